Background: an optimization exercise with open tools, aiming at small area. Do not read the settings as production practice.
RTL that was checked went through simulation tests only; none was proved equivalent to the original.
The runs stand in the order in which they began. Some may have run side by side, so a run need not build on the results above it, and the first need not be the original design.
The series may have gaps, and a smaller design here may also do less where the tests do not look.
No functional check of the RTL was part of runs 2 and 3.
No activity file was given, so power comes from the tool's default toggle rates.

==> design.v <==
module ALU (	OpA,
		OpB,
		ALUOp,
		OpCode,
		ShiftA,
		ALUOut
	  );
input [31:0]	OpA;
input [31:0]	OpB;
input [5:0]	ALUOp;
input [5:0]	OpCode;
input [4:0]	ShiftA;
output [31:0]	ALUOut;
 reg [32:0]	Xout;
    always @(OpA or OpB or ALUOp or OpCode)
	    casex ({OpCode, ALUOp})
		    {6'h00,6'h20}  : Xout = OpA + OpB;
		    {6'h08,6'hxx} : Xout = OpA + OpB;
		    {6'h09,6'hxx}: Xout = {1'b0, OpA + OpB};
		    {6'h00,6'h21} : Xout = {1'b0, OpA + OpB};
		    {6'h00,6'h24}  : Xout = {1'b0, OpA & OpB};
		    {6'h0C,6'hxx} : Xout = {1'b0, OpA & OpB};
		    {6'h23,6'hxx}   : Xout = OpA + OpB;
		    {6'h00,6'h27}  : Xout = {1'b0, ~(OpA | OpB)};
		    {6'h00,6'h25}   : Xout = {1'b0,  (OpA | OpB)};
		    {6'h0D,6'hxx}  : Xout = {1'b0,  (OpA | OpB)};
		    {6'h00,6'h2A}  : Xout = (OpA < OpB) ? 32'h1 : 32'h0;
		    {6'h0A,6'hxx} : Xout = (OpA < OpB) ? 32'h1 : 32'h0;
		    {6'h0B,6'hxx}: Xout = (OpA < OpB) ? 32'h1 : 32'h0;
		    {6'h00,6'h2B} : Xout = (OpA < OpB) ? 32'h1 : 32'h0;
		    {6'h00,6'h00}  : Xout = OpA << ShiftA;
		    {6'h00,6'h02}  : Xout = OpA >> ShiftA;
		    {6'h2B,6'hxx}   : Xout = OpA + OpB;
		    {6'h00,6'h22}  : Xout = OpA - OpB;
		    {6'h00,6'h23} : Xout = {1'b0, (OpA - OpB)};
		    {6'h0F,6'hxx}  : Xout = {OpB[15:0],16'b0};
		   default: Xout = {1'b0,OpB}; 
	    endcase
 assign ALUOut = Xout[31:0];
endmodule
module branch_unit (
		RFOutA,
		RFOutB,
		id_ALUOut,
		ex_ALUOut,
		wr_Data,
		OpCode,
		ALUOp,
		ex_MemRd,
		ex_RegDest,
		id_RegDest,
		wr_RegDest,
		ex_RegWriteSel,
		id_RegWriteSel,
		wr_RegWriteSel,
		RS,
		RT,
		if_PCSrcSel,      
 		BranchInstr,
		JumpRegInstr,
		JumpLnkInstr,
		JBInstr,
		BranchTaken
		);
input [31:0]	RFOutA;
input [31:0]	RFOutB;
input [31:0]	id_ALUOut;
input [31:0]	ex_ALUOut;
input [31:0]	wr_Data;
input [5:0]	OpCode;
input [5:0]	ALUOp;
input		ex_MemRd;
input [4:0]	ex_RegDest;
input [4:0]	id_RegDest;
input [4:0]	wr_RegDest;
input		ex_RegWriteSel;
input		id_RegWriteSel;
input		wr_RegWriteSel;
input [4:0]	RS;
input [4:0]	RT;
output [2:0]	if_PCSrcSel;   
output		BranchInstr;
output		JumpRegInstr;  		
output          JumpLnkInstr;
output		JBInstr;
output          BranchTaken;
wire [1:0]	BForwardA;
wire [1:0]	BForwardB;
reg [31:0]	BRFOutA;
reg [31:0]	BRFOutB;
reg		CondTrue;
assign 	BranchInstr  = (OpCode == 6'h04) || (OpCode == 6'h05) || (OpCode == 6'h01 && RT==1) || (OpCode == 6'h07 && RT==0) || (OpCode == 6'h06 && RT==0) || (OpCode == 6'h01 && RT==0);
wire 	JumpInstr    = (OpCode == 6'h02);
assign 	JumpLnkInstr = (OpCode == 6'h03);
assign 	JumpRegInstr = (OpCode == 6'h00	 && ALUOp == 6'h8);
wire 	JInstr  = JumpInstr || JumpLnkInstr || JumpRegInstr;
assign	JBInstr = BranchInstr || JInstr;
wire  	RegDepInstr = BranchInstr || JumpRegInstr;
assign  BranchTaken = JBInstr && CondTrue;
 always @(RFOutA or id_ALUOut or ex_ALUOut or wr_Data or BForwardA)
	 case (BForwardA)
		 0: BRFOutA = RFOutA;
		 1: BRFOutA = id_ALUOut;
		 2: BRFOutA = ex_ALUOut;
		 3: BRFOutA = wr_Data;
	 endcase
  always @(RFOutB or id_ALUOut or ex_ALUOut or wr_Data or BForwardB)
	 case (BForwardB)
		 0: BRFOutB = RFOutB;
		 1: BRFOutB = id_ALUOut;
		 2: BRFOutB = ex_ALUOut;
		 3: BRFOutB = wr_Data;
	 endcase
 assign 
    BForwardA = (RegDepInstr && id_RegWriteSel && (id_RegDest == RS))              ? 1
              : (RegDepInstr && ex_RegWriteSel && (ex_RegDest == RS) && !ex_MemRd) ? 2
	      : (RegDepInstr && wr_RegWriteSel && (wr_RegDest == RS))              ? 3
		  							           : 0;
 assign 
    BForwardB = (RegDepInstr && id_RegWriteSel && (id_RegDest == RT))              ? 1
              : (RegDepInstr && ex_RegWriteSel && (ex_RegDest == RT) && !ex_MemRd) ? 2
	      : (RegDepInstr && wr_RegWriteSel && (wr_RegDest == RT))              ? 3
		  							           : 0;
 always @(OpCode or ALUOp or RT or BRFOutA or BRFOutB)
	case (OpCode)
	      6'h04  : CondTrue = (BRFOutA == BRFOutB); 
              6'h05  : CondTrue = (BRFOutA != BRFOutB);
	      6'h01 : begin
		       CondTrue = (BRFOutA >= 0) && RT == 1;  
		       CondTrue = (BRFOutA <  0) && RT == 0;  
	       	       end
              6'h07 : CondTrue = (BRFOutA >  0) && RT == 0;
              6'h06 : CondTrue = (BRFOutA <= 0) && RT == 0;
              6'h00   : CondTrue = ALUOp == 6'h08;
              6'h02  : CondTrue = 1;
              6'h03  : CondTrue = 1;
	      default: CondTrue = 0;
        endcase
 assign
	if_PCSrcSel = (BranchInstr  && CondTrue) ? 1
      		    : (JumpInstr    && CondTrue) ? 2
		    : (JumpLnkInstr && CondTrue) ? 2
	    	    : (JumpRegInstr && CondTrue) ? 3
					         : 0;	    
endmodule
module decode_stage (	clock, 
			reset,
		        if_instr,
			if_PC,
                        wr_RegWriteSel,
		        wr_Data,       
                        wr_RegDest,
			hz_clear,
			ex_MemRd,
			ex_RegDest,
			ex_RegWriteSel,
			id_ALUOut,
			ex_ALUOut,
	  		id_PC,
                        id_ALUOp,
			id_OpCode,
                        id_ALUSrcSel,
                        id_SHF,
                        id_RT,
                        id_RS,
                        id_RD,
                        id_RegDestSel,
			id_MemRegSel,
                        id_RegWriteSel,
			id_RFOutA,
			id_RFOutB,
			id_SignExtImm,
			id_ZeroExtImm,
			id_MemRd,
			id_MemWr,
			if_RFOutA,
			if_PCSrcSel,
			stall
		        );
input		clock;
input		reset;
input  [31:0]	if_instr;
input  [31:0]	if_PC;
input  		wr_RegWriteSel;
input  [31:0]	wr_Data;
input  [4:0]	wr_RegDest;   
input		hz_clear;
input  [4:0]	ex_RegDest;
input		ex_MemRd;
input  [31:0]	id_ALUOut;
input  [31:0]	ex_ALUOut;
input		ex_RegWriteSel;
output [31:0]	id_PC;
output [5:0]	id_ALUOp;
output [5:0]	id_OpCode;
output [1:0]	id_ALUSrcSel;
output [4:0]	id_SHF;
output [4:0]	id_RT;
output [4:0]	id_RS;
output [4:0]	id_RD;
output		id_RegDestSel;
output		id_MemRegSel;
output		id_RegWriteSel;
output [31:0]	id_RFOutA;
output [31:0]	id_RFOutB;
output [31:0]	id_SignExtImm;
output [31:0]	id_ZeroExtImm;
output 		id_MemWr;
output		id_MemRd;
output [31:0]	if_RFOutA;
output [2:0]	if_PCSrcSel;
output		stall;
integer		i,j;
reg 		RFormat;
reg		JFormat;
reg		FFormat;
reg		IFormat;
reg		MemRd;
reg		MemWr;
reg [ 5:0]	id_ALUOp     ;
reg [ 4:0]	id_SHF       ;
reg [ 4:0]	id_RD        ;
reg [ 4:0]	id_RT        ;
reg [ 4:0]	id_RS        ;
reg [ 5:0]	id_OpCode    ;
reg 		id_RegDestSel;
reg [ 4:0] 	id_RegDest   ;
reg [ 1:0] 	id_ALUSrcSel ;
reg 		id_MemRegSel ;
reg 		id_RegWriteSel;
reg [31:0]	id_RFOutA    ;
reg [31:0]	id_RFOutB    ;
reg [31:0]	id_PC	     ;
reg 		id_MemRd     ;
reg		id_MemWr     ;
reg [31:0]	id_SignExtImm;
reg [31:0]	id_ZeroExtImm;
reg [1:0]	ALUSrcSel    ;
reg [31:0]	SignExtImm   ;
reg             BranchTaken_q;
reg             clear_q      ;
reg [31:0]	rf_mem[0:31] ;
wire[31:0]      rf_zero = rf_mem[00];
wire[31:0]      rf_at   = rf_mem[01];
wire[31:0]      rf_v0   = rf_mem[02];
wire[31:0]      rf_v1   = rf_mem[03];
wire[31:0]      rf_a0   = rf_mem[04];
wire[31:0]      rf_a1   = rf_mem[05];
wire[31:0]      rf_a2   = rf_mem[06];
wire[31:0]      rf_a3   = rf_mem[07];
wire[31:0]      rf_t0   = rf_mem[08];
wire[31:0]      rf_t1   = rf_mem[09];
wire[31:0]      rf_t2   = rf_mem[10];
wire[31:0]      rf_t3   = rf_mem[11];
wire[31:0]      rf_t4   = rf_mem[12];
wire[31:0]      rf_t5   = rf_mem[13];
wire[31:0]      rf_t6   = rf_mem[14];
wire[31:0]      rf_t7   = rf_mem[15];
wire[31:0]      rf_s0   = rf_mem[16];
wire[31:0]      rf_s1   = rf_mem[17];
wire[31:0]      rf_s2   = rf_mem[18];
wire[31:0]      rf_s3   = rf_mem[19];
wire[31:0]      rf_s4   = rf_mem[20];
wire[31:0]      rf_s5   = rf_mem[21];
wire[31:0]      rf_s6   = rf_mem[22];
wire[31:0]      rf_s7   = rf_mem[23];
wire[31:0]      rf_t8   = rf_mem[24];
wire[31:0]      rf_t9   = rf_mem[25];
wire[31:0]      rf_k0   = rf_mem[26];
wire[31:0]      rf_k1   = rf_mem[27];
wire[31:0]      rf_gp   = rf_mem[28];
wire[31:0]      rf_sp   = rf_mem[29];
wire[31:0]      rf_fp   = rf_mem[30];
wire[31:0]      rf_ra   = rf_mem[31];
wire[31:0]	RFOutA;
wire[31:0]	RFOutB;
wire 		LwForwardRS;
wire		LwForwardRT;
wire		stall1;
wire		stall2;
wire            stall3;
wire 		BranchInstr;
wire 		JumpRegInstr;
wire            JumpLnkInstr;
wire		JInstr;
wire            BranchTaken;
wire [5:0]	ALUOp    = if_instr[5:0]  ;
wire [4:0]	SHF      = if_instr[10:6] ;
wire [4:0]	RD       = if_instr[15:11];
wire [4:0]	RT       = (JumpLnkInstr) ? 31 : if_instr[20:16];
wire [4:0] 	RS       = if_instr[25:21];
wire [5:0]	OpCode   = if_instr[31:26];
wire [15:0]	Imm      = if_instr[15:0] ;
wire 		RegDestSel = RFormat;
wire		MemRegSel  = MemRd;
assign		if_RFOutA = RFOutA;
wire [31:0]	ZeroExtImm = {16'b0,Imm[15:0]};
 always @(Imm)
 	begin
	SignExtImm[15:0] = Imm[15:0];
	for (j=16;j<=31;j=j+1)
	     SignExtImm[j] = Imm[15];
     	end
  always @(OpCode)
	  begin
	  RFormat = 0;
	  JFormat = 0;
	  FFormat = 0;
	  IFormat = 0;
	  casex (OpCode)
		  6'b00_0000: RFormat = 1;
		  6'b00_001x: JFormat = 1;
		  6'b01_00xx: FFormat = 1;
		  default   : IFormat = 1;
	  endcase
	  end
 always @(IFormat or RFormat or ALUOp or OpCode)
	 if (IFormat)
		 case (OpCode)
			 6'h0C,
			 6'h0D,
			 6'h0f : ALUSrcSel = 2'b10;
		      default : ALUSrcSel = 2'b01;
		 endcase
	else
		ALUSrcSel = 2'b00;
 always @(OpCode)
	case (OpCode)
		6'h24,
		6'h25,
		6'h23 : begin
		      MemRd = 1;
		      MemWr = 0;
	      	      end
		6'h28,
		6'h29,
		6'h2B : begin
		      MemWr = 1;
		      MemRd = 0;
	              end
	     default: begin
		      MemRd = 0;
		      MemWr = 0;
	      	      end
	endcase
 branch_unit branch (
		.RFOutA		(RFOutA),
		.RFOutB		(RFOutB),
		.id_ALUOut	(id_ALUOut),
		.ex_ALUOut	(ex_ALUOut),
		.wr_Data	(wr_Data),
		.OpCode		(OpCode),
		.ALUOp		(ALUOp),
		.ex_MemRd	(ex_MemRd),
		.ex_RegDest	(ex_RegDest),
		.id_RegDest	(id_RegDest),
		.wr_RegDest	(wr_RegDest),
		.ex_RegWriteSel (ex_RegWriteSel),
		.id_RegWriteSel (id_RegWriteSel),
		.wr_RegWriteSel (wr_RegWriteSel),
		.RS		(RS),
		.RT		(RT),
		.if_PCSrcSel	(if_PCSrcSel),
		.JBInstr	(JBInstr),
		.BranchInstr  	(BranchInstr),
		.JumpRegInstr	(JumpRegInstr),
		.JumpLnkInstr   (JumpLnkInstr),
		.BranchTaken    (BranchTaken)
		);
wire 	RegWriteEn = !(MemWr || JBInstr) || JumpLnkInstr; 
wire [4:0]  RegDest =  (RegDestSel)  ? RD : RT;
 always @(posedge clock)
	if (reset)
	    for (i=0;i<=31;i=i+1)
		    rf_mem[i] = 0;
	else
	   if (wr_RegWriteSel)
	       rf_mem[wr_RegDest] = wr_Data;
 assign       
	 RFOutA = (LwForwardRS) ? wr_Data : rf_mem[RS],
 	 RFOutB = (JumpLnkInstr) ? if_PC + 4
	        : (LwForwardRT)  ? wr_Data 
		                 : rf_mem[RT];
 assign
 	stall1 = id_MemRd && (id_RT == RS || id_RT == RT),
	stall2 =    ex_MemRd
       		&& (BranchInstr || JumpRegInstr)	
		&& (ex_RegDest == RS || ex_RegDest == RT),
	stall  = stall1 || stall2;
 assign
       	LwForwardRS = (wr_RegDest == RS) && wr_RegWriteSel,
       	LwForwardRT = (wr_RegDest == RT) && wr_RegWriteSel;
 wire	clear = BranchTaken && !BranchTaken_q;
 always @(posedge clock)
       if (reset)
          begin
          id_ALUOp     <= 0;
          id_SHF       <= 0;
          id_RD        <= 0;
          id_RT        <= 0;
          id_RS        <= 0;
          id_OpCode    <= 0;
          id_RegDestSel<= 0;
          id_ALUSrcSel <= 0;
          id_MemRegSel <= 0;
          id_RegWriteSel<= 0;
	  id_RFOutA    <= 0;
	  id_RFOutB    <= 0;
          id_PC        <= 0;
	  id_SignExtImm<= 0;
	  id_ZeroExtImm<= 0;
	  id_MemWr     <= 0;
	  id_MemRd     <= 0;
	  id_RegDest   <= 0;
          end
       else
	  begin
	  id_PC <= if_PC;
	  BranchTaken_q <= BranchTaken;
	  clear_q <= clear;
          if (hz_clear || stall)  
	     begin
             id_ALUOp     <= 0;
             id_SHF       <= 0;
             id_RD        <= 0;
             id_RT        <= 0;
             id_RS        <= 0;
             id_OpCode    <= 0;
             id_RegDestSel<= 0;
             id_ALUSrcSel <= 0;
             id_MemRegSel <= 0;
             id_RegWriteSel<= 0;
	     id_RFOutA    <= 0;
	     id_RFOutB    <= 0;
             id_SignExtImm<= 0;
	     id_ZeroExtImm<= 0;
	     id_MemWr     <= 0;
	     id_MemRd     <= 0;
	     id_RegDest   <= 0;
             end
	  else
	     begin
             id_ALUOp     <= ALUOp;
             id_SHF       <= SHF;
             id_RD        <= RD;
             id_RT        <= RT;
             id_RS        <= RS;
             id_OpCode    <= OpCode;
             id_RegDestSel<= RegDestSel;
             id_ALUSrcSel <= ALUSrcSel;
             id_MemRegSel <= MemRegSel;
             id_RegWriteSel<= RegWriteEn;
	     id_RFOutA    <= RFOutA;
	     id_RFOutB    <= RFOutB;
	     id_SignExtImm<= SignExtImm;
             id_ZeroExtImm<= ZeroExtImm;
	     id_MemWr     <= MemWr;
	     id_MemRd     <= MemRd;
	     id_RegDest   <= RegDest;
	     end
          end
endmodule       
module execute_stage (	clock, 
			reset, 
                        id_ALUOp,
			id_OpCode,
                        id_ALUSrcSel,
                        id_SHF,
                        id_RT,
                        id_RS,
                        id_RD,
                        id_RegDestSel,
			id_MemRegSel,
                        id_RegWriteSel,
			id_RFOutA,
			id_RFOutB,
			id_SignExtImm,
			id_ZeroExtImm,
			id_MemRd,
			id_MemWr,
			me_Data,
			wr_Data,
			me_RegDest,
			me_RegWriteSel,
			ex_MemWr,
                        ex_MemRd,
                        ex_ALUOut,
                        id_ALUOut,
                        ex_OpB_pre,
                        ex_RegDest,
                        ex_MemRegSel,
                        ex_RegWriteSel
		     );
input		clock;
input		reset;
input [5:0]	id_ALUOp;
input [5:0]	id_OpCode;
input [1:0] 	id_ALUSrcSel;
input [4:0]	id_SHF;
input [4:0]	id_RT;
input [4:0]	id_RS;
input [4:0]	id_RD;
input		id_RegDestSel;
input		id_MemRegSel;
input		id_RegWriteSel;
input [31:0]	id_RFOutA;
input [31:0]	id_RFOutB;
input [31:0]	id_SignExtImm;
input [31:0]	id_ZeroExtImm;
input [31:0]	me_Data;
input [31:0]	wr_Data;
input [4:0]	me_RegDest;
input		me_RegWriteSel;
input		id_MemWr;
input		id_MemRd;
output 		ex_MemWr;
output 		ex_MemRd;
output [31:0]	ex_ALUOut;
output [31:0]	id_ALUOut;
output [31:0]	ex_OpB_pre;
output [4:0]	ex_RegDest;
output 		ex_MemRegSel;
output 		ex_RegWriteSel;
reg  [31:0]	OpA;
reg  [31:0]	OpB;
reg  [31:0]	OpB_pre;
reg		ex_MemWr;
reg		ex_MemRd;
reg  [31:0]	ex_ALUOut;
reg  [31:0]	ex_OpB_pre;
reg  [4:0]	ex_RegDest;
reg		ex_MemRegSel;
reg		ex_RegWriteSel;
wire [31:0]	ALUOut;
wire [1:0]      ForwardA;
wire [1:0]      ForwardB;
assign		id_ALUOut = ALUOut;
 always @(ForwardA or ex_ALUOut or wr_Data or id_RFOutA)
	 case (ForwardA)
		2'b00: OpA = id_RFOutA;
	        2'b01: OpA = ex_ALUOut;
		2'b10: OpA = wr_Data;
	      default: OpA = id_RFOutA;
        endcase
 always @(ForwardB or ex_ALUOut or wr_Data or id_RFOutB)
 	case (ForwardB)
       		2'b00: OpB_pre = id_RFOutB;
		2'b01: OpB_pre = ex_ALUOut;
		2'b10: OpB_pre = wr_Data;
	     default : OpB_pre = id_RFOutB;
         endcase
 always @(id_ALUSrcSel or OpB_pre or id_SignExtImm or id_ZeroExtImm)
	 case(id_ALUSrcSel)
		 2'b00: OpB = OpB_pre;
		 2'b01: OpB = id_SignExtImm;
		 2'b10: OpB = id_ZeroExtImm;
	     default  : OpB = OpB_pre;
          endcase
 ALU ALU (
	 .OpA	(OpA),
	 .OpB	(OpB),
	 .ALUOp (id_ALUOp),
	 .OpCode(id_OpCode),
	 .ShiftA(id_SHF),
	 .ALUOut(ALUOut)
 	 );
wire [4:0]  RegDest = (id_RegDestSel) ? id_RD : id_RT;
 assign ForwardA = (ex_RegWriteSel && (ex_RegDest == id_RS))   ? 2'b01
                 : (ex_RegWriteSel && (ex_RegDest == RegDest)) ? 2'b01
 		 : (me_RegWriteSel && (me_RegDest == id_RS))   ? 2'b10
		                                               : 2'b00;
 assign ForwardB = (ex_RegWriteSel && (ex_RegDest == id_RT)) ? 2'b01
 		 : (me_RegWriteSel && (me_RegDest == id_RT)) ? 2'b10
		                                             : 2'b00;
 always @(posedge clock)
	 if (reset)
	     begin
	     ex_MemWr       <= 0;
	     ex_MemRd       <= 0;
	     ex_ALUOut      <= 0;
	     ex_OpB_pre     <= 0;
	     ex_RegDest     <= 0;
	     ex_MemRegSel   <= 0;
	     ex_RegWriteSel <= 0;
             end
	 else
 	     begin
 	     ex_MemWr       <= id_MemWr;
	     ex_MemRd       <= id_MemRd;
	     ex_ALUOut	    <= ALUOut;
	     ex_OpB_pre     <= OpB_pre;
	     ex_RegDest     <= RegDest;
	     ex_MemRegSel   <= id_MemRegSel;
	     ex_RegWriteSel <= id_RegWriteSel;
  	     end
endmodule       
module fetch_stage (	clock, 
			reset, 
			if_instr, 
			id_PC,
			if_PCSrcSel,
			if_RFOutA,
			stall,
			if_PC);
input		clock;
input		reset;
input  [31:0]	if_instr;
input  [31:0]	id_PC;
input  [2:0]	if_PCSrcSel;
input  [31:0]	if_RFOutA;
input		stall;
output [31:0]	if_PC;
integer i;
reg  [31:0]	PCMuxOut;
reg  [31:0]	PCReg;
reg  [31:0]	BranchAddr;
reg  [31:0]	AddrSignExtend;
wire [15:0] 	ImmAddr     = if_instr[15:0];
wire [25:0]	JAddr       = if_instr[25:0];
wire [31:0] 	JumpAddr    = {id_PC[31:28],JAddr,2'b00};
assign		if_PC       = PCReg;
 always @(id_PC or ImmAddr)
 	 begin
	 AddrSignExtend[17:0] = {ImmAddr,2'b00};
	 for (i=18;i<=31;i=i+1)
		 AddrSignExtend[i] = ImmAddr[15];
	 BranchAddr = id_PC + 4 + AddrSignExtend;
 	 end
 always @(if_PCSrcSel or  BranchAddr or JumpAddr or PCReg or if_RFOutA)
	  case (if_PCSrcSel)
 		  2'b00: PCMuxOut = PCReg + 4;
		  2'b01: PCMuxOut = BranchAddr;
		  2'b10: PCMuxOut = JumpAddr;
		  3'b11: PCMuxOut = if_RFOutA;
		default: PCMuxOut = PCReg;
	  endcase
 always @(posedge clock)
	if (reset)
	    PCReg <= 0;
	else
	   if (!stall)
	       PCReg <= PCMuxOut;
endmodule       
module memory_stage (	 
		clock,
		reset,
		ex_MemWr,
		ex_MemRd,
		ex_ALUOut,
		ex_OpB_pre,
		ex_RegDest,
		ex_MemRegSel,
		ex_RegWriteSel,
		me_ExtMemAddr,
		me_ExtMemWrData,
		me_ExtMemWrEn,
		me_ExtMemRdEn,
		me_MemRegSel,
		me_RegWriteSel,
		me_RegDest,
		me_ByData        
		);
input  		clock;
input  		reset;
input  		ex_MemWr;
input  		ex_MemRd;
input  [31:0]	ex_ALUOut;
input  [31:0]	ex_OpB_pre;
input  [4:0]	ex_RegDest;
input  		ex_MemRegSel;
input		ex_RegWriteSel;
output [31:0]	me_ExtMemAddr;
output [31:0]	me_ExtMemWrData;
output 		me_ExtMemWrEn;
output 		me_ExtMemRdEn;
output 		me_MemRegSel;
output 		me_RegWriteSel;
output [4:0]	me_RegDest;
output [31:0]	me_ByData;
reg 		me_MemRegSel;
reg 		me_RegWriteSel;
reg [4:0]	me_RegDest;
reg [31:0]	me_ByData;
assign		me_ExtMemAddr   = ex_ALUOut;
assign 		me_ExtMemWrData = ex_OpB_pre;
assign		me_ExtMemWrEn   = ex_MemWr;
assign		me_ExtMemRdEn   = ex_MemRd;
 always @(posedge clock)
	 if (reset)
	    begin
	    me_MemRegSel    <= 0;
            me_RegWriteSel  <= 0;
            me_RegDest      <= 0;
	    me_ByData       <= 0;            
  	    end
	 else
	    begin
	    me_MemRegSel    <= ex_MemRegSel;
            me_RegWriteSel  <= ex_RegWriteSel;
            me_RegDest      <= ex_RegDest;
            me_ByData       <= ex_ALUOut; 
	    end
endmodule       
module wback_stage (	 
		me_ExtMemRdData,
		me_MemRegSel,
		me_RegWriteSel,
		me_RegDest,
		me_ByData,
		wr_RegDest,
		wr_Data,
		wr_RegWriteSel	
		);
input  [31:0]	me_ExtMemRdData;
input 		me_MemRegSel;
input 		me_RegWriteSel;
input  [4:0]	me_RegDest;
input  [31:0]	me_ByData;
output [4:0]	wr_RegDest;
output [31:0]	wr_Data;
output 		wr_RegWriteSel;
 assign	  wr_Data = (me_MemRegSel) ? me_ExtMemRdData
 				   : me_ByData;
 assign   wr_RegDest     = me_RegDest;
 assign   wr_RegWriteSel = me_RegWriteSel;
endmodule       
module mips_top (	
		clock, 
		reset,
		instr_data,
		me_ExtMemRdData,
		instr_addr,
		instr_en,
		me_ExtMemWrData,
		me_ExtMemAddr,
		me_ExtMemWrEn,
		me_ExtMemRdEn
	    );
input 		clock;
input		reset;
input  [31:0]	instr_data;
input  [31:0]	me_ExtMemRdData;
output [31:0]	instr_addr;
output		instr_en;
output		me_ExtMemWrEn;
output		me_ExtMemRdEn;
output [31:0]	me_ExtMemWrData;
output [31:0]	me_ExtMemAddr;
wire		clock;
wire		reset;
wire  [31:0]	if_instr = instr_data;
wire  [31:0]	if_PC;
wire  [2:0]	if_PCSrcSel;
wire  [31:0]	if_RFOutA;
wire [31:0]	id_PC;
wire [5:0]	id_ALUOp;
wire [5:0]	id_OpCode;
wire [1:0]	id_ALUSrcSel;
wire [4:0]	id_SHF;
wire [4:0]	id_RT;
wire [4:0]	id_RS;
wire [4:0]	id_RD;
wire		id_RegDestSel;
wire		id_MemRegSel;
wire		id_RegWriteSel;
wire [31:0]	id_RFOutA;
wire [31:0]	id_RFOutB;
wire [31:0]	id_SignExtImm;
wire [31:0]	id_ZeroExtImm;
wire		ex_MemWr;      
wire 		ex_MemRd;      
wire  [31:0]	ex_ALUOut;     
wire  [31:0]	id_ALUOut;     
wire  [31:0]	ex_OpB_pre;    
wire  [4:0]	ex_RegDest;   
wire 		ex_MemRegSel;  
wire 		ex_RegWriteSel;
wire  [31:0]	me_Data = me_ExtMemAddr;
wire 		me_MemRegSel;
wire 		me_RegWriteSel;
wire  [4:0]	me_RegDest;
wire  [31:0]	me_ByData;
wire  		wr_RegWriteSel;
wire  [31:0]	wr_Data;
wire  [4:0]	wr_RegDest;
wire		hz_clear = 0;
wire 		stall;
assign          instr_addr = if_PC;
assign          instr_en   = !stall;
 fetch_stage fetch_stage (
	 	.clock 		(clock		),
		.reset 		(reset		),
		.if_instr 	(if_instr	),
		.id_PC 		(id_PC		),
		.if_PCSrcSel	(if_PCSrcSel	),
		.if_RFOutA      (if_RFOutA      ),
		.stall		(stall	        ),
		.if_PC		(if_PC		)
		);
 decode_stage decode_stage (
		.clock		(clock	       ), 
		.reset		(reset	       ),
		.if_instr	(if_instr      ),
		.if_PC		(if_PC	       ),
                .wr_RegWriteSel (wr_RegWriteSel),
		.wr_Data	(wr_Data       ),       
                .wr_RegDest	(wr_RegDest    ),
		.hz_clear	(hz_clear      ),
		.ex_MemRd 	(ex_MemRd      ),
		.ex_RegDest	(ex_RegDest    ),
		.ex_RegWriteSel (ex_RegWriteSel),
		.ex_ALUOut	(ex_ALUOut     ),
		.id_ALUOut	(id_ALUOut     ),
	  	.id_PC		(id_PC	       ),
                .id_ALUOp	(id_ALUOp      ),
		.id_OpCode	(id_OpCode     ),
                .id_ALUSrcSel	(id_ALUSrcSel  ),
                .id_SHF		(id_SHF	       ),
                .id_RT		(id_RT	       ),
                .id_RS		(id_RS	       ),
                .id_RD		(id_RD	       ),
                .id_RegDestSel	(id_RegDestSel ),
		.id_MemRegSel	(id_MemRegSel  ),
                .id_RegWriteSel (id_RegWriteSel),
		.id_RFOutA      (id_RFOutA     ),
		.id_RFOutB      (id_RFOutB     ),
		.id_SignExtImm  (id_SignExtImm ),
		.id_ZeroExtImm  (id_ZeroExtImm ),
		.id_MemWr	(id_MemWr      ),
		.id_MemRd	(id_MemRd      ),
		.if_PCSrcSel    (if_PCSrcSel   ),
		.if_RFOutA      (if_RFOutA     ),
		.stall		(stall	       )
		);	 	
execute_stage execute_stage (	
		.clock		(clock	       ), 
		.reset		(reset	       ), 
                .id_ALUOp	(id_ALUOp      ),
		.id_OpCode	(id_OpCode     ),
                .id_ALUSrcSel	(id_ALUSrcSel  ),
                .id_SHF		(id_SHF	       ),
                .id_RT		(id_RT	       ),
                .id_RS		(id_RS	       ),
                .id_RD		(id_RD	       ),
                .id_RegDestSel	(id_RegDestSel ),
		.id_MemRegSel	(id_MemRegSel  ),
                .id_RegWriteSel	(id_RegWriteSel),
		.id_RFOutA	(id_RFOutA     ),
		.id_RFOutB	(id_RFOutB     ),
		.id_SignExtImm	(id_SignExtImm ),
		.id_ZeroExtImm	(id_ZeroExtImm ),
		.id_MemRd	(id_MemRd      ),
		.id_MemWr	(id_MemWr      ),
		.me_Data	(me_Data       ),
		.wr_Data	(wr_Data       ),
		.me_RegDest	(me_RegDest    ),
		.me_RegWriteSel (me_RegWriteSel),
		.ex_MemWr	(ex_MemWr      ),
                .ex_MemRd	(ex_MemRd      ),
                .ex_ALUOut	(ex_ALUOut     ),
		.id_ALUOut	(id_ALUOut     ),
                .ex_OpB_pre	(ex_OpB_pre    ),
                .ex_RegDest	(ex_RegDest    ),
                .ex_MemRegSel	(ex_MemRegSel  ),
                .ex_RegWriteSel (ex_RegWriteSel)
		);
memory_stage memory_stage (
		.clock		(clock		),
		.reset		(reset		),
		.ex_MemWr	(ex_MemWr	),
		.ex_MemRd	(ex_MemRd	),
		.ex_ALUOut	(ex_ALUOut	),
		.ex_OpB_pre	(ex_OpB_pre	),
		.ex_RegDest	(ex_RegDest	),
		.ex_MemRegSel   (ex_MemRegSel	),
		.ex_RegWriteSel (ex_RegWriteSel ),
		.me_ExtMemAddr	(me_ExtMemAddr	),
		.me_ExtMemWrData(me_ExtMemWrData),
		.me_ExtMemWrEn	(me_ExtMemWrEn	),
		.me_ExtMemRdEn	(me_ExtMemRdEn	),
		.me_MemRegSel   (me_MemRegSel   ),
		.me_RegWriteSel (me_RegWriteSel ),
		.me_RegDest     (me_RegDest     ),
		.me_ByData      (me_ByData      )
		);
wback_stage wback_stage (
		.me_ExtMemRdData(me_ExtMemRdData),
		.me_MemRegSel   (me_MemRegSel   ),
		.me_RegWriteSel (me_RegWriteSel ),
		.me_RegDest     (me_RegDest     ),
		.me_ByData	(me_ByData	),
		.wr_RegDest	(wr_RegDest	),
		.wr_Data	(wr_Data	),
		.wr_RegWriteSel (wr_RegWriteSel )
		);
endmodule       
==> run.sh <==
#!/bin/bash
# synth_recipe.tcl (not shown) runs the flow's synth.tcl, then flattens the netlist and writes it again
# the make line also repeats each setting of config.mk as NAME=value (left out here)
make -C /OpenROAD-flow-scripts/flow DESIGN_CONFIG=/design/flow/config.mk WORK_HOME=/design/flow/orfs CLKGATE_MAP_FILE= SYNTH_SCRIPT=/design/flow/synth_recipe.tcl finish
==> config.mk <==
export PLATFORM = sky130hd
export DESIGN_NAME = mips_top
export DESIGN_NICKNAME = mips_top
export VERILOG_FILES = /design/flow/design.v
export SDC_FILE = /design/flow/constraint.sdc
export NUM_CORES = 4
export LEC_CHECK = 0
export CAP_MARGIN = 20
export CORE_MARGIN = 2
export CORE_UTILIZATION = 30
export PLACE_DENSITY = 0.5
export SLEW_MARGIN = 20
==> constraint.sdc <==
create_clock -name core_clock -period 12.0 [get_ports {clock}]
set_input_delay 2.4000 -clock core_clock [delete_from_list [all_inputs] [get_ports {clock}]]
set_output_delay 2.4000 -clock core_clock [all_outputs]
set_load 0.01 [all_outputs]
==> flow_summary.toml, run 1 <==
[global_route]
grt-ovfl-total = 0
grt_pass1_wl_mm = 699
grtUsageTotal = 0.357
grt_max_degree = 118
antenna_found_initial = 47
first_global_vias = 75400

[synth]
ys_ff_latch = 1306
ys_seq_area_frac = 0.432
synth-edff-count = 1024
synth_cell_types = 110
synthArstFlopShare = 0
ys_warn_count = 9
netlist_area_mm2 = 0.0842
avgSynthCellArea_um2 = 10.1
synthesis.instances = 8350
synth_flop_cell = "edfxtp_1"

[die]
fp.dieW_um = 534
initial_core_util = 0.301
rows = 194
fp.dieH_um = 534
pin_count = 165
dieArea_mm2 = 0.285
core_mm2 = 0.279

[cts]
cts_hold_buf = 0
cts_max_path_buffers = 4
h-tree-depth = 4
root_buffer = "clkbuf_16"
path_clk_slew_ns = 0.06
cts_buffers = 163
cts-resized-gates = 0
cts_tree = "yes"
post_cts_buffers = 0
clk_latency_ns = 0.92
cts.sinks = 1306

[timing]
maxSlewViolCount = 0
tns_ns = 0
period_share = 0.931
grt_setup_unrepaired = "no"
tightest_slew_ns = 1.29
period_needed_ns = 11.17
timing.fmax_mhz = 89.5
hold_viol = 0
skew_ns = 0.0974
max_slew_margin = 0.135
finalSetupViolations = 0

[power]
p_per_area_mw_per_mm2 = 138
p_seq_frac = 0.391
clkPwrFrac = 0.375
p_int_mw = 8.83
p_sw_mw = 4.58
irDropWorstVdd_mv = 0.104
leakage_nw = 33.6
p_comb_frac = 0.235
switching_share = 0.342

[setup_path]
startpoint = "memory_stage.me_RegDest[0]"
reg2reg_to = "fetch_stage.PCReg[19]"
slowest_delay_ns = 1.03
path_max_fanout = 20
arrival_ns = 11.86
crit_path_start_kind = "flip-flop"
path_class = "reg -> reg"
rrSetupSlack_ns = 0.83
endpoint = "fetch_stage.PCReg[19]"
crit_required_ns = 12.69
crit_path_end_kind = "flip-flop"
timing.rr.start = "memory_stage.me_RegDest[0]"
critPathSlowestCell = "xnor2_1"
rr_worst_depth = 33

[placement]
gp_congestion = 1.05
io_buffers = 164
placed_area_mm2 = 0.0918
dpl.hpwl_mm = 371

[drt]
drt_iter0_markers = 13900
avgViaCountPerCell = 6.57
wire_per_inst_um = 43.3
wl_mm = 527
drt_first_pass_iters = 10
ant_nets = 0
vias = 80000
drc = 0

[final_layout]
finish.instance_area_mm2 = 0.0970
final_nets = 8545
layout-drive-gt1-share = 0.174
syn_to_final_growth_pct = 15.2

[run]
drv_cap = 0

[outcome]
status = "timing/DRC/antenna clean"

[worst_hold_path]
holdCritPathClass = "reg -> reg"
[kinds of logic after synthesis]
family | Yosys count | share of synthesized area
xor+xnor | 124 | 0.0129
compound gates | 1979 | 0.166
mux | 876 | 0.161
simple gates | 2917 | 0.156
fa+ha+maj | 165 | 0.0248
flops | 1306 | 0.432
buf+inv | 983 | 0.0479
[how the worst min path moves through the flow]
stage / startpoint / to / slack [ns] / cells after the start
finish: decode_stage.id_MemRegSel / execute_stage.ex_MemRegSel / 0.55 / 1
global route: decode_stage.id_MemRegSel / execute_stage.ex_MemRegSel / 0.54 / 1
CTS: decode_stage.id_MemRegSel / execute_stage.ex_MemRegSel / 0.54 / 1
detailed placement: decode_stage.id_MemRegSel / execute_stage.ex_MemRegSel / 0.53 / 1
global placement: decode_stage.id_MemWr / execute_stage.ex_MemWr / 0.53 / 1
floorplan: decode_stage.id_MemWr / execute_stage.ex_MemWr / 0.41 / 1
[flip-flops by register name, summed over array words and instances, names as in the netlist, 2 cells and up]
| register | count |
|---|---|
| fetch_stage.PCReg | 32 |
| decode_stage.rf_mem | 1024 |
| decode_stage.id_RFOutA | 32 |
| memory_stage.me_RegDest | 5 |
| execute_stage.ex_OpB_pre | 32 |
| decode_stage.id_RS | 5 |
| decode_stage.id_RT | 5 |
| execute_stage.ex_RegDest | 5 |
| decode_stage.id_ALUSrcSel | 2 |
| decode_stage.id_SignExtImm | 16 |
| decode_stage.id_RegDest | 5 |
| memory_stage.me_ByData | 32 |
| decode_stage.id_OpCode | 6 |
| decode_stage.id_PC | 32 |
| decode_stage.id_RFOutB | 32 |
| execute_stage.ex_ALUOut | 32 |
[metal layers]
metal | track usage | vias up | share of wire
met2 | 0.526 | 6433 | 0.42
li1 | - | 31600 | -
met1 | 0.455 | 40500 | 0.38
met4 | 0.236 | 30 | 0.080
met5 | 0 | - | 0.00035
met3 | 0.103 | 1409 | 0.12
[worst max-delay path, delay by kind of cell, from the launching register on]
kind	cells	cell delay, ns
AO/OA/AOI/OAI	16	4.47
AND/OR/NAND/NOR	8	3.24
buffers and inverters	6	1.04
XOR/XNOR	1	1.03
adder cells (fa/ha/maj)	2	0.68
flip-flops	1	0.53
[final cells by class]
type / count / area (um^2)
clock buffers: 199 / 4320
repair buffers: 596 / 5150
clock inverters: 83 / 830
flip-flops and latches: 1306 / 36400
inverters: 186 / 703
multi-input cells: 6061 / 44900
fillers: 28000 / 182000
diodes: 19 / 47.5
well taps: 3724 / 4660
[power groups by stage]
stage	clock network, mW	registers (mW)	logic (mW)
after floorplan	0	5.22	1.52
after global placement	0	5.32	3.02
after detailed placement	0	5.32	3.00
after CTS	5.04	5.23	3.01
after global routing	5.20	5.25	3.17
final	5.03	5.24	3.15
[through the flow]
step	total power [mW]	hold WS, ns	worst slack (ns)	utilization	cells
after detailed placement	8.32	0.528	0.449	0.328	11900
after CTS	13.3	0.540	1.23	0.347	12200
after floorplan	6.74	0.414	3.39	-	8350
after global routing	13.6	0.543	0.862	0.347	12200
final	13.4	0.555	0.833	0.347	12200
after global placement	8.33	0.529	0.429	0.328	11900
[synthesized netlist by cell type, types with 133 or more instances]
cell / n / share of area
a21oi_1: 372 / 0.022
clkbuf_1: 523 / 0.023
dfxtp_1: 282 / 0.067
edfxtp_1: 1024 / 0.37
ha_1: 162 / 0.024
inv_1: 181 / 0.0081
mux2_2: 176 / 0.024
mux2i_1: 326 / 0.039
mux4_2: 362 / 0.097
nand2_1: 488 / 0.022
nand3_1: 140 / 0.0083
nor2_1: 1549 / 0.069
nor2b_1: 133 / 0.0099
o21ai_0: 301 / 0.018
[placed cells by master, fill, tap and decap left out, types with 60 or more instances in the layout]
cell / n
inv_1: 179
clkbuf_16: 163
nor2b_1: 132
dfxtp_1: 276
a221oi_1: 127
nor3_1: 118
nand2_1: 454
a21oi_1: 366
ha_1: 160
o221ai_1: 105
edfxtp_1: 1024
o22ai_1: 110
nor2_1: 1538
nand3_1: 140
clkdlybuf4s50_1: 153
mux2_2: 176
buf_4: 413
mux4_2: 362
and2_1: 60
o211ai_1: 84
o21ai_0: 292
a22oi_1: 110
mux2i_1: 300
a211oi_1: 101
xnor2_1: 82
==> run 2: changes to the inputs <==
==> design.v (replaced) <==
module mips_top (
		clock,
		reset,
		instr_data,
		me_ExtMemRdData,
		instr_addr,
		instr_en,
		me_ExtMemWrData,
		me_ExtMemAddr,
		me_ExtMemWrEn,
		me_ExtMemRdEn
	    );
input 		clock;
input		reset;
input  [31:0]	instr_data;
input  [31:0]	me_ExtMemRdData;
output [31:0]	instr_addr;
output		instr_en;
output		me_ExtMemWrEn;
output		me_ExtMemRdEn;
output [31:0]	me_ExtMemWrData;
output [31:0]	me_ExtMemAddr;
reg  [31:0]	PCReg;
reg		id_RegWriteSel;		 
reg		id_MemRd;		 
reg		id_MemWr;		 
reg  [31:0]	id_PCp4;		 
reg  [31:0]	id_OpA;			 
reg  [31:0]	id_OpB;			 
reg		id_LdA;			 
reg		id_LdB;			 
reg  [15:0]	id_Imm;
reg  [4:0]	id_RegDest;
reg  [1:0]	id_BSel;		 
reg		id_Sub;
reg		id_Right;
reg  [2:0]	id_RSel;		 
reg		ex_RegWriteSel;
reg		ex_MemRd;
reg		ex_MemWr;
reg  [31:0]	ex_ALUOut;
reg  [31:0]	ex_OpB;
reg  [4:0]	ex_RegDest;
reg		me_RegWriteSel;
reg		me_MemRegSel;
reg  [4:0]	me_RegDest;
reg  [31:0]	me_ByData;
reg  [31:0]	rf [0:31];
wire [1023:0]	rf_flat;
 genvar gf;
 generate
	for (gf = 0; gf < 32; gf = gf + 1) begin : rff
	    assign rf_flat[gf*32 +: 32] = rf[gf];
	end
 endgenerate
wire [31:0]	wr_Data = me_MemRegSel ? me_ExtMemRdData : me_ByData;
wire [31:0]	instr  = instr_data;
wire [5:0]	OpCode = instr[31:26];
wire [4:0]	RS     = instr[25:21];
wire [4:0]	RTraw  = instr[20:16];
wire [4:0]	RD     = instr[15:11];
wire [5:0]	Funct  = instr[5:0];
wire [15:0]	Imm    = instr[15:0];
wire		opR    = (OpCode == 6'h00);
wire		opJAL  = (OpCode == 6'h03);
wire		opJ    = (OpCode[5:1] == 5'b00001);
wire		opF    = (OpCode[5:2] == 4'b0100);
wire		opI    = !(opR || opJ || opF);
wire [4:0]	RT     = RTraw | {5{opJAL}};
wire		rt0    = (RTraw == 5'd0);
wire		opBEQ  = (OpCode == 6'h04);
wire		opBNE  = (OpCode == 6'h05);
wire		opBLEZ = (OpCode == 6'h06) && rt0;
wire		opBGTZ = (OpCode == 6'h07) && rt0;
wire		opB01  = (OpCode == 6'h01) && (RTraw[4:1] == 4'd0);
wire		JR     = opR && (Funct == 6'h08);
wire		BranchInstr = opBEQ || opBNE || opBLEZ || opBGTZ || opB01;
wire		RegDep = BranchInstr || JR;
wire		JBInstr = BranchInstr || opJ || JR;
wire		MemRd  = (OpCode == 6'h23) || (OpCode == 6'h24) || (OpCode == 6'h25);
wire		MemWr  = (OpCode == 6'h28) || (OpCode == 6'h29) || (OpCode == 6'h2B);
wire		RegWriteEn = !(MemWr || JBInstr) || opJAL;
wire [4:0]	RegDest = opR ? RD : RT;
wire		opZX   = (OpCode == 6'h0C) || (OpCode == 6'h0D);
wire		opLUI  = (OpCode == 6'h0F);
wire [1:0]	BSel   = !opI ? 2'd0 : opLUI ? 2'd3 : opZX ? 2'd2 : 2'd1;
wire		aADD = (opR && (Funct == 6'h20 || Funct == 6'h21))
		     || OpCode == 6'h08 || OpCode == 6'h09
		     || OpCode == 6'h23 || OpCode == 6'h2B;
wire		aSUB = opR && (Funct == 6'h22 || Funct == 6'h23);
wire		aAND = (opR && Funct == 6'h24) || OpCode == 6'h0C;
wire		aOR  = (opR && Funct == 6'h25) || OpCode == 6'h0D;
wire		aNOR = opR && Funct == 6'h27;
wire		aSLT = (opR && (Funct == 6'h2A || Funct == 6'h2B))
		     || OpCode == 6'h0A || OpCode == 6'h0B;
wire		aSLL = opR && Funct == 6'h00;
wire		aSRL = opR && Funct == 6'h02;
wire [2:0]	RSel = aADD || aSUB ? 3'd0
		     : aAND ? 3'd1
		     : aOR  ? 3'd2
		     : aNOR ? 3'd3
		     : aSLT ? 3'd4
		     : (aSLL || aSRL) ? 3'd5
		     : 3'd7;
wire		Sub  = aSUB || aSLT;
wire [31:0]	ALUOut;
wire [31:0]	PCp4 = PCReg + 32'd4;
wire		wbA = me_RegWriteSel && (me_RegDest == RS);
wire		wbB = me_RegWriteSel && (me_RegDest == RT);
wire		idA = id_RegWriteSel && ((id_RegDest == RS) || (!RegDep && id_RegDest == RegDest));
wire		exA = ex_RegWriteSel && (ex_RegDest == RS);
wire		idB = id_RegWriteSel && (id_RegDest == RT);
wire		exB = ex_RegWriteSel && (ex_RegDest == RT);
wire		sA_id = idA && !JR;
wire		sA_ex = !sA_id && exA && !ex_MemRd && !JR;
wire		sA_wb = !sA_id && !sA_ex && wbA;
wire		sA_rf = !sA_id && !sA_ex && !wbA;
wire		sB_id = idB;
wire		sB_ex = !idB && exB && !ex_MemRd;
wire		sB_pc = !sB_id && !sB_ex && opJAL;
wire		sB_wb = !sB_id && !sB_ex && !opJAL && wbB;
wire		sB_rf = !sB_id && !sB_ex && !opJAL && !wbB;
wire		LdA  = !idA && exA && ex_MemRd;
wire		LdB  = !idB && exB && ex_MemRd;
wire [35:0]	selA, selB;
 genvar g;
 generate
	for (g = 0; g < 32; g = g + 1) begin : dec
	    assign selA[g] = sA_rf && (RS == g);
	    assign selB[g] = sB_rf && (RT == g);
	end
 endgenerate
assign selA[35:32] = {1'b0, sA_ex, sA_id, sA_wb};
assign selB[35:32] = {sB_pc, sB_ex, sB_id, sB_wb};
wire [31:0]	FwdA, FwdB;
 rf_port portA (.rf(rf_flat), .wb(wr_Data), .idv(ALUOut), .exv(ex_ALUOut), .xv(32'd0),
		.sel(selA), .out(FwdA));
 rf_port portB (.rf(rf_flat), .wb(wr_Data), .idv(ALUOut), .exv(ex_ALUOut), .xv(PCp4),
		.sel(selB), .out(FwdB));
wire [31:0]	RFOutA = FwdA;
wire		eqAB = (FwdA == FwdB);
wire		zA   = (FwdA == 32'd0);
wire		Taken = (opBEQ && eqAB) || (opBNE && !eqAB)
		      || (opBGTZ && !zA) || (opBLEZ && zA);
wire		stall1 = id_MemRd && (id_RegDest == RS || id_RegDest == RT);
wire		stall2 = ex_MemRd && RegDep && (ex_RegDest == RS || ex_RegDest == RT);
wire		stall  = stall1 || stall2;
wire [3:0]	idPCHi = (id_PCp4[27:2] == 26'd0) ? id_PCp4[31:28] - 4'd1 : id_PCp4[31:28];
wire [31:0]	BranchAddr = id_PCp4 + {{14{Imm[15]}}, Imm, 2'b00};
wire [31:0]	JumpAddr = {idPCHi, instr[25:0], 2'b00};
wire [31:0]	PCNext = Taken ? BranchAddr
		       : opJ   ? JumpAddr
		       : JR    ? RFOutA
		               : PCp4;
 always @(posedge clock)
	if (reset)
	    PCReg <= 0;
	else if (!stall)
	    PCReg <= PCNext;
 always @(posedge clock)
	if (reset) begin
	    id_RegWriteSel <= 0;
	    id_MemRd       <= 0;
	    id_MemWr       <= 0;
	    id_PCp4        <= 32'd4;
	end else begin
	    id_RegWriteSel <= RegWriteEn && !stall;
	    id_MemRd       <= MemRd && !stall;
	    id_MemWr       <= MemWr && !stall;
	    id_PCp4        <= PCp4;
	end
 always @(posedge clock) begin
	id_OpA     <= FwdA;
	id_OpB     <= FwdB;
	id_LdA     <= LdA;
	id_LdB     <= LdB;
	id_Imm     <= Imm;
	id_RegDest <= RegDest;
	id_BSel    <= BSel;
	id_Sub     <= Sub;
	id_Right   <= aSRL;
	id_RSel    <= RSel;
 end
wire [31:0]	OpA  = id_LdA ? me_ExtMemRdData : id_OpA;
wire [31:0]	OpBp = id_LdB ? me_ExtMemRdData : id_OpB;
wire [31:0]	OpB  = (id_BSel == 2'd0) ? OpBp
		     : (id_BSel == 2'd1) ? {{16{id_Imm[15]}}, id_Imm}
		     : (id_BSel == 2'd2) ? {16'd0, id_Imm}
		                         : {id_Imm, 16'd0};
wire [32:0]	Sum  = {1'b0, OpA} + {1'b0, OpB ^ {32{id_Sub}}} + {32'd0, id_Sub};
wire		Less = !Sum[32];
wire [4:0]	ShA  = id_Imm[10:6];
wire [31:0]	Shift = id_Right ? (OpA >> ShA) : (OpA << ShA);
 assign ALUOut = (id_RSel == 3'd0) ? Sum[31:0]
		: (id_RSel == 3'd1) ? (OpA & OpB)
		: (id_RSel == 3'd2) ? (OpA | OpB)
		: (id_RSel == 3'd3) ? ~(OpA | OpB)
		: (id_RSel == 3'd4) ? {31'd0, Less}
		: (id_RSel == 3'd5) ? Shift
		:                     OpB;
 always @(posedge clock)
	if (reset) begin
	    ex_RegWriteSel <= 0;
	    ex_MemRd       <= 0;
	    ex_MemWr       <= 0;
	end else begin
	    ex_RegWriteSel <= id_RegWriteSel;
	    ex_MemRd       <= id_MemRd;
	    ex_MemWr       <= id_MemWr;
	end
 always @(posedge clock) begin
	ex_ALUOut  <= ALUOut;
	ex_OpB     <= OpBp;
	ex_RegDest <= id_RegDest;
 end
 always @(posedge clock)
	if (reset)
	    me_RegWriteSel <= 0;
	else
	    me_RegWriteSel <= ex_RegWriteSel;
 always @(posedge clock) begin
	me_MemRegSel <= ex_MemRd;
	me_RegDest   <= ex_RegDest;
	me_ByData    <= ex_ALUOut;
 end
wire [31:0]	wd = reset ? 32'd0 : wr_Data;
 generate
	for (g = 0; g < 32; g = g + 1) begin : rfw
	    always @(posedge clock)
		if (reset || (me_RegWriteSel && me_RegDest == g))
		    rf[g] <= wd;
	end
 endgenerate
assign instr_addr      = PCReg;
assign instr_en        = !stall;
assign me_ExtMemAddr   = ex_ALUOut;
assign me_ExtMemWrData = ex_OpB;
assign me_ExtMemWrEn   = ex_MemWr;
assign me_ExtMemRdEn   = ex_MemRd;
endmodule
module rf_port (rf, wb, idv, exv, xv, sel, out);
input  [1023:0]	rf;
input  [31:0]	wb, idv, exv, xv;
input  [35:0]	sel;
output [31:0]	out;
 genvar b, r;
 generate
	for (b = 0; b < 32; b = b + 1) begin : bt
	    wire [35:0] d;
	    for (r = 0; r < 32; r = r + 1) begin : row
		assign d[r] = rf[r*32 + b];
	    end
	    assign d[35:32] = {xv[b], exv[b], idv[b], wb[b]};
	    ao36 u (.d(d), .s(sel), .y(out[b]));
	end
 endgenerate
endmodule
module ao36 (d, s, y);
input  [35:0]	d;
input  [35:0]	s;
output		y;
wire   [11:0]	t;
 genvar k;
 generate
	for (k = 0; k < 12; k = k + 1) begin : g
	    aoi222 u (.a1(d[3*k]), .a2(s[3*k]), .b1(d[3*k+1]), .b2(s[3*k+1]),
		      .c1(d[3*k+2]), .c2(s[3*k+2]), .y(t[k]));
	end
 endgenerate
assign y = ~&t;
endmodule
module aoi222 (a1, a2, b1, b2, c1, c2, y);
input  a1, a2, b1, b2, c1, c2;
output y;
assign y = ~((a1 & a2) | (b1 & b2) | (c1 & c2));
endmodule
--- a/config.mk
+++ b/config.mk
@@ -10,3 +10,4 @@
 export CORE_UTILIZATION = 30
 export PLACE_DENSITY = 0.5
 export SLEW_MARGIN = 20
+export SYNTH_HIERARCHICAL = 1
==> run 2 against run 1 <==
Compared with the run above: largest cell class is now registers; first-iteration DRC count is 16% lower; cell count shrank 36%; final area fell by 25%.
==> flow_summary.toml, run 2 <==
[outcome]
status = "timing/DRC/antenna clean"

[setup_path]
crit_path_start_kind = "primary input"
reg2reg_to = "PCReg[0]"
crit_required_ns = 12.69
rrSetupSlack_ns = 2.84
rr_worst_depth = 30
arrival_ns = 11.86
timing.rr.start = "id_BSel[1]"
path_max_fanout = 25
crit_path_end_kind = "flip-flop"
path_class = "in -> reg"

[synth]
synth_top_area_cell = "edfxtp_1"
ys_ff_latch = 1296
synthTopCellsByCount = "edfxtp_1 (1024), a222oi_1 (768), dfxtp_1 (272), nor2_1 (261), nand2_1 (210)"
synth_top_cell_area_share = 0.505
avgSynthCellArea_um2 = 13.1
synthesis.instances = 4649
synth_cell_types = 85
synth-edff-count = 1024
synth_flop_cell = "edfxtp_1"
synthTopCellsByArea = "edfxtp_1 (50%), a222oi_1 (13%), dfxtp_1 (8.9%), mux2_2 (2.4%), nand4_1 (2.1%)"
yosysMostFrequentCell = "edfxtp_1"
synthArstFlopShare = 0
ys_warn_count = 8
ys_seq_area_frac = 0.594
netlist_area_mm2 = 0.0609

[drt]
drc = 0
wl_mm = 286
met1_length_mm = 106
topRoutingLayerUsed = "met5"
avgViaCountPerCell = 6.58
drt_iter0_markers = 11700
wl_met2_mm = 129
vias = 51600
wire_per_inst_um = 36.5
drt_first_pass_iters = 15
wl_met3_mm = 35.5
ant_nets = 0

[die]
initial_core_util = 0.302
pin_count = 165
fp.dieW_um = 455
rows = 165
core_mm2 = 0.202
dieArea_mm2 = 0.207
fp.dieH_um = 455

[worst_hold_path]
whs_path_depth = 0
holdCritPathClass = "reg -> reg"
min_from = "ex_RegDest[1]"
holdPathEnd = "me_RegDest[1]"

[placement]
io_buffers = 164
gp_congestion = 0.950
placed_area_mm2 = 0.0677
dpl.hpwl_mm = 200

[power]
p_sw_mw = 3.76
p_comb_frac = 0.172
p_seq_frac = 0.463
irDropWorstVdd_mv = 0.130
switching_share = 0.303
clkPwrFrac = 0.365
p_per_area_mw_per_mm2 = 171
p_int_mw = 8.65
leakage_nw = 25.4

[timing]
period_share = 0.931
grt_setup_unrepaired = "no"
hold_viol = 0
period_needed_ns = 11.17
finalSetupViolations = 0
timing.fmax_mhz = 89.5
max_slew_margin = 0.168
skew_ns = 0.0635
maxSlewViolCount = 0
tns_ns = 0
tightest_slew_ns = 1.25

[final_layout]
finish.instance_area_mm2 = 0.0726
syn_to_final_growth_pct = 19.2
layout_common_cells = "edfxtp_1 (1024), a222oi_1 (768), dfxtp_1 (262), nor2_1 (212), nand4_1 (208)"
fillers = 19600
layout_commonest_cell = "edfxtp_1"
multi_input_area_mm2 = 0.0246
layout-drive-gt1-share = 0.148
final_nets = 5170
largest_reg_flops = 1024
area.sequential_mm2 = 0.0362

[cts]
path_clk_slew_ns = 0.06
cts_max_path_buffers = 3
cts_buffers = 146
cts_tree = "yes"
cts.sinks = 1296
root_buffer = "clkbuf_16"
cts_hold_buf = 0
post_cts_buffers = 0
cts-resized-gates = 0
h-tree-depth = 4
clk_latency_ns = 0.82

[global_route]
grt-ovfl-total = 0
grt_max_degree = 66
antenna_found_initial = 29
grt_pass1_wl_mm = 388
grtUsageTotal = 0.265
first_global_vias = 48100

[run]
drv_cap = 0
-- run 2: worst max-delay path, cell delays in order --
cell and delay [ns]:
clkdlybuf4s50_1 0.71, or3_1 0.55, or4_1 0.65, mux2_2 0.37, xnor2_1 0.12, or4_1 0.54
o41ai_2 0.38, o2bb2ai_2 0.28, a211oi_2 0.22, nand2_1 0.54, nor2_4 0.17, buf_4 0.34
a222oi_1 0.42, nand4_1 0.29, or3_1 0.66, xor2_1 0.23, nor4_1 0.82, buf_4 0.23
nand4_1 0.12, o311a_1 0.43, a31oi_4 0.37, nor2_1 0.31, nor3_1 0.35, nor2_1 0.08
a211oi_1 0.23
-- run 2: area by class of cell --
| class | count | area share |
|---|---|---|
| Tap cell | 2672 | 0.0461 |
| Clock inverter | 86 | 0.0134 |
| Inverter | 87 | 0.00452 |
| Clock buffer | 180 | 0.0535 |
| Multi-Input combinational cell | 3144 | 0.339 |
| Timing Repair Buffer | 365 | 0.0439 |
| Sequential cell | 1296 | 0.499 |
| Antenna cell | 14 | 0.000483 |
-- run 2: power by group through the flow --
| stage | combinational [mW] | clock [mW] | sequential (mW) |
|---|---|---|---|
| floorplan | 1.08 | 0 | 5.69 |
| global placement | 2.06 | 0 | 5.82 |
| detailed placement | 2.06 | 0 | 5.82 |
| CTS | 2.07 | 4.57 | 5.73 |
| global route | 2.22 | 4.75 | 5.78 |
| finish | 2.14 | 4.53 | 5.74 |
-- run 2: per-stage QoR --
| step | hold WS [ns] | utilization | power (mW) | instances | worst slack, ns |
|---|---|---|---|---|---|
| floorplan | 0.374 | - | 6.77 | 4712 | 2.88 |
| global placement | 0.393 | 0.335 | 7.87 | 7562 | 0.507 |
| detailed placement | 0.389 | 0.335 | 7.88 | 7564 | 0.448 |
| CTS | 0.388 | 0.359 | 12.4 | 7830 | 1.24 |
| global route | 0.397 | 0.359 | 12.7 | 7831 | 0.797 |
| finish | 0.397 | 0.359 | 12.4 | 7844 | 0.832 |
-- run 2: worst max-delay path by stage --
stage | cells past startpoint | slack [ns] | from | to
final | 25 | 0.83 | instr_data[31] | PCReg[0]
after global routing | 25 | 0.80 | instr_data[31] | PCReg[0]
after CTS | 25 | 1.24 | instr_data[31] | PCReg[0]
after detailed placement | 25 | 0.45 | instr_data[31] | PCReg[0]
after global placement | 25 | 0.51 | instr_data[31] | PCReg[0]
after floorplan | 22 | 2.88 | instr_data[31] | PCReg[25]
-- run 2: metal layers --
layer  global-route usage  up-vias
li1                     -    21000
met1                0.341    26000
met2                0.419     3943
met3               0.0688      628
met4                0.120       12
met5             0.000233        -
-- run 2: Yosys stat by module (local to each module, per instance), a selection --
module | cells inside | times used | cell area (um^2)
mips_top | 3625 | 1 | 51600
ao36 | 4 | 64 | 25.0
aoi222 | 1 | 768 | 10.0
-- run 2: kinds of logic after synthesis --
logic type / after synthesis / synth area share
and+or+nand+nor: 1088 / 0.0910
buffers and inverters: 272 / 0.0173
AOI/OAI and AO/OA: 1464 / 0.200
DFF: 1296 / 0.594
xor gates and xnor gates: 163 / 0.0234
muxes: 301 / 0.0606
other: 1 / 0.0000616
adders and majority gates: 64 / 0.0134
==> run 3: changes to the inputs <==
--- a/design.v
+++ b/design.v
@@ -24,7 +24,7 @@
 reg		id_RegWriteSel;		 
 reg		id_MemRd;		 
 reg		id_MemWr;		 
-reg  [31:0]	id_PCp4;		 
+reg  [31:0]	id_PC;			 
 reg  [31:0]	id_OpA;			 
 reg  [31:0]	id_OpB;			 
 reg		id_LdA;			 
@@ -34,7 +34,8 @@
 reg  [1:0]	id_BSel;		 
 reg		id_Sub;
 reg		id_Right;
-reg  [2:0]	id_RSel;		 
+reg		id_SelSum, id_SelShL, id_SelShR, id_SelSlt;
+reg  [3:0]	id_Lutn;		 
 reg		ex_RegWriteSel;
 reg		ex_MemRd;
 reg		ex_MemWr;
@@ -53,7 +54,15 @@
 	    assign rf_flat[gf*32 +: 32] = rf[gf];
 	end
  endgenerate
-wire [31:0]	wr_Data = me_MemRegSel ? me_ExtMemRdData : me_ByData;
+wire [31:0]	wd;
+wire		wdRd = !reset && me_MemRegSel;
+wire		wdBy = !reset && !me_MemRegSel;
+ genvar gw;
+ generate
+	for (gw = 0; gw < 32; gw = gw + 1) begin : wdm
+	    c_ao2 W (.a1(wdRd), .a2(me_ExtMemRdData[gw]), .b1(wdBy), .b2(me_ByData[gw]), .y(wd[gw]));
+	end
+ endgenerate
 wire [31:0]	instr  = instr_data;
 wire [5:0]	OpCode = instr[31:26];
 wire [4:0]	RS     = instr[25:21];
@@ -95,16 +104,16 @@
 		     || OpCode == 6'h0A || OpCode == 6'h0B;
 wire		aSLL = opR && Funct == 6'h00;
 wire		aSRL = opR && Funct == 6'h02;
-wire [2:0]	RSel = aADD || aSUB ? 3'd0
-		     : aAND ? 3'd1
-		     : aOR  ? 3'd2
-		     : aNOR ? 3'd3
-		     : aSLT ? 3'd4
-		     : (aSLL || aSRL) ? 3'd5
-		     : 3'd7;
+wire		selSum = aADD || aSUB;
+wire		selShL = aSLL;
+wire		selShR = aSRL;
+wire		selSlt = aSLT;
+wire		aPASS = !(aADD || aSUB || aAND || aOR || aNOR || aSLT || aSLL || aSRL);
+wire [3:0]	lut  = aAND ? 4'b1000 : aOR ? 4'b1110 : aNOR ? 4'b0001
+		     : aPASS ? 4'b1010 : 4'b0000;
 wire		Sub  = aSUB || aSLT;
 wire [31:0]	ALUOut;
-wire [31:0]	PCp4 = PCReg + 32'd4;
+wire [31:0]	PCp4;
 wire		wbA = me_RegWriteSel && (me_RegDest == RS);
 wire		wbB = me_RegWriteSel && (me_RegDest == RT);
 wire		idA = id_RegWriteSel && ((id_RegDest == RS) || (!RegDep && id_RegDest == RegDest));
@@ -133,9 +142,9 @@
 assign selA[35:32] = {1'b0, sA_ex, sA_id, sA_wb};
 assign selB[35:32] = {sB_pc, sB_ex, sB_id, sB_wb};
 wire [31:0]	FwdA, FwdB;
- rf_port portA (.rf(rf_flat), .wb(wr_Data), .idv(ALUOut), .exv(ex_ALUOut), .xv(32'd0),
+ rf_port portA (.rf(rf_flat), .wb(wd), .idv(ALUOut), .exv(ex_ALUOut), .xv(32'd0),
 		.sel(selA), .out(FwdA));
- rf_port portB (.rf(rf_flat), .wb(wr_Data), .idv(ALUOut), .exv(ex_ALUOut), .xv(PCp4),
+ rf_port portB (.rf(rf_flat), .wb(wd), .idv(ALUOut), .exv(ex_ALUOut), .xv(PCp4),
 		.sel(selB), .out(FwdB));
 wire [31:0]	RFOutA = FwdA;
 wire		eqAB = (FwdA == FwdB);
@@ -145,29 +154,28 @@
 wire		stall1 = id_MemRd && (id_RegDest == RS || id_RegDest == RT);
 wire		stall2 = ex_MemRd && RegDep && (ex_RegDest == RS || ex_RegDest == RT);
 wire		stall  = stall1 || stall2;
-wire [3:0]	idPCHi = (id_PCp4[27:2] == 26'd0) ? id_PCp4[31:28] - 4'd1 : id_PCp4[31:28];
-wire [31:0]	BranchAddr = id_PCp4 + {{14{Imm[15]}}, Imm, 2'b00};
-wire [31:0]	JumpAddr = {idPCHi, instr[25:0], 2'b00};
-wire [31:0]	PCNext = Taken ? BranchAddr
-		       : opJ   ? JumpAddr
-		       : JR    ? RFOutA
-		               : PCp4;
+wire		sH = !reset && stall;
+wire		sG = !reset && !stall;
+wire		sB = sG && Taken;
+wire		sJ = sG && opJ;
+wire		sR = sG && JR;
+wire		sP = sG && !Taken && !opJ && !JR;
+wire [31:0]	PCNext;
+ pcu PCU (.PC(PCReg), .idPC(id_PC), .jt(instr[25:0]), .FwdA(FwdA),
+	  .sH(sH), .sB(sB), .sJ(sJ), .sR(sR), .sP(sP), .PCNext(PCNext), .PCp4(PCp4));
  always @(posedge clock)
-	if (reset)
-	    PCReg <= 0;
-	else if (!stall)
-	    PCReg <= PCNext;
+	PCReg <= PCNext;
  always @(posedge clock)
 	if (reset) begin
 	    id_RegWriteSel <= 0;
 	    id_MemRd       <= 0;
 	    id_MemWr       <= 0;
-	    id_PCp4        <= 32'd4;
+	    id_PC          <= 32'd0;
 	end else begin
 	    id_RegWriteSel <= RegWriteEn && !stall;
 	    id_MemRd       <= MemRd && !stall;
 	    id_MemWr       <= MemWr && !stall;
-	    id_PCp4        <= PCp4;
+	    id_PC          <= PCReg;
 	end
  always @(posedge clock) begin
 	id_OpA     <= FwdA;
@@ -179,25 +187,17 @@
 	id_BSel    <= BSel;
 	id_Sub     <= Sub;
 	id_Right   <= aSRL;
-	id_RSel    <= RSel;
+	id_SelSum  <= selSum;
+	id_SelShL  <= selShL;
+	id_SelShR  <= selShR;
+	id_SelSlt  <= selSlt;
+	id_Lutn    <= ~lut;
  end
-wire [31:0]	OpA  = id_LdA ? me_ExtMemRdData : id_OpA;
-wire [31:0]	OpBp = id_LdB ? me_ExtMemRdData : id_OpB;
-wire [31:0]	OpB  = (id_BSel == 2'd0) ? OpBp
-		     : (id_BSel == 2'd1) ? {{16{id_Imm[15]}}, id_Imm}
-		     : (id_BSel == 2'd2) ? {16'd0, id_Imm}
-		                         : {id_Imm, 16'd0};
-wire [32:0]	Sum  = {1'b0, OpA} + {1'b0, OpB ^ {32{id_Sub}}} + {32'd0, id_Sub};
-wire		Less = !Sum[32];
-wire [4:0]	ShA  = id_Imm[10:6];
-wire [31:0]	Shift = id_Right ? (OpA >> ShA) : (OpA << ShA);
- assign ALUOut = (id_RSel == 3'd0) ? Sum[31:0]
-		: (id_RSel == 3'd1) ? (OpA & OpB)
-		: (id_RSel == 3'd2) ? (OpA | OpB)
-		: (id_RSel == 3'd3) ? ~(OpA | OpB)
-		: (id_RSel == 3'd4) ? {31'd0, Less}
-		: (id_RSel == 3'd5) ? Shift
-		:                     OpB;
+wire [31:0]	OpBp;
+ alu ALU (.id_OpA(id_OpA), .id_OpB(id_OpB), .rd(me_ExtMemRdData), .LdA(id_LdA), .LdB(id_LdB),
+	  .BSel(id_BSel), .Imm(id_Imm), .Sub(id_Sub), .Right(id_Right),
+	  .selSum(id_SelSum), .selShL(id_SelShL), .selShR(id_SelShR), .selSlt(id_SelSlt),
+	  .lutn(id_Lutn), .ALUOut(ALUOut), .OpBp(OpBp));
  always @(posedge clock)
 	if (reset) begin
 	    ex_RegWriteSel <= 0;
@@ -223,7 +223,6 @@
 	me_RegDest   <= ex_RegDest;
 	me_ByData    <= ex_ALUOut;
  end
-wire [31:0]	wd = reset ? 32'd0 : wr_Data;
  generate
 	for (g = 0; g < 32; g = g + 1) begin : rfw
 	    always @(posedge clock)
@@ -274,3 +273,232 @@
 output y;
 assign y = ~((a1 & a2) | (b1 & b2) | (c1 & c2));
 endmodule
+module alu (id_OpA, id_OpB, rd, LdA, LdB, BSel, Imm, Sub, Right,
+	    selSum, selShL, selShR, selSlt, lutn, ALUOut, OpBp);
+input  [31:0]	id_OpA, id_OpB, rd;
+input		LdA, LdB;
+input  [1:0]	BSel;
+input  [15:0]	Imm;
+input		Sub, Right, selSum, selShL, selShR, selSlt;
+input  [3:0]	lutn;
+output [31:0]	ALUOut, OpBp;
+wire [31:0]	OpA, OpB, Sum, ShL;
+wire		Less;
+ opsel OPS (.id_OpA(id_OpA), .id_OpB(id_OpB), .rd(rd), .LdA(LdA), .LdB(LdB),
+	    .BSel(BSel), .Imm(Imm), .OpA(OpA), .OpBp(OpBp), .OpB(OpB));
+ adder ADD (.a(OpA), .b(OpB), .sub(Sub), .sum(Sum), .less(Less));
+ shifter SH (.a(OpA), .right(Right), .sh(Imm[10:6]), .y(ShL));
+ genvar i;
+ generate
+	for (i = 0; i < 32; i = i + 1) begin : rb
+	    wire lgn, ao;
+	    c_mx4 LG (.a0(lutn[0]), .a1(lutn[1]), .a2(lutn[2]), .a3(lutn[3]),
+		      .s0(OpB[i]), .s1(OpA[i]), .y(lgn));
+	    aoi222 AO (.a1(selSum), .a2(Sum[i]), .b1(selShL), .b2(ShL[i]),
+		       .c1(selShR), .c2(ShL[31-i]), .y(ao));
+	    if (i == 0) begin : b0
+		wire sl;
+		c_nd2 SL (.a(selSlt), .b(Less), .y(sl));
+		c_nd3 O (.a(ao), .b(lgn), .c(sl), .y(ALUOut[i]));
+	    end else begin : bn
+		c_nd2 O (.a(ao), .b(lgn), .y(ALUOut[i]));
+	    end
+	end
+ endgenerate
+endmodule
+module opsel (id_OpA, id_OpB, rd, LdA, LdB, BSel, Imm, OpA, OpBp, OpB);
+input  [31:0]	id_OpA, id_OpB, rd;
+input		LdA, LdB;
+input  [1:0]	BSel;		 
+input  [15:0]	Imm;
+output [31:0]	OpA, OpBp, OpB;
+wire		nLdA = !LdA;
+wire		nLdB = !LdB;
+wire		sR = (BSel == 2'd0);		 
+wire		sI = (BSel == 2'd1) || (BSel == 2'd2);	 
+wire		sS = (BSel == 2'd1) && Imm[15];	 
+wire		sU = (BSel == 2'd3);		 
+ genvar i;
+ generate
+	for (i = 0; i < 32; i = i + 1) begin : b
+	    c_ao2 A (.a1(LdA), .a2(rd[i]), .b1(nLdA), .b2(id_OpA[i]), .y(OpA[i]));
+	    c_ao2 B (.a1(LdB), .a2(rd[i]), .b1(nLdB), .b2(id_OpB[i]), .y(OpBp[i]));
+	    if (i < 16) begin : lo
+		c_ao2 S (.a1(sR), .a2(OpBp[i]), .b1(sI), .b2(Imm[i]), .y(OpB[i]));
+	    end else begin : hi
+		c_ao3 S (.a1(sR), .a2(OpBp[i]), .b1(sU), .b2(Imm[i-16]), .c1(sS), .c2(1'b1), .y(OpB[i]));
+	    end
+	end
+ endgenerate
+endmodule
+module c_ao2 (a1, a2, b1, b2, y);
+input a1, a2, b1, b2; output y;
+assign y = (a1 & a2) | (b1 & b2);
+endmodule
+module adder (a, b, sub, sum, less);
+input  [31:0]	a, b;
+input		sub;
+output [31:0]	sum;
+output		less;
+wire   [33:0]	t = {1'b0, a, 1'b1} + {1'b0, b ^ {32{sub}}, sub};
+assign sum  = t[32:1];
+assign less = !t[33];
+endmodule
+module shifter (a, right, sh, y);
+input  [31:0]	a;
+input		right;
+input  [4:0]	sh;
+output [31:0]	y;
+wire   [31:0]	l0, l1, l2, l3, l4, l5;
+wire		sh1n, sh3n;
+ c_inv I1 (.a(sh[1]), .y(sh1n));
+ c_inv I3 (.a(sh[3]), .y(sh3n));
+ genvar i;
+ generate
+	for (i = 0; i < 32; i = i + 1) begin : s
+	    c_mx2i R (.a0(a[i]), .a1(a[31-i]), .s(right), .y(l0[i]));
+	    if (i >= 1) begin : m1 c_mx2i M (.a0(l0[i]), .a1(l0[i-1]), .s(sh[0]), .y(l1[i])); end
+	    else        begin : z1 c_nr2  Z (.a(l0[i]), .b(sh[0]), .y(l1[i])); end
+	    if (i >= 2) begin : m2 c_mx2i M (.a0(l1[i]), .a1(l1[i-2]), .s(sh[1]), .y(l2[i])); end
+	    else        begin : z2 c_nd2  Z (.a(l1[i]), .b(sh1n), .y(l2[i])); end
+	    if (i >= 4) begin : m3 c_mx2i M (.a0(l2[i]), .a1(l2[i-4]), .s(sh[2]), .y(l3[i])); end
+	    else        begin : z3 c_nr2  Z (.a(l2[i]), .b(sh[2]), .y(l3[i])); end
+	    if (i >= 8) begin : m4 c_mx2i M (.a0(l3[i]), .a1(l3[i-8]), .s(sh[3]), .y(l4[i])); end
+	    else        begin : z4 c_nd2  Z (.a(l3[i]), .b(sh3n), .y(l4[i])); end
+	    if (i >= 16) begin : m5 c_mx2i M (.a0(l4[i]), .a1(l4[i-16]), .s(sh[4]), .y(l5[i])); end
+	    else         begin : z5 c_nr2  Z (.a(l4[i]), .b(sh[4]), .y(l5[i])); end
+	end
+ endgenerate
+assign y = l5;
+endmodule
+module c_inv (a, y);
+input a; output y;
+assign y = ~a;
+endmodule
+module c_nd2 (a, b, y);
+input a, b; output y;
+assign y = ~(a & b);
+endmodule
+module c_nr2 (a, b, y);
+input a, b; output y;
+assign y = ~(a | b);
+endmodule
+module c_nd3 (a, b, c, y);
+input a, b, c; output y;
+assign y = ~(a & b & c);
+endmodule
+module c_mx2i (a0, a1, s, y);
+input a0, a1, s; output y;
+assign y = ~(s ? a1 : a0);
+endmodule
+module c_mx4 (a0, a1, a2, a3, s0, s1, y);
+input a0, a1, a2, a3, s0, s1; output y;
+assign y = s1 ? (s0 ? a3 : a2) : (s0 ? a1 : a0);
+endmodule
+module pcu (PC, idPC, jt, FwdA, sH, sB, sJ, sR, sP, PCNext, PCp4);
+input  [31:0]	PC, idPC, FwdA;
+input  [25:0]	jt;		 
+input		sH, sB, sJ, sR, sP;
+output [31:0]	PCNext, PCp4;
+wire [31:0]	inc_c;
+assign PCp4[1:0] = PC[1:0];
+ c_inv PI (.a(PC[2]), .y(PCp4[2]));
+assign inc_c[3] = PC[2];
+ genvar i;
+ generate
+	for (i = 3; i < 32; i = i + 1) begin : pinc
+	    if (i < 31) begin : h
+		c_ha H (.a(PC[i]), .b(inc_c[i]), .s(PCp4[i]), .c(inc_c[i+1]));
+	    end else begin : x
+		c_xr2 X (.a(PC[i]), .b(inc_c[i]), .y(PCp4[i]));
+	    end
+	end
+ endgenerate
+wire [18:2]	bc;
+wire [17:2]	BA;
+ c_xn2 B2S (.a(idPC[2]), .b(jt[0]), .y(BA[2]));
+ c_or2 B2C (.a(idPC[2]), .b(jt[0]), .y(bc[3]));
+ generate
+	for (i = 3; i < 18; i = i + 1) begin : badd
+	    c_fa F (.a(idPC[i]), .b(jt[i-2]), .ci(bc[i]), .s(BA[i]), .co(bc[i+1]));
+	end
+ endgenerate
+wire [31:18]	U = idPC[31:18];
+wire [31:18]	Ui, Ud;
+wire [32:18]	ic, nb;		 
+ c_inv UI (.a(U[18]), .y(Ui[18]));
+ c_inv UD (.a(U[18]), .y(Ud[18]));
+assign ic[19] = U[18];
+assign nb[19] = U[18];
+ generate
+	for (i = 19; i < 32; i = i + 1) begin : ud
+	    c_ha H (.a(U[i]), .b(ic[i]), .s(Ui[i]), .c(ic[i+1]));
+	    c_xn2 D (.a(U[i]), .b(nb[i]), .y(Ud[i]));
+	    c_or2 DB (.a(U[i]), .b(nb[i]), .y(nb[i+1]));
+	end
+ endgenerate
+wire		s  = jt[15];
+wire		c18 = bc[18];
+wire		sBU = sB && (s == c18);
+wire		sBI = sB && !s && c18;
+wire		sBD = sB && s && !c18;
+wire		sHP = sH || sP;
+wire		sBUJ = sBU || sJ;
+ generate
+	for (i = 0; i < 32; i = i + 1) begin : nx
+	    if (i < 2) begin : lo
+		c_ao3 A (.a1(sHP), .a2(PC[i]), .b1(sB), .b2(idPC[i]), .c1(sR), .c2(FwdA[i]),
+			 .y(PCNext[i]));
+	    end else if (i < 18) begin : ba
+		c_ao5 A (.a1(sH), .a2(PC[i]), .b1(sB), .b2(BA[i]), .c1(sJ), .c2(jt[i-2]),
+			 .d1(sR), .d2(FwdA[i]), .e1(sP), .e2(PCp4[i]), .y(PCNext[i]));
+	    end else if (i < 28) begin : up
+		c_ao7 A (.a1(sH), .a2(PC[i]), .b1(sBU), .b2(U[i]), .c1(sBI), .c2(Ui[i]),
+			 .d1(sBD), .d2(Ud[i]), .e1(sJ), .e2(jt[i-2]),
+			 .f1(sR), .f2(FwdA[i]), .g1(sP), .g2(PCp4[i]), .y(PCNext[i]));
+	    end else begin : hi
+		c_ao6 A (.a1(sH), .a2(PC[i]), .b1(sBUJ), .b2(U[i]), .c1(sBI), .c2(Ui[i]),
+			 .d1(sBD), .d2(Ud[i]), .e1(sR), .e2(FwdA[i]), .f1(sP), .f2(PCp4[i]),
+			 .y(PCNext[i]));
+	    end
+	end
+ endgenerate
+endmodule
+module c_ha (a, b, s, c);
+input a, b; output s, c;
+assign s = a ^ b;
+assign c = a & b;
+endmodule
+module c_fa (a, b, ci, s, co);
+input a, b, ci; output s, co;
+assign s  = a ^ b ^ ci;
+assign co = (a & b) | (ci & (a ^ b));
+endmodule
+module c_xr2 (a, b, y);
+input a, b; output y;
+assign y = a ^ b;
+endmodule
+module c_xn2 (a, b, y);
+input a, b; output y;
+assign y = ~(a ^ b);
+endmodule
+module c_or2 (a, b, y);
+input a, b; output y;
+assign y = a | b;
+endmodule
+module c_ao3 (a1, a2, b1, b2, c1, c2, y);
+input a1, a2, b1, b2, c1, c2; output y;
+assign y = (a1 & a2) | (b1 & b2) | (c1 & c2);
+endmodule
+module c_ao5 (a1, a2, b1, b2, c1, c2, d1, d2, e1, e2, y);
+input a1, a2, b1, b2, c1, c2, d1, d2, e1, e2; output y;
+assign y = (a1 & a2) | (b1 & b2) | (c1 & c2) | (d1 & d2) | (e1 & e2);
+endmodule
+module c_ao6 (a1, a2, b1, b2, c1, c2, d1, d2, e1, e2, f1, f2, y);
+input a1, a2, b1, b2, c1, c2, d1, d2, e1, e2, f1, f2; output y;
+assign y = (a1 & a2) | (b1 & b2) | (c1 & c2) | (d1 & d2) | (e1 & e2) | (f1 & f2);
+endmodule
+module c_ao7 (a1, a2, b1, b2, c1, c2, d1, d2, e1, e2, f1, f2, g1, g2, y);
+input a1, a2, b1, b2, c1, c2, d1, d2, e1, e2, f1, f2, g1, g2; output y;
+assign y = (a1 & a2) | (b1 & b2) | (c1 & c2) | (d1 & d2) | (e1 & e2) | (f1 & f2) | (g1 & g2);
+endmodule
==> flow/run.sh (new file) <==
#!/bin/bash
# Standard layout, with two changes: ports are buffered with the
# smallest buffer, and the clock tree uses larger sink clusters and
# no dummy loads.  Make's output goes to flow_make.log.
set -euo pipefail
bash standard.sh \
  BUFFER_PORTS_ARGS="-buffer_cell sky130_fd_sc_hd__buf_2" \
  CTS_ARGS="-sink_clustering_enable -repair_clock_nets -sink_clustering_size 30 -sink_clustering_max_diameter 100 -buf_list {sky130_fd_sc_hd__clkbuf_8 sky130_fd_sc_hd__clkbuf_16} -dont_use_dummy_load" \
  finish > flow_make.log 2>&1
==> standard.sh (new file) <==
#!/bin/bash
# synth_recipe.tcl (not shown) runs the flow's synth.tcl, then flattens the netlist and writes it again
# the make line also repeats each setting of config.mk as NAME=value (left out here)
make -C /OpenROAD-flow-scripts/flow DESIGN_CONFIG=/design/flow/config.mk WORK_HOME=/design/flow/orfs CLKGATE_MAP_FILE= SYNTH_SCRIPT=/design/flow/synth_recipe.tcl "${@:-finish}"
removed: run.sh
==> run 3 against run 2 <==
Compared with the run above: still clean on timing, DRC and antenna; synthesized cell count down 19%; routed wire length down 11%; sequential share of layout area up 6.7 points; setup slack better by 0.35 ns; largest cell class unchanged; highest routed layer unchanged.
==> flow_summary.toml, run 3 <==
[timing]
timing.fmax_mhz = 92.4
maxSlewViolCount = 0
period_share = 0.902
grt_setup_unrepaired = "no"
hold_viol = 0
finalSetupViolations = 0
skew_ns = 0.107
period_needed_ns = 10.82
tightest_slew_ns = 1.17
tns_ns = 0
max_slew_margin = 0.217

[setup_path]
path_class = "reg -> reg"
arrival_ns = 11.44
crit_buf_inv = 1
critPathSlowestCell = "nor2_1"
crit_path_start_kind = "flip-flop"
crit_required_ns = 12.62
crit_path_end_kind = "flip-flop"
path_max_fanout = 14
slowest_delay_ns = 0.82
crit_path_frequent_cell = "ha_1"
path_delay_family = "adder cells"

[global_route]
grt_pass1_wl_mm = 347
grt-ovfl-total = 0
antenna_found_initial = 24
grtUsageTotal = 0.254
grt_max_degree = 65
first_global_vias = 42000

[cts]
cts_hold_buf = 0
root_buffer = "clkbuf_16"
cts_buffers = 53
cts_tree = "yes"
cts_max_path_buffers = 3
path_clk_slew_ns = 0.12
cts-resized-gates = 0
post_cts_buffers = 0
clk_latency_ns = 0.74
h-tree-depth = 2
cts.sinks = 1300

[placement]
gp_congestion = 0.943
dpl.hpwl_mm = 172
io_buffers = 164

[synth]
ys_ff_latch = 1300
synthArstFlopShare = 0
netlist_area_mm2 = 0.0568
synth-edff-count = 1024
synthTopCellsByArea = "edfxtp_1 (54%), a222oi_1 (15%), dfxtp_1 (9.7%), mux2i_1 (2.9%), nand4_1 (2.3%)"
synthesis.instances = 3773
ys_warn_count = 8
ys_seq_area_frac = 0.638
synth_top_cell_area_share = 0.541
synthTopCellsByCount = "edfxtp_1 (1024), a222oi_1 (844), dfxtp_1 (276), nand4_1 (213), mux2i_1 (162)"
synth_top_area_cell = "edfxtp_1"
yosysMostFrequentCell = "edfxtp_1"
synth_cell_types = 83
synth_flop_cell = "edfxtp_1"
avgSynthCellArea_um2 = 15.1

[drt]
drt_first_pass_iters = 17
ant_nets = 0
drc = 0
vias = 45100
wl_mm = 256
avgViaCountPerCell = 6.75
drt_iter0_markers = 11700
wire_per_inst_um = 38.3

[final_layout]
syn_to_final_growth_pct = 12.9
layout_common_cells = "edfxtp_1 (1024), a222oi_1 (844), dfxtp_1 (271), nand4_1 (213), buf_4 (171)"
fillers = 18300
layout-drive-gt1-share = 0.135
largest_reg_flops = 1024
final_nets = 4334
post-route-util = 0.341
layout_commonest_cell = "edfxtp_1"

[die]
pin_count = 165
rows = 159
fp.dieH_um = 439
core_mm2 = 0.188
dieArea_mm2 = 0.193
fp.dieW_um = 439
initial_core_util = 0.302

[worst_hold_path]
holdCritPathClass = "reg -> reg"

[run]
drv_cap = 0

[power]
p_per_area_mw_per_mm2 = 150
irDropWorstVdd_mv = 0.121
leakage_nw = 22.5

[outcome]
status = "timing/DRC/antenna clean"
[run 3: layout make-up]
| type | instances | area (um^2) | share of cell area |
|---|---|---|---|
| Tap cell | 2495 | 3120 | 0.0487 |
| Timing Repair Buffer | 334 | 2100 | 0.0327 |
| Multi-Input combinational cell | 2441 | 21100 | 0.329 |
| Clock buffer | 53 | 1330 | 0.0207 |
| Inverter | 47 | 176 | 0.00275 |
| Antenna cell | 14 | 35.0 | 0.000546 |
| Sequential cell | 1300 | 36300 | 0.566 |
[run 3: final timing paths]
kind / cells past startpoint / slack, ns / from / to
max: 43 / 1.18 / PCReg[3] / PCReg[24]
min: 0 / 0.38 / ex_ALUOut[25] / me_ByData[25]
max reg2reg: 43 / 1.18 / PCReg[3] / PCReg[24]
min reg2reg: 0 / 0.38 / ex_ALUOut[25] / me_ByData[25]
[run 3: logic make-up after synthesis]
logic type      synth area share
other cells             0.000132
compound gates             0.198
mux                       0.0412
buf+inv                  0.00850
xor+xnor                  0.0202
simple gates              0.0719
flops                      0.638
fa+ha+maj                 0.0220
[run 3: power by group]
part	internal, mW	switching [mW]
Sequential	5.37	0.278
Combinational	0.499	1.27
Clock	0.794	1.39
Total	6.66	2.94
[run 3: routing by layer]
layer | GRT usage | wire length (um) | vias up
li1 | - | - | 18100
met1 | 0.336 | 97000 | 23000
met2 | 0.397 | 114000 | 3482
met3 | 0.0541 | 30000 | 482
met4 | 0.119 | 14900 | 12
met5 | 0 | 74 | -
[run 3: per-stage QoR]
step	instance area [um^2]	hold slack [ns]	setup WS, ns	power, mW	instances
2_1_floorplan	57100	0.329	1.09	6.55	3851
3_3_place_gp	62800	0.373	0.977	7.44	6617
3_5_place_dp	62800	0.373	0.936	7.45	6617
4_1_cts	64100	0.384	1.40	9.56	6670
5_1_grt	64100	0.386	0.967	9.85	6672
6_report	64200	0.376	1.18	9.60	6684
[run 3: modules after synthesis, one instance, submodules excluded, a selection]
module,area [um^2],flops+latches,cells,times used
mips_top,39400,1300,1802,1
pcu,61.3,0,9,1
c_xr2,8.76,0,1,1
c_inv,3.75,0,1,5
c_mx2i,10.0,0,1,161
c_ha,12.5,0,1,41
c_mx4,22.5,0,1,32
c_or2,6.26,0,1,13
ao36,25.0,0,4,64
==> run 4: changes to the inputs <==
--- a/design.v
+++ b/design.v
@@ -139,11 +139,11 @@
 	    assign selB[g] = sB_rf && (RT == g);
 	end
  endgenerate
-assign selA[35:32] = {1'b0, sA_ex, sA_id, sA_wb};
+assign selA[35:32] = {1'b0, sA_ex, sA_id, sA_wb};	 
 assign selB[35:32] = {sB_pc, sB_ex, sB_id, sB_wb};
 wire [31:0]	FwdA, FwdB;
- rf_port portA (.rf(rf_flat), .wb(wd), .idv(ALUOut), .exv(ex_ALUOut), .xv(32'd0),
-		.sel(selA), .out(FwdA));
+ rf_port35 portA (.rf(rf_flat), .wb(wd), .idv(ALUOut), .exv(ex_ALUOut),
+		.sel(selA[34:0]), .out(FwdA));
  rf_port portB (.rf(rf_flat), .wb(wd), .idv(ALUOut), .exv(ex_ALUOut), .xv(PCp4),
 		.sel(selB), .out(FwdB));
 wire [31:0]	RFOutA = FwdA;
@@ -254,6 +254,38 @@
 	end
  endgenerate
 endmodule
+module rf_port35 (rf, wb, idv, exv, sel, out);
+input  [1023:0]	rf;
+input  [31:0]	wb, idv, exv;
+input  [34:0]	sel;
+output [31:0]	out;
+ genvar b, r;
+ generate
+	for (b = 0; b < 32; b = b + 1) begin : bt
+	    wire [34:0] d;
+	    for (r = 0; r < 32; r = r + 1) begin : row
+		assign d[r] = rf[r*32 + b];
+	    end
+	    assign d[34:32] = {exv[b], idv[b], wb[b]};
+	    ao35 u (.d(d), .s(sel), .y(out[b]));
+	end
+ endgenerate
+endmodule
+module ao35 (d, s, y);
+input  [34:0]	d;
+input  [34:0]	s;
+output		y;
+wire   [11:0]	t;
+ genvar k;
+ generate
+	for (k = 0; k < 11; k = k + 1) begin : g
+	    aoi222 u (.a1(d[3*k]), .a2(s[3*k]), .b1(d[3*k+1]), .b2(s[3*k+1]),
+		      .c1(d[3*k+2]), .c2(s[3*k+2]), .y(t[k]));
+	end
+ endgenerate
+assign t[11] = ~((d[33] & s[33]) | (d[34] & s[34]));
+assign y = ~&t;
+endmodule
 module ao36 (d, s, y);
 input  [35:0]	d;
 input  [35:0]	s;
@@ -316,7 +348,7 @@
 wire		nLdB = !LdB;
 wire		sR = (BSel == 2'd0);		 
 wire		sI = (BSel == 2'd1) || (BSel == 2'd2);	 
-wire		sS = (BSel == 2'd1) && Imm[15];	 
+wire		sS = (BSel == 2'd1);		 
 wire		sU = (BSel == 2'd3);		 
  genvar i;
  generate
@@ -326,7 +358,7 @@
 	    if (i < 16) begin : lo
 		c_ao2 S (.a1(sR), .a2(OpBp[i]), .b1(sI), .b2(Imm[i]), .y(OpB[i]));
 	    end else begin : hi
-		c_ao3 S (.a1(sR), .a2(OpBp[i]), .b1(sU), .b2(Imm[i-16]), .c1(sS), .c2(1'b1), .y(OpB[i]));
+		c_ao3 S (.a1(sR), .a2(OpBp[i]), .b1(sU), .b2(Imm[i-16]), .c1(sS), .c2(Imm[15]), .y(OpB[i]));
 	    end
 	end
  endgenerate
==> flow/run.sh (replaced) <==
#!/bin/bash
# Standard layout (standard.sh) with two changes: the ports are
# buffered with the smallest buffer, and the clock tree uses larger sink
# clusters and no dummy loads.  Make's full output goes to flow_make.log;
# each ORFS step also keeps its own log under orfs/logs.
set -euo pipefail
bash standard.sh \
  BUFFER_PORTS_ARGS="-buffer_cell sky130_fd_sc_hd__buf_1" \
  CTS_ARGS="-sink_clustering_enable -repair_clock_nets -sink_clustering_size 20 -sink_clustering_max_diameter 80 -buf_list {sky130_fd_sc_hd__clkbuf_8 sky130_fd_sc_hd__clkbuf_16} -dont_use_dummy_load" \
  finish > flow_make.log 2>&1
==> run 4 against run 3 <==
Compared with the run above: still clean on timing, DRC and antenna; utilization rose by 0.13 points; synthesized cell count about the same; register-to-register slack better by 0.19 ns; hold slack improved by 0.034 ns; combinational power rose by 4%; critical path type is now in -> reg; critical endpoint is now PCReg[1]; largest power group unchanged.
==> flow_summary.toml, run 4 <==
[outcome]
status = "timing/DRC/antenna clean"

[final_layout]
final_nets = 4291
largest_reg_flops = 1024
post-route-util = 0.343
syn_to_final_growth_pct = 13.4
layout_commonest_cell = "edfxtp_1"
fillers = 18200
layout_common_cells = "edfxtp_1 (1024), a222oi_1 (812), dfxtp_1 (271), nand4_1 (181), buf_4 (167)"
final_cells = 6636
layout-drive-gt1-share = 0.109

[die]
pin_count = 165
core_mm2 = 0.188
fp.dieW_um = 439
rows = 159
initial_core_util = 0.302
dieArea_mm2 = 0.193
fp.dieH_um = 439

[cts]
h-tree-depth = 3
cts_tree = "yes"
cts_buffers = 86
cts_max_path_buffers = 3
clk_latency_ns = 0.72
root_buffer = "clkbuf_16"
cts_hold_buf = 0
path_clk_slew_ns = 0.09
cts-resized-gates = 0
post_cts_buffers = 0
cts.sinks = 1300

[global_route]
grt-ovfl-total = 0
grt_pass1_wl_mm = 358
grt_max_degree = 46
grtUsageTotal = 0.264
antenna_found_initial = 14
first_global_vias = 42200

[timing]
tightest_slew_ns = 1.31
period_needed_ns = 10.66
tns_ns = 0
finalSetupViolations = 0
maxSlewViolCount = 0
skew_ns = 0.0766
fin_ws_ns = 1.34
hold_viol = 0
grt_setup_unrepaired = "no"
period_share = 0.888
timing.fmax_mhz = 93.8
max_slew_margin = 0.126

[placement]
io_buffers = 164
dpl.hpwl_mm = 180
gp_congestion = 0.999
pre_cts_ws_ns = 1.12
placed_cells = 6537

[synth]
synth-edff-count = 1024
avgSynthCellArea_um2 = 15.1
synthArstFlopShare = 0
ys_ff_latch = 1300
synth_top_area_cell = "edfxtp_1"
synth_top_cell_area_share = 0.541
yosysMostFrequentCell = "edfxtp_1"
netlist_area_mm2 = 0.0568
synth_flop_cell = "edfxtp_1"
synthesis.instances = 3770
synthTopCellsByArea = "edfxtp_1 (54%), a222oi_1 (14%), dfxtp_1 (9.7%), mux2i_1 (2.9%), a22o_1 (2.3%)"
ys_warn_count = 8
synth_cell_types = 82
synthTopCellsByCount = "edfxtp_1 (1024), a222oi_1 (812), dfxtp_1 (276), nand4_1 (181), mux2i_1 (162)"
ys_seq_area_frac = 0.639

[power]
leakage_nw = 22.2
p_per_area_mw_per_mm2 = 160
irDropWorstVdd_mv = 0.112

[drt]
drc = 0
avgViaCountPerCell = 6.90
wl_mm = 266
drt_first_pass_iters = 14
vias = 45800
drt_iter0_markers = 12100
wire_per_inst_um = 40.0
ant_nets = 0

[setup_path]
crit_path_end_kind = "flip-flop"
path_max_fanout = 31
arrival_ns = 11.22
path_class = "in -> reg"
crit_path_start_kind = "primary input"
crit_required_ns = 12.56

[run]
drv_cap = 0

[worst_hold_path]
holdCritPathClass = "reg -> reg"
==> run 4: cell types whose count changed in the layout (fill, tap and decap cells not counted), moves of 15 or more <==
cell / before / now
a222oi_1: 844 / 812
a22o_1: 110 / 127
nor2_4: 34 / 12
nand4_1: 213 / 181
nor2_2: 2 / 24
a22o_2: 4 / 19
conb_1: 80 / 0
clkbuf_16: 53 / 86
or4_1: 2 / 34
nand3_1: 38 / 70
buf_2: 163 / 0
buf_1: 0 / 162
or3_1: 67 / 35
==> run 4: area by class of cell <==
type / count / area, um^2 / area share
tap: 2495 / 3120 / 0.0485
clock buffer: 86 / 2150 / 0.0334
antenna: 9 / 22.5 / 0.000350
multi-input combinational: 2360 / 20700 / 0.321
sequential: 1300 / 36300 / 0.563
timing repair buffer: 339 / 1980 / 0.0308
inverter: 47 / 176 / 0.00274
==> run 4: cells by family (layout without fill, tap and decap cells) <==
group | after synthesis | in the layout | share of synthesized area
compound gates | 1214 | 1214 | 0.197
xor+xnor | 131 | 131 | 0.0202
fa+ha+maj | 91 | 91 | 0.0220
buf+inv | 110 | 472 | 0.00850
flops | 1300 | 1300 | 0.639
mux | 194 | 194 | 0.0412
other cells | 0 | 9 | 0
simple gates | 730 | 730 | 0.0718
==> run 4: critical path: stages <==
cell and delay, ns:
buf_1 0.40, a22o_1 0.28, a22o_1 0.20, xor2_1 0.20, ha_1 0.30, a21oi_1 0.29
o21ai_2 0.15, a2111oi_4 0.50, o31ai_2 0.26, o211ai_1 0.22, nand3b_1 0.15, xnor2_1 0.20
a222oi_1 0.45, nand2_1 0.28, a222oi_1 0.63, nand4_1 0.18, or3_1 0.51, xnor2_1 0.71
nand4_1 0.47, nor4_1 0.43, nand2_1 0.35, nor3_1 0.23, o21bai_1 0.13, nor4b_2 0.17
buf_4 0.29, or2_2 0.35, a222oi_1 0.38, inv_1 0.06
==> run 4: stage by stage <==
stage / cell area, um^2 / hold WS (ns) / power (mW)
final: 64400 / 0.411 / 10.3
after global routing: 64400 / 0.410 / 10.6
after CTS: 64300 / 0.407 / 10.2
after detailed placement: 62200 / 0.394 / 7.54
after global placement: 62200 / 0.393 / 7.53
after floorplan: 56800 / 0.329 / 6.62
==> run 4: where the power goes <==
group | switching [mW] | internal, mW | total [mW]
clock network | 1.51 | 1.27 | 2.78
registers | 0.286 | 5.40 | 5.69
logic | 1.34 | 0.506 | 1.84
total | 3.13 | 7.18 | 10.3
==> run 4: final timing paths <==
| check | start | end | slack (ns) | depth (start not counted) |
|---|---|---|---|---|
| min reg2reg | ex_ALUOut[4] | me_ByData[4] | 0.41 | 0 |
| max | me_ExtMemRdData[2] | PCReg[1] | 1.34 | 28 |
| max reg2reg | PCReg[2] | PCReg[1] | 1.37 | 43 |
| min | ex_ALUOut[4] | me_ByData[4] | 0.41 | 0 |
==> run 4: per-module statistics from Yosys (local to each module, per instance), excerpt <==
module / flip-flops and latches / times used
ao35: 0 / 32
ao36: 0 / 32
c_ao2: 0 / 112
c_ao3: 0 / 18
c_ao5: 0 / 16
c_ao7: 0 / 10
c_fa: 0 / 15
c_ha: 0 / 41
c_mx2i: 0 / 161
c_xn2: 0 / 14
c_xr2: 0 / 1
mips_top: 1300 / 1
opsel: 0 / 1
pcu: 0 / 1
==> run 4: per-layer routing <==
metal | vias to the layer above | global-route usage | wire [um]
met4 | 8 | 0.105 | 12300
met5 | - | 0.00546 | 56
met1 | 23700 | 0.338 | 98400
met2 | 3498 | 0.422 | 121000
li1 | 18100 | - | -
met3 | 474 | 0.0725 | 33500
==> run 5: changes to the inputs <==
--- a/config.mk
+++ b/config.mk
@@ -7,7 +7,7 @@
 export LEC_CHECK = 0
 export CAP_MARGIN = 20
 export CORE_MARGIN = 2
-export CORE_UTILIZATION = 30
-export PLACE_DENSITY = 0.5
+export CORE_UTILIZATION = 38
+export PLACE_DENSITY = 0.6
 export SLEW_MARGIN = 20
 export SYNTH_HIERARCHICAL = 1
==> run 5 against run 4 <==
Compared with the run above: sequential share of layout area increased by 0.70 points; register-to-register slack better by 0.40 ns; utilization increased by 8.7 points; clock-buffer cell count is 7 lower; final area is 1.2% lower; global-route usage grew 3.6 points; largest power group unchanged.
==> flow_summary.toml, run 5 <==
[outcome]
status = "timing/DRC/antenna clean"

[cts]
h-tree-depth = 3
clk_latency_ns = 0.74
post_cts_buffers = 0
cts_buffers = 79
cts_max_path_buffers = 3
root_buffer = "clkbuf_16"
cts-resized-gates = 0
cts.sinks = 1300
path_clk_slew_ns = 0.09
cts_tree = "yes"
cts_hold_buf = 0

[setup_path]
crit_path_end_kind = "flip-flop"
crit_path_start_kind = "flip-flop"
crit_path_frequent_cell = "ha_1"
reg2reg_to = "PCReg[23]"
rr_worst_depth = 44
startpoint = "PCReg[2]"
path_max_fanout = 22
path_class = "reg -> reg"
endpoint = "PCReg[23]"
rrSetupSlack_ns = 1.77
critPathSlowestCell = "nor2_1"
timing.rr.start = "PCReg[2]"
slowest_delay_ns = 0.76
crit_required_ns = 12.59
arrival_ns = 10.82

[run]
drv_cap = 0

[final_layout]
finish.instance_area_mm2 = 0.0636
post-route-util = 0.430
area.sequential_mm2 = 0.0363
largest_reg_flops = 1024
multi_input_area_mm2 = 0.0206
final_nets = 4310
fillers = 13200
layout-drive-gt1-share = 0.111
layout_common_cells = "edfxtp_1 (1024), a222oi_1 (812), dfxtp_1 (271), buf_4 (199), nand4_1 (181)"
layout_commonest_cell = "edfxtp_1"
final_cells = 6084
syn_to_final_growth_pct = 12.0

[synth]
synth_top_area_cell = "edfxtp_1"
synth_cell_types = 82
synthTopCellsByCount = "edfxtp_1 (1024), a222oi_1 (812), dfxtp_1 (276), nand4_1 (181), mux2i_1 (162)"
synth-edff-count = 1024
netlist_area_mm2 = 0.0568
avgSynthCellArea_um2 = 15.1
ys_ff_latch = 1300
synthArstFlopShare = 0
synthTopCellsByArea = "edfxtp_1 (54%), a222oi_1 (14%), dfxtp_1 (9.7%), mux2i_1 (2.9%), a22o_1 (2.3%)"
ys_seq_area_frac = 0.639
ys_warn_count = 8
synth_top_cell_area_share = 0.541
synth_flop_cell = "edfxtp_1"
yosysMostFrequentCell = "edfxtp_1"
synthesis.instances = 3770

[die]
core_mm2 = 0.148
dieArea_mm2 = 0.153
fp.dieH_um = 391
initial_core_util = 0.384
rows = 141
pin_count = 165
fp.dieW_um = 391

[placement]
dpl.hpwl_mm = 170
io_buffers = 164
gp_congestion = 1.05
placed_area_mm2 = 0.0616
placed_cells = 6002

[timing]
timing.fmax_mhz = 97.8
grt_setup_unrepaired = "no"
tightest_slew_ns = 1.04
hold_viol = 0
period_share = 0.852
tns_ns = 0
skew_ns = 0.0871
period_needed_ns = 10.23
finalSetupViolations = 0
hold_ws_ns = 0.394
max_slew_margin = 0.304
maxSlewViolCount = 0

[drt]
drt_iter0_markers = 11900
vias = 45300
ant_nets = 0
avgViaCountPerCell = 7.44
drt_first_pass_iters = 14
drc = 0
wl_mm = 238
wire_per_inst_um = 39.1

[global_route]
grt_pass1_wl_mm = 328
grtUsageTotal = 0.300
grt_max_degree = 51
antenna_found_initial = 14
grt-ovfl-total = 0
first_global_vias = 42000

[power]
p_per_area_mw_per_mm2 = 159
irDropWorstVdd_mv = 0.102
leakage_nw = 22.3

[worst_hold_path]
holdCritPathClass = "reg -> reg"
[run 5: cell counts after synthesis]
No cell type changed its count.
[run 5: cell type report]
class / instances / share of cell area
sequential: 1300 / 0.570
timing repair buffer: 365 / 0.0339
clock buffer: 79 / 0.0311
tap: 1930 / 0.0380
inverter: 47 / 0.00277
antenna: 3 / 0.000118
multi-input combinational: 2360 / 0.324
[run 5: how the worst min path moves through the flow]
stage,from,endpoint,cells after the start
after floorplan,id_RegDest[3],ex_RegDest[3],0
after global placement,ex_ALUOut[2],me_ByData[2],0
after global routing,ex_ALUOut[30],me_ByData[30],0
final,ex_ALUOut[30],me_ByData[30],0
after CTS,ex_ALUOut[30],me_ByData[30],0
after detailed placement,ex_ALUOut[2],me_ByData[2],0
[run 5: modules after synthesis (local to each module, per instance), excerpt]
module  area, um^2  copies in the design
ao35          33.8                    32
aoi222        10.0                   768
c_ao2         8.76                   112
c_ao5         21.3                    16
c_fa          20.0                    15
c_inv         3.75                     5
c_mx4         22.5                    32
c_nd2         3.75                    42
c_nr2         3.75                    21
c_or2         6.26                    13
[run 5: per-stage QoR]
stage	power [mW]	worst slack, ns
global placement	7.45	1.69
floorplan	6.62	1.08
CTS	10.0	1.96
detailed placement	7.47	1.70
finish	10.1	1.77
global route	10.3	1.49
[run 5: kinds of logic after synthesis]
| kind of cell | after synthesis | synth area share |
|---|---|---|
| flip-flops | 1300 | 0.639 |
| XOR/XNOR | 131 | 0.0202 |
| buffers and inverters | 110 | 0.00850 |
| adder cells (fa/ha/maj) | 91 | 0.0220 |
| multiplexers | 194 | 0.0412 |
| AND/OR/NAND/NOR | 730 | 0.0718 |
| AO/OA/AOI/OAI | 1214 | 0.197 |
[run 5: per-layer routing]
layer	part of all wire	up-vias	global-route usage
li1	-	18100	-
met1	0.35	22800	0.380
met2	0.45	3812	0.468
met3	0.14	599	0.0841
met4	0.062	12	0.160
met5	0.00031	-	0
[run 5: critical path: cells and delay by family, from the launching register on]
family	cells	cell delay (ns)
AO/OA/AOI/OAI	3	0.78
adder cells (fa/ha/maj)	28	5.50
flip-flops	1	0.41
buffers and inverters	1	0.30
XOR/XNOR	2	0.65
AND/OR/NAND/NOR	10	2.48
[run 5: report_power, final]
| part | switching [mW] | leakage, nW | total, mW | internal [mW] |
|---|---|---|---|---|
| combinational | 1.27 | 8.55 | 1.78 | 0.513 |
| clock | 1.46 | 0.974 | 2.63 | 1.17 |
| sequential | 0.286 | 12.8 | 5.69 | 5.40 |
| total | 3.01 | 22.3 | 10.1 | 7.08 |
==> run 6: changes to the inputs <==
--- a/design.v
+++ b/design.v
@@ -124,11 +124,12 @@
 wire		sA_ex = !sA_id && exA && !ex_MemRd && !JR;
 wire		sA_wb = !sA_id && !sA_ex && wbA;
 wire		sA_rf = !sA_id && !sA_ex && !wbA;
-wire		sB_id = idB;
-wire		sB_ex = !idB && exB && !ex_MemRd;
+wire		op67 = (OpCode[5:1] == 5'b00011);
+wire		sB_id = idB && !op67;
+wire		sB_ex = !idB && exB && !ex_MemRd && !op67;
 wire		sB_pc = !sB_id && !sB_ex && opJAL;
-wire		sB_wb = !sB_id && !sB_ex && !opJAL && wbB;
-wire		sB_rf = !sB_id && !sB_ex && !opJAL && !wbB;
+wire		sB_wb = !sB_id && !sB_ex && !opJAL && wbB && !op67;
+wire		sB_rf = !sB_id && !sB_ex && !opJAL && !wbB && !op67;
 wire		LdA  = !idA && exA && ex_MemRd;
 wire		LdB  = !idB && exB && ex_MemRd;
 wire [35:0]	selA, selB;
@@ -148,9 +149,7 @@
 		.sel(selB), .out(FwdB));
 wire [31:0]	RFOutA = FwdA;
 wire		eqAB = (FwdA == FwdB);
-wire		zA   = (FwdA == 32'd0);
-wire		Taken = (opBEQ && eqAB) || (opBNE && !eqAB)
-		      || (opBGTZ && !zA) || (opBLEZ && zA);
+wire		Taken = ((opBEQ || opBLEZ) && eqAB) || ((opBNE || opBGTZ) && !eqAB);
 wire		stall1 = id_MemRd && (id_RegDest == RS || id_RegDest == RT);
 wire		stall2 = ex_MemRd && RegDep && (ex_RegDest == RS || ex_RegDest == RT);
 wire		stall  = stall1 || stall2;
@@ -372,9 +371,28 @@
 input		sub;
 output [31:0]	sum;
 output		less;
-wire   [33:0]	t = {1'b0, a, 1'b1} + {1'b0, b ^ {32{sub}}, sub};
-assign sum  = t[32:1];
-assign less = !t[33];
+wire [31:0] bb = b ^ {32{sub}};
+wire [32:0] g0, p0;
+assign g0[0] = sub; assign p0[0] = 1'b0;
+assign g0[32:1] = a & bb; assign p0[32:1] = a ^ bb;
+reg [32:0] G, P; integer l, i;
+always @* begin
+  G = g0; P = p0;
+  for (l = 1; l < 33; l = l * 2) begin
+    for (i = 2*l - 1; i < 33; i = i + 2*l) begin
+      G[i] = G[i] | (P[i] & G[i-l]);
+      P[i] = P[i] & P[i-l];
+    end
+  end
+  for (l = 16; l >= 1; l = l / 2) begin
+    for (i = 3*l - 1; i < 33; i = i + 2*l) begin
+      G[i] = G[i] | (P[i] & G[i-l]);
+      P[i] = P[i] & P[i-l];
+    end
+  end
+end
+assign sum = p0[32:1] ^ G[31:0];
+assign less = !G[32];
 endmodule
 module shifter (a, right, sh, y);
 input  [31:0]	a;
@@ -433,18 +451,35 @@
 input		sH, sB, sJ, sR, sP;
 output [31:0]	PCNext, PCp4;
 wire [31:0]	inc_c;
+wire [31:17]	hi1;
 assign PCp4[1:0] = PC[1:0];
  c_inv PI (.a(PC[2]), .y(PCp4[2]));
 assign inc_c[3] = PC[2];
+ c_inv HI (.a(PC[17]), .y(hi1[17]));
+assign inc_c[18] = PC[17];
  genvar i;
  generate
-	for (i = 3; i < 32; i = i + 1) begin : pinc
-	    if (i < 31) begin : h
+	for (i = 3; i < 17; i = i + 1) begin : pinc
+	    if (i < 16) begin : h
 		c_ha H (.a(PC[i]), .b(inc_c[i]), .s(PCp4[i]), .c(inc_c[i+1]));
 	    end else begin : x
 		c_xr2 X (.a(PC[i]), .b(inc_c[i]), .y(PCp4[i]));
 	    end
 	end
+	for (i = 18; i < 32; i = i + 1) begin : hinc
+	    if (i < 31) begin : h
+		c_ha H (.a(PC[i]), .b(inc_c[i]), .s(hi1[i]), .c(inc_c[i+1]));
+	    end else begin : x
+		c_xr2 X (.a(PC[i]), .b(inc_c[i]), .y(hi1[i]));
+	    end
+	end
+ endgenerate
+wire		lo1 = &PC[16:2];
+wire		nlo1 = !lo1;
+ generate
+	for (i = 17; i < 32; i = i + 1) begin : hsel
+	    c_ao2 M (.a1(lo1), .a2(hi1[i]), .b1(nlo1), .b2(PC[i]), .y(PCp4[i]));
+	end
  endgenerate
 wire [18:2]	bc;
 wire [17:2]	BA;
--- a/flow/run.sh
+++ b/flow/run.sh
@@ -6,5 +6,5 @@
 set -euo pipefail
 bash standard.sh \
   BUFFER_PORTS_ARGS="-buffer_cell sky130_fd_sc_hd__buf_1" \
-  CTS_ARGS="-sink_clustering_enable -repair_clock_nets -sink_clustering_size 20 -sink_clustering_max_diameter 80 -buf_list {sky130_fd_sc_hd__clkbuf_8 sky130_fd_sc_hd__clkbuf_16} -dont_use_dummy_load" \
+  CTS_ARGS="-sink_clustering_enable -repair_clock_nets -sink_clustering_size 26 -sink_clustering_max_diameter 90 -buf_list {sky130_fd_sc_hd__clkbuf_8 sky130_fd_sc_hd__clkbuf_16} -dont_use_dummy_load" \
   finish > flow_make.log 2>&1
--- a/config.mk
+++ b/config.mk
@@ -7,7 +7,7 @@
 export LEC_CHECK = 0
 export CAP_MARGIN = 20
 export CORE_MARGIN = 2
-export CORE_UTILIZATION = 38
-export PLACE_DENSITY = 0.6
+export CORE_UTILIZATION = 34
+export PLACE_DENSITY = 0.55
 export SLEW_MARGIN = 20
 export SYNTH_HIERARCHICAL = 1
==> run 6 against run 5 <==
Compared with the run above: utilization decreased by 4.8 points; hold slack worse by 0.013 ns; critical endpoint is now PCReg[19]; combinational power is 13% lower; critical path depth shrank 21; sequential power down 0.7%; clock power is 13% lower; critical path type is now in -> reg; register-to-register slack better by 0.99 ns; final area fell by 0.97%.
==> flow_summary.toml, run 6 <==
[timing]
tns_ns = 0
hold_ws_ns = 0.381
skew_ns = 0.0738
hold_viol = 0
maxSlewViolCount = 0
tightest_slew_ns = 1.15
finalSetupViolations = 0
grt_setup_unrepaired = "no"
timing.fmax_mhz = 91.0
period_needed_ns = 10.99
fin_ws_ns = 1.01
max_slew_margin = 0.231
period_share = 0.916

[outcome]
status = "timing/DRC/antenna clean"

[global_route]
grt_max_degree = 55
grt-ovfl-total = 0
grt_pass1_wl_mm = 340
first_global_vias = 41300
antenna_found_initial = 20
grtUsageTotal = 0.283

[power]
leakage_nw = 22.0
irDropWorstVdd_mv = 0.122
finalPower_mw = 9.49
switching_share = 0.295
p_seq_frac = 0.595
p_int_mw = 6.69
p_per_area_mw_per_mm2 = 151
clkPwrFrac = 0.241
p_comb_frac = 0.163
p_sw_mw = 2.80

[cts]
clk_latency_ns = 0.73
cts_buffers = 59
cts-resized-gates = 0
cts_hold_buf = 0
h-tree-depth = 2
cts.sinks = 1300
path_clk_slew_ns = 0.10
root_buffer = "clkbuf_16"
cts_tree = "yes"
cts_max_path_buffers = 3
post_cts_buffers = 0

[synth]
synth_top_cell_area_share = 0.544
synthTopCellsByCount = "edfxtp_1 (1024), a222oi_1 (812), dfxtp_1 (276), nand4_1 (170), mux2i_1 (162)"
synthTopCellsByArea = "edfxtp_1 (54%), a222oi_1 (14%), dfxtp_1 (9.8%), mux2i_1 (2.9%), a22o_1 (2.5%)"
ys_warn_count = 9
synthArstFlopShare = 0
yosysMostFrequentCell = "edfxtp_1"
synth-edff-count = 1024
synth_flop_cell = "edfxtp_1"
synthesis.instances = 3700
avgSynthCellArea_um2 = 15.3
ys_ff_latch = 1300
ys_seq_area_frac = 0.642
synth_cell_types = 84
netlist_area_mm2 = 0.0565
synth_top_area_cell = "edfxtp_1"

[drt]
avgViaCountPerCell = 7.24
wl_met2_mm = 111
met1_length_mm = 91.3
vias = 45200
wl_met3_mm = 35.7
drt_first_pass_iters = 31
wire_per_inst_um = 40.1
wl_mm = 250
drt_iter0_markers = 12200
drc = 0
topRoutingLayerUsed = "met5"
ant_nets = 0

[placement]
io_buffers = 164
pre_cts_ws_ns = 0.821
dpl.hpwl_mm = 166
gp_congestion = 1.00
placed_area_mm2 = 0.0615
placed_cells = 6176

[setup_path]
path_class = "in -> reg"
crit_path_end_kind = "flip-flop"
path_max_fanout = 26
crit_required_ns = 12.64
arrival_ns = 11.63
slowest_delay_ns = 1.02
critPathSlowestCell = "nor4_2"
crit_chain = "buf_1 > nor4_4 > nand2_2 > nor4_2 > a21oi_1 > nor2_1 > o21ai_2 > nor4_2 > buf_4 > a222oi_1 > nand4_1 > or4_1 > xor2_1 > nor4_1 > nand4_1 > nor2_1 > buf_4 > xnor2_1 > nor4_2 > buf_4 > and2_1 > a222oi_1 > nand3_1"
crit_path_start_kind = "primary input"

[final_layout]
final_nets = 4221
layout-drive-gt1-share = 0.102
layout_common_cells = "edfxtp_1 (1024), a222oi_1 (812), dfxtp_1 (271), buf_4 (175), nand4_1 (170)"
final_cells = 6247
area.sequential_mm2 = 0.0363
largest_reg_flops = 1024
post-route-util = 0.382
syn_to_final_growth_pct = 11.5
fillers = 15500
finish.instance_area_mm2 = 0.0630
multi_input_area_mm2 = 0.0203
layout_commonest_cell = "edfxtp_1"

[die]
rows = 149
pin_count = 165
fp.dieH_um = 412
initial_core_util = 0.342
dieArea_mm2 = 0.169
fp.dieW_um = 412
core_mm2 = 0.165

[run]
drv_cap = 0

[worst_hold_path]
holdCritPathClass = "reg -> reg"
run 6: modules after synthesis (local to each module, per instance), a selection:
| module | cell area (um^2) | times used | flops+latches | cells |
|---|---|---|---|---|
| ao36 | 25.0 | 32 | 0 | 4 |
| c_ao2 | 8.76 | 127 | 0 | 1 |
| c_mx4 | 22.5 | 32 | 0 | 1 |
| c_ha | 12.5 | 39 | 0 | 1 |
| c_xr2 | 8.76 | 2 | 0 | 1 |
| aoi222 | 10.0 | 768 | 0 | 1 |
| c_nr2 | 3.75 | 21 | 0 | 1 |
| pcu | 97.6 | 1 | 0 | 15 |
| adder | 1670 | 1 | 0 | 197 |
| ao35 | 33.8 | 32 | 0 | 5 |
| c_ao5 | 21.3 | 16 | 0 | 3 |
| c_nd3 | 5.00 | 1 | 0 | 1 |
| c_ao6 | 27.5 | 4 | 0 | 4 |
| c_ao3 | 13.8 | 18 | 0 | 2 |
| c_or2 | 6.26 | 13 | 0 | 1 |
| opsel | 52.6 | 1 | 0 | 7 |
run 6: final timing paths:
check / start / endpoint / slack, ns / cells after the start
hold reg to reg: id_RegDest[2] / ex_RegDest[2] / 0.38 / 0
setup / recovery: instr_data[31] / PCReg[19] / 1.01 / 23
hold / removal: id_RegDest[2] / ex_RegDest[2] / 0.38 / 0
setup reg to reg: id_BSel[0] / PCReg[19] / 2.76 / 31
run 6: per-layer routing:
layer	global-route usage	up-vias
li1	-	17700
met1	0.374	23100
met2	0.440	3881
met3	0.0774	525
met4	0.107	8
met5	0	-
run 6: critical path: cells and delay by family:
family | cells | cell delay [ns]
buffers and inverters | 4 | 1.29
and+or+nand+nor | 13 | 6.51
xor gates and xnor gates | 2 | 0.36
AOI/OAI and AO/OA | 4 | 0.99
run 6: cells by family (layout without fill, tap and decap cells):
group	after synthesis	in the layout	synth area share
flops	1300	1300	0.642
compound gates	1148	1148	0.191
simple gates	713	713	0.0695
mux	196	196	0.0419
xor+xnor	120	120	0.0186
buf+inv	120	470	0.0101
fa+ha+maj	103	103	0.0269
other cells	0	8	0
run 6: power groups by stage:
stage / sequential (mW) / combinational (mW) / clock [mW]
after floorplan: 5.68 / 0.779 / 0
after global placement: 5.72 / 1.48 / 0
after detailed placement: 5.74 / 1.49 / 0
after CTS: 5.64 / 1.50 / 2.30
after global routing: 5.69 / 1.60 / 2.43
final: 5.65 / 1.55 / 2.29
run 6: cell type report:
class                      count  share of cell area
tap                         2189              0.0435
inverter                      67             0.00399
antenna                        8            0.000318
clock buffer                  59              0.0234
multi-input combinational   2280               0.321
sequential                  1300               0.576
timing repair buffer         344              0.0314
==> run 7: changes to the inputs <==
--- a/config.mk
+++ b/config.mk
@@ -5,9 +5,9 @@
 export SDC_FILE = /design/flow/constraint.sdc
 export NUM_CORES = 4
 export LEC_CHECK = 0
-export CAP_MARGIN = 20
+export CAP_MARGIN = 5
 export CORE_MARGIN = 2
 export CORE_UTILIZATION = 34
 export PLACE_DENSITY = 0.55
-export SLEW_MARGIN = 20
+export SLEW_MARGIN = 5
 export SYNTH_HIERARCHICAL = 1
==> run 7 against run 6 <==
Compared with the run above: now fails the layout checks on slew limit; die area stayed put; via count is 0.19% lower; largest power group unchanged; largest cell class unchanged; sequential cell count unchanged.
==> flow_summary.toml, run 7 <==
[outcome]
status = "failed layout checks"
violations = "slew limit"

[cts]
cts-resized-gates = 0
cts.sinks = 1300
h-tree-depth = 2
root_buffer = "clkbuf_16"
cts_tree = "yes"
cts_buffers = 60
path_clk_slew_ns = 0.11
clk_latency_ns = 0.74
post_cts_buffers = 0
cts_hold_buf = 0
cts_max_path_buffers = 3

[timing]
tns_ns = 0
finalSetupViolations = 0
hold_ws_ns = 0.392
hold_viol = 0
grt_setup_unrepaired = "no"
maxSlewViolCount = 1
tightest_slew_ns = 1.52
fin_ws_ns = 1.03
timing.fmax_mhz = 91.1
period_share = 0.914
period_needed_ns = 10.97
max_slew_margin = -0.0130
skew_ns = 0.0594

[global_route]
grt_pass1_wl_mm = 340
first_global_vias = 41500
grtUsageTotal = 0.282
grt-ovfl-total = 0
grt_max_degree = 55
antenna_found_initial = 15

[synth]
ys_ff_latch = 1300
netlist_area_mm2 = 0.0565
synth_top_cell_area_share = 0.544
synth_flop_cell = "edfxtp_1"
avgSynthCellArea_um2 = 15.3
synth-edff-count = 1024
synthTopCellsByArea = "edfxtp_1 (54%), a222oi_1 (14%), dfxtp_1 (9.8%), mux2i_1 (2.9%), a22o_1 (2.5%)"
synth_cell_types = 84
synthTopCellsByCount = "edfxtp_1 (1024), a222oi_1 (812), dfxtp_1 (276), nand4_1 (170), mux2i_1 (162)"
ys_warn_count = 9
yosysMostFrequentCell = "edfxtp_1"
ys_seq_area_frac = 0.642
synth_top_area_cell = "edfxtp_1"
synthesis.instances = 3700
synthArstFlopShare = 0

[power]
p_seq_frac = 0.594
p_int_mw = 6.70
switching_share = 0.296
clkPwrFrac = 0.243
p_comb_frac = 0.163
irDropWorstVdd_mv = 0.127
leakage_nw = 22.0
p_sw_mw = 2.81
p_per_area_mw_per_mm2 = 151

[placement]
io_buffers = 164
pre_cts_ws_ns = 0.725
gp_congestion = 1.00
placed_cells = 6174
dpl.hpwl_mm = 165

[setup_path]
crit_required_ns = 12.67
slowest_delay_ns = 1.23
arrival_ns = 11.64
crit_path_start_kind = "primary input"
rr_worst_depth = 31
path_class = "in -> reg"
crit_path_end_kind = "flip-flop"
critPathSlowestCell = "nor4_2"
crit_buf_inv = 4
crit_chain = "buf_1 > nor4_4 > nand2_2 > nor4_2 > a21oi_1 > nor2_1 > o21ai_2 > nor4_2 > buf_4 > a222oi_1 > nand4_1 > or4_1 > xor2_1 > nor4_1 > nand4_1 > nor2_1 > buf_4 > xnor2_1 > nor4_2 > buf_4 > and2_1 > a222oi_1 > nand3_1"
path_delay_family = "simple AND/OR/NAND/NOR gates"
rrSetupSlack_ns = 2.82
timing.rr.start = "id_BSel[1]"
path_max_fanout = 24
reg2reg_to = "PCReg[19]"

[drt]
vias = 45100
drt_iter0_markers = 12400
wl_mm = 249
wire_per_inst_um = 40.0
ant_nets = 0
avgViaCountPerCell = 7.23
drc = 0
drt_first_pass_iters = 30

[final_layout]
syn_to_final_growth_pct = 11.5
final_nets = 4217
final_cells = 6242
layout_common_cells = "edfxtp_1 (1024), a222oi_1 (812), dfxtp_1 (271), buf_4 (174), nand4_1 (170)"
fillers = 15500
layout-drive-gt1-share = 0.0994
largest_reg_flops = 1024
layout_commonest_cell = "edfxtp_1"

[worst_hold_path]
min_from = "id_RegDest[2]"
whs_path_depth = 0
holdPathEnd = "ex_RegDest[2]"
holdCritPathClass = "reg -> reg"

[run]
drv_cap = 0

[die]
fp.dieH_um = 412
core_mm2 = 0.165
dieArea_mm2 = 0.169
rows = 149
fp.dieW_um = 412
pin_count = 165
initial_core_util = 0.342
-- run 7: power groups by stage --
stage | combinational (mW) | sequential [mW] | clock, mW
3_3_place_gp | 1.48 | 5.72 | 0
3_5_place_dp | 1.49 | 5.74 | 0
2_1_floorplan | 0.779 | 5.68 | 0
5_1_grt | 1.59 | 5.69 | 2.45
4_1_cts | 1.49 | 5.64 | 2.32
6_report | 1.55 | 5.65 | 2.31
-- run 7: how the worst max path moves through the flow --
stage,cells after the start,slack [ns],endpoint,from
2_1_floorplan,23,1.58,PCReg[18],instr_data[31]
3_3_place_gp,23,0.83,PCReg[24],instr_data[31]
3_5_place_dp,23,0.73,PCReg[26],instr_data[31]
4_1_cts,23,1.47,PCReg[19],instr_data[31]
5_1_grt,24,1.08,PCReg[18],instr_data[31]
6_report,23,1.03,PCReg[19],instr_data[31]
-- run 7: final cells by class --
cell class | count | area (um^2) | area share
clock buffers | 60 | 1500 | 0.0239
inverters | 67 | 251 | 0.00399
diodes | 7 | 17.5 | 0.000278
well taps | 2189 | 2740 | 0.0435
repair buffers | 339 | 1940 | 0.0308
flip-flops and latches | 1300 | 36300 | 0.576
multi-input cells | 2280 | 20200 | 0.321
-- run 7: per-stage QoR --
step / utilization / instance area [um^2] / total power, mW
2_1_floorplan: - / 56500 / 6.46
3_3_place_gp: 0.372 / 61400 / 7.21
3_5_place_dp: 0.372 / 61400 / 7.23
4_1_cts: 0.381 / 62900 / 9.45
5_1_grt: 0.381 / 62900 / 9.73
6_report: 0.382 / 63000 / 9.52
-- run 7: kinds of logic after synthesis --
group,after synthesis,synth area share
buffers and inverters,120,0.0101
XOR/XNOR,120,0.0186
AO/OA/AOI/OAI,1148,0.191
adder cells (fa/ha/maj),103,0.0269
multiplexers,196,0.0419
AND/OR/NAND/NOR,713,0.0695
flip-flops,1300,0.642
-- run 7: routing by layer --
metal  global-route usage  part of all wire  vias to the layer above
li1                     -                 -                    17600
met1                0.371              0.36                    23000
met2                0.438              0.44                     3891
met3               0.0842              0.15                      544
met4                0.105             0.046                       12
met5                    0           0.00044                        -
-- run 7: Yosys stat by module, one instance, submodules excluded, a selection --
module | cells | flops+latches | cell area [um^2]
aoi222 | 1 | 0 | 10.0
c_or2 | 1 | 0 | 6.26
c_xn2 | 1 | 0 | 8.76
opsel | 7 | 0 | 52.6
ao36 | 4 | 0 | 25.0
c_mx2i | 1 | 0 | 10.0
==> run 8: changes to the inputs <==
==> config.mk (replaced) <==
export PLATFORM = sky130hd
export DESIGN_NAME = mips_top
export DESIGN_NICKNAME = mips_top
export VERILOG_FILES = /design/flow/design.v
export SDC_FILE = /design/flow/constraint.sdc
export NUM_CORES = 4
export LEC_CHECK = 0
export CAP_MARGIN = 20
export CORE_MARGIN = 2
export CORE_UTILIZATION = 30
export PLACE_DENSITY = 0.5
export SLEW_MARGIN = 20
export SYNTH_HIERARCHICAL = 1
==> run 8 against run 7 <==
Compared with the run above: the run now finishes clean; synthesized cell count unchanged; sequential cell count unchanged; register-to-register slack lost 0.65 ns; combinational power grew 3%; critical path depth did not move; first-iteration DRC count fell by 1.8%; critical path type unchanged; largest power group unchanged.
==> flow_summary.toml, run 8 <==
[placement]
gp_congestion = 0.976
dpl.hpwl_mm = 180
placed_area_mm2 = 0.0623
io_buffers = 164

[drt]
wl_mm = 266
vias = 45400
avgViaCountPerCell = 6.88
drc = 0
wire_per_inst_um = 40.3
drt_first_pass_iters = 14
drt_iter0_markers = 12100
ant_nets = 0

[cts]
cts.sinks = 1300
path_clk_slew_ns = 0.11
cts_max_path_buffers = 3
cts_tree = "yes"
root_buffer = "clkbuf_16"
post_cts_buffers = 0
cts_buffers = 67
cts-resized-gates = 0
clk_latency_ns = 0.74
h-tree-depth = 3
cts_hold_buf = 0

[global_route]
first_global_vias = 41400
grt_pass1_wl_mm = 357
antenna_found_initial = 17
grt-ovfl-total = 0
grt_max_degree = 39
grtUsageTotal = 0.265

[power]
irDropWorstVdd_mv = 0.111
p_seq_frac = 0.582
p_sw_mw = 2.89
clkPwrFrac = 0.253
switching_share = 0.297
p_int_mw = 6.82
p_per_area_mw_per_mm2 = 152
p_comb_frac = 0.165
leakage_nw = 22.4

[die]
initial_core_util = 0.301
fp.dieH_um = 438
core_mm2 = 0.187
dieArea_mm2 = 0.192
rows = 159
fp.dieW_um = 438
pin_count = 165

[synth]
synth_flop_cell = "edfxtp_1"
synth_cell_types = 84
ys_seq_area_frac = 0.642
synth-edff-count = 1024
synth_top_area_cell = "edfxtp_1"
netlist_area_mm2 = 0.0565
synthesis.instances = 3700
synth_top_cell_area_share = 0.544
synthTopCellsByArea = "edfxtp_1 (54%), a222oi_1 (14%), dfxtp_1 (9.8%), mux2i_1 (2.9%), a22o_1 (2.5%)"
synthTopCellsByCount = "edfxtp_1 (1024), a222oi_1 (812), dfxtp_1 (276), nand4_1 (170), mux2i_1 (162)"
yosysMostFrequentCell = "edfxtp_1"
ys_warn_count = 9
avgSynthCellArea_um2 = 15.3
ys_ff_latch = 1300
synthArstFlopShare = 0

[timing]
hold_ws_ns = 0.402
max_slew_margin = 0.119
finalSetupViolations = 0
period_share = 0.908
grt_setup_unrepaired = "no"
period_needed_ns = 10.90
tns_ns = 0
timing.fmax_mhz = 91.7
tightest_slew_ns = 1.32
skew_ns = 0.117
maxSlewViolCount = 0
hold_viol = 0

[final_layout]
post-route-util = 0.342
fillers = 18200
finish.instance_area_mm2 = 0.0640
layout_commonest_cell = "edfxtp_1"
syn_to_final_growth_pct = 13.4
layout_common_cells = "edfxtp_1 (1024), a222oi_1 (812), dfxtp_1 (271), buf_4 (202), nand4_1 (170)"
layout-drive-gt1-share = 0.114
final_nets = 4268
largest_reg_flops = 1024

[setup_path]
path_max_fanout = 31
path_class = "in -> reg"
slowest_delay_ns = 0.92
crit_required_ns = 12.56
crit_chain = "buf_1 > nor4_4 > a21oi_1 > o221ai_1 > nand4_1 > or4_1 > o2111ai_1 > nor2_2 > buf_4 > buf_4 > a222oi_1 > nand4_1 > or4_1 > xor2_1 > nor4_1 > nand4_1 > nor2_1 > xnor2_1 > o211ai_1 > nor3_2 > buf_4 > a22oi_1 > nand3_1"
crit_path_end_kind = "flip-flop"
crit_path_start_kind = "primary input"
rr_worst_depth = 29
critPathSlowestCell = "nor4_4"
arrival_ns = 11.46

[run]
drv_cap = 0

[worst_hold_path]
holdCritPathClass = "reg -> reg"
whs_path_depth = 0

[outcome]
status = "timing/DRC/antenna clean"
## run 8: cell counts after synthesis
Identical to the previous run, type by type.
## run 8: final timing paths
kind / from / to / slack (ns)
worst max register to register: id_LdB / PCReg[20] / 2.17
worst min-delay path: ex_ALUOut[21] / me_ByData[21] / 0.40
worst max-delay path: instr_data[31] / PCReg[20] / 1.10
worst min register to register: ex_ALUOut[21] / me_ByData[21] / 0.40
## run 8: stage by stage
| step | setup WS (ns) | total power [mW] | cells |
|---|---|---|---|
| floorplan | 1.58 | 6.46 | 3700 |
| global placement | 0.578 | 7.27 | 6519 |
| detailed placement | 0.726 | 7.28 | 6520 |
| CTS | 1.47 | 9.67 | 6587 |
| global route | 1.07 | 9.95 | 6595 |
| finish | 1.10 | 9.71 | 6596 |
## run 8: power by group through the flow
stage               clock network [mW]  logic, mW  registers (mW)
global placement                     0       1.53            5.73
global route                      2.62       1.64            5.69
finish                            2.46       1.60            5.65
CTS                               2.49       1.54            5.64
detailed placement                   0       1.54            5.74
floorplan                            0      0.779            5.68
## run 8: Yosys stat by module (local to each module, per instance), excerpt
module	cell area, um^2	flip-flops and latches	copies in the design
c_ao3	13.8	0	18
ao35	33.8	0	32
c_ao6	27.5	0	4
mips_top	39400	1300	1
c_xr2	8.76	0	2
c_ao5	21.3	0	16
c_or2	6.26	0	13
c_ha	12.5	0	39
c_nd3	5.00	0	1
pcu	97.6	0	1
adder	1670	0	1
aoi222	10.0	0	768
c_nr2	3.75	0	21
c_xn2	8.76	0	14
c_mx2i	10.0	0	161
## run 8: kinds of logic after synthesis
group,count (synthesis),share of synthesized area
compound gates,1148,0.191
xor+xnor,120,0.0186
fa+ha+maj,103,0.0269
buf+inv,120,0.0101
flops,1300,0.642
mux,196,0.0419
simple gates,713,0.0695
## run 8: cell type report
class,count,area [um^2],area share
sequential,1300,36300,0.567
multi-input combinational,2280,20300,0.317
tap,2495,3120,0.0488
timing repair buffer,383,2410,0.0376
clock buffer,67,1680,0.0262
inverter,67,251,0.00393
antenna,4,10.0,0.000156
## run 8: layer usage
layer | share of wire | GRT usage | up-vias
li1 | - | - | 17800
met4 | 0.045 | 0.102 | 4
met3 | 0.14 | 0.0741 | 472
met5 | 0.000079 | 0 | -
met2 | 0.44 | 0.409 | 3792
met1 | 0.38 | 0.353 | 23300
## run 8: critical path, delay by kind of cell
| family | cells | cell delay (ns) |
|---|---|---|
| xor gates and xnor gates | 2 | 0.43 |
| and+or+nand+nor | 11 | 4.80 |
| buffers and inverters | 4 | 1.02 |
| AOI/OAI and AO/OA | 6 | 2.65 |
==> run 9: changes to the inputs <==
--- a/flow/run.sh
+++ b/flow/run.sh
@@ -6,5 +6,5 @@
 set -euo pipefail
 bash standard.sh \
   BUFFER_PORTS_ARGS="-buffer_cell sky130_fd_sc_hd__buf_1" \
-  CTS_ARGS="-sink_clustering_enable -repair_clock_nets -sink_clustering_size 26 -sink_clustering_max_diameter 90 -buf_list {sky130_fd_sc_hd__clkbuf_8 sky130_fd_sc_hd__clkbuf_16} -dont_use_dummy_load" \
+  CTS_ARGS="-sink_clustering_enable -repair_clock_nets -sink_clustering_size 28 -sink_clustering_max_diameter 90 -buf_list {sky130_fd_sc_hd__clkbuf_8 sky130_fd_sc_hd__clkbuf_16} -dont_use_dummy_load" \
   finish > flow_make.log 2>&1
==> config.mk (replaced) <==
export PLATFORM = sky130hd
export DESIGN_NAME = mips_top
export DESIGN_NICKNAME = mips_top
export VERILOG_FILES = /design/flow/design.v
export SDC_FILE = /design/flow/constraint.sdc
export NUM_CORES = 4
export LEC_CHECK = 0
export CAP_MARGIN = 12
export CORE_MARGIN = 2
export CORE_UTILIZATION = 32
export PLACE_DENSITY = 0.5
export SLEW_MARGIN = 12
export SYNTH_HIERARCHICAL = 1
==> run 9 against run 8 <==
Compared with the run above: hold slack better by 0.013 ns; highest routed layer unchanged; still clean on timing, DRC and antenna; clock skew decreased by 0.020 ns; sequential power about the same; critical endpoint unchanged; largest cell class unchanged.
==> flow_summary.toml, run 9 <==
[timing]
maxSlewViolCount = 0
period_share = 0.932
tns_ns = 0
max_slew_margin = 0.117
tightest_slew_ns = 1.32
timing.fmax_mhz = 89.4
finalSetupViolations = 0
hold_ws_ns = 0.414
period_needed_ns = 11.18
grt_setup_unrepaired = "no"
skew_ns = 0.0978
hold_viol = 0

[cts]
cts_tree = "yes"
cts_buffers = 57
cts-resized-gates = 0
path_clk_slew_ns = 0.11
post_cts_buffers = 0
h-tree-depth = 2
clk_latency_ns = 0.74
cts.sinks = 1300
cts_max_path_buffers = 3
root_buffer = "clkbuf_16"
cts_hold_buf = 0

[synth]
synthesis.instances = 3700
synth_top_cell_area_share = 0.544
yosysMostFrequentCell = "edfxtp_1"
synth_flop_cell = "edfxtp_1"
synth_cell_types = 84
ys_warn_count = 9
ys_seq_area_frac = 0.642
synth-edff-count = 1024
synth-simple-area-share = 0.0695
synthTopCellsByCount = "edfxtp_1 (1024), a222oi_1 (812), dfxtp_1 (276), nand4_1 (170), mux2i_1 (162)"
ys_ff_latch = 1300
synth_top_area_cell = "edfxtp_1"
synthTopCellsByArea = "edfxtp_1 (54%), a222oi_1 (14%), dfxtp_1 (9.8%), mux2i_1 (2.9%), a22o_1 (2.5%)"
synthArstFlopShare = 0
netlist_area_mm2 = 0.0565
synth_xor_area_frac = 0.0186
avgSynthCellArea_um2 = 15.3
muxShareOfSynthArea = 0.0419
synthAdderAreaFrac = 0.0269
synth-compound-area-share = 0.191
synth_top_family_by_area = "compound AO/OA/AOI/OAI gates"

[setup_path]
path_delay_family = "simple AND/OR/NAND/NOR gates"
crit_cells = 22
timing.rr.start = "id_LdB"
crit_chain = "buf_1 > nor4_4 > a21oi_1 > o221ai_1 > nand4_1 > or4_1 > o2111ai_1 > nor2_2 > buf_4 > a222oi_1 > nand4_1 > or4_1 > xor2_1 > nor4_1 > nand4_1 > nor2_1 > xnor2_1 > o211ai_1 > nor3_2 > buf_12 > a22oi_1 > nand3_1"
path_max_fanout = 31
crit_buf_inv = 3
path_class = "in -> reg"
arrival_ns = 11.77
crit_path_frequent_cell = "nand4_1"
crit_required_ns = 12.59
slowest_delay_ns = 1.05
reg2reg_to = "PCReg[20]"
crit_path_end_kind = "flip-flop"
critPathSlowestCell = "o2111ai_1"
startpoint = "instr_data[31]"
rr_worst_depth = 27
rrSetupSlack_ns = 2.13
endpoint = "PCReg[20]"
crit_path_start_kind = "primary input"

[final_layout]
post-route-util = 0.360
multi_input_area_mm2 = 0.0203
final_nets = 4238
largest_reg_flops = 1024
syn_to_final_growth_pct = 12.1
fillers = 16800
layout_commonest_cell = "edfxtp_1"
area.sequential_mm2 = 0.0363
layout-drive-gt1-share = 0.107
layout_common_cells = "edfxtp_1 (1024), a222oi_1 (812), dfxtp_1 (271), buf_4 (194), nand4_1 (170)"

[die]
dieArea_mm2 = 0.180
pin_count = 165
rows = 154
fp.dieH_um = 424
fp.dieW_um = 424
initial_core_util = 0.321
core_mm2 = 0.176

[drt]
wire_per_inst_um = 40.7
wl_met2_mm = 116
avgViaCountPerCell = 7.04
vias = 45100
drt_first_pass_iters = 15
drt_iter0_markers = 12300
ant_nets = 0
topRoutingLayerUsed = "met5"
wl_met3_mm = 34.2
wl_mm = 261
met1_length_mm = 97.4
drc = 0

[power]
p_sw_mw = 2.83
p_per_area_mw_per_mm2 = 150
p_seq_frac = 0.596
clkPwrFrac = 0.240
switching_share = 0.298
irDropWorstVdd_mv = 0.143
finalPower_mw = 9.49
p_comb_frac = 0.165
p_int_mw = 6.66
leakage_nw = 22.1

[global_route]
grt_pass1_wl_mm = 352
grt-ovfl-total = 0
grt_max_degree = 65
antenna_found_initial = 20
grtUsageTotal = 0.277
first_global_vias = 41500

[run]
drv_cap = 0

[outcome]
status = "timing/DRC/antenna clean"

[worst_hold_path]
holdCritPathClass = "reg -> reg"

[placement]
dpl.hpwl_mm = 177
io_buffers = 164
gp_congestion = 0.989
-- run 9: metrics by stage --
stage | instances | setup WS, ns | cell area, um^2
detailed placement | 6348 | 0.301 | 61800
CTS | 6405 | 1.07 | 63300
global placement | 6348 | 0.377 | 61800
floorplan | 3700 | 1.58 | 56500
global route | 6408 | 0.803 | 63300
finish | 6412 | 0.815 | 63300
-- run 9: worst min path at each step --
stage                                to  depth (start not counted)          start  slack [ns]
after floorplan           ex_RegDest[3]                          0  id_RegDest[3]        0.33
after global placement    me_ByData[27]                          0  ex_ALUOut[27]        0.39
after detailed placement  me_ByData[27]                          0  ex_ALUOut[27]        0.39
after CTS                 me_ByData[25]                          0  ex_ALUOut[25]        0.41
after global routing      me_ByData[22]                          0  ex_ALUOut[22]        0.40
final                     ex_RegDest[2]                          0  id_RegDest[2]        0.41
-- run 9: worst register-to-register path, cell delays in order (launching register included) --
cell and delay [ns]:
dfxtp_1 0.34, inv_1 0.66, buf_4 0.36, a22o_1 0.28
a22o_1 0.24, xor2_1 0.45, ha_1 0.36, and4_1 0.25
a221oi_1 0.32, o21ai_1 0.23, a21oi_1 0.29, o21ai_1 0.14
fa_1 0.45, a222oi_1 0.83, nand2_1 0.37, a222oi_1 0.66
nand4_1 0.25, or3_1 0.50, xor2_1 0.23, nor4_1 0.19
nand4_1 0.12, nor2_1 0.51, xnor2_1 0.19, o211ai_1 0.26
nor3_2 0.09, buf_12 0.19, a22oi_1 0.85, nand3_1 0.13
-- run 9: cell type report --
type,instances,share of cell area
flip-flops and latches,1300,0.573
repair buffers,363,0.0339
multi-input cells,2280,0.320
diodes,5,0.000198
well taps,2340,0.0462
inverters,67,0.00397
clock buffers,57,0.0225
-- run 9: kinds of logic after synthesis --
logic type | Yosys count
muxes | 196
DFF | 1300
adders and majority gates | 103
buffers and inverters | 120
and+or+nand+nor | 713
AOI/OAI and AO/OA | 1148
xor gates and xnor gates | 120
-- run 9: routing by layer --
metal	global-route usage	vias to the layer above
met3	0.0788	489
li1	-	17700
met1	0.364	23300
met5	0	-
met2	0.431	3629
met4	0.113	10
-- run 9: power by group through the flow --
stage               registers (mW)  clock network, mW  logic [mW]
floorplan                     5.68                  0       0.779
global placement              5.73                  0        1.50
detailed placement            5.74                  0        1.50
CTS                           5.64               2.29        1.51
global route                  5.69               2.43        1.62
finish                        5.65               2.28        1.56
-- run 9: per-module statistics from Yosys (local to each module, per instance), excerpt --
module	times used	flops+latches	area [um^2]
adder	1	0	1670
c_ao3	18	0	13.8
pcu	1	0	97.6
c_inv	6	0	3.75
c_xn2	14	0	8.76
c_fa	15	0	20.0
c_ao7	10	0	30.0
c_or2	13	0	6.26
mips_top	1	1300	39400
ao36	32	0	25.0
c_mx4	32	0	22.5
ao35	32	0	33.8
aoi222	768	0	10.0
c_ao2	127	0	8.76
c_ao6	4	0	27.5
==> run 10: changes to the inputs <==
--- a/flow/run.sh
+++ b/flow/run.sh
@@ -6,5 +6,5 @@
 set -euo pipefail
 bash standard.sh \
   BUFFER_PORTS_ARGS="-buffer_cell sky130_fd_sc_hd__buf_1" \
-  CTS_ARGS="-sink_clustering_enable -repair_clock_nets -sink_clustering_size 28 -sink_clustering_max_diameter 90 -buf_list {sky130_fd_sc_hd__clkbuf_8 sky130_fd_sc_hd__clkbuf_16} -dont_use_dummy_load" \
+  CTS_ARGS="-sink_clustering_enable -repair_clock_nets -sink_clustering_size 26 -sink_clustering_max_diameter 90 -buf_list {sky130_fd_sc_hd__clkbuf_8 sky130_fd_sc_hd__clkbuf_16} -dont_use_dummy_load" \
   finish > flow_make.log 2>&1
==> config.mk (replaced) <==
export PLATFORM = sky130hd
export DESIGN_NAME = mips_top
export DESIGN_NICKNAME = mips_top
export VERILOG_FILES = /design/flow/design.v
export SDC_FILE = /design/flow/constraint.sdc
export NUM_CORES = 4
export LEC_CHECK = 0
export CAP_MARGIN = 20
export CORE_MARGIN = 2
export CORE_UTILIZATION = 40
export PLACE_DENSITY = 0.62
export SLEW_MARGIN = 20
export SYNTH_HIERARCHICAL = 1
==> run 10 against run 9 <==
Compared with the run above: still clean on timing, DRC and antenna; clock skew fell by 0.038 ns; setup slack gained 0.13 ns; fmax grew 1.2%; largest cell class unchanged; largest power group unchanged; highest routed layer unchanged.
==> flow_summary.toml, run 10 <==
[outcome]
status = "timing/DRC/antenna clean"

[drt]
ant_nets = 0
drt_first_pass_iters = 15
wl_mm = 235
vias = 45000
drt_iter0_markers = 12800
drc = 0
wire_per_inst_um = 39.7
avgViaCountPerCell = 7.60

[final_layout]
largest_reg_flops = 1024
layout_common_cells = "edfxtp_1 (1024), a222oi_1 (812), dfxtp_1 (271), nand4_1 (170), buf_4 (167)"
final_cells = 5918
syn_to_final_growth_pct = 10.6
layout_commonest_cell = "edfxtp_1"
layout-drive-gt1-share = 0.0988
final_nets = 4210

[cts]
cts_buffers = 59
h-tree-depth = 2
post_cts_buffers = 0
root_buffer = "clkbuf_16"
path_clk_slew_ns = 0.11
cts_tree = "yes"
cts-resized-gates = 0
cts_hold_buf = 0
cts.sinks = 1300
cts_max_path_buffers = 3
clk_latency_ns = 0.72

[run]
drv_cap = 0

[synth]
netlist_area_mm2 = 0.0565
synthTopCellsByCount = "edfxtp_1 (1024), a222oi_1 (812), dfxtp_1 (276), nand4_1 (170), mux2i_1 (162)"
synth-edff-count = 1024
avgSynthCellArea_um2 = 15.3
synth_top_area_cell = "edfxtp_1"
synth_cell_types = 84
ys_seq_area_frac = 0.642
synthesis.instances = 3700
ys_ff_latch = 1300
synth_flop_cell = "edfxtp_1"
synthTopCellsByArea = "edfxtp_1 (54%), a222oi_1 (14%), dfxtp_1 (9.8%), mux2i_1 (2.9%), a22o_1 (2.5%)"
synthArstFlopShare = 0
synth_top_cell_area_share = 0.544
ys_warn_count = 9
yosysMostFrequentCell = "edfxtp_1"

[setup_path]
rrSetupSlack_ns = 2.18
path_max_fanout = 18
path_class = "in -> reg"
endpoint = "PCReg[21]"
arrival_ns = 11.69
startpoint = "instr_data[31]"
crit_path_start_kind = "primary input"
crit_required_ns = 12.64
crit_path_end_kind = "flip-flop"
rr_worst_depth = 27
reg2reg_to = "PCReg[21]"
timing.rr.start = "id_LdB"

[placement]
placed_cells = 5856
io_buffers = 164
dpl.hpwl_mm = 158
gp_congestion = 1.00

[die]
fp.dieW_um = 380
pin_count = 165
dieArea_mm2 = 0.144
fp.dieH_um = 380
initial_core_util = 0.404
core_mm2 = 0.140
rows = 137

[power]
leakage_nw = 22.0
p_int_mw = 6.69
p_seq_frac = 0.597
clkPwrFrac = 0.240
p_comb_frac = 0.163
switching_share = 0.293
p_per_area_mw_per_mm2 = 151
p_sw_mw = 2.77
irDropWorstVdd_mv = 0.117

[timing]
period_needed_ns = 11.05
timing.fmax_mhz = 90.5
tightest_slew_ns = 1.26
max_slew_margin = 0.150
grt_setup_unrepaired = "no"
finalSetupViolations = 0
maxSlewViolCount = 0
skew_ns = 0.0595
hold_ws_ns = 0.408
tns_ns = 0
period_share = 0.921
hold_viol = 0

[global_route]
antenna_found_initial = 13
grt_pass1_wl_mm = 323
first_global_vias = 41100
grt-ovfl-total = 0
grt_max_degree = 65
grtUsageTotal = 0.310

[worst_hold_path]
holdCritPathClass = "reg -> reg"
==> run 10: critical path, stage by stage <==
cell       delay, ns
buf_1           0.22
nor4_4          0.95
nand2_2         0.37
nor4_2          0.75
a21oi_1         0.21
nor2_1          0.61
o2111ai_1       0.41
nor2_2          0.98
buf_4           0.45
a222oi_1        0.16
nand4_1         0.34
or4_1           0.55
xor2_1          0.13
nor4_1          1.08
nand4_1         0.16
nor2_1          0.27
xnor2_1         0.15
nor4_2          0.50
and3b_1         0.64
a22oi_1         0.18
nand3_1         0.13
==> run 10: power groups by stage <==
stage	combinational [mW]	clock [mW]	sequential, mW
floorplan	0.779	0	5.68
global placement	1.46	0	5.71
detailed placement	1.47	0	5.74
CTS	1.47	2.27	5.63
global route	1.58	2.41	5.68
finish	1.54	2.28	5.65
==> run 10: worst min path at each step <==
| stage | startpoint | endpoint | depth (start not counted) |
|---|---|---|---|
| 2_1_floorplan | id_RegDest[3] | ex_RegDest[3] | 0 |
| 5_1_grt | ex_ALUOut[27] | me_ByData[27] | 0 |
| 3_5_place_dp | id_RegDest[2] | ex_RegDest[2] | 0 |
| 3_3_place_gp | id_RegDest[2] | ex_RegDest[2] | 0 |
| 4_1_cts | ex_ALUOut[27] | me_ByData[27] | 0 |
| 6_report | ex_ALUOut[27] | me_ByData[27] | 0 |
==> run 10: layer usage <==
metal  GRT usage  share of wire  wire length [um]  up-vias
li1            -              -                 -    17600
met5           0        0.00024                57        -
met4       0.135          0.055             13000        8
met3      0.0890           0.15             35500      577
met2       0.481           0.44            104000     4162
met1       0.404           0.35             81800    22600
==> run 10: cell type report <==
cell class	instances	area [um^2]
fillers	12500	77400
flip-flops and latches	1300	36300
multi-input cells	2280	20200
well taps	1876	2350
repair buffers	333	1890
clock buffers	59	1480
inverters	67	251
diodes	3	7.51
==> run 10: cell families after synthesis <==
logic type      count (synthesis)  synth area share
xor+xnor                      120            0.0186
flops                        1300             0.642
simple gates                  713            0.0695
compound gates               1148             0.191
buf+inv                       120            0.0101
fa+ha+maj                     103            0.0269
mux                           196            0.0419
==> run 10: per-stage QoR <==
step,worst slack [ns],area (um^2),util,power (mW)
2_1_floorplan,1.58,56500,-,6.46
3_3_place_gp,0.635,61000,0.436,7.17
3_5_place_dp,0.613,61000,0.436,7.20
4_1_cts,1.32,62400,0.446,9.38
5_1_grt,0.787,62500,0.447,9.67
6_report,0.949,62500,0.447,9.46
==> run 10: per-module statistics from Yosys (local to each module, per instance), excerpt <==
module | flops+latches | times used | cells
opsel | 0 | 1 | 7
c_ao7 | 0 | 10 | 4
ao36 | 0 | 32 | 4
c_fa | 0 | 15 | 1
aoi222 | 0 | 768 | 1
c_mx2i | 0 | 161 | 1
c_xr2 | 0 | 2 | 1
c_ao2 | 0 | 127 | 1
c_nd3 | 0 | 1 | 1
c_nr2 | 0 | 21 | 1
==> run 11: changes to the inputs <==
--- a/config.mk
+++ b/config.mk
@@ -7,7 +7,8 @@
 export LEC_CHECK = 0
 export CAP_MARGIN = 20
 export CORE_MARGIN = 2
-export CORE_UTILIZATION = 40
-export PLACE_DENSITY = 0.62
+export CORE_UTILIZATION = 34
+export GPL_TIMING_DRIVEN = 0
+export PLACE_DENSITY = 0.55
 export SLEW_MARGIN = 20
 export SYNTH_HIERARCHICAL = 1
==> run 11 against run 10 <==
Compared with the run above: register-to-register slack got worse by 1.1 ns; still clean on timing, DRC and antenna; critical path type unchanged; power rose by 1.0%; fmax fell by 1.1%; largest cell class unchanged; non-clock buffer count rose by 183.
==> flow_summary.toml, run 11 <==
[die]
core_mm2 = 0.165
rows = 149
dieArea_mm2 = 0.169
pin_count = 165
fp.dieW_um = 412
initial_core_util = 0.342
fp.dieH_um = 412

[final_layout]
layout_commonest_cell = "edfxtp_1"
layout-drive-gt1-share = 0.142
multi_input_area_mm2 = 0.0205
syn_to_final_growth_pct = 16.2
layout_common_cells = "edfxtp_1 (1024), a222oi_1 (812), dfxtp_1 (262), nand4_1 (170), buf_1 (166)"
fillers = 15300
final_nets = 4394
post-route-util = 0.398
area.sequential_mm2 = 0.0363
largest_reg_flops = 1024

[cts]
cts_tree = "yes"
cts_hold_buf = 0
h-tree-depth = 2
path_clk_slew_ns = 0.12
post_cts_buffers = 0
root_buffer = "clkbuf_16"
cts_buffers = 60
cts_max_path_buffers = 3
clk_latency_ns = 0.74
cts-resized-gates = 0
cts.sinks = 1300

[run]
drv_cap = 0

[timing]
hold_ws_ns = 0.312
hold_viol = 0
maxSlewViolCount = 0
skew_ns = 0.0707
max_slew_margin = 0.138
period_share = 0.931
period_needed_ns = 11.17
timing.fmax_mhz = 89.5
grt_setup_unrepaired = "no"
tightest_slew_ns = 1.29
finalSetupViolations = 0

[outcome]
status = "timing/DRC/antenna clean"

[power]
switching_share = 0.295
p_sw_mw = 2.82
p_seq_frac = 0.590
p_comb_frac = 0.168
p_int_mw = 6.74
p_per_area_mw_per_mm2 = 146
leakage_nw = 23.3
irDropWorstVdd_mv = 0.117
clkPwrFrac = 0.242

[setup_path]
crit_buf_inv = 2
arrival_ns = 11.85
crit_required_ns = 12.68
crit_path_start_kind = "primary input"
path_class = "in -> reg"
crit_path_end_kind = "flip-flop"
crit_cells = 30
rr_worst_depth = 30
slowest_delay_ns = 0.81
path_max_fanout = 14
path_delay_family = "simple AND/OR/NAND/NOR gates"
critPathSlowestCell = "a222oi_1"

[drt]
drt_iter0_markers = 11400
vias = 45900
ant_nets = 0
wire_per_inst_um = 38.6
wl_mm = 248
avgViaCountPerCell = 7.15
drt_first_pass_iters = 31
drc = 0

[synth]
synth-edff-count = 1024
ys_warn_count = 9
synthArstFlopShare = 0
synthTopCellsByArea = "edfxtp_1 (54%), a222oi_1 (14%), dfxtp_1 (9.8%), mux2i_1 (2.9%), a22o_1 (2.5%)"
synth_top_area_cell = "edfxtp_1"
synth_cell_types = 84
synthesis.instances = 3700
yosysMostFrequentCell = "edfxtp_1"
netlist_area_mm2 = 0.0565
synth_flop_cell = "edfxtp_1"
synthTopCellsByCount = "edfxtp_1 (1024), a222oi_1 (812), dfxtp_1 (276), nand4_1 (170), mux2i_1 (162)"
ys_seq_area_frac = 0.642
synth_top_cell_area_share = 0.544
avgSynthCellArea_um2 = 15.3
ys_ff_latch = 1300

[placement]
gp_congestion = 1.02
dpl.hpwl_mm = 185
io_buffers = 160

[global_route]
antenna_found_initial = 10
first_global_vias = 42200
grt_pass1_wl_mm = 337
grtUsageTotal = 0.279
grt-ovfl-total = 0
grt_max_degree = 48

[worst_hold_path]
holdCritPathClass = "reg -> reg"
whs_path_depth = 0
run 11: cell count changes in the layout (fill, tap and decap cells not counted), sizes merged:
cell	previous run	this run
buf	332	492
clkbuf	60	84
run 11: final cells by class:
class                           instances  share of cell area
Sequential cell                      1300               0.553
Multi-Input combinational cell       2280               0.312
Timing Repair Buffer                  463              0.0616
Tap cell                             2189              0.0417
Clock buffer                           60              0.0229
Buffer                                 53             0.00490
Inverter                               67             0.00383
Antenna cell                            3            0.000114
run 11: worst paths after layout:
| path | startpoint | endpoint | slack, ns |
|---|---|---|---|
| setup / recovery | me_ExtMemRdData[5] | PCReg[18] | 0.83 |
| hold / removal | id_RegDest[4] | ex_RegDest[4] | 0.31 |
| setup reg to reg | id_LdB | PCReg[18] | 1.12 |
| hold reg to reg | id_RegDest[4] | ex_RegDest[4] | 0.31 |
run 11: metal layers:
layer / track usage / vias up / share of wire
met5: 0 / - / 0.000097
li1: - / 18000 / -
met1: 0.357 / 23400 / 0.36
met2: 0.447 / 3875 / 0.46
met3: 0.0773 / 583 / 0.14
met4: 0.112 / 6 / 0.049
run 11: power groups by stage:
stage               combinational [mW]  clock [mW]  sequential [mW]
global route                      1.66        2.46             5.67
detailed placement                1.55           0             5.73
finish                            1.61        2.32             5.64
floorplan                        0.779           0             5.68
global placement                  1.45           0             5.73
CTS                               1.55        2.32             5.62
run 11: Yosys stat by module, one instance, submodules excluded, excerpt:
module  flops+latches  times used  cells inside
ao35                0          32             5
ao36                0          32             4
c_ao3               0          18             2
c_ao6               0           4             4
c_ao7               0          10             4
c_ha                0          39             1
c_mx4               0          32             1
c_nd2               0          42             1
c_xn2               0          14             1
c_xr2               0           2             1
pcu                 0           1            15
run 11: logic make-up after synthesis:
kind of cell             count (synthesis)  synth area share
AND/OR/NAND/NOR                        713            0.0695
XOR/XNOR                               120            0.0186
flip-flops                            1300             0.642
AO/OA/AOI/OAI                         1148             0.191
buffers and inverters                  120            0.0101
multiplexers                           196            0.0419
adder cells (fa/ha/maj)                103            0.0269
run 11: through the flow:
stage               setup WS (ns)  power [mW]  std cells  setup TNS (ns)  cell area, um^2
finish                      0.828        9.56       6415               0            65600
global route                0.773        9.79       6412               0            65600
CTS                         0.742        9.49       6410               0            65600
detailed placement        -0.0313        7.27       6350          -0.213            64100
global placement            -8.52        7.18       6049         -323.61            59800
floorplan                    1.58        6.46       3700               0            56500
==> run 12: changes to the inputs <==
--- a/config.mk
+++ b/config.mk
@@ -7,8 +7,7 @@
 export LEC_CHECK = 0
 export CAP_MARGIN = 20
 export CORE_MARGIN = 2
-export CORE_UTILIZATION = 34
-export GPL_TIMING_DRIVEN = 0
-export PLACE_DENSITY = 0.55
+export CORE_UTILIZATION = 45
+export PLACE_DENSITY = 0.68
 export SLEW_MARGIN = 20
 export SYNTH_HIERARCHICAL = 1
==> run 12 against run 11 <==
Compared with the run above: non-clock buffer count shrank 187; sequential power is essentially flat; sequential cell count is the same; area after synthesis is the same; via count shrank 2.0%; cell count shrank 12%; critical path depth shrank 8; utilization grew 10 points; clock power shrank 3%; routed wire length shrank 6.8%; combinational power shrank 5%; global-route usage grew 6.7 points.
==> flow_summary.toml, run 12 <==
[outcome]
status = "timing/DRC/antenna clean"

[synth]
netlist_area_mm2 = 0.0565
ys_ff_latch = 1300
ys_warn_count = 9
synth_flop_cell = "edfxtp_1"
synth-edff-count = 1024
synthArstFlopShare = 0
synthTopCellsByArea = "edfxtp_1 (54%), a222oi_1 (14%), dfxtp_1 (9.8%), mux2i_1 (2.9%), a22o_1 (2.5%)"
yosysMostFrequentCell = "edfxtp_1"
synth_cell_types = 84
synthTopCellsByCount = "edfxtp_1 (1024), a222oi_1 (812), dfxtp_1 (276), nand4_1 (170), mux2i_1 (162)"
synth_top_area_cell = "edfxtp_1"
synth_top_cell_area_share = 0.544
avgSynthCellArea_um2 = 15.3
synthesis.instances = 3700
ys_seq_area_frac = 0.642

[placement]
placed_cells = 5611
gp_congestion = 1.03
dpl.hpwl_mm = 153
io_buffers = 164
pre_cts_ws_ns = 1.31
placed_area_mm2 = 0.0606

[drt]
wl_mm = 231
avgViaCountPerCell = 7.92
vias = 44900
drc = 0
ant_nets = 0
drt_iter0_markers = 13300
drt_first_pass_iters = 17
wire_per_inst_um = 40.7

[final_layout]
final_nets = 4205
layout_commonest_cell = "edfxtp_1"
fillers = 10400
largest_reg_flops = 1024
final_cells = 5673
finish.instance_area_mm2 = 0.0621
layout-drive-gt1-share = 0.0989
syn_to_final_growth_pct = 10.0
layout_common_cells = "edfxtp_1 (1024), a222oi_1 (812), dfxtp_1 (269), nand4_1 (170), buf_1 (163)"
post-route-util = 0.501

[setup_path]
startpoint = "instr_data[31]"
endpoint = "PCReg[28]"
crit_required_ns = 12.66
crit_buf_inv = 3
rrSetupSlack_ns = 2.38
crit_chain = "buf_1 > nor4_4 > nand2_2 > nor4_2 > a211o_1 > or4_1 > o2111ai_1 > buf_4 > nor2_2 > buf_4 > a222oi_1 > nand4_1 > or4_1 > xor2_1 > nor4_1 > nand4_1 > nor2_1 > xnor2_1 > nor4_2 > and3b_1 > a22oi_1 > nand3_1"
path_delay_family = "simple AND/OR/NAND/NOR gates"
crit_path_start_kind = "primary input"
critPathSlowestCell = "nor4_4"
crit_cells = 22
path_max_fanout = 18
slowest_delay_ns = 0.98
crit_path_end_kind = "flip-flop"
timing.rr.start = "id_BSel[0]"
rr_worst_depth = 28
path_class = "in -> reg"
reg2reg_to = "PCReg[28]"
arrival_ns = 11.39

[timing]
period_needed_ns = 10.74
finalSetupViolations = 0
period_share = 0.895
tightest_slew_ns = 1.30
tns_ns = 0
hold_viol = 0
hold_ws_ns = 0.401
maxSlewViolCount = 0
skew_ns = 0.0612
max_slew_margin = 0.135
grt_setup_unrepaired = "no"
fin_ws_ns = 1.26
timing.fmax_mhz = 93.1

[global_route]
first_global_vias = 41100
grt_pass1_wl_mm = 316
antenna_found_initial = 17
grt-ovfl-total = 0
grtUsageTotal = 0.346
grt_max_degree = 58

[cts]
root_buffer = "clkbuf_16"
cts_hold_buf = 0
path_clk_slew_ns = 0.11
post_cts_buffers = 0
cts.sinks = 1300
cts_buffers = 58
clk_latency_ns = 0.72
h-tree-depth = 2
cts-resized-gates = 0
cts_max_path_buffers = 3
cts_tree = "yes"

[die]
fp.dieW_um = 358
pin_count = 165
fp.dieH_um = 358
initial_core_util = 0.455
core_mm2 = 0.124
rows = 129
dieArea_mm2 = 0.128

[power]
leakage_nw = 21.9
p_per_area_mw_per_mm2 = 152
irDropWorstVdd_mv = 0.107
finalPower_mw = 9.43

[run]
drv_cap = 0

[worst_hold_path]
holdCritPathClass = "reg -> reg"
==> run 12: cell counts after synthesis <==
No cell type changed its count.
==> run 12: modules after synthesis, one instance, submodules excluded, a selection <==
module / cell area (um^2) / flip-flops and latches / copies in the design
c_mx4: 22.5 / 0 / 32
c_ao7: 30.0 / 0 / 10
c_xn2: 8.76 / 0 / 14
ao36: 25.0 / 0 / 32
c_fa: 20.0 / 0 / 15
c_ao5: 21.3 / 0 / 16
c_or2: 6.26 / 0 / 13
c_inv: 3.75 / 0 / 6
c_nr2: 3.75 / 0 / 21
c_ao3: 13.8 / 0 / 18
adder: 1670 / 0 / 1
c_nd2: 3.75 / 0 / 42
mips_top: 39400 / 1300 / 1
==> run 12: layer usage <==
layer  vias to the layer above  GRT usage  wire length [um]
li1                      17600          -                 -
met1                     22200      0.457             78400
met2                      4444      0.527            101000
met3                       637      0.110             38500
met4                        18      0.145             12600
met5                         -    0.00481               202
==> run 12: worst reg2reg max path, delay by kind of cell, from the launching register on <==
| family | cells | cell delay (ns) |
|---|---|---|
| buffers and inverters | 1 | 0.07 |
| DFF | 1 | 0.42 |
| xor gates and xnor gates | 4 | 1.15 |
| AOI/OAI and AO/OA | 8 | 2.79 |
| adders and majority gates | 3 | 1.51 |
| and+or+nand+nor | 12 | 3.64 |
==> run 12: power by group <==
group / switching [mW] / internal, mW / total [mW]
Combinational: 1.10 / 0.427 / 1.53
Clock: 1.38 / 0.862 / 2.25
Sequential: 0.269 / 5.39 / 5.66
Total: 2.75 / 6.67 / 9.43
==> run 12: final cells by class <==
class / instances / area [um^2] / share of cell area
sequential: 1300 / 36300 / 0.584
multi-input combinational: 2280 / 20200 / 0.326
tap: 1637 / 2050 / 0.0330
timing repair buffer: 329 / 1870 / 0.0301
clock buffer: 58 / 1450 / 0.0234
inverter: 67 / 251 / 0.00405
antenna: 2 / 5.00 / 0.0000805
==> run 12: cell families (layout without fill, tap and decap cells) <==
| logic type | Yosys count | in the layout | share of synthesized area |
|---|---|---|---|
| xor gates and xnor gates | 120 | 120 | 0.0186 |
| adders and majority gates | 103 | 103 | 0.0269 |
| other | 0 | 2 | 0 |
| buffers and inverters | 120 | 454 | 0.0101 |
| AOI/OAI and AO/OA | 1148 | 1148 | 0.191 |
| muxes | 196 | 196 | 0.0419 |
| DFF | 1300 | 1300 | 0.642 |
| and+or+nand+nor | 713 | 713 | 0.0695 |
==> run 12: how the worst min path moves through the flow <==
stage / start / to / slack (ns) / cells after the start
after floorplan: id_RegDest[3] / ex_RegDest[3] / 0.33 / 0
after global placement: ex_ALUOut[31] / me_ByData[31] / 0.41 / 0
after detailed placement: ex_ALUOut[31] / me_ByData[31] / 0.40 / 0
after CTS: ex_ALUOut[31] / me_ByData[31] / 0.41 / 0
after global routing: ex_ALUOut[31] / me_ByData[31] / 0.40 / 0
final: ex_ALUOut[31] / me_ByData[31] / 0.40 / 0
==> run 13: changes to the inputs <==
--- a/config.mk
+++ b/config.mk
@@ -7,7 +7,7 @@
 export LEC_CHECK = 0
 export CAP_MARGIN = 20
 export CORE_MARGIN = 2
-export CORE_UTILIZATION = 45
-export PLACE_DENSITY = 0.68
+export CORE_UTILIZATION = 52
+export PLACE_DENSITY = 0.72
 export SLEW_MARGIN = 20
 export SYNTH_HIERARCHICAL = 1
==> run 13 against run 12 <==
Compared with the run above: still clean; critical path depth stayed put; clock-buffer cell count stayed put; area after synthesis stayed put; critical path type unchanged.
==> flow_summary.toml, run 13 <==
[final_layout]
largest_reg_flops = 1024
area.sequential_mm2 = 0.0363
multi_input_area_mm2 = 0.0202
layout_commonest_cell = "edfxtp_1"
layout_common_cells = "edfxtp_1 (1024), a222oi_1 (812), dfxtp_1 (271), nand4_1 (170), buf_4 (165)"
fillers = 8435
final_nets = 4207
layout-drive-gt1-share = 0.0974
final_cells = 5442
syn_to_final_growth_pct = 9.48

[power]
irDropWorstVdd_mv = 0.122
p_per_area_mw_per_mm2 = 152
leakage_nw = 21.9

[placement]
gp_congestion = 1.03
io_buffers = 164
dpl.hpwl_mm = 149
placed_cells = 5379

[synth]
ys_seq_area_frac = 0.642
synth_flop_cell = "edfxtp_1"
synthArstFlopShare = 0
synth_top_cell_area_share = 0.544
synth_cell_types = 84
netlist_area_mm2 = 0.0565
synthTopCellsByArea = "edfxtp_1 (54%), a222oi_1 (14%), dfxtp_1 (9.8%), mux2i_1 (2.9%), a22o_1 (2.5%)"
synthTopCellsByCount = "edfxtp_1 (1024), a222oi_1 (812), dfxtp_1 (276), nand4_1 (170), mux2i_1 (162)"
yosysMostFrequentCell = "edfxtp_1"
avgSynthCellArea_um2 = 15.3
ys_warn_count = 9
synth_top_area_cell = "edfxtp_1"
synth-edff-count = 1024
ys_ff_latch = 1300
synthesis.instances = 3700

[drt]
drt_first_pass_iters = 22
drt_iter0_markers = 14300
avgViaCountPerCell = 8.36
vias = 45500
wire_per_inst_um = 42.0
drc = 0
ant_nets = 0
wl_mm = 228

[cts]
cts_max_path_buffers = 3
cts.sinks = 1300
clk_latency_ns = 0.74
cts_tree = "yes"
cts_buffers = 58
post_cts_buffers = 0
cts-resized-gates = 0
root_buffer = "clkbuf_16"
h-tree-depth = 2
cts_hold_buf = 0
path_clk_slew_ns = 0.11

[timing]
hold_viol = 0
tightest_slew_ns = 1.41
grt_setup_unrepaired = "no"
period_needed_ns = 10.87
tns_ns = 0
max_slew_margin = 0.0617
skew_ns = 0.0605
hold_ws_ns = 0.404
period_share = 0.906
timing.fmax_mhz = 92.0
maxSlewViolCount = 0
finalSetupViolations = 0

[setup_path]
arrival_ns = 11.49
rrSetupSlack_ns = 2.31
crit_path_start_kind = "primary input"
crit_required_ns = 12.63
path_max_fanout = 18
path_class = "in -> reg"
crit_path_end_kind = "flip-flop"

[die]
fp.dieW_um = 334
pin_count = 165
dieArea_mm2 = 0.111
rows = 120
fp.dieH_um = 334
initial_core_util = 0.526
core_mm2 = 0.107

[global_route]
grt_max_degree = 65
grtUsageTotal = 0.396
grt-ovfl-total = 0
antenna_found_initial = 12
first_global_vias = 41800
grt_pass1_wl_mm = 316

[worst_hold_path]
holdCritPathClass = "reg -> reg"

[run]
drv_cap = 0

[outcome]
status = "timing/DRC/antenna clean"
run 13: layout make-up:
type,count,share of cell area
clock buffers,58,0.0235
well taps,1403,0.0284
repair buffers,331,0.0303
multi-input cells,2280,0.327
inverters,67,0.00407
flip-flops and latches,1300,0.587
diodes,3,0.000121
run 13: worst paths after layout:
| check | endpoint | cells after the start | startpoint |
|---|---|---|---|
| worst max-delay path | PCReg[19] | 22 | instr_data[31] |
| worst min-delay path | me_ByData[15] | 0 | ex_ALUOut[15] |
| worst max register to register | PCReg[19] | 30 | id_LdB |
| worst min register to register | me_ByData[15] | 0 | ex_ALUOut[15] |
run 13: routing by layer:
layer,GRT usage,up-vias,part of all wire
met5,0,-,0.00045
li1,-,17600,-
met3,0.156,740,0.18
met2,0.594,4706,0.43
met1,0.508,22400,0.33
met4,0.174,14,0.060
run 13: metrics by stage:
step	total power [mW]	util	setup slack, ns	area (um^2)
detailed placement	7.17	0.562	0.953	60300
finish	9.41	0.576	1.13	61800
global route	9.59	0.576	1.17	61800
floorplan	6.46	-	1.58	56500
CTS	9.29	0.576	1.65	61800
global placement	7.13	0.562	1.07	60300
run 13: power breakdown:
part	switching [mW]	internal, mW
registers	0.265	5.39
logic	1.10	0.426
clock network	1.37	0.862
run 13: logic make-up (layout without fill, tap and decap cells):
group | Yosys count | in the layout | share of synthesized area
other cells | 0 | 3 | 0
fa+ha+maj | 103 | 103 | 0.0269
flops | 1300 | 1300 | 0.642
mux | 196 | 196 | 0.0419
simple gates | 713 | 713 | 0.0695
xor+xnor | 120 | 120 | 0.0186
compound gates | 1148 | 1148 | 0.191
buf+inv | 120 | 456 | 0.0101
run 13: per-module statistics from Yosys (local to each module, per instance), excerpt:
| module | copies in the design | cells inside | cell area, um^2 | flops+latches |
|---|---|---|---|---|
| adder | 1 | 197 | 1670 | 0 |
| ao35 | 32 | 5 | 33.8 | 0 |
| ao36 | 32 | 4 | 25.0 | 0 |
| c_ao2 | 127 | 1 | 8.76 | 0 |
| c_ao3 | 18 | 2 | 13.8 | 0 |
| c_ao7 | 10 | 4 | 30.0 | 0 |
| c_fa | 15 | 1 | 20.0 | 0 |
| c_ha | 39 | 1 | 12.5 | 0 |
| c_or2 | 13 | 1 | 6.26 | 0 |
| c_xr2 | 2 | 1 | 8.76 | 0 |
| opsel | 1 | 7 | 52.6 | 0 |
run 13: worst max-delay path, cell delays in order:
cell      delay, ns
buf_1          0.22
nor4_4         0.95
nand2_2        0.37
nor4_2         0.77
a21oi_1        0.21
nor2_1         0.62
o21ai_2        0.41
nor4_2         0.96
buf_4          0.45
a222oi_1       0.17
nand4_1        0.34
or4_1          0.63
xor2_1         0.14
nor4_1         0.62
nand4_1        0.18
nor2_1         0.21
xnor2_1        0.19
o211ai_1       0.13
nor3_2         0.85
buf_4          0.39
a22oi_1        0.12
nand3_1        0.11

==> static timing again, ports no longer ideal <==
In the flow no input, the clock included, has a driving cell. The finished layouts below were timed again as built, in two steps.
Step 1 assumes that a clkbuf_16 drives the clock port and a buf_2 every other input.
Step 2 times the ports against the registers' clock, not the clock port: input delays grow and output delays shrink by t, the midpoint of the rising clock arrivals with the driver on.
a / b / c = no drivers / after step 1 / after step 2; a / b = the first two.
run	t (ns)	slack for setup (ns)	cell pins on the clock port's net
run 1	0.943	0.833 / 0.833 / 0.028	1
run 2	0.864	0.832 / 0.884 / 0.020	1
run 3	0.773	1.182 / 1.182 / 0.482	1
run 4	0.761	1.342 / 1.373 / 0.635	1
run 5	0.774	1.771 / 1.771 / 1.202	1
run 6	0.772	1.012 / 1.064 / 0.292	1
run 7	0.800	1.029 / 1.093 / 0.292	1
run 8	0.762	1.100 / 1.161 / 0.398	1
run 9	0.787	0.815 / 0.883 / 0.096	1
run 10	0.775	0.949 / 0.987 / 0.212	1
run 11	0.787	0.828 / 0.892 / 0.104	1
run 12	0.782	1.264 / 1.321 / 0.538	1
run 13	0.782	1.132 / 1.185 / 0.402	1
The setup slack of run 2, which loses most, moves by +0.052 ns with the drivers and by -0.812 ns with both steps.
